Context: an optimization exercise on an open-source flow, tuned for small area, a short achievable clock period and few clock cycles per item. The choices shown serve that exercise and are no tape-out recipe. Where RTL was checked, it was by simulation tests only, not by an equivalence proof against the original. Runs are listed by start time; runs that overlapped did not see each other's results, and the first one shown may already differ from the original design. Some runs may be left out. An edit can pass the tests and still lose a function that they never use. For run 1, only the layout was checked, not whether the RTL still works. Power is estimated from default activity; no workload was simulated.

[design/flow/config.mk]
export PLATFORM = sky130hd
export DESIGN_NAME = jpeg_ycbcr
export DESIGN_NICKNAME = jpeg_ycbcr
export VERILOG_FILES = /design/flow/design.v
export SDC_FILE = /design/flow/constraint.sdc
export NUM_CORES = 4
export LEC_CHECK = 0
export CAP_MARGIN = 20
export CORE_MARGIN = 2
export CORE_UTILIZATION = 60
export SLEW_MARGIN = 20
export SYNTH_MEMORY_MAX_BITS = 16384
[design/flow/constraint.sdc]
create_clock -name core_clock -period 10.0 [get_ports {clk}]
set_input_delay 2.0000 -clock core_clock [delete_from_list [all_inputs] [get_ports {clk}]]
set_output_delay 2.0000 -clock core_clock [all_outputs]
set_load 0.01 [all_outputs]
[design/flow/run.sh]
#!/bin/bash
# synth_recipe.tcl (not shown) runs the flow's synth.tcl, then flattens the netlist and writes it again
# the make line also repeats each setting of config.mk as NAME=value (left out here)
make -C /OpenROAD-flow-scripts/flow DESIGN_CONFIG=/design/flow/config.mk WORK_HOME=/design/flow/orfs CLKGATE_MAP_FILE= SYNTH_SCRIPT=/design/flow/synth_recipe.tcl finish
[design/flow/design.v]
`timescale 1ps / 1ps
module jpeg_ycbcr_mem(
    clk,
    WriteEnable,
    WriteBank,
    WriteColor,
    WriteCount,
    Data0In,
    Data1In,
    ReadActive,
    ReadBank,
    ReadXOdd,
    ReadYOdd,
    DataOutY,
    DataOutCb,
    DataOutCr
);
    input           clk;
    input           WriteEnable;
    input           WriteBank;
    input [2:0]     WriteColor;
    input [1:0]     WriteCount;
    input [8:0]     Data0In;
    input [8:0]     Data1In;
    input           ReadActive;
    input           ReadBank;
    input           ReadXOdd;
    input           ReadYOdd;
    output [8:0]    DataOutY;
    output [8:0]    DataOutCb;
    output [8:0]    DataOutCr;
    wire [2*16*9-1:0] TailY;
    wire [2*8*9-1:0]  TailCb;
    wire [2*8*9-1:0]  TailCr;
    genvar b, r;
    generate
        for(b = 0; b < 2; b = b + 1) begin : g_bank
            localparam [0:0] B = b;
            wire Write = WriteEnable & (WriteBank == B);
            wire Read  = ReadActive  & (ReadBank  == B);
            for(r = 0; r < 16; r = r + 1) begin : g_y
                localparam [3:0] R = r;
                reg  [16*9-1:0] Row;
                wire            Strobe = Write & (WriteColor[2] == 1'b0) &
                                         (WriteColor[1] == R[3]) &
                                         (WriteCount == ((R[2] == 1'b0) ? R[1:0] : ~R[1:0]));
                wire [8:0]      Din    = (R[2] == 1'b0) ? Data0In : Data1In;
                wire [8:0]      Head;
                if(r < 15) begin : g_head
                    assign Head = Read ? TailY[(b*16+r+1)*9 +: 9] : Din;
                end else begin : g_head
                    assign Head = Din;
                end
                always @(posedge clk) begin
                    if(Strobe | Read) Row <= {Row[15*9-1:0], Head};
                end
                assign TailY[(b*16+r)*9 +: 9] = Row[16*9-1:15*9];
            end
            for(r = 0; r < 8; r = r + 1) begin : g_c
                localparam [3:0] R = r;
                reg  [8*9-1:0]  RowCb;
                reg  [8*9-1:0]  RowCr;
                wire            RowWrite = Write &
                                           (WriteCount == ((R[2] == 1'b0) ? R[1:0] : ~R[1:0]));
                wire            StrobeCb = RowWrite & (WriteColor == 3'b100);
                wire            StrobeCr = RowWrite & (WriteColor == 3'b101);
                wire            Shift    = Read & ReadXOdd & ((r == 0) | ReadYOdd);
                wire [8:0]      Din      = (R[2] == 1'b0) ? Data0In : Data1In;
                wire [8:0]      HeadCb;
                wire [8:0]      HeadCr;
                if(r == 0) begin : g_head
                    assign HeadCb = Read ? (ReadYOdd ? TailCb[(b*8+1)*9 +: 9] : TailCb[(b*8+0)*9 +: 9]) : Din;
                    assign HeadCr = Read ? (ReadYOdd ? TailCr[(b*8+1)*9 +: 9] : TailCr[(b*8+0)*9 +: 9]) : Din;
                end else if(r < 7) begin : g_head
                    assign HeadCb = Read ? TailCb[(b*8+r+1)*9 +: 9] : Din;
                    assign HeadCr = Read ? TailCr[(b*8+r+1)*9 +: 9] : Din;
                end else begin : g_head
                    assign HeadCb = Din;
                    assign HeadCr = Din;
                end
                always @(posedge clk) begin
                    if(StrobeCb | Shift) RowCb <= {RowCb[7*9-1:0], HeadCb};
                    if(StrobeCr | Shift) RowCr <= {RowCr[7*9-1:0], HeadCr};
                end
                assign TailCb[(b*8+r)*9 +: 9] = RowCb[8*9-1:7*9];
                assign TailCr[(b*8+r)*9 +: 9] = RowCr[8*9-1:7*9];
            end
        end
    endgenerate
    assign DataOutY  = ReadBank ? TailY[16*9 +: 9]  : TailY[0 +: 9];
    assign DataOutCb = ReadBank ? TailCb[8*9 +: 9] : TailCb[0 +: 9];
    assign DataOutCr = ReadBank ? TailCr[8*9 +: 9] : TailCr[0 +: 9];
endmodule
`timescale 1ps / 1ps
module jpeg_ycbcr2rgb(
    rst,
    clk,
    Init,
    InEnable,
    InY,
    InCb,
    InCr,
    BlockWidth,
    OutEnable,
    OutPixelX,
    OutPixelY,
    OutR,
    OutG,
    OutB
);
    input           clk;
    input           rst;
    input           Init;
    input           InEnable;
    input [8:0]     InY;
    input [8:0]     InCb;
    input [8:0]     InCr;
    input [11:0]    BlockWidth;
    output          OutEnable;
    output [15:0]   OutPixelX;
    output [15:0]   OutPixelY;
    output [7:0]    OutR;
    output [7:0]    OutG;
    output [7:0]    OutB;
    reg             Phase1Enable;
    reg             Phase2Enable;
    reg             Phase3Enable;
    always @(posedge clk or negedge rst) begin
        if(!rst) begin
            Phase1Enable <= 1'b0;
            Phase2Enable <= 1'b0;
            Phase3Enable <= 1'b0;
        end else begin
            Phase1Enable <= InEnable;
            Phase2Enable <= Phase1Enable;
            Phase3Enable <= Phase2Enable;
        end
    end
    reg signed [8:0]  Phase1Y;
    reg signed [8:0]  Phase1Cb;
    reg signed [8:0]  Phase1Cr;
    always @(posedge clk) begin
        Phase1Y  <= InY;
        Phase1Cb <= InCb;
        Phase1Cr <= InCr;
    end
    wire signed [31:0] ProdR = Phase1Cr * 32'sh59BA5;
    wire signed [31:0] ProdG = -(Phase1Cb * 32'sh16066) - (Phase1Cr * 32'sh2DB47);
    wire signed [31:0] ProdB = Phase1Cb * 32'sh71687;
    reg signed [9:0]  Phase2Y;
    reg signed [9:0]  Phase2R;
    reg signed [9:0]  Phase2G;
    reg signed [9:0]  Phase2B;
    always @(posedge clk) begin
        Phase2Y <= {Phase1Y[8], Phase1Y} + 10'sd128;
        Phase2R <= ProdR[27:18];
        Phase2G <= ProdG[27:18];
        Phase2B <= ProdB[27:18];
    end
    wire signed [10:0] SumR = Phase2Y + Phase2R;
    wire signed [10:0] SumG = Phase2Y + Phase2G;
    wire signed [10:0] SumB = Phase2Y + Phase2B;
    function [7:0] F_Clip;
        input [10:0] v;
        begin
            F_Clip = v[10] ? 8'h00 : v[8] ? 8'hFF : v[7:0];
        end
    endfunction
    reg [7:0]   RegR;
    reg [7:0]   RegG;
    reg [7:0]   RegB;
    always @(posedge clk) begin
        RegR <= F_Clip(SumR);
        RegG <= F_Clip(SumG);
        RegB <= F_Clip(SumB);
    end
    reg             First;
    reg [11:0]      BlockX;
    reg [11:0]      BlockY;
    reg [3:0]       PixelX;
    reg [3:0]       PixelY;
    always @(posedge clk or negedge rst) begin
        if(!rst) begin
            First  <= 1'b1;
            BlockX <= 12'h000;
            BlockY <= 12'h000;
            PixelX <= 4'h0;
            PixelY <= 4'h0;
        end else begin
            if(Init) begin
                First  <= 1'b1;
            end else if(Phase2Enable) begin
                First  <= 1'b0;
                if(First) begin
                    BlockX <= 12'h000;
                    BlockY <= 12'h000;
                    PixelX <= 4'h0;
                    PixelY <= 4'h0;
                end else begin
                    PixelX <= PixelX + 4'h1;
                    if(PixelX == 4'hF) begin
                        PixelY <= PixelY + 4'h1;
                        if(PixelY == 4'hF) begin
                            if(BlockWidth == BlockX + 1) begin
                                BlockX <= 12'h000;
                                BlockY <= BlockY + 12'h001;
                            end else begin
                                BlockX <= BlockX + 12'h001;
                            end
                        end
                    end
                end
            end
        end
    end
    assign OutEnable = Phase3Enable;
    assign OutPixelX = {BlockX, PixelX};
    assign OutPixelY = {BlockY, PixelY};
    assign OutR      = RegR;
    assign OutG      = RegG;
    assign OutB      = RegB;
endmodule
`timescale 1ps / 1ps
module jpeg_ycbcr(
    rst,
    clk,
    ProcessInit,
    DataInEnable,
    DataInPage,
    DataInCount,
    Data0In,
    Data1In,
    DataInBlockWidth,
    OutEnable,
    OutPixelX,
    OutPixelY,
    OutR,
    OutG,
    OutB
    );
    input           rst;
    input           clk;
    input           ProcessInit;
    input           DataInEnable;
    input [2:0]     DataInPage;
    input [1:0]     DataInCount;
    input [8:0]     Data0In;
    input [8:0]     Data1In;
    input [11:0]    DataInBlockWidth;
    output          OutEnable;
    output [15:0]   OutPixelX;
    output [15:0]   OutPixelY;
    output [7:0]    OutR;
    output [7:0]    OutG;
    output [7:0]    OutB;
    reg             InInit;
    reg             InEnable;
    reg [2:0]       InPage;
    reg [1:0]       InCount;
    reg [8:0]       InData0;
    reg [8:0]       InData1;
    reg [11:0]      InWidth;
    always @(posedge clk or negedge rst) begin
        if(!rst) begin
            InInit   <= 1'b0;
            InEnable <= 1'b0;
        end else begin
            InInit   <= ProcessInit;
            InEnable <= DataInEnable;
        end
    end
    always @(posedge clk) begin
        InPage  <= DataInPage;
        InCount <= DataInCount;
        InData0 <= Data0In;
        InData1 <= Data1In;
        InWidth <= DataInBlockWidth;
    end
    reg [2:0]       DataInColor;
    reg             WriteBank;
    wire            BlockLast = InEnable & (InPage == 3'b111) & (InCount == 2'b11);
    wire            McuLast   = BlockLast & (DataInColor == 3'b101);
    always @(posedge clk or negedge rst) begin
        if(!rst) begin
            DataInColor <= 3'b000;
            WriteBank   <= 1'b0;
        end else begin
            if(InInit) begin
                DataInColor <= 3'b000;
                WriteBank   <= 1'b0;
            end else if(BlockLast) begin
                if(DataInColor == 3'b101) begin
                    DataInColor <= 3'b000;
                    WriteBank   <= ~WriteBank;
                end else begin
                    DataInColor <= DataInColor + 3'b001;
                end
            end
        end
    end
    reg [1:0]       ReadAvail;
    reg             ReadBank;
    reg [7:0]       ReadCount;       
    wire            ReadActive = (ReadAvail != 2'd0);
    wire            ReadLast   = ReadActive & (ReadCount == 8'hFF);
    always @(posedge clk or negedge rst) begin
        if(!rst) begin
            ReadAvail <= 2'd0;
            ReadBank  <= 1'b0;
            ReadCount <= 8'h00;
        end else begin
            if(InInit) begin
                ReadAvail <= 2'd0;
                ReadBank  <= 1'b0;
                ReadCount <= 8'h00;
            end else begin
                ReadAvail <= ReadAvail + {1'b0, McuLast} - {1'b0, ReadLast};
                if(ReadActive) ReadCount <= ReadCount + 8'd1;
                if(ReadLast)   ReadBank  <= ~ReadBank;
            end
        end
    end
    wire [8:0]      DataY;
    wire [8:0]      DataCb;
    wire [8:0]      DataCr;
    jpeg_ycbcr_mem u_jpeg_ycbcr_mem(
        .clk            ( clk               ),
        .WriteEnable    ( InEnable          ),
        .WriteBank      ( WriteBank         ),
        .WriteColor     ( DataInColor       ),
        .WriteCount     ( InCount           ),
        .Data0In        ( InData0           ),
        .Data1In        ( InData1           ),
        .ReadActive     ( ReadActive        ),
        .ReadBank       ( ReadBank          ),
        .ReadXOdd       ( ReadCount[0]      ),
        .ReadYOdd       ( ReadCount[4]      ),
        .DataOutY       ( DataY             ),
        .DataOutCb      ( DataCb            ),
        .DataOutCr      ( DataCr            )
    );
    jpeg_ycbcr2rgb u_jpeg_ycbcr2rgb(
        .rst        ( rst               ),
        .clk        ( clk               ),
        .Init       ( InInit            ),
        .InEnable   ( ReadActive        ),
        .InY        ( DataY             ),
        .InCb       ( DataCb            ),
        .InCr       ( DataCr            ),
        .BlockWidth ( InWidth           ),
        .OutEnable  ( OutEnable         ),
        .OutPixelX  ( OutPixelX         ),
        .OutPixelY  ( OutPixelY         ),
        .OutR       ( OutR              ),
        .OutG       ( OutG              ),
        .OutB       ( OutB              )
    );
endmodule
==> impl_metrics.py, run 1 <==
metrics = {
    "cts": {
        "hold_buffers": 0,
        "cts_buffer_depth": 4,
        "cts.reportedPaths.clkPinSlew_ns": 0.06,
        "cts_root_buf": "clkbuf_16",
        "numCtsBuffers": 663,
        "cts-resized-gates": 0,
        "clock_sinks": 7091,
        "htree_levels": 6,
        "cts_setup_buffers": 0,
        "cts_tree": "done",
        "clk-insertion-delay-late_ns": 1.06,
    },
    "drt": {
        "wirelength_mm": 369,
        "dr.pass1.iters": 7,
        "drtAntennaViolNets": 0,
        "avgViaCountPerCell": 5.41,
        "drc": 0,
        "avgRoutedWirePerCell_microns": 23.0,
        "via_count": 86700,
        "dr.first_iter.drc_count": 8238,
    },
    "critical_path": {
        "end_kind": "flip-flop",
        "cp_max_fo": 9,
        "arrival_ns": 10.18,
        "path_class": "flip-flop to flip-flop",
        "cp_slowest_cell": "dfxtp_1",
        "critPathTopFamily": "adder cells",
        "required_ns": 10.88,
        "start_kind": "flip-flop",
        "cpPeakStageDelay_ns": 0.68,
        "cp_num_buf_inv": 2,
    },
    "sta": {
        "worst_pin_slew_ns": 1.22,
        "fmax_ghz": 0.108,
        "fin_crit_sh": 0.930,
        "setup_tns_ns": 0,
        "relSlewSlack": 0.187,
        "slew_violations": 0,
        "fin_worst_skew_ns": 0.0736,
        "timing.final.crit_period_ns": 9.30,
        "timing.final.ws_setup_ns": 0.705,
        "finalSetupViolCount": 0,
        "hold_violations": 0,
        "rsz0062_at_grt": "false",
        "whs_ns": 0.325,
    },
    "synthesis": {
        "async_reset_ff_frac": 0.00747,
        "ys.flop_type": "edfxtp_1",
        "synth_cell_type_count": 64,
        "synth.avg_cell_area_sq_um": 23.8,
        "synth_area_sq_um": 231000,
        "ys_warn_count": 3,
        "synth-seq-area-share": 0.917,
        "syn_inst": 9698,
        "synth_enable_flop_cells": 6912,
        "synth.ff_latch_count": 7091,
        "synth_nets": 10300,
    },
    "placement": {
        "port_buffers": 95,
        "place_congestion": 0.775,
        "placed_area_sq_um": 239000,
        "dp.cells": 14800,
        "pre_cts_ws_ns": 0.658,
        "hpwl_mm": 203,
    },
    "die": {
        "boundaryPins": 96,
        "num_rows": 227,
        "die_height_microns": 624,
        "start_util": 0.603,
        "die_w_microns": 624,
        "die_area_sq_um": 389000,
        "coreArea_sq_um": 383000,
    },
    "power": {
        "p_total_mw": 56.4,
        "peakVddDrop_mv": 0.205,
        "power_density_nw_per_um2": 217,
        "p_leak_nw": 86.2,
    },
    "layout": {
        "utilization": 0.679,
        "drive_gt1_frac": 0.102,
        "area_growth_pct": 12.7,
        "final_cell_area_sq_um": 260000,
        "final_cells": 16000,
        "final_nets": 11100,
    },
    "global_routing": {
        "grt_max_degree": 225,
        "grt_pass1_wl_mm": 551,
        "antenna_found_initial": 13,
        "grt_use_total": 0.189,
        "grt.overflow.total": 0,
        "grt_pass1_vias": 88400,
    },
    "outcome": {
        "status": "finished clean",
    },
    "worst_hold_path": {
        "hp-class": "flip-flop to flip-flop",
    },
    "run": {
        "max_cap_violations": 0,
    },
}
==> metal layers <==
metal | vias up | share of wire | track usage
met1 | 45400 | 0.46 | 0.280
li1 | 39100 | - | -
met2 | 1604 | 0.48 | 0.302
met5 | - | 0 | 0
met4 | 0 | 0.022 | 0.0493
met3 | 554 | 0.037 | 0.0258
==> logic make-up after synthesis <==
| logic type | synth area share |
|---|---|
| AOI/OAI and AO/OA | 0.0166 |
| xor gates and xnor gates | 0.00406 |
| adders and majority gates | 0.0364 |
| buffers and inverters | 0.00749 |
| DFF | 0.917 |
| muxes | 0.00324 |
| and+or+nand+nor | 0.0154 |
==> worst paths after layout <==
path	startpoint	cells after the start	slack, ns	end
max in group asynchronous	rst	1	8.16	ReadBank
worst min-delay path	u_jpeg_ycbcr2rgb.Phase1Y[1]	0	0.32	u_jpeg_ycbcr2rgb.Phase2Y[1]
worst max-delay path	u_jpeg_ycbcr2rgb.Phase1Cb[7]	29	0.70	u_jpeg_ycbcr2rgb.Phase2G[8]
worst min register to register	u_jpeg_ycbcr2rgb.Phase1Y[1]	0	0.32	u_jpeg_ycbcr2rgb.Phase2Y[1]
min in group asynchronous	rst	1	1.07	u_jpeg_ycbcr2rgb.BlockX[5]
worst max register to register	u_jpeg_ycbcr2rgb.Phase1Cb[7]	29	0.70	u_jpeg_ycbcr2rgb.Phase2G[8]
==> placed cells by master (no fill, tap or decap), types with 36 or more instances in the layout <==
| cell | n |
|---|---|
| dfxtp_1 | 126 |
| o21ai_0 | 66 |
| xnor2_1 | 64 |
| xor2_1 | 43 |
| mux2i_1 | 42 |
| o21ai_4 | 36 |
| fa_1 | 188 |
| edfxtp_1 | 6912 |
| clkinv_2 | 102 |
| ha_1 | 370 |
| nand2_1 | 576 |
| inv_1 | 323 |
| clkinv_1 | 161 |
| a21oi_1 | 105 |
| buf_4 | 115 |
| clkbuf_1 | 153 |
| clkbuf_16 | 677 |
| nor2_1 | 98 |
| a21o_1 | 264 |
| dfrtp_1 | 50 |
| clkdlybuf4s50_1 | 94 |
==> synth_stat cells (3+ instances only) <==
master	instances	share of area
a211o_1	5	0.00019
a211oi_1	8	0.00026
a21boi_0	3	0.000098
a21o_1	264	0.0086
a21oi_1	105	0.0023
a31o_2	3	0.00011
a31oi_1	8	0.00022
and2_1	25	0.00068
and3_1	13	0.00035
and4_1	5	0.00019
buf_1	12	0.00020
buf_2	4	0.000087
clkbuf_1	115	0.0019
dfrtp_1	52	0.0056
dfxtp_1	126	0.011
edfxtp_1	6912	0.90
fa_1	188	0.016
ha_1	370	0.020
inv_1	323	0.0053
mux2_2	29	0.0014
mux2i_1	42	0.0018
nand2_1	579	0.0094
nand2b_1	12	0.00033
nand3_1	29	0.00063
nand4_1	19	0.00052
nor2_1	99	0.0016
nor2b_1	16	0.00043
nor3_1	19	0.00041
nor3b_1	4	0.00013
o2111ai_1	4	0.00015
o21a_1	33	0.0011
o21ai_0	102	0.0022
o21bai_1	7	0.00023
o31ai_1	8	0.00026
o41ai_1	5	0.00019
or2_2	7	0.00019
or3_1	4	0.00011
xnor2_1	64	0.0024
xor2_1	43	0.0016
==> cell type report <==
class | count | area [sq um]
Sequential cell | 7091 | 211000
Antenna cell | 7 | 17.5
Fill cell | 23500 | 123000
Multi-Input combinational cell | 2150 | 17900
Tap cell | 5038 | 6300
Clock inverter | 352 | 2960
Timing Repair Buffer | 230 | 2250
Clock buffer | 846 | 17700
Inverter | 324 | 1220
==> sequential cells by signal, indices dropped and copies added (netlist names), 10 cells and up <==
signal and flops:
u_jpeg_ycbcr2rgb.Phase2B 10, InWidth 12, u_jpeg_ycbcr_mem.g_bank.g_c.RowCr 1152, u_jpeg_ycbcr2rgb.BlockY 12, u_jpeg_ycbcr2rgb.Phase2Y 10, u_jpeg_ycbcr2rgb.Phase2G 10
u_jpeg_ycbcr2rgb.Phase2R 10, u_jpeg_ycbcr_mem.g_bank.g_y.Row 4608, u_jpeg_ycbcr_mem.g_bank.g_c.RowCb 1152, u_jpeg_ycbcr2rgb.BlockX 12
==> report_power, final <==
| part | switching [mW] | leakage [nW] | internal (mW) | total, mW |
|---|---|---|---|---|
| clock | 10.3 | 10.1 | 13.4 | 23.7 |
| combinational | 0.253 | 11.9 | 0.0900 | 0.343 |
| sequential | 0.0507 | 64.1 | 32.3 | 32.4 |
## Run 2: large edit since run 1, in outline
design/flow/design.v: 358 -> 1314 lines; modules unchanged: 0
  jpeg_ycbcr_mem: edited, 92 -> 679 lines, not shown
  jpeg_ycbcr2rgb: edited, 128 -> 473 lines, shown in part
  jpeg_ycbcr: edited, 135 -> 159 lines
==> module jpeg_ycbcr2rgb, changes in run 2, first 19 of 460 lines <==
@@ -28,44 +28,387 @@
     output [7:0]    OutR;
     output [7:0]    OutG;
     output [7:0]    OutB;
+    function [22:0] F_R0;
+        input [3:0] x;
+        begin
+            F_R0[0] = (x == 4'd1) | (x == 4'd3) | (x == 4'd5) | (x == 4'd7) | (x == 4'd9) | (x == 4'd11) | (x == 4'd13) | (x == 4'd15);
+            F_R0[1] = (x == 4'd2) | (x == 4'd3) | (x == 4'd6) | (x == 4'd7) | (x == 4'd10) | (x == 4'd11) | (x == 4'd14) | (x == 4'd15);
+            F_R0[2] = (x == 4'd1) | (x == 4'd3) | (x == 4'd4) | (x == 4'd6) | (x == 4'd9) | (x == 4'd11) | (x == 4'd12) | (x == 4'd14);
+            F_R0[3] = (x == 4'd1) | (x == 4'd2) | (x == 4'd6) | (x == 4'd7) | (x == 4'd8) | (x == 4'd11) | (x == 4'd12) | (x == 4'd13);
+            F_R0[4] = (x == 4'd1) | (x == 4'd2) | (x == 4'd3) | (x == 4'd4) | (x == 4'd5) | (x == 4'd11) | (x == 4'd12) | (x == 4'd13) | (x == 4'd14) | (x == 4'd15);
+            F_R0[5] = (x == 4'd2) | (x == 4'd4) | (x == 4'd6) | (x == 4'd8) | (x == 4'd10) | (x == 4'd11) | (x == 4'd13) | (x == 4'd15);
+            F_R0[6] = (x == 4'd1) | (x == 4'd4) | (x == 4'd5) | (x == 4'd8) | (x == 4'd9) | (x == 4'd11) | (x == 4'd12) | (x == 4'd15);
+            F_R0[7] = (x == 4'd1) | (x == 4'd2) | (x == 4'd3) | (x == 4'd8) | (x == 4'd9) | (x == 4'd10) | (x == 4'd15);
+            F_R0[8] = (x == 4'd2) | (x == 4'd4) | (x == 4'd6) | (x == 4'd9) | (x == 4'd11) | (x == 4'd13);
+            F_R0[9] = (x == 4'd3) | (x == 4'd4) | (x == 4'd7) | (x == 4'd8) | (x == 4'd9) | (x == 4'd12) | (x == 4'd13);
+            F_R0[10] = (x == 4'd1) | (x == 4'd3) | (x == 4'd6) | (x == 4'd8) | (x == 4'd11) | (x == 4'd13) | (x == 4'd14);
+            F_R0[11] = (x == 4'd1) | (x == 4'd2) | (x == 4'd6) | (x == 4'd7) | (x == 4'd11) | (x == 4'd12);
==> module jpeg_ycbcr as of run 2 <==
module jpeg_ycbcr(
    rst,
    clk,
    ProcessInit,
    DataInEnable,
    DataInPage,
    DataInCount,
    Data0In,
    Data1In,
    DataInBlockWidth,
    OutEnable,
    OutPixelX,
    OutPixelY,
    OutR,
    OutG,
    OutB
    );
    input           rst;
    input           clk;
    input           ProcessInit;
    input           DataInEnable;
    input [2:0]     DataInPage;
    input [1:0]     DataInCount;
    input [8:0]     Data0In;
    input [8:0]     Data1In;
    input [11:0]    DataInBlockWidth;
    output          OutEnable;
    output [15:0]   OutPixelX;
    output [15:0]   OutPixelY;
    output [7:0]    OutR;
    output [7:0]    OutG;
    output [7:0]    OutB;
    reg             InInit;
    reg             InEnable;
    reg [2:0]       InPage;
    reg [1:0]       InCount;
    reg [8:0]       InData0;
    reg [8:0]       InData1;
    reg [11:0]      InWidth;
    always @(posedge clk or negedge rst) begin
        if(!rst) begin
            InInit   <= 1'b0;
            InEnable <= 1'b0;
        end else begin
            InInit   <= ProcessInit;
            InEnable <= DataInEnable;
        end
    end
    always @(posedge clk) begin
        InPage  <= DataInPage;
        InCount <= DataInCount;
        InData0 <= Data0In;
        InData1 <= Data1In;
        InWidth <= DataInBlockWidth;
    end
    reg [2:0]       DataInColor;
    reg [1:0]       WritePhase3;
    reg [1:0]       WritePhase4;
    wire            BlockLast = InEnable & (InPage == 3'b111) & (InCount == 2'b11);
    wire            McuLast   = BlockLast & (DataInColor == 3'b101);
    always @(posedge clk or negedge rst) begin
        if(!rst) begin
            DataInColor <= 3'b000;
            WritePhase3 <= 2'd0;
            WritePhase4 <= 2'd0;
        end else begin
            if(InInit) begin
                DataInColor <= 3'b000;
                WritePhase3 <= 2'd0;
                WritePhase4 <= 2'd0;
            end else if(BlockLast) begin
                if(DataInColor == 3'b101) begin
                    DataInColor <= 3'b000;
                    WritePhase3 <= (WritePhase3 == 2'd2) ? 2'd0 : WritePhase3 + 2'd1;
                    WritePhase4 <= WritePhase4 + 2'd1;
                end else begin
                    DataInColor <= DataInColor + 3'b001;
                end
            end
        end
    end
    reg [1:0]       ReadAvail;
    reg [1:0]       ReadPhase3;
    reg [1:0]       ReadPhase4;
    reg [7:0]       ReadCount;       
    wire            ReadActive = (ReadAvail != 2'd0);
    wire [7:0]      ReadCountInc;
    function [7:0] F_Inc8;
        input [7:0] x;
        reg   [7:0] a;
        integer d;
        begin
            a = x;
            for(d = 1; d < 8; d = d * 2)
                a = a & ((a << d) | ((8'd1 << d) - 8'd1));
            F_Inc8 = x ^ {a[6:0], 1'b1};
        end
    endfunction
    assign ReadCountInc = F_Inc8(ReadCount);
    wire            ReadLast   = ReadActive & (ReadCount == 8'hFF);
    always @(posedge clk or negedge rst) begin
        if(!rst) begin
            ReadAvail  <= 2'd0;
            ReadPhase3 <= 2'd0;
            ReadPhase4 <= 2'd0;
            ReadCount  <= 8'h00;
        end else begin
            if(InInit) begin
                ReadAvail  <= 2'd0;
                ReadPhase3 <= 2'd0;
                ReadPhase4 <= 2'd0;
                ReadCount  <= 8'h00;
            end else begin
                ReadAvail <= ReadAvail + {1'b0, McuLast} - {1'b0, ReadLast};
                if(ReadActive) ReadCount <= ReadCountInc;
                if(ReadLast) begin
                    ReadPhase3 <= (ReadPhase3 == 2'd2) ? 2'd0 : ReadPhase3 + 2'd1;
                    ReadPhase4 <= ReadPhase4 + 2'd1;
                end
            end
        end
    end
    wire [8:0]      DataY;
    wire [8:0]      DataCb;
    wire [8:0]      DataCr;
    jpeg_ycbcr_mem u_jpeg_ycbcr_mem(
        .clk            ( clk               ),
        .WriteEnable    ( InEnable          ),
        .WriteColor     ( DataInColor       ),
        .WriteCount     ( InCount           ),
        .WritePhase3    ( WritePhase3       ),
        .WritePhase4    ( WritePhase4       ),
        .Data0In        ( InData0           ),
        .Data1In        ( InData1           ),
        .ReadActive     ( ReadActive        ),
        .ReadCount      ( ReadCount         ),
        .ReadPhase3     ( ReadPhase3        ),
        .ReadPhase4     ( ReadPhase4        ),
        .DataOutY       ( DataY             ),
        .DataOutCb      ( DataCb            ),
        .DataOutCr      ( DataCr            )
    );
    jpeg_ycbcr2rgb u_jpeg_ycbcr2rgb(
        .rst        ( rst               ),
        .clk        ( clk               ),
        .Init       ( InInit            ),
        .InEnable   ( ReadActive        ),
        .InY        ( DataY             ),
        .InCb       ( DataCb            ),
        .InCr       ( DataCr            ),
        .BlockWidth ( InWidth           ),
        .OutEnable  ( OutEnable         ),
        .OutPixelX  ( OutPixelX         ),
        .OutPixelY  ( OutPixelY         ),
        .OutR       ( OutR              ),
        .OutG       ( OutG              ),
        .OutB       ( OutB              )
    );
endmodule
--- a/design/flow/config.mk
+++ b/design/flow/config.mk
@@ -5,8 +5,13 @@
 export SDC_FILE = /design/flow/constraint.sdc
 export NUM_CORES = 4
 export LEC_CHECK = 0
+export ABC_CLOCK_PERIOD_IN_PS = 3000
 export CAP_MARGIN = 20
 export CORE_MARGIN = 2
 export CORE_UTILIZATION = 60
+export CTS_BUF_LIST = sky130_fd_sc_hd__clkbuf_16
+export CTS_CLUSTER_DIAMETER = 60
+export CTS_CLUSTER_SIZE = 25
+export SETUP_SLACK_MARGIN = 5
 export SLEW_MARGIN = 20
 export SYNTH_MEMORY_MAX_BITS = 16384
==> run 2 against run 1 <==
Count of clock-buffer cells in the layout decreased by 555. Sequential share of layout area decreased by 1.1 points. Final cell count decreased by 22%. Setup slack improved by 4.7 ns. Fmax increased by 100%. Global-route usage increased by 10 points. Hold slack improved by 0.0044 ns. Clock skew decreased by 0.015 ns. Register-to-register slack improved by 4.7 ns. Via count decreased by 11%. Largest power group unchanged.
==> impl_metrics.py, run 2 <==
metrics = {
    "drt": {
        "drc": 0,
        "drtAntennaViolNets": 0,
        "wl_met3_mm": 41.4,
        "dr.first_iter.drc_count": 12000,
        "wl_met1_mm": 173,
        "avgRoutedWirePerCell_microns": 33.3,
        "wirelength_mm": 416,
        "highest_layer": "met5",
        "via_count": 77100,
        "dr.pass1.iters": 9,
        "avgViaCountPerCell": 6.16,
        "dr_wl_met2_mm": 177,
    },
    "cts": {
        "clock_sinks": 5017,
        "cts_root_buf": "clkbuf_16",
        "cts_tree": "done",
        "cts.reportedPaths.clkPinSlew_ns": 0.09,
        "cts_buffer_depth": 4,
        "htree_levels": 5,
        "numCtsBuffers": 288,
        "hold_buffers": 0,
        "cts_setup_buffers": 0,
        "cts-resized-gates": 0,
        "clk-insertion-delay-late_ns": 0.94,
    },
    "synthesis": {
        "synth-seq-area-share": 0.882,
        "synth.avg_cell_area_sq_um": 20.4,
        "syn_inst": 8249,
        "async_reset_ff_frac": 0.0120,
        "synth_area_leaders": "edfxtp_1 (85%), dfxtp_1 (2.4%), nand2_1 (1.9%)",
        "synth.ff_latch_count": 5017,
        "yosys.area.top_type_share": 0.849,
        "synth_area_sq_um": 168000,
        "synth_xor_area_frac": 0.00505,
        "synth_enable_flop_cells": 4752,
        "synth_cell_type_count": 103,
        "synth_fa_ha_area_frac": 0.0130,
        "ys_warn_count": 3,
        "synth_compound_area_frac": 0.0401,
        "synthSimpleGateAreaFrac": 0.0432,
        "synth_area_leader_cell": "edfxtp_1",
        "synth_top_family_by_area": "simple AND/OR/NAND/NOR gates",
        "ys.flop_type": "edfxtp_1",
        "synth_nets": 8434,
        "muxShareOfSynthArea": 0.00876,
        "yosys-top-cells-count": "edfxtp_1 (4752), nand2_1 (849), nor2_1 (267)",
        "synth.most_common_cell": "edfxtp_1",
    },
    "die": {
        "boundaryPins": 96,
        "start_util": 0.602,
        "num_rows": 194,
        "die_area_sq_um": 285000,
        "coreArea_sq_um": 279000,
        "die_height_microns": 533,
        "die_w_microns": 533,
    },
    "run": {
        "max_cap_violations": 0,
    },
    "power": {
        "power_density_nw_per_um2": 195,
        "p_leak_nw": 60.1,
        "peakVddDrop_mv": 0.264,
        "p_total_mw": 36.0,
    },
    "critical_path": {
        "end_kind": "flip-flop",
        "start_kind": "flip-flop",
        "path_class": "flip-flop to flip-flop",
        "arrival_ns": 5.38,
        "required_ns": 10.77,
        "cp_max_fo": 12,
    },
    "sta": {
        "hold_violations": 0,
        "worst_pin_slew_ns": 1.37,
        "fmax_ghz": 0.217,
        "fin_worst_skew_ns": 0.0586,
        "slew_violations": 0,
        "fin_crit_sh": 0.461,
        "relSlewSlack": 0.0889,
        "setup_tns_ns": 0,
        "finalSetupViolCount": 0,
        "whs_ns": 0.329,
        "timing.final.crit_period_ns": 4.61,
        "rsz0062_at_grt": "false",
    },
    "layout": {
        "final_nets": 8769,
        "final_cells": 12500,
        "utilization": 0.662,
        "drive_gt1_frac": 0.103,
        "area_growth_pct": 9.85,
        "final_cell_mix": "edfxtp_1 (4752), nand2_1 (845), clkbuf_16 (291)",
        "layout_commonest_cell": "edfxtp_1",
    },
    "placement": {
        "place_congestion": 1.09,
        "port_buffers": 95,
        "hpwl_mm": 284,
        "dp.cells": 12000,
    },
    "global_routing": {
        "grt_pass1_wl_mm": 566,
        "grt.overflow.total": 0,
        "grt_use_total": 0.290,
        "grt_max_degree": 73,
        "antenna_found_initial": 46,
        "grt_pass1_vias": 71400,
    },
    "outcome": {
        "status": "finished clean",
    },
    "worst_hold_path": {
        "hp-class": "flip-flop to flip-flop",
    },
}
-- run 2: cell types whose count changed after synthesis, sizes merged, moves of 74 or more --
cell	delta
a221oi	+114
a22o	+83
a22oi	+154
nand2	+274
ha	-271
a21o	-242
nand3	+74
mux2	+77
inv	-249
nand4	+79
nor2	+173
edfxtp	-2160
dfxtp	+79
fa	-141
-- run 2: layout make-up --
cell class,count,area [sq um]
repair buffers,280,2510
inverters,76,285
flip-flops and latches,5017,148000
clock inverters,189,2380
fillers,18100,94400
clock buffers,291,7280
multi-input cells,2921,19200
diodes,20,50.0
well taps,3724,4660
-- run 2: report_power, final --
part | internal (mW) | leakage [nW] | switching, mW
registers | 22.7 | 45.3 | 0.0639
logic | 0.0558 | 10.0 | 0.177
clock network | 6.01 | 4.81 | 6.97
-- run 2: final timing paths --
| kind | startpoint | endpoint | slack (ns) | depth (start not counted) |
|---|---|---|---|---|
| setup / recovery | ReadCount[6] | u_jpeg_ycbcr2rgb.Phase1Y[3] | 5.39 | 10 |
| hold / removal | u_jpeg_ycbcr2rgb.Phase2R[2] | u_jpeg_ycbcr2rgb.Phase3R[2] | 0.33 | 0 |
| setup reg to reg | ReadCount[6] | u_jpeg_ycbcr2rgb.Phase1Y[3] | 5.39 | 10 |
| hold reg to reg | u_jpeg_ycbcr2rgb.Phase2R[2] | u_jpeg_ycbcr2rgb.Phase3R[2] | 0.33 | 0 |
| max in group asynchronous | rst | WritePhase3[0] | 7.79 | 2 |
| min in group asynchronous | rst | u_jpeg_ycbcr2rgb.BlockX[9] | 0.95 | 1 |
-- run 2: stage by stage --
step,instance area (sq um),worst slack [ns]
2_1_floorplan,168000,3.32
3_3_place_gp,175000,5.09
3_5_place_dp,175000,5.47
4_1_cts,184000,5.41
5_1_grt,185000,5.19
6_report,185000,5.39
-- run 2: cell families after synthesis --
group / Yosys count
AND/OR/NAND/NOR: 1612
multiplexers: 134
XOR/XNOR: 97
flip-flops: 5017
adder cells (fa/ha/maj): 147
AO/OA/AOI/OAI: 931
buffers and inverters: 311
-- run 2: worst max-delay path, cell delays in order (launching register included) --
cell	delay, ns
dfrtp_1	0.76
nand2b_1	0.32
nor2_1	0.18
a22oi_1	0.30
nor3_2	0.08
buf_4	0.24
a22o_1	0.32
a221oi_1	0.53
nand3_1	0.56
nor3_1	0.92
nand4_1	0.20
-- run 2: per-layer routing --
metal / global-route usage / vias to the layer above
li1: - / 32800
met3: 0.0628 / 957
met1: 0.437 / 39200
met4: 0.144 / 20
met5: 0 / -
met2: 0.407 / 4114
Testbench counts for the RTL of run 2, summed over its fixed seeds: cycles 99,872, mcus 384.
==> run 3, diff against run 2 <==
--- a/design/flow/design.v
+++ b/design/flow/design.v
@@ -1,9 +1,7 @@
 `timescale 1ps / 1ps
 module jpeg_ycbcr_mem(
     clk,
-    WriteEnable,
-    WriteColor,
-    WriteCount,
+    WriteStrobe,
     WritePhase3,
     WritePhase4,
     Data0In,
@@ -17,442 +15,440 @@
     DataOutCr
 );
     input           clk;
-    input           WriteEnable;
-    input [2:0]     WriteColor;
-    input [1:0]     WriteCount;
-    input [1:0]     WritePhase3;
-    input [1:0]     WritePhase4;
+    input [23:0]    WriteStrobe;     
+    input [2:0]     WritePhase3;     
+    input [3:0]     WritePhase4;     
     input [8:0]     Data0In;
     input [8:0]     Data1In;
     input           ReadActive;
     input [7:0]     ReadCount;       
-    input [1:0]     ReadPhase3;
-    input [1:0]     ReadPhase4;
+    input [2:0]     ReadPhase3;      
+    input [3:0]     ReadPhase4;      
     output [8:0]    DataOutY;
     output [8:0]    DataOutCb;
     output [8:0]    DataOutCr;
-    wire WrY00 = WriteEnable & (WriteColor == 3'd0) & (WriteCount == 2'd0);
+    wire WrY00 = WriteStrobe[0];
     wire RdY00 = ReadActive & (ReadCount[7:3] == 5'd0);
-    wire WrY01 = WriteEnable & (WriteColor == 3'd0) & (WriteCount == 2'd1);
+    wire WrY01 = WriteStrobe[1];
     wire RdY01 = ReadActive & (ReadCount[7:3] == 5'd2);
-    wire WrY02 = WriteEnable & (WriteColor == 3'd0) & (WriteCount == 2'd2);
+    wire WrY02 = WriteStrobe[2];
     wire RdY02 = ReadActive & (ReadCount[7:3] == 5'd4);
-    wire WrY03 = WriteEnable & (WriteColor == 3'd0) & (WriteCount == 2'd3);
+    wire WrY03 = WriteStrobe[3];
     wire RdY03 = ReadActive & (ReadCount[7:3] == 5'd6);
-    wire WrY04 = WriteEnable & (WriteColor == 3'd0) & (WriteCount == 2'd3);
+    wire WrY04 = WriteStrobe[3];
     wire RdY04 = ReadActive & (ReadCount[7:3] == 5'd8);
-    wire WrY05 = WriteEnable & (WriteColor == 3'd0) & (WriteCount == 2'd2);
+    wire WrY05 = WriteStrobe[2];
     wire RdY05 = ReadActive & (ReadCount[7:3] == 5'd10);
-    wire WrY06 = WriteEnable & (WriteColor == 3'd0) & (WriteCount == 2'd1);
+    wire WrY06 = WriteStrobe[1];
     wire RdY06 = ReadActive & (ReadCount[7:3] == 5'd12);
-    wire WrY07 = WriteEnable & (WriteColor == 3'd0) & (WriteCount == 2'd0);
+    wire WrY07 = WriteStrobe[0];
     wire RdY07 = ReadActive & (ReadCount[7:3] == 5'd14);
-    wire WrY10 = WriteEnable & (WriteColor == 3'd1) & (WriteCount == 2'd0);
+    wire WrY10 = WriteStrobe[4];
     wire RdY10 = ReadActive & (ReadCount[7:3] == 5'd1);
-    wire WrY11 = WriteEnable & (WriteColor == 3'd1) & (WriteCount == 2'd1);
+    wire WrY11 = WriteStrobe[5];
     wire RdY11 = ReadActive & (ReadCount[7:3] == 5'd3);
-    wire WrY12 = WriteEnable & (WriteColor == 3'd1) & (WriteCount == 2'd2);
+    wire WrY12 = WriteStrobe[6];
     wire RdY12 = ReadActive & (ReadCount[7:3] == 5'd5);
-    wire WrY13 = WriteEnable & (WriteColor == 3'd1) & (WriteCount == 2'd3);
+    wire WrY13 = WriteStrobe[7];
     wire RdY13 = ReadActive & (ReadCount[7:3] == 5'd7);
-    wire WrY14 = WriteEnable & (WriteColor == 3'd1) & (WriteCount == 2'd3);
+    wire WrY14 = WriteStrobe[7];
     wire RdY14 = ReadActive & (ReadCount[7:3] == 5'd9);
-    wire WrY15 = WriteEnable & (WriteColor == 3'd1) & (WriteCount == 2'd2);
+    wire WrY15 = WriteStrobe[6];
     wire RdY15 = ReadActive & (ReadCount[7:3] == 5'd11);
-    wire WrY16 = WriteEnable & (WriteColor == 3'd1) & (WriteCount == 2'd1);
+    wire WrY16 = WriteStrobe[5];
     wire RdY16 = ReadActive & (ReadCount[7:3] == 5'd13);
-    wire WrY17 = WriteEnable & (WriteColor == 3'd1) & (WriteCount == 2'd0);
+    wire WrY17 = WriteStrobe[4];
     wire RdY17 = ReadActive & (ReadCount[7:3] == 5'd15);
-    wire WrY20 = WriteEnable & (WriteColor == 3'd2) & (WriteCount == 2'd0);
+    wire WrY20 = WriteStrobe[8];
     wire RdY20 = ReadActive & (ReadCount[7:3] == 5'd16);
-    wire WrY21 = WriteEnable & (WriteColor == 3'd2) & (WriteCount == 2'd1);
+    wire WrY21 = WriteStrobe[9];
     wire RdY21 = ReadActive & (ReadCount[7:3] == 5'd18);
-    wire WrY22 = WriteEnable & (WriteColor == 3'd2) & (WriteCount == 2'd2);
+    wire WrY22 = WriteStrobe[10];
     wire RdY22 = ReadActive & (ReadCount[7:3] == 5'd20);
-    wire WrY23 = WriteEnable & (WriteColor == 3'd2) & (WriteCount == 2'd3);
+    wire WrY23 = WriteStrobe[11];
     wire RdY23 = ReadActive & (ReadCount[7:3] == 5'd22);
-    wire WrY24 = WriteEnable & (WriteColor == 3'd2) & (WriteCount == 2'd3);
+    wire WrY24 = WriteStrobe[11];
     wire RdY24 = ReadActive & (ReadCount[7:3] == 5'd24);
-    wire WrY25 = WriteEnable & (WriteColor == 3'd2) & (WriteCount == 2'd2);
+    wire WrY25 = WriteStrobe[10];
     wire RdY25 = ReadActive & (ReadCount[7:3] == 5'd26);
-    wire WrY26 = WriteEnable & (WriteColor == 3'd2) & (WriteCount == 2'd1);
+    wire WrY26 = WriteStrobe[9];
     wire RdY26 = ReadActive & (ReadCount[7:3] == 5'd28);
-    wire WrY27 = WriteEnable & (WriteColor == 3'd2) & (WriteCount == 2'd0);
+    wire WrY27 = WriteStrobe[8];
     wire RdY27 = ReadActive & (ReadCount[7:3] == 5'd30);
-    wire WrY30 = WriteEnable & (WriteColor == 3'd3) & (WriteCount == 2'd0);
+    wire WrY30 = WriteStrobe[12];
     wire RdY30 = ReadActive & (ReadCount[7:3] == 5'd17);
-    wire WrY31 = WriteEnable & (WriteColor == 3'd3) & (WriteCount == 2'd1);
+    wire WrY31 = WriteStrobe[13];
     wire RdY31 = ReadActive & (ReadCount[7:3] == 5'd19);
-    wire WrY32 = WriteEnable & (WriteColor == 3'd3) & (WriteCount == 2'd2);
+    wire WrY32 = WriteStrobe[14];
     wire RdY32 = ReadActive & (ReadCount[7:3] == 5'd21);
-    wire WrY33 = WriteEnable & (WriteColor == 3'd3) & (WriteCount == 2'd3);
+    wire WrY33 = WriteStrobe[15];
     wire RdY33 = ReadActive & (ReadCount[7:3] == 5'd23);
-    wire WrY34 = WriteEnable & (WriteColor == 3'd3) & (WriteCount == 2'd3);
+    wire WrY34 = WriteStrobe[15];
     wire RdY34 = ReadActive & (ReadCount[7:3] == 5'd25);
-    wire WrY35 = WriteEnable & (WriteColor == 3'd3) & (WriteCount == 2'd2);
+    wire WrY35 = WriteStrobe[14];
     wire RdY35 = ReadActive & (ReadCount[7:3] == 5'd27);
-    wire WrY36 = WriteEnable & (WriteColor == 3'd3) & (WriteCount == 2'd1);
+    wire WrY36 = WriteStrobe[13];
     wire RdY36 = ReadActive & (ReadCount[7:3] == 5'd29);
-    wire WrY37 = WriteEnable & (WriteColor == 3'd3) & (WriteCount == 2'd0);
+    wire WrY37 = WriteStrobe[12];
     wire RdY37 = ReadActive & (ReadCount[7:3] == 5'd31);
-    wire WrCb0 = WriteEnable & (WriteColor == 3'd4) & (WriteCount == 2'd0);
+    wire WrCb0 = WriteStrobe[16];
     wire RdCb0 = ReadActive & (ReadCount[7:5] == 3'd0);
-    wire WrCb1 = WriteEnable & (WriteColor == 3'd4) & (WriteCount == 2'd1);
+    wire WrCb1 = WriteStrobe[17];
     wire RdCb1 = ReadActive & (ReadCount[7:5] == 3'd1);
-    wire WrCb2 = WriteEnable & (WriteColor == 3'd4) & (WriteCount == 2'd2);
+    wire WrCb2 = WriteStrobe[18];
     wire RdCb2 = ReadActive & (ReadCount[7:5] == 3'd2);
-    wire WrCb3 = WriteEnable & (WriteColor == 3'd4) & (WriteCount == 2'd3);
+    wire WrCb3 = WriteStrobe[19];
     wire RdCb3 = ReadActive & (ReadCount[7:5] == 3'd3);
-    wire WrCb4 = WriteEnable & (WriteColor == 3'd4) & (WriteCount == 2'd3);
+    wire WrCb4 = WriteStrobe[19];
     wire RdCb4 = ReadActive & (ReadCount[7:5] == 3'd4);
-    wire WrCb5 = WriteEnable & (WriteColor == 3'd4) & (WriteCount == 2'd2);
+    wire WrCb5 = WriteStrobe[18];
     wire RdCb5 = ReadActive & (ReadCount[7:5] == 3'd5);
-    wire WrCb6 = WriteEnable & (WriteColor == 3'd4) & (WriteCount == 2'd1);
+    wire WrCb6 = WriteStrobe[17];
     wire RdCb6 = ReadActive & (ReadCount[7:5] == 3'd6);
-    wire WrCb7 = WriteEnable & (WriteColor == 3'd4) & (WriteCount == 2'd0);
+    wire WrCb7 = WriteStrobe[16];
     wire RdCb7 = ReadActive & (ReadCount[7:5] == 3'd7);
-    wire WrCr0 = WriteEnable & (WriteColor == 3'd5) & (WriteCount == 2'd0);
+    wire WrCr0 = WriteStrobe[20];
     wire RdCr0 = ReadActive & (ReadCount[7:5] == 3'd0);
-    wire WrCr1 = WriteEnable & (WriteColor == 3'd5) & (WriteCount == 2'd1);
+    wire WrCr1 = WriteStrobe[21];
     wire RdCr1 = ReadActive & (ReadCount[7:5] == 3'd1);
-    wire WrCr2 = WriteEnable & (WriteColor == 3'd5) & (WriteCount == 2'd2);
+    wire WrCr2 = WriteStrobe[22];
     wire RdCr2 = ReadActive & (ReadCount[7:5] == 3'd2);
-    wire WrCr3 = WriteEnable & (WriteColor == 3'd5) & (WriteCount == 2'd3);
+    wire WrCr3 = WriteStrobe[23];
     wire RdCr3 = ReadActive & (ReadCount[7:5] == 3'd3);
-    wire WrCr4 = WriteEnable & (WriteColor == 3'd5) & (WriteCount == 2'd3);
+    wire WrCr4 = WriteStrobe[23];
     wire RdCr4 = ReadActive & (ReadCount[7:5] == 3'd4);
-    wire WrCr5 = WriteEnable & (WriteColor == 3'd5) & (WriteCount == 2'd2);
+    wire WrCr5 = WriteStrobe[22];
     wire RdCr5 = ReadActive & (ReadCount[7:5] == 3'd5);
-    wire WrCr6 = WriteEnable & (WriteColor == 3'd5) & (WriteCount == 2'd1);
+    wire WrCr6 = WriteStrobe[21];
     wire RdCr6 = ReadActive & (ReadCount[7:5] == 3'd6);
-    wire WrCr7 = WriteEnable & (WriteColor == 3'd5) & (WriteCount == 2'd0);
+    wire WrCr7 = WriteStrobe[20];
     wire RdCr7 = ReadActive & (ReadCount[7:5] == 3'd7);
     reg  [71:0] Slot_0_0;
-    wire        Slot_0_0_Wr = ((WritePhase4 == 2'd0) & WrY00) | ((WritePhase4 == 2'd1) & WrCb2) | ((WritePhase4 == 2'd2) & WrY33);
-    wire        Slot_0_0_RdY = ((ReadPhase4 == 2'd0) & RdY00) | ((ReadPhase4 == 2'd2) & RdY33);
-    wire        Slot_0_0_RdCb = ((ReadPhase4 == 2'd1) & RdCb2);
+    wire        Slot_0_0_Wr = (WritePhase4[0] & WrY00) | (WritePhase4[1] & WrCb2) | (WritePhase4[2] & WrY33);
+    wire        Slot_0_0_RdY = (ReadPhase4[0] & RdY00) | (ReadPhase4[2] & RdY33);
+    wire        Slot_0_0_RdCb = (ReadPhase4[1] & RdCb2);
     always @(posedge clk) begin
         if(Slot_0_0_Wr | Slot_0_0_RdY | ((Slot_0_0_RdCb) & ReadCount[0])) Slot_0_0 <= {Slot_0_0[62:0], (Slot_0_0_RdCb) ? Slot_0_0[71:63] : Data0In};
     end
     reg  [71:0] Slot_0_1;
-    wire        Slot_0_1_Wr = ((WritePhase4 == 2'd1) & WrY00) | ((WritePhase4 == 2'd2) & WrCb2) | ((WritePhase4 == 2'd3) & WrY33);
-    wire        Slot_0_1_RdY = ((ReadPhase4 == 2'd1) & RdY00) | ((ReadPhase4 == 2'd3) & RdY33);
-    wire        Slot_0_1_RdCb = ((ReadPhase4 == 2'd2) & RdCb2);
+    wire        Slot_0_1_Wr = (WritePhase4[1] & WrY00) | (WritePhase4[2] & WrCb2) | (WritePhase4[3] & WrY33);
+    wire        Slot_0_1_RdY = (ReadPhase4[1] & RdY00) | (ReadPhase4[3] & RdY33);
+    wire        Slot_0_1_RdCb = (ReadPhase4[2] & RdCb2);
     always @(posedge clk) begin
         if(Slot_0_1_Wr | Slot_0_1_RdY | ((Slot_0_1_RdCb) & ReadCount[0])) Slot_0_1 <= {Slot_0_1[62:0], (Slot_0_1_RdCb) ? Slot_0_1[71:63] : Data0In};
     end
     reg  [71:0] Slot_0_2;
-    wire        Slot_0_2_Wr = ((WritePhase4 == 2'd2) & WrY00) | ((WritePhase4 == 2'd3) & WrCb2) | ((WritePhase4 == 2'd0) & WrY33);
-    wire        Slot_0_2_RdY = ((ReadPhase4 == 2'd2) & RdY00) | ((ReadPhase4 == 2'd0) & RdY33);
-    wire        Slot_0_2_RdCb = ((ReadPhase4 == 2'd3) & RdCb2);
+    wire        Slot_0_2_Wr = (WritePhase4[2] & WrY00) | (WritePhase4[3] & WrCb2) | (WritePhase4[0] & WrY33);
+    wire        Slot_0_2_RdY = (ReadPhase4[2] & RdY00) | (ReadPhase4[0] & RdY33);
+    wire        Slot_0_2_RdCb = (ReadPhase4[3] & RdCb2);
     always @(posedge clk) begin
         if(Slot_0_2_Wr | Slot_0_2_RdY | ((Slot_0_2_RdCb) & ReadCount[0])) Slot_0_2 <= {Slot_0_2[62:0], (Slot_0_2_RdCb) ? Slot_0_2[71:63] : Data0In};
     end
     reg  [71:0] Slot_0_3;
-    wire        Slot_0_3_Wr = ((WritePhase4 == 2'd3) & WrY00) | ((WritePhase4 == 2'd0) & WrCb2) | ((WritePhase4 == 2'd1) & WrY33);
-    wire        Slot_0_3_RdY = ((ReadPhase4 == 2'd3) & RdY00) | ((ReadPhase4 == 2'd1) & RdY33);
-    wire        Slot_0_3_RdCb = ((ReadPhase4 == 2'd0) & RdCb2);
+    wire        Slot_0_3_Wr = (WritePhase4[3] & WrY00) | (WritePhase4[0] & WrCb2) | (WritePhase4[1] & WrY33);
+    wire        Slot_0_3_RdY = (ReadPhase4[3] & RdY00) | (ReadPhase4[1] & RdY33);
+    wire        Slot_0_3_RdCb = (ReadPhase4[0] & RdCb2);
     always @(posedge clk) begin
         if(Slot_0_3_Wr | Slot_0_3_RdY | ((Slot_0_3_RdCb) & ReadCount[0])) Slot_0_3 <= {Slot_0_3[62:0], (Slot_0_3_RdCb) ? Slot_0_3[71:63] : Data0In};
     end
     reg  [71:0] Slot_1_0;
-    wire        Slot_1_0_Wr = ((WritePhase3 == 2'd0) & WrY01) | ((WritePhase3 == 2'd1) & WrY22);
-    wire        Slot_1_0_RdY = ((ReadPhase3 == 2'd0) & RdY01) | ((ReadPhase3 == 2'd1) & RdY22);
+    wire        Slot_1_0_Wr = (WritePhase3[0] & WrY01) | (WritePhase3[1] & WrY22);
+    wire        Slot_1_0_RdY = (ReadPhase3[0] & RdY01) | (ReadPhase3[1] & RdY22);
     always @(posedge clk) begin
         if(Slot_1_0_Wr | Slot_1_0_RdY) Slot_1_0 <= {Slot_1_0[62:0], Data0In};
     end
     reg  [71:0] Slot_1_1;
-    wire        Slot_1_1_Wr = ((WritePhase3 == 2'd1) & WrY01) | ((WritePhase3 == 2'd2) & WrY22);
-    wire        Slot_1_1_RdY = ((ReadPhase3 == 2'd1) & RdY01) | ((ReadPhase3 == 2'd2) & RdY22);
+    wire        Slot_1_1_Wr = (WritePhase3[1] & WrY01) | (WritePhase3[2] & WrY22);
+    wire        Slot_1_1_RdY = (ReadPhase3[1] & RdY01) | (ReadPhase3[2] & RdY22);
     always @(posedge clk) begin
         if(Slot_1_1_Wr | Slot_1_1_RdY) Slot_1_1 <= {Slot_1_1[62:0], Data0In};
     end
     reg  [71:0] Slot_1_2;
-    wire        Slot_1_2_Wr = ((WritePhase3 == 2'd2) & WrY01) | ((WritePhase3 == 2'd0) & WrY22);
-    wire        Slot_1_2_RdY = ((ReadPhase3 == 2'd2) & RdY01) | ((ReadPhase3 == 2'd0) & RdY22);
+    wire        Slot_1_2_Wr = (WritePhase3[2] & WrY01) | (WritePhase3[0] & WrY22);
+    wire        Slot_1_2_RdY = (ReadPhase3[2] & RdY01) | (ReadPhase3[0] & RdY22);
     always @(posedge clk) begin
         if(Slot_1_2_Wr | Slot_1_2_RdY) Slot_1_2 <= {Slot_1_2[62:0], Data0In};
     end
     reg  [71:0] Slot_2_0;
-    wire        Slot_2_0_Wr = ((WritePhase3 == 2'd0) & WrY02) | ((WritePhase3 == 2'd1) & WrY32);
-    wire        Slot_2_0_RdY = ((ReadPhase3 == 2'd0) & RdY02) | ((ReadPhase3 == 2'd1) & RdY32);
+    wire        Slot_2_0_Wr = (WritePhase3[0] & WrY02) | (WritePhase3[1] & WrY32);
+    wire        Slot_2_0_RdY = (ReadPhase3[0] & RdY02) | (ReadPhase3[1] & RdY32);
     always @(posedge clk) begin
         if(Slot_2_0_Wr | Slot_2_0_RdY) Slot_2_0 <= {Slot_2_0[62:0], Data0In};
     end
     reg  [71:0] Slot_2_1;
-    wire        Slot_2_1_Wr = ((WritePhase3 == 2'd1) & WrY02) | ((WritePhase3 == 2'd2) & WrY32);
-    wire        Slot_2_1_RdY = ((ReadPhase3 == 2'd1) & RdY02) | ((ReadPhase3 == 2'd2) & RdY32);
+    wire        Slot_2_1_Wr = (WritePhase3[1] & WrY02) | (WritePhase3[2] & WrY32);
+    wire        Slot_2_1_RdY = (ReadPhase3[1] & RdY02) | (ReadPhase3[2] & RdY32);
     always @(posedge clk) begin
         if(Slot_2_1_Wr | Slot_2_1_RdY) Slot_2_1 <= {Slot_2_1[62:0], Data0In};
     end
     reg  [71:0] Slot_2_2;
-    wire        Slot_2_2_Wr = ((WritePhase3 == 2'd2) & WrY02) | ((WritePhase3 == 2'd0) & WrY32);
-    wire        Slot_2_2_RdY = ((ReadPhase3 == 2'd2) & RdY02) | ((ReadPhase3 == 2'd0) & RdY32);
+    wire        Slot_2_2_Wr = (WritePhase3[2] & WrY02) | (WritePhase3[0] & WrY32);
+    wire        Slot_2_2_RdY = (ReadPhase3[2] & RdY02) | (ReadPhase3[0] & RdY32);
     always @(posedge clk) begin
         if(Slot_2_2_Wr | Slot_2_2_RdY) Slot_2_2 <= {Slot_2_2[62:0], Data0In};
     end
     reg  [71:0] Slot_3_0;
-    wire        Slot_3_0_Wr = ((WritePhase3 == 2'd0) & WrY03) | ((WritePhase3 == 2'd1) & WrY23);
-    wire        Slot_3_0_RdY = ((ReadPhase3 == 2'd0) & RdY03) | ((ReadPhase3 == 2'd1) & RdY23);
+    wire        Slot_3_0_Wr = (WritePhase3[0] & WrY03) | (WritePhase3[1] & WrY23);
+    wire        Slot_3_0_RdY = (ReadPhase3[0] & RdY03) | (ReadPhase3[1] & RdY23);
     always @(posedge clk) begin
         if(Slot_3_0_Wr | Slot_3_0_RdY) Slot_3_0 <= {Slot_3_0[62:0], Data0In};
     end
     reg  [71:0] Slot_3_1;
-    wire        Slot_3_1_Wr = ((WritePhase3 == 2'd1) & WrY03) | ((WritePhase3 == 2'd2) & WrY23);
-    wire        Slot_3_1_RdY = ((ReadPhase3 == 2'd1) & RdY03) | ((ReadPhase3 == 2'd2) & RdY23);
+    wire        Slot_3_1_Wr = (WritePhase3[1] & WrY03) | (WritePhase3[2] & WrY23);
+    wire        Slot_3_1_RdY = (ReadPhase3[1] & RdY03) | (ReadPhase3[2] & RdY23);
     always @(posedge clk) begin
         if(Slot_3_1_Wr | Slot_3_1_RdY) Slot_3_1 <= {Slot_3_1[62:0], Data0In};
     end
     reg  [71:0] Slot_3_2;
-    wire        Slot_3_2_Wr = ((WritePhase3 == 2'd2) & WrY03) | ((WritePhase3 == 2'd0) & WrY23);
-    wire        Slot_3_2_RdY = ((ReadPhase3 == 2'd2) & RdY03) | ((ReadPhase3 == 2'd0) & RdY23);
+    wire        Slot_3_2_Wr = (WritePhase3[2] & WrY03) | (WritePhase3[0] & WrY23);
+    wire        Slot_3_2_RdY = (ReadPhase3[2] & RdY03) | (ReadPhase3[0] & RdY23);
     always @(posedge clk) begin
         if(Slot_3_2_Wr | Slot_3_2_RdY) Slot_3_2 <= {Slot_3_2[62:0], Data0In};
     end
     reg  [71:0] Slot_4_0;
-    wire        Slot_4_0_Wr = ((WritePhase3 == 2'd0) & WrY04) | ((WritePhase3 == 2'd1) & WrY36);
-    wire        Slot_4_0_RdY = ((ReadPhase3 == 2'd0) & RdY04) | ((ReadPhase3 == 2'd1) & RdY36);
+    wire        Slot_4_0_Wr = (WritePhase3[0] & WrY04) | (WritePhase3[1] & WrY36);
+    wire        Slot_4_0_RdY = (ReadPhase3[0] & RdY04) | (ReadPhase3[1] & RdY36);
     always @(posedge clk) begin
         if(Slot_4_0_Wr | Slot_4_0_RdY) Slot_4_0 <= {Slot_4_0[62:0], Data1In};
     end
     reg  [71:0] Slot_4_1;
-    wire        Slot_4_1_Wr = ((WritePhase3 == 2'd1) & WrY04) | ((WritePhase3 == 2'd2) & WrY36);
-    wire        Slot_4_1_RdY = ((ReadPhase3 == 2'd1) & RdY04) | ((ReadPhase3 == 2'd2) & RdY36);
+    wire        Slot_4_1_Wr = (WritePhase3[1] & WrY04) | (WritePhase3[2] & WrY36);
+    wire        Slot_4_1_RdY = (ReadPhase3[1] & RdY04) | (ReadPhase3[2] & RdY36);
     always @(posedge clk) begin
         if(Slot_4_1_Wr | Slot_4_1_RdY) Slot_4_1 <= {Slot_4_1[62:0], Data1In};
     end
     reg  [71:0] Slot_4_2;
-    wire        Slot_4_2_Wr = ((WritePhase3 == 2'd2) & WrY04) | ((WritePhase3 == 2'd0) & WrY36);
-    wire        Slot_4_2_RdY = ((ReadPhase3 == 2'd2) & RdY04) | ((ReadPhase3 == 2'd0) & RdY36);
+    wire        Slot_4_2_Wr = (WritePhase3[2] & WrY04) | (WritePhase3[0] & WrY36);
+    wire        Slot_4_2_RdY = (ReadPhase3[2] & RdY04) | (ReadPhase3[0] & RdY36);
     always @(posedge clk) begin
         if(Slot_4_2_Wr | Slot_4_2_RdY) Slot_4_2 <= {Slot_4_2[62:0], Data1In};
     end
     reg  [71:0] Slot_5_0;
-    wire        Slot_5_0_Wr = ((WritePhase3 == 2'd0) & WrY05) | ((WritePhase3 == 2'd1) & WrY34);
-    wire        Slot_5_0_RdY = ((ReadPhase3 == 2'd0) & RdY05) | ((ReadPhase3 == 2'd1) & RdY34);
+    wire        Slot_5_0_Wr = (WritePhase3[0] & WrY05) | (WritePhase3[1] & WrY34);
+    wire        Slot_5_0_RdY = (ReadPhase3[0] & RdY05) | (ReadPhase3[1] & RdY34);
     always @(posedge clk) begin
         if(Slot_5_0_Wr | Slot_5_0_RdY) Slot_5_0 <= {Slot_5_0[62:0], Data1In};
     end
     reg  [71:0] Slot_5_1;
-    wire        Slot_5_1_Wr = ((WritePhase3 == 2'd1) & WrY05) | ((WritePhase3 == 2'd2) & WrY34);
-    wire        Slot_5_1_RdY = ((ReadPhase3 == 2'd1) & RdY05) | ((ReadPhase3 == 2'd2) & RdY34);
+    wire        Slot_5_1_Wr = (WritePhase3[1] & WrY05) | (WritePhase3[2] & WrY34);
+    wire        Slot_5_1_RdY = (ReadPhase3[1] & RdY05) | (ReadPhase3[2] & RdY34);
     always @(posedge clk) begin
         if(Slot_5_1_Wr | Slot_5_1_RdY) Slot_5_1 <= {Slot_5_1[62:0], Data1In};
     end
     reg  [71:0] Slot_5_2;
-    wire        Slot_5_2_Wr = ((WritePhase3 == 2'd2) & WrY05) | ((WritePhase3 == 2'd0) & WrY34);
-    wire        Slot_5_2_RdY = ((ReadPhase3 == 2'd2) & RdY05) | ((ReadPhase3 == 2'd0) & RdY34);
+    wire        Slot_5_2_Wr = (WritePhase3[2] & WrY05) | (WritePhase3[0] & WrY34);
+    wire        Slot_5_2_RdY = (ReadPhase3[2] & RdY05) | (ReadPhase3[0] & RdY34);
     always @(posedge clk) begin
         if(Slot_5_2_Wr | Slot_5_2_RdY) Slot_5_2 <= {Slot_5_2[62:0], Data1In};
     end
     reg  [71:0] Slot_6_0;
-    wire        Slot_6_0_Wr = ((WritePhase3 == 2'd0) & WrY06) | ((WritePhase3 == 2'd1) & WrCb6);
-    wire        Slot_6_0_RdY = ((ReadPhase3 == 2'd0) & RdY06);
-    wire        Slot_6_0_RdCb = ((ReadPhase3 == 2'd1) & RdCb6);
+    wire        Slot_6_0_Wr = (WritePhase3[0] & WrY06) | (WritePhase3[1] & WrCb6);
+    wire        Slot_6_0_RdY = (ReadPhase3[0] & RdY06);
+    wire        Slot_6_0_RdCb = (ReadPhase3[1] & RdCb6);
     always @(posedge clk) begin
         if(Slot_6_0_Wr | Slot_6_0_RdY | ((Slot_6_0_RdCb) & ReadCount[0])) Slot_6_0 <= {Slot_6_0[62:0], (Slot_6_0_RdCb) ? Slot_6_0[71:63] : Data1In};
     end
     reg  [71:0] Slot_6_1;
-    wire        Slot_6_1_Wr = ((WritePhase3 == 2'd1) & WrY06) | ((WritePhase3 == 2'd2) & WrCb6);
-    wire        Slot_6_1_RdY = ((ReadPhase3 == 2'd1) & RdY06);
-    wire        Slot_6_1_RdCb = ((ReadPhase3 == 2'd2) & RdCb6);
+    wire        Slot_6_1_Wr = (WritePhase3[1] & WrY06) | (WritePhase3[2] & WrCb6);
+    wire        Slot_6_1_RdY = (ReadPhase3[1] & RdY06);
+    wire        Slot_6_1_RdCb = (ReadPhase3[2] & RdCb6);
     always @(posedge clk) begin
         if(Slot_6_1_Wr | Slot_6_1_RdY | ((Slot_6_1_RdCb) & ReadCount[0])) Slot_6_1 <= {Slot_6_1[62:0], (Slot_6_1_RdCb) ? Slot_6_1[71:63] : Data1In};
     end
     reg  [71:0] Slot_6_2;
-    wire        Slot_6_2_Wr = ((WritePhase3 == 2'd2) & WrY06) | ((WritePhase3 == 2'd0) & WrCb6);
-    wire        Slot_6_2_RdY = ((ReadPhase3 == 2'd2) & RdY06);
-    wire        Slot_6_2_RdCb = ((ReadPhase3 == 2'd0) & RdCb6);
+    wire        Slot_6_2_Wr = (WritePhase3[2] & WrY06) | (WritePhase3[0] & WrCb6);
+    wire        Slot_6_2_RdY = (ReadPhase3[2] & RdY06);
+    wire        Slot_6_2_RdCb = (ReadPhase3[0] & RdCb6);
     always @(posedge clk) begin
         if(Slot_6_2_Wr | Slot_6_2_RdY | ((Slot_6_2_RdCb) & ReadCount[0])) Slot_6_2 <= {Slot_6_2[62:0], (Slot_6_2_RdCb) ? Slot_6_2[71:63] : Data1In};
     end
     reg  [71:0] Slot_7_0;
-    wire        Slot_7_0_Wr = ((WritePhase3 == 2'd0) & WrY07) | ((WritePhase3 == 2'd1) & WrCr5);
-    wire        Slot_7_0_RdY = ((ReadPhase3 == 2'd0) & RdY07);
-    wire        Slot_7_0_RdCr = ((ReadPhase3 == 2'd1) & RdCr5);
+    wire        Slot_7_0_Wr = (WritePhase3[0] & WrY07) | (WritePhase3[1] & WrCr5);
+    wire        Slot_7_0_RdY = (ReadPhase3[0] & RdY07);
+    wire        Slot_7_0_RdCr = (ReadPhase3[1] & RdCr5);
     always @(posedge clk) begin
         if(Slot_7_0_Wr | Slot_7_0_RdY | ((Slot_7_0_RdCr) & ReadCount[0])) Slot_7_0 <= {Slot_7_0[62:0], (Slot_7_0_RdCr) ? Slot_7_0[71:63] : Data1In};
     end
     reg  [71:0] Slot_7_1;
-    wire        Slot_7_1_Wr = ((WritePhase3 == 2'd1) & WrY07) | ((WritePhase3 == 2'd2) & WrCr5);
-    wire        Slot_7_1_RdY = ((ReadPhase3 == 2'd1) & RdY07);
-    wire        Slot_7_1_RdCr = ((ReadPhase3 == 2'd2) & RdCr5);
+    wire        Slot_7_1_Wr = (WritePhase3[1] & WrY07) | (WritePhase3[2] & WrCr5);
+    wire        Slot_7_1_RdY = (ReadPhase3[1] & RdY07);
+    wire        Slot_7_1_RdCr = (ReadPhase3[2] & RdCr5);
     always @(posedge clk) begin
         if(Slot_7_1_Wr | Slot_7_1_RdY | ((Slot_7_1_RdCr) & ReadCount[0])) Slot_7_1 <= {Slot_7_1[62:0], (Slot_7_1_RdCr) ? Slot_7_1[71:63] : Data1In};
     end
     reg  [71:0] Slot_7_2;
-    wire        Slot_7_2_Wr = ((WritePhase3 == 2'd2) & WrY07) | ((WritePhase3 == 2'd0) & WrCr5);
-    wire        Slot_7_2_RdY = ((ReadPhase3 == 2'd2) & RdY07);
-    wire        Slot_7_2_RdCr = ((ReadPhase3 == 2'd0) & RdCr5);
+    wire        Slot_7_2_Wr = (WritePhase3[2] & WrY07) | (WritePhase3[0] & WrCr5);
+    wire        Slot_7_2_RdY = (ReadPhase3[2] & RdY07);
+    wire        Slot_7_2_RdCr = (ReadPhase3[0] & RdCr5);
     always @(posedge clk) begin
         if(Slot_7_2_Wr | Slot_7_2_RdY | ((Slot_7_2_RdCr) & ReadCount[0])) Slot_7_2 <= {Slot_7_2[62:0], (Slot_7_2_RdCr) ? Slot_7_2[71:63] : Data1In};
     end
     reg  [71:0] Slot_8_0;
-    wire        Slot_8_0_Wr = ((WritePhase3 == 2'd0) & WrY14) | ((WritePhase3 == 2'd1) & WrCb7);
-    wire        Slot_8_0_RdY = ((ReadPhase3 == 2'd0) & RdY14);
-    wire        Slot_8_0_RdCb = ((ReadPhase3 == 2'd1) & RdCb7);
+    wire        Slot_8_0_Wr = (WritePhase3[0] & WrY14) | (WritePhase3[1] & WrCb7);
+    wire        Slot_8_0_RdY = (ReadPhase3[0] & RdY14);
+    wire        Slot_8_0_RdCb = (ReadPhase3[1] & RdCb7);
     always @(posedge clk) begin
         if(Slot_8_0_Wr | Slot_8_0_RdY | ((Slot_8_0_RdCb) & ReadCount[0])) Slot_8_0 <= {Slot_8_0[62:0], (Slot_8_0_RdCb) ? Slot_8_0[71:63] : Data1In};
     end
     reg  [71:0] Slot_8_1;
-    wire        Slot_8_1_Wr = ((WritePhase3 == 2'd1) & WrY14) | ((WritePhase3 == 2'd2) & WrCb7);
-    wire        Slot_8_1_RdY = ((ReadPhase3 == 2'd1) & RdY14);
-    wire        Slot_8_1_RdCb = ((ReadPhase3 == 2'd2) & RdCb7);
+    wire        Slot_8_1_Wr = (WritePhase3[1] & WrY14) | (WritePhase3[2] & WrCb7);
+    wire        Slot_8_1_RdY = (ReadPhase3[1] & RdY14);
+    wire        Slot_8_1_RdCb = (ReadPhase3[2] & RdCb7);
     always @(posedge clk) begin
         if(Slot_8_1_Wr | Slot_8_1_RdY | ((Slot_8_1_RdCb) & ReadCount[0])) Slot_8_1 <= {Slot_8_1[62:0], (Slot_8_1_RdCb) ? Slot_8_1[71:63] : Data1In};
     end
     reg  [71:0] Slot_8_2;
-    wire        Slot_8_2_Wr = ((WritePhase3 == 2'd2) & WrY14) | ((WritePhase3 == 2'd0) & WrCb7);
-    wire        Slot_8_2_RdY = ((ReadPhase3 == 2'd2) & RdY14);
-    wire        Slot_8_2_RdCb = ((ReadPhase3 == 2'd0) & RdCb7);
+    wire        Slot_8_2_Wr = (WritePhase3[2] & WrY14) | (WritePhase3[0] & WrCb7);
+    wire        Slot_8_2_RdY = (ReadPhase3[2] & RdY14);
+    wire        Slot_8_2_RdCb = (ReadPhase3[0] & RdCb7);
     always @(posedge clk) begin
         if(Slot_8_2_Wr | Slot_8_2_RdY | ((Slot_8_2_RdCb) & ReadCount[0])) Slot_8_2 <= {Slot_8_2[62:0], (Slot_8_2_RdCb) ? Slot_8_2[71:63] : Data1In};
     end
     reg  [71:0] Slot_9_0;
-    wire        Slot_9_0_Wr = ((WritePhase3 == 2'd0) & WrY15) | ((WritePhase3 == 2'd1) & WrY37);
-    wire        Slot_9_0_RdY = ((ReadPhase3 == 2'd0) & RdY15) | ((ReadPhase3 == 2'd1) & RdY37);
+    wire        Slot_9_0_Wr = (WritePhase3[0] & WrY15) | (WritePhase3[1] & WrY37);
+    wire        Slot_9_0_RdY = (ReadPhase3[0] & RdY15) | (ReadPhase3[1] & RdY37);
     always @(posedge clk) begin
         if(Slot_9_0_Wr | Slot_9_0_RdY) Slot_9_0 <= {Slot_9_0[62:0], Data1In};
     end
     reg  [71:0] Slot_9_1;
-    wire        Slot_9_1_Wr = ((WritePhase3 == 2'd1) & WrY15) | ((WritePhase3 == 2'd2) & WrY37);
-    wire        Slot_9_1_RdY = ((ReadPhase3 == 2'd1) & RdY15) | ((ReadPhase3 == 2'd2) & RdY37);
+    wire        Slot_9_1_Wr = (WritePhase3[1] & WrY15) | (WritePhase3[2] & WrY37);
+    wire        Slot_9_1_RdY = (ReadPhase3[1] & RdY15) | (ReadPhase3[2] & RdY37);
     always @(posedge clk) begin
         if(Slot_9_1_Wr | Slot_9_1_RdY) Slot_9_1 <= {Slot_9_1[62:0], Data1In};
     end
     reg  [71:0] Slot_9_2;
-    wire        Slot_9_2_Wr = ((WritePhase3 == 2'd2) & WrY15) | ((WritePhase3 == 2'd0) & WrY37);
-    wire        Slot_9_2_RdY = ((ReadPhase3 == 2'd2) & RdY15) | ((ReadPhase3 == 2'd0) & RdY37);
+    wire        Slot_9_2_Wr = (WritePhase3[2] & WrY15) | (WritePhase3[0] & WrY37);
+    wire        Slot_9_2_RdY = (ReadPhase3[2] & RdY15) | (ReadPhase3[0] & RdY37);
     always @(posedge clk) begin
         if(Slot_9_2_Wr | Slot_9_2_RdY) Slot_9_2 <= {Slot_9_2[62:0], Data1In};
     end
     reg  [71:0] Slot_10_0;
-    wire        Slot_10_0_Wr = ((WritePhase4 == 2'd0) & WrY16) | ((WritePhase4 == 2'd1) & WrCr4) | ((WritePhase4 == 2'd2) & WrCr7);
-    wire        Slot_10_0_RdY = ((ReadPhase4 == 2'd0) & RdY16);
-    wire        Slot_10_0_RdCr = ((ReadPhase4 == 2'd1) & RdCr4) | ((ReadPhase4 == 2'd2) & RdCr7);
+    wire        Slot_10_0_Wr = (WritePhase4[0] & WrY16) | (WritePhase4[1] & WrCr4) | (WritePhase4[2] & WrCr7);
+    wire        Slot_10_0_RdY = (ReadPhase4[0] & RdY16);
+    wire        Slot_10_0_RdCr = (ReadPhase4[1] & RdCr4) | (ReadPhase4[2] & RdCr7);
     always @(posedge clk) begin
         if(Slot_10_0_Wr | Slot_10_0_RdY | ((Slot_10_0_RdCr) & ReadCount[0])) Slot_10_0 <= {Slot_10_0[62:0], (Slot_10_0_RdCr) ? Slot_10_0[71:63] : Data1In};
     end
     reg  [71:0] Slot_10_1;
-    wire        Slot_10_1_Wr = ((WritePhase4 == 2'd1) & WrY16) | ((WritePhase4 == 2'd2) & WrCr4) | ((WritePhase4 == 2'd3) & WrCr7);
-    wire        Slot_10_1_RdY = ((ReadPhase4 == 2'd1) & RdY16);
-    wire        Slot_10_1_RdCr = ((ReadPhase4 == 2'd2) & RdCr4) | ((ReadPhase4 == 2'd3) & RdCr7);
+    wire        Slot_10_1_Wr = (WritePhase4[1] & WrY16) | (WritePhase4[2] & WrCr4) | (WritePhase4[3] & WrCr7);
+    wire        Slot_10_1_RdY = (ReadPhase4[1] & RdY16);
+    wire        Slot_10_1_RdCr = (ReadPhase4[2] & RdCr4) | (ReadPhase4[3] & RdCr7);
     always @(posedge clk) begin
         if(Slot_10_1_Wr | Slot_10_1_RdY | ((Slot_10_1_RdCr) & ReadCount[0])) Slot_10_1 <= {Slot_10_1[62:0], (Slot_10_1_RdCr) ? Slot_10_1[71:63] : Data1In};
     end
     reg  [71:0] Slot_10_2;
-    wire        Slot_10_2_Wr = ((WritePhase4 == 2'd2) & WrY16) | ((WritePhase4 == 2'd3) & WrCr4) | ((WritePhase4 == 2'd0) & WrCr7);
-    wire        Slot_10_2_RdY = ((ReadPhase4 == 2'd2) & RdY16);
-    wire        Slot_10_2_RdCr = ((ReadPhase4 == 2'd3) & RdCr4) | ((ReadPhase4 == 2'd0) & RdCr7);
+    wire        Slot_10_2_Wr = (WritePhase4[2] & WrY16) | (WritePhase4[3] & WrCr4) | (WritePhase4[0] & WrCr7);
+    wire        Slot_10_2_RdY = (ReadPhase4[2] & RdY16);
+    wire        Slot_10_2_RdCr = (ReadPhase4[3] & RdCr4) | (ReadPhase4[0] & RdCr7);
     always @(posedge clk) begin
         if(Slot_10_2_Wr | Slot_10_2_RdY | ((Slot_10_2_RdCr) & ReadCount[0])) Slot_10_2 <= {Slot_10_2[62:0], (Slot_10_2_RdCr) ? Slot_10_2[71:63] : Data1In};
     end
     reg  [71:0] Slot_10_3;
-    wire        Slot_10_3_Wr = ((WritePhase4 == 2'd3) & WrY16) | ((WritePhase4 == 2'd0) & WrCr4) | ((WritePhase4 == 2'd1) & WrCr7);
-    wire        Slot_10_3_RdY = ((ReadPhase4 == 2'd3) & RdY16);
-    wire        Slot_10_3_RdCr = ((ReadPhase4 == 2'd0) & RdCr4) | ((ReadPhase4 == 2'd1) & RdCr7);
+    wire        Slot_10_3_Wr = (WritePhase4[3] & WrY16) | (WritePhase4[0] & WrCr4) | (WritePhase4[1] & WrCr7);
+    wire        Slot_10_3_RdY = (ReadPhase4[3] & RdY16);
+    wire        Slot_10_3_RdCr = (ReadPhase4[0] & RdCr4) | (ReadPhase4[1] & RdCr7);
     always @(posedge clk) begin
         if(Slot_10_3_Wr | Slot_10_3_RdY | ((Slot_10_3_RdCr) & ReadCount[0])) Slot_10_3 <= {Slot_10_3[62:0], (Slot_10_3_RdCr) ? Slot_10_3[71:63] : Data1In};
     end
     reg  [71:0] Slot_11_0;
-    wire        Slot_11_0_Wr = ((WritePhase3 == 2'd0) & WrY17) | ((WritePhase3 == 2'd1) & WrCb5);
-    wire        Slot_11_0_RdY = ((ReadPhase3 == 2'd0) & RdY17);
-    wire        Slot_11_0_RdCb = ((ReadPhase3 == 2'd1) & RdCb5);
+    wire        Slot_11_0_Wr = (WritePhase3[0] & WrY17) | (WritePhase3[1] & WrCb5);
+    wire        Slot_11_0_RdY = (ReadPhase3[0] & RdY17);
+    wire        Slot_11_0_RdCb = (ReadPhase3[1] & RdCb5);
     always @(posedge clk) begin
         if(Slot_11_0_Wr | Slot_11_0_RdY | ((Slot_11_0_RdCb) & ReadCount[0])) Slot_11_0 <= {Slot_11_0[62:0], (Slot_11_0_RdCb) ? Slot_11_0[71:63] : Data1In};
     end
     reg  [71:0] Slot_11_1;
-    wire        Slot_11_1_Wr = ((WritePhase3 == 2'd1) & WrY17) | ((WritePhase3 == 2'd2) & WrCb5);
-    wire        Slot_11_1_RdY = ((ReadPhase3 == 2'd1) & RdY17);
-    wire        Slot_11_1_RdCb = ((ReadPhase3 == 2'd2) & RdCb5);
+    wire        Slot_11_1_Wr = (WritePhase3[1] & WrY17) | (WritePhase3[2] & WrCb5);
+    wire        Slot_11_1_RdY = (ReadPhase3[1] & RdY17);
+    wire        Slot_11_1_RdCb = (ReadPhase3[2] & RdCb5);
     always @(posedge clk) begin
         if(Slot_11_1_Wr | Slot_11_1_RdY | ((Slot_11_1_RdCb) & ReadCount[0])) Slot_11_1 <= {Slot_11_1[62:0], (Slot_11_1_RdCb) ? Slot_11_1[71:63] : Data1In};
     end
     reg  [71:0] Slot_11_2;
-    wire        Slot_11_2_Wr = ((WritePhase3 == 2'd2) & WrY17) | ((WritePhase3 == 2'd0) & WrCb5);
-    wire        Slot_11_2_RdY = ((ReadPhase3 == 2'd2) & RdY17);
-    wire        Slot_11_2_RdCb = ((ReadPhase3 == 2'd0) & RdCb5);
+    wire        Slot_11_2_Wr = (WritePhase3[2] & WrY17) | (WritePhase3[0] & WrCb5);
+    wire        Slot_11_2_RdY = (ReadPhase3[2] & RdY17);
+    wire        Slot_11_2_RdCb = (ReadPhase3[0] & RdCb5);
     always @(posedge clk) begin
         if(Slot_11_2_Wr | Slot_11_2_RdY | ((Slot_11_2_RdCb) & ReadCount[0])) Slot_11_2 <= {Slot_11_2[62:0], (Slot_11_2_RdCb) ? Slot_11_2[71:63] : Data1In};
     end
     reg  [71:0] Slot_12_0;
-    wire        Slot_12_0_Wr = ((WritePhase4[0] == 1'b0) & WrY24);
-    wire        Slot_12_0_RdY = ((ReadPhase4[0] == 1'b0) & RdY24);
+    wire        Slot_12_0_Wr = ((WritePhase4[0] | WritePhase4[2]) & WrY24);
+    wire        Slot_12_0_RdY = ((ReadPhase4[0] | ReadPhase4[2]) & RdY24);
     always @(posedge clk) begin
         if(Slot_12_0_Wr | Slot_12_0_RdY) Slot_12_0 <= {Slot_12_0[62:0], Data1In};
     end
     reg  [71:0] Slot_12_1;
-    wire        Slot_12_1_Wr = ((WritePhase4[0] == 1'b1) & WrY24);
-    wire        Slot_12_1_RdY = ((ReadPhase4[0] == 1'b1) & RdY24);
+    wire        Slot_12_1_Wr = ((WritePhase4[1] | WritePhase4[3]) & WrY24);
+    wire        Slot_12_1_RdY = ((ReadPhase4[1] | ReadPhase4[3]) & RdY24);
     always @(posedge clk) begin
         if(Slot_12_1_Wr | Slot_12_1_RdY) Slot_12_1 <= {Slot_12_1[62:0], Data1In};
     end
     reg  [71:0] Slot_13_0;
-    wire        Slot_13_0_Wr = ((WritePhase4[0] == 1'b0) & WrY25);
-    wire        Slot_13_0_RdY = ((ReadPhase4[0] == 1'b0) & RdY25);
+    wire        Slot_13_0_Wr = ((WritePhase4[0] | WritePhase4[2]) & WrY25);
+    wire        Slot_13_0_RdY = ((ReadPhase4[0] | ReadPhase4[2]) & RdY25);
     always @(posedge clk) begin
         if(Slot_13_0_Wr | Slot_13_0_RdY) Slot_13_0 <= {Slot_13_0[62:0], Data1In};
     end
     reg  [71:0] Slot_13_1;
-    wire        Slot_13_1_Wr = ((WritePhase4[0] == 1'b1) & WrY25);
-    wire        Slot_13_1_RdY = ((ReadPhase4[0] == 1'b1) & RdY25);
+    wire        Slot_13_1_Wr = ((WritePhase4[1] | WritePhase4[3]) & WrY25);
+    wire        Slot_13_1_RdY = ((ReadPhase4[1] | ReadPhase4[3]) & RdY25);
     always @(posedge clk) begin
         if(Slot_13_1_Wr | Slot_13_1_RdY) Slot_13_1 <= {Slot_13_1[62:0], Data1In};
     end
     reg  [71:0] Slot_14_0;
-    wire        Slot_14_0_Wr = ((WritePhase4[0] == 1'b0) & WrY26);
-    wire        Slot_14_0_RdY = ((ReadPhase4[0] == 1'b0) & RdY26);
+    wire        Slot_14_0_Wr = ((WritePhase4[0] | WritePhase4[2]) & WrY26);
+    wire        Slot_14_0_RdY = ((ReadPhase4[0] | ReadPhase4[2]) & RdY26);
     always @(posedge clk) begin
         if(Slot_14_0_Wr | Slot_14_0_RdY) Slot_14_0 <= {Slot_14_0[62:0], Data1In};
     end
     reg  [71:0] Slot_14_1;
-    wire        Slot_14_1_Wr = ((WritePhase4[0] == 1'b1) & WrY26);
-    wire        Slot_14_1_RdY = ((ReadPhase4[0] == 1'b1) & RdY26);
+    wire        Slot_14_1_Wr = ((WritePhase4[1] | WritePhase4[3]) & WrY26);
+    wire        Slot_14_1_RdY = ((ReadPhase4[1] | ReadPhase4[3]) & RdY26);
     always @(posedge clk) begin
         if(Slot_14_1_Wr | Slot_14_1_RdY) Slot_14_1 <= {Slot_14_1[62:0], Data1In};
     end
     reg  [71:0] Slot_15_0;
-    wire        Slot_15_0_Wr = ((WritePhase4[0] == 1'b0) & WrY27);
-    wire        Slot_15_0_RdY = ((ReadPhase4[0] == 1'b0) & RdY27);
+    wire        Slot_15_0_Wr = ((WritePhase4[0] | WritePhase4[2]) & WrY27);
+    wire        Slot_15_0_RdY = ((ReadPhase4[0] | ReadPhase4[2]) & RdY27);
     always @(posedge clk) begin
         if(Slot_15_0_Wr | Slot_15_0_RdY) Slot_15_0 <= {Slot_15_0[62:0], Data1In};
     end
     reg  [71:0] Slot_15_1;
-    wire        Slot_15_1_Wr = ((WritePhase4[0] == 1'b1) & WrY27);
-    wire        Slot_15_1_RdY = ((ReadPhase4[0] == 1'b1) & RdY27);
+    wire        Slot_15_1_Wr = ((WritePhase4[1] | WritePhase4[3]) & WrY27);
+    wire        Slot_15_1_RdY = ((ReadPhase4[1] | ReadPhase4[3]) & RdY27);
     always @(posedge clk) begin
         if(Slot_15_1_Wr | Slot_15_1_RdY) Slot_15_1 <= {Slot_15_1[62:0], Data1In};
     end
     reg  [71:0] Slot_16_0;
-    wire        Slot_16_0_Wr = ((WritePhase4[0] == 1'b0) & WrY35);
-    wire        Slot_16_0_RdY = ((ReadPhase4[0] == 1'b0) & RdY35);
+    wire        Slot_16_0_Wr = ((WritePhase4[0] | WritePhase4[2]) & WrY35);
+    wire        Slot_16_0_RdY = ((ReadPhase4[0] | ReadPhase4[2]) & RdY35);
     always @(posedge clk) begin
         if(Slot_16_0_Wr | Slot_16_0_RdY) Slot_16_0 <= {Slot_16_0[62:0], Data1In};
     end
     reg  [71:0] Slot_16_1;
-    wire        Slot_16_1_Wr = ((WritePhase4[0] == 1'b1) & WrY35);
-    wire        Slot_16_1_RdY = ((ReadPhase4[0] == 1'b1) & RdY35);
+    wire        Slot_16_1_Wr = ((WritePhase4[1] | WritePhase4[3]) & WrY35);
+    wire        Slot_16_1_RdY = ((ReadPhase4[1] | ReadPhase4[3]) & RdY35);
     always @(posedge clk) begin
         if(Slot_16_1_Wr | Slot_16_1_RdY) Slot_16_1 <= {Slot_16_1[62:0], Data1In};
     end
     reg  [71:0] Slot_17_0;
-    wire        Slot_17_0_Wr = ((WritePhase3 == 2'd0) & WrCb4) | ((WritePhase3 == 2'd1) & WrCr6);
-    wire        Slot_17_0_RdCb = ((ReadPhase3 == 2'd0) & RdCb4);
-    wire        Slot_17_0_RdCr = ((ReadPhase3 == 2'd1) & RdCr6);
+    wire        Slot_17_0_Wr = (WritePhase3[0] & WrCb4) | (WritePhase3[1] & WrCr6);
+    wire        Slot_17_0_RdCb = (ReadPhase3[0] & RdCb4);
+    wire        Slot_17_0_RdCr = (ReadPhase3[1] & RdCr6);
     always @(posedge clk) begin
         if(Slot_17_0_Wr | ((Slot_17_0_RdCb | Slot_17_0_RdCr) & ReadCount[0])) Slot_17_0 <= {Slot_17_0[62:0], (Slot_17_0_RdCb | Slot_17_0_RdCr) ? Slot_17_0[71:63] : Data1In};
     end
     reg  [71:0] Slot_17_1;
-    wire        Slot_17_1_Wr = ((WritePhase3 == 2'd1) & WrCb4) | ((WritePhase3 == 2'd2) & WrCr6);
-    wire        Slot_17_1_RdCb = ((ReadPhase3 == 2'd1) & RdCb4);
-    wire        Slot_17_1_RdCr = ((ReadPhase3 == 2'd2) & RdCr6);
+    wire        Slot_17_1_Wr = (WritePhase3[1] & WrCb4) | (WritePhase3[2] & WrCr6);
+    wire        Slot_17_1_RdCb = (ReadPhase3[1] & RdCb4);
+    wire        Slot_17_1_RdCr = (ReadPhase3[2] & RdCr6);
     always @(posedge clk) begin
         if(Slot_17_1_Wr | ((Slot_17_1_RdCb | Slot_17_1_RdCr) & ReadCount[0])) Slot_17_1 <= {Slot_17_1[62:0], (Slot_17_1_RdCb | Slot_17_1_RdCr) ? Slot_17_1[71:63] : Data1In};
     end
     reg  [71:0] Slot_17_2;
-    wire        Slot_17_2_Wr = ((WritePhase3 == 2'd2) & WrCb4) | ((WritePhase3 == 2'd0) & WrCr6);
-    wire        Slot_17_2_RdCb = ((ReadPhase3 == 2'd2) & RdCb4);
-    wire        Slot_17_2_RdCr = ((ReadPhase3 == 2'd0) & RdCr6);
+    wire        Slot_17_2_Wr = (WritePhase3[2] & WrCb4) | (WritePhase3[0] & WrCr6);
+    wire        Slot_17_2_RdCb = (ReadPhase3[2] & RdCb4);
+    wire        Slot_17_2_RdCr = (ReadPhase3[0] & RdCr6);
     always @(posedge clk) begin
         if(Slot_17_2_Wr | ((Slot_17_2_RdCb | Slot_17_2_RdCr) & ReadCount[0])) Slot_17_2 <= {Slot_17_2[62:0], (Slot_17_2_RdCb | Slot_17_2_RdCr) ? Slot_17_2[71:63] : Data1In};
     end
@@ -469,101 +465,101 @@
         if(Slot_19_0_Wr | Slot_19_0_RdY) Slot_19_0 <= {Slot_19_0[62:0], Data0In};
     end
     reg  [71:0] Slot_20_0;
-    wire        Slot_20_0_Wr = ((WritePhase3 == 2'd0) & WrY12) | ((WritePhase3 == 2'd1) & WrY31) | ((WritePhase3 == 2'd2) & WrCr0);
-    wire        Slot_20_0_RdY = ((ReadPhase3 == 2'd0) & RdY12) | ((ReadPhase3 == 2'd1) & RdY31);
-    wire        Slot_20_0_RdCr = ((ReadPhase3 == 2'd2) & RdCr0);
+    wire        Slot_20_0_Wr = (WritePhase3[0] & WrY12) | (WritePhase3[1] & WrY31) | (WritePhase3[2] & WrCr0);
+    wire        Slot_20_0_RdY = (ReadPhase3[0] & RdY12) | (ReadPhase3[1] & RdY31);
+    wire        Slot_20_0_RdCr = (ReadPhase3[2] & RdCr0);
     always @(posedge clk) begin
         if(Slot_20_0_Wr | Slot_20_0_RdY | ((Slot_20_0_RdCr) & ReadCount[0])) Slot_20_0 <= {Slot_20_0[62:0], (Slot_20_0_RdCr) ? Slot_20_0[71:63] : Data0In};
     end
     reg  [71:0] Slot_20_1;
-    wire        Slot_20_1_Wr = ((WritePhase3 == 2'd1) & WrY12) | ((WritePhase3 == 2'd2) & WrY31) | ((WritePhase3 == 2'd0) & WrCr0);
-    wire        Slot_20_1_RdY = ((ReadPhase3 == 2'd1) & RdY12) | ((ReadPhase3 == 2'd2) & RdY31);
-    wire        Slot_20_1_RdCr = ((ReadPhase3 == 2'd0) & RdCr0);
+    wire        Slot_20_1_Wr = (WritePhase3[1] & WrY12) | (WritePhase3[2] & WrY31) | (WritePhase3[0] & WrCr0);
+    wire        Slot_20_1_RdY = (ReadPhase3[1] & RdY12) | (ReadPhase3[2] & RdY31);
+    wire        Slot_20_1_RdCr = (ReadPhase3[0] & RdCr0);
     always @(posedge clk) begin
         if(Slot_20_1_Wr | Slot_20_1_RdY | ((Slot_20_1_RdCr) & ReadCount[0])) Slot_20_1 <= {Slot_20_1[62:0], (Slot_20_1_RdCr) ? Slot_20_1[71:63] : Data0In};
     end
     reg  [71:0] Slot_20_2;
-    wire        Slot_20_2_Wr = ((WritePhase3 == 2'd2) & WrY12) | ((WritePhase3 == 2'd0) & WrY31) | ((WritePhase3 == 2'd1) & WrCr0);
-    wire        Slot_20_2_RdY = ((ReadPhase3 == 2'd2) & RdY12) | ((ReadPhase3 == 2'd0) & RdY31);
-    wire        Slot_20_2_RdCr = ((ReadPhase3 == 2'd1) & RdCr0);
+    wire        Slot_20_2_Wr = (WritePhase3[2] & WrY12) | (WritePhase3[0] & WrY31) | (WritePhase3[1] & WrCr0);
+    wire        Slot_20_2_RdY = (ReadPhase3[2] & RdY12) | (ReadPhase3[0] & RdY31);
+    wire        Slot_20_2_RdCr = (ReadPhase3[1] & RdCr0);
     always @(posedge clk) begin
         if(Slot_20_2_Wr | Slot_20_2_RdY | ((Slot_20_2_RdCr) & ReadCount[0])) Slot_20_2 <= {Slot_20_2[62:0], (Slot_20_2_RdCr) ? Slot_20_2[71:63] : Data0In};
     end
     reg  [71:0] Slot_21_0;
-    wire        Slot_21_0_Wr = ((WritePhase4 == 2'd0) & WrY13) | ((WritePhase4 == 2'd1) & WrY30) | ((WritePhase4 == 2'd2) & WrCr3) | ((WritePhase4 == 2'd3) & WrCb0);
-    wire        Slot_21_0_RdY = ((ReadPhase4 == 2'd0) & RdY13) | ((ReadPhase4 == 2'd1) & RdY30);
-    wire        Slot_21_0_RdCb = ((ReadPhase4 == 2'd3) & RdCb0);
-    wire        Slot_21_0_RdCr = ((ReadPhase4 == 2'd2) & RdCr3);
+    wire        Slot_21_0_Wr = (WritePhase4[0] & WrY13) | (WritePhase4[1] & WrY30) | (WritePhase4[2] & WrCr3) | (WritePhase4[3] & WrCb0);
+    wire        Slot_21_0_RdY = (ReadPhase4[0] & RdY13) | (ReadPhase4[1] & RdY30);
+    wire        Slot_21_0_RdCb = (ReadPhase4[3] & RdCb0);
+    wire        Slot_21_0_RdCr = (ReadPhase4[2] & RdCr3);
     always @(posedge clk) begin
         if(Slot_21_0_Wr | Slot_21_0_RdY | ((Slot_21_0_RdCb | Slot_21_0_RdCr) & ReadCount[0])) Slot_21_0 <= {Slot_21_0[62:0], (Slot_21_0_RdCb | Slot_21_0_RdCr) ? Slot_21_0[71:63] : Data0In};
     end
     reg  [71:0] Slot_21_1;
-    wire        Slot_21_1_Wr = ((WritePhase4 == 2'd1) & WrY13) | ((WritePhase4 == 2'd2) & WrY30) | ((WritePhase4 == 2'd3) & WrCr3) | ((WritePhase4 == 2'd0) & WrCb0);
-    wire        Slot_21_1_RdY = ((ReadPhase4 == 2'd1) & RdY13) | ((ReadPhase4 == 2'd2) & RdY30);
-    wire        Slot_21_1_RdCb = ((ReadPhase4 == 2'd0) & RdCb0);
-    wire        Slot_21_1_RdCr = ((ReadPhase4 == 2'd3) & RdCr3);
+    wire        Slot_21_1_Wr = (WritePhase4[1] & WrY13) | (WritePhase4[2] & WrY30) | (WritePhase4[3] & WrCr3) | (WritePhase4[0] & WrCb0);
+    wire        Slot_21_1_RdY = (ReadPhase4[1] & RdY13) | (ReadPhase4[2] & RdY30);
+    wire        Slot_21_1_RdCb = (ReadPhase4[0] & RdCb0);
+    wire        Slot_21_1_RdCr = (ReadPhase4[3] & RdCr3);
     always @(posedge clk) begin
         if(Slot_21_1_Wr | Slot_21_1_RdY | ((Slot_21_1_RdCb | Slot_21_1_RdCr) & ReadCount[0])) Slot_21_1 <= {Slot_21_1[62:0], (Slot_21_1_RdCb | Slot_21_1_RdCr) ? Slot_21_1[71:63] : Data0In};
     end
     reg  [71:0] Slot_21_2;
-    wire        Slot_21_2_Wr = ((WritePhase4 == 2'd2) & WrY13) | ((WritePhase4 == 2'd3) & WrY30) | ((WritePhase4 == 2'd0) & WrCr3) | ((WritePhase4 == 2'd1) & WrCb0);
-    wire        Slot_21_2_RdY = ((ReadPhase4 == 2'd2) & RdY13) | ((ReadPhase4 == 2'd3) & RdY30);
-    wire        Slot_21_2_RdCb = ((ReadPhase4 == 2'd1) & RdCb0);
-    wire        Slot_21_2_RdCr = ((ReadPhase4 == 2'd0) & RdCr3);
+    wire        Slot_21_2_Wr = (WritePhase4[2] & WrY13) | (WritePhase4[3] & WrY30) | (WritePhase4[0] & WrCr3) | (WritePhase4[1] & WrCb0);
+    wire        Slot_21_2_RdY = (ReadPhase4[2] & RdY13) | (ReadPhase4[3] & RdY30);
+    wire        Slot_21_2_RdCb = (ReadPhase4[1] & RdCb0);
+    wire        Slot_21_2_RdCr = (ReadPhase4[0] & RdCr3);
     always @(posedge clk) begin
         if(Slot_21_2_Wr | Slot_21_2_RdY | ((Slot_21_2_RdCb | Slot_21_2_RdCr) & ReadCount[0])) Slot_21_2 <= {Slot_21_2[62:0], (Slot_21_2_RdCb | Slot_21_2_RdCr) ? Slot_21_2[71:63] : Data0In};
     end
     reg  [71:0] Slot_21_3;
-    wire        Slot_21_3_Wr = ((WritePhase4 == 2'd3) & WrY13) | ((WritePhase4 == 2'd0) & WrY30) | ((WritePhase4 == 2'd1) & WrCr3) | ((WritePhase4 == 2'd2) & WrCb0);
-    wire        Slot_21_3_RdY = ((ReadPhase4 == 2'd3) & RdY13) | ((ReadPhase4 == 2'd0) & RdY30);
-    wire        Slot_21_3_RdCb = ((ReadPhase4 == 2'd2) & RdCb0);
-    wire        Slot_21_3_RdCr = ((ReadPhase4 == 2'd1) & RdCr3);
+    wire        Slot_21_3_Wr = (WritePhase4[3] & WrY13) | (WritePhase4[0] & WrY30) | (WritePhase4[1] & WrCr3) | (WritePhase4[2] & WrCb0);
+    wire        Slot_21_3_RdY = (ReadPhase4[3] & RdY13) | (ReadPhase4[0] & RdY30);
+    wire        Slot_21_3_RdCb = (ReadPhase4[2] & RdCb0);
+    wire        Slot_21_3_RdCr = (ReadPhase4[1] & RdCr3);
     always @(posedge clk) begin
         if(Slot_21_3_Wr | Slot_21_3_RdY | ((Slot_21_3_RdCb | Slot_21_3_RdCr) & ReadCount[0])) Slot_21_3 <= {Slot_21_3[62:0], (Slot_21_3_RdCb | Slot_21_3_RdCr) ? Slot_21_3[71:63] : Data0In};
     end
     reg  [71:0] Slot_22_0;
-    wire        Slot_22_0_Wr = ((WritePhase4[0] == 1'b0) & WrY20) | ((WritePhase4[0] == 1'b1) & WrCr1);
-    wire        Slot_22_0_RdY = ((ReadPhase4[0] == 1'b0) & RdY20);
-    wire        Slot_22_0_RdCr = ((ReadPhase4[0] == 1'b1) & RdCr1);
+    wire        Slot_22_0_Wr = ((WritePhase4[0] | WritePhase4[2]) & WrY20) | ((WritePhase4[1] | WritePhase4[3]) & WrCr1);
+    wire        Slot_22_0_RdY = ((ReadPhase4[0] | ReadPhase4[2]) & RdY20);
+    wire        Slot_22_0_RdCr = ((ReadPhase4[1] | ReadPhase4[3]) & RdCr1);
     always @(posedge clk) begin
         if(Slot_22_0_Wr | Slot_22_0_RdY | ((Slot_22_0_RdCr) & ReadCount[0])) Slot_22_0 <= {Slot_22_0[62:0], (Slot_22_0_RdCr) ? Slot_22_0[71:63] : Data0In};
     end
     reg  [71:0] Slot_22_1;
-    wire        Slot_22_1_Wr = ((WritePhase4[0] == 1'b1) & WrY20) | ((WritePhase4[0] == 1'b0) & WrCr1);
-    wire        Slot_22_1_RdY = ((ReadPhase4[0] == 1'b1) & RdY20);
-    wire        Slot_22_1_RdCr = ((ReadPhase4[0] == 1'b0) & RdCr1);
+    wire        Slot_22_1_Wr = ((WritePhase4[1] | WritePhase4[3]) & WrY20) | ((WritePhase4[0] | WritePhase4[2]) & WrCr1);
+    wire        Slot_22_1_RdY = ((ReadPhase4[1] | ReadPhase4[3]) & RdY20);
+    wire        Slot_22_1_RdCr = ((ReadPhase4[0] | ReadPhase4[2]) & RdCr1);
     always @(posedge clk) begin
         if(Slot_22_1_Wr | Slot_22_1_RdY | ((Slot_22_1_RdCr) & ReadCount[0])) Slot_22_1 <= {Slot_22_1[62:0], (Slot_22_1_RdCr) ? Slot_22_1[71:63] : Data0In};
     end
     reg  [71:0] Slot_23_0;
-    wire        Slot_23_0_Wr = ((WritePhase4 == 2'd0) & WrY21) | ((WritePhase4 == 2'd1) & WrCr2) | ((WritePhase4 == 2'd2) & WrCb3) | ((WritePhase4 == 2'd3) & WrCb1);
-    wire        Slot_23_0_RdY = ((ReadPhase4 == 2'd0) & RdY21);
-    wire        Slot_23_0_RdCb = ((ReadPhase4 == 2'd2) & RdCb3) | ((ReadPhase4 == 2'd3) & RdCb1);
-    wire        Slot_23_0_RdCr = ((ReadPhase4 == 2'd1) & RdCr2);
+    wire        Slot_23_0_Wr = (WritePhase4[0] & WrY21) | (WritePhase4[1] & WrCr2) | (WritePhase4[2] & WrCb3) | (WritePhase4[3] & WrCb1);
+    wire        Slot_23_0_RdY = (ReadPhase4[0] & RdY21);
+    wire        Slot_23_0_RdCb = (ReadPhase4[2] & RdCb3) | (ReadPhase4[3] & RdCb1);
+    wire        Slot_23_0_RdCr = (ReadPhase4[1] & RdCr2);
     always @(posedge clk) begin
         if(Slot_23_0_Wr | Slot_23_0_RdY | ((Slot_23_0_RdCb | Slot_23_0_RdCr) & ReadCount[0])) Slot_23_0 <= {Slot_23_0[62:0], (Slot_23_0_RdCb | Slot_23_0_RdCr) ? Slot_23_0[71:63] : Data0In};
     end
     reg  [71:0] Slot_23_1;
-    wire        Slot_23_1_Wr = ((WritePhase4 == 2'd1) & WrY21) | ((WritePhase4 == 2'd2) & WrCr2) | ((WritePhase4 == 2'd3) & WrCb3) | ((WritePhase4 == 2'd0) & WrCb1);
-    wire        Slot_23_1_RdY = ((ReadPhase4 == 2'd1) & RdY21);
-    wire        Slot_23_1_RdCb = ((ReadPhase4 == 2'd3) & RdCb3) | ((ReadPhase4 == 2'd0) & RdCb1);
-    wire        Slot_23_1_RdCr = ((ReadPhase4 == 2'd2) & RdCr2);
+    wire        Slot_23_1_Wr = (WritePhase4[1] & WrY21) | (WritePhase4[2] & WrCr2) | (WritePhase4[3] & WrCb3) | (WritePhase4[0] & WrCb1);
+    wire        Slot_23_1_RdY = (ReadPhase4[1] & RdY21);
+    wire        Slot_23_1_RdCb = (ReadPhase4[3] & RdCb3) | (ReadPhase4[0] & RdCb1);
+    wire        Slot_23_1_RdCr = (ReadPhase4[2] & RdCr2);
     always @(posedge clk) begin
         if(Slot_23_1_Wr | Slot_23_1_RdY | ((Slot_23_1_RdCb | Slot_23_1_RdCr) & ReadCount[0])) Slot_23_1 <= {Slot_23_1[62:0], (Slot_23_1_RdCb | Slot_23_1_RdCr) ? Slot_23_1[71:63] : Data0In};
     end
     reg  [71:0] Slot_23_2;
-    wire        Slot_23_2_Wr = ((WritePhase4 == 2'd2) & WrY21) | ((WritePhase4 == 2'd3) & WrCr2) | ((WritePhase4 == 2'd0) & WrCb3) | ((WritePhase4 == 2'd1) & WrCb1);
-    wire        Slot_23_2_RdY = ((ReadPhase4 == 2'd2) & RdY21);
-    wire        Slot_23_2_RdCb = ((ReadPhase4 == 2'd0) & RdCb3) | ((ReadPhase4 == 2'd1) & RdCb1);
-    wire        Slot_23_2_RdCr = ((ReadPhase4 == 2'd3) & RdCr2);
+    wire        Slot_23_2_Wr = (WritePhase4[2] & WrY21) | (WritePhase4[3] & WrCr2) | (WritePhase4[0] & WrCb3) | (WritePhase4[1] & WrCb1);
+    wire        Slot_23_2_RdY = (ReadPhase4[2] & RdY21);
+    wire        Slot_23_2_RdCb = (ReadPhase4[0] & RdCb3) | (ReadPhase4[1] & RdCb1);
+    wire        Slot_23_2_RdCr = (ReadPhase4[3] & RdCr2);
     always @(posedge clk) begin
         if(Slot_23_2_Wr | Slot_23_2_RdY | ((Slot_23_2_RdCb | Slot_23_2_RdCr) & ReadCount[0])) Slot_23_2 <= {Slot_23_2[62:0], (Slot_23_2_RdCb | Slot_23_2_RdCr) ? Slot_23_2[71:63] : Data0In};
     end
     reg  [71:0] Slot_23_3;
-    wire        Slot_23_3_Wr = ((WritePhase4 == 2'd3) & WrY21) | ((WritePhase4 == 2'd0) & WrCr2) | ((WritePhase4 == 2'd1) & WrCb3) | ((WritePhase4 == 2'd2) & WrCb1);
-    wire        Slot_23_3_RdY = ((ReadPhase4 == 2'd3) & RdY21);
-    wire        Slot_23_3_RdCb = ((ReadPhase4 == 2'd1) & RdCb3) | ((ReadPhase4 == 2'd2) & RdCb1);
-    wire        Slot_23_3_RdCr = ((ReadPhase4 == 2'd0) & RdCr2);
+    wire        Slot_23_3_Wr = (WritePhase4[3] & WrY21) | (WritePhase4[0] & WrCr2) | (WritePhase4[1] & WrCb3) | (WritePhase4[2] & WrCb1);
+    wire        Slot_23_3_RdY = (ReadPhase4[3] & RdY21);
+    wire        Slot_23_3_RdCb = (ReadPhase4[1] & RdCb3) | (ReadPhase4[2] & RdCb1);
+    wire        Slot_23_3_RdCr = (ReadPhase4[0] & RdCr2);
     always @(posedge clk) begin
         if(Slot_23_3_Wr | Slot_23_3_RdY | ((Slot_23_3_RdCb | Slot_23_3_RdCr) & ReadCount[0])) Slot_23_3 <= {Slot_23_3[62:0], (Slot_23_3_RdCb | Slot_23_3_RdCr) ? Slot_23_3[71:63] : Data0In};
     end
@@ -1113,32 +1109,32 @@
     wire [12:0]     BlockYInc = F_Inc13({1'b0, BlockY});
     always @(posedge clk or negedge rst) begin
         if(!rst) begin
-            First  <= 1'b1;
-            BlockX <= 12'h000;
-            BlockY <= 12'h000;
-            PixelX <= 4'h0;
-            PixelY <= 4'h0;
+            First <= 1'b1;
         end else begin
             if(Init) begin
-                First  <= 1'b1;
+                First <= 1'b1;
             end else if(Phase3Enable) begin
-                First  <= 1'b0;
-                if(First) begin
-                    BlockX <= 12'h000;
-                    BlockY <= 12'h000;
-                    PixelX <= 4'h0;
-                    PixelY <= 4'h0;
-                end else begin
-                    PixelX <= PixelX + 4'h1;
-                    if(PixelX == 4'hF) begin
-                        PixelY <= PixelY + 4'h1;
-                        if(PixelY == 4'hF) begin
-                            if({1'b0, BlockWidth} == BlockXInc) begin
-                                BlockX <= 12'h000;
-                                BlockY <= BlockYInc[11:0];
-                            end else begin
-                                BlockX <= BlockXInc[11:0];
-                            end
+                First <= 1'b0;
+            end
+        end
+    end
+    always @(posedge clk) begin
+        if(Phase3Enable) begin
+            if(First) begin
+                BlockX <= 12'h000;
+                BlockY <= 12'h000;
+                PixelX <= 4'h0;
+                PixelY <= 4'h0;
+            end else begin
+                PixelX <= PixelX + 4'h1;
+                if(PixelX == 4'hF) begin
+                    PixelY <= PixelY + 4'h1;
+                    if(PixelY == 4'hF) begin
+                        if({1'b0, BlockWidth} == BlockXInc) begin
+                            BlockX <= 12'h000;
+                            BlockY <= BlockYInc[11:0];
+                        end else begin
+                            BlockX <= BlockXInc[11:0];
                         end
                     end
                 end
@@ -1185,58 +1181,62 @@
     output [7:0]    OutR;
     output [7:0]    OutG;
     output [7:0]    OutB;
-    reg             InInit;
-    reg             InEnable;
-    reg [2:0]       InPage;
-    reg [1:0]       InCount;
-    reg [8:0]       InData0;
-    reg [8:0]       InData1;
-    reg [11:0]      InWidth;
-    always @(posedge clk or negedge rst) begin
-        if(!rst) begin
-            InInit   <= 1'b0;
-            InEnable <= 1'b0;
-        end else begin
-            InInit   <= ProcessInit;
-            InEnable <= DataInEnable;
-        end
-    end
-    always @(posedge clk) begin
-        InPage  <= DataInPage;
-        InCount <= DataInCount;
-        InData0 <= Data0In;
-        InData1 <= Data1In;
-        InWidth <= DataInBlockWidth;
-    end
     reg [2:0]       DataInColor;
-    reg [1:0]       WritePhase3;
-    reg [1:0]       WritePhase4;
-    wire            BlockLast = InEnable & (InPage == 3'b111) & (InCount == 2'b11);
-    wire            McuLast   = BlockLast & (DataInColor == 3'b101);
+    reg [2:0]       WritePhase3;
+    reg [3:0]       WritePhase4;
+    wire            BlockLast = DataInEnable & (DataInPage == 3'b111) & (DataInCount == 2'b11);
     always @(posedge clk or negedge rst) begin
         if(!rst) begin
             DataInColor <= 3'b000;
-            WritePhase3 <= 2'd0;
-            WritePhase4 <= 2'd0;
+            WritePhase3 <= 3'b001;
+            WritePhase4 <= 4'b0001;
         end else begin
-            if(InInit) begin
+            if(ProcessInit) begin
                 DataInColor <= 3'b000;
-                WritePhase3 <= 2'd0;
-                WritePhase4 <= 2'd0;
+                WritePhase3 <= 3'b001;
+                WritePhase4 <= 4'b0001;
             end else if(BlockLast) begin
                 if(DataInColor == 3'b101) begin
                     DataInColor <= 3'b000;
-                    WritePhase3 <= (WritePhase3 == 2'd2) ? 2'd0 : WritePhase3 + 2'd1;
-                    WritePhase4 <= WritePhase4 + 2'd1;
+                    WritePhase3 <= {WritePhase3[1:0], WritePhase3[2]};
+                    WritePhase4 <= {WritePhase4[2:0], WritePhase4[3]};
                 end else begin
                     DataInColor <= DataInColor + 3'b001;
                 end
             end
         end
     end
+    reg             InInit;
+    reg             McuLast;
+    reg [23:0]      InStrobe;
+    reg [2:0]       InPhase3;
+    reg [3:0]       InPhase4;
+    reg [8:0]       InData0;
+    reg [8:0]       InData1;
+    reg [11:0]      InWidth;
+    integer         i;
+    always @(posedge clk or negedge rst) begin
+        if(!rst) begin
+            InInit   <= 1'b0;
+            McuLast  <= 1'b0;
+            InStrobe <= 24'h000000;
+        end else begin
+            InInit   <= ProcessInit;
+            McuLast  <= BlockLast & (DataInColor == 3'b101);
+            for(i = 0; i < 24; i = i + 1)
+                InStrobe[i] <= DataInEnable & (DataInColor == i / 4) & (DataInCount == i % 4);
+        end
+    end
+    always @(posedge clk) begin
+        InPhase3 <= WritePhase3;
+        InPhase4 <= WritePhase4;
+        InData0  <= Data0In;
+        InData1  <= Data1In;
+        InWidth  <= DataInBlockWidth;
+    end
     reg [1:0]       ReadAvail;
-    reg [1:0]       ReadPhase3;
-    reg [1:0]       ReadPhase4;
+    reg [2:0]       ReadPhase3;
+    reg [3:0]       ReadPhase4;
     reg [7:0]       ReadCount;       
     wire            ReadActive = (ReadAvail != 2'd0);
     wire [7:0]      ReadCountInc;
@@ -1256,21 +1256,21 @@
     always @(posedge clk or negedge rst) begin
         if(!rst) begin
             ReadAvail  <= 2'd0;
-            ReadPhase3 <= 2'd0;
-            ReadPhase4 <= 2'd0;
+            ReadPhase3 <= 3'b001;
+            ReadPhase4 <= 4'b0001;
             ReadCount  <= 8'h00;
         end else begin
             if(InInit) begin
                 ReadAvail  <= 2'd0;
-                ReadPhase3 <= 2'd0;
-                ReadPhase4 <= 2'd0;
+                ReadPhase3 <= 3'b001;
+                ReadPhase4 <= 4'b0001;
                 ReadCount  <= 8'h00;
             end else begin
                 ReadAvail <= ReadAvail + {1'b0, McuLast} - {1'b0, ReadLast};
                 if(ReadActive) ReadCount <= ReadCountInc;
                 if(ReadLast) begin
-                    ReadPhase3 <= (ReadPhase3 == 2'd2) ? 2'd0 : ReadPhase3 + 2'd1;
-                    ReadPhase4 <= ReadPhase4 + 2'd1;
+                    ReadPhase3 <= {ReadPhase3[1:0], ReadPhase3[2]};
+                    ReadPhase4 <= {ReadPhase4[2:0], ReadPhase4[3]};
                 end
             end
         end
@@ -1280,11 +1280,9 @@
     wire [8:0]      DataCr;
     jpeg_ycbcr_mem u_jpeg_ycbcr_mem(
         .clk            ( clk               ),
-        .WriteEnable    ( InEnable          ),
-        .WriteColor     ( DataInColor       ),
-        .WriteCount     ( InCount           ),
-        .WritePhase3    ( WritePhase3       ),
-        .WritePhase4    ( WritePhase4       ),
+        .WriteStrobe    ( InStrobe          ),
+        .WritePhase3    ( InPhase3          ),
+        .WritePhase4    ( InPhase4          ),
         .Data0In        ( InData0           ),
         .Data1In        ( InData1           ),
         .ReadActive     ( ReadActive        ),
==> design/flow/flow/run.sh (new file) <==
#!/bin/bash
# Layout flow: the standard layout (standard.sh, all steps from the
# standard synthesis to the routed layout), with one change: the timing
# repair steps aim at a setup slack of 6.4 ns instead of the 5 ns that
# flow/config.mk's SETUP_SLACK_MARGIN may ask for, so that repair_timing
# works on the paths longer than about 3.6 ns.  The clock, its period, the
# constraints and every other setting are the standard flow's.
set -euo pipefail
MARGIN=6.4
grep -q "SETUP_SLACK_MARGIN=5" standard.sh
sed "s/SETUP_SLACK_MARGIN=5/SETUP_SLACK_MARGIN=${MARGIN}/" standard.sh > standard_margin.sh
grep -q "SETUP_SLACK_MARGIN=${MARGIN}" standard_margin.sh
bash standard_margin.sh > make_standard.log 2>&1
test -s out/final.def
==> design/flow/standard.sh (new file) <==
#!/bin/bash
# synth_recipe.tcl (not shown) runs the flow's synth.tcl, then flattens the netlist and writes it again
# the make line also repeats each setting of config.mk as NAME=value (left out here)
make -C /OpenROAD-flow-scripts/flow DESIGN_CONFIG=/design/flow/config.mk WORK_HOME=/design/flow/orfs CLKGATE_MAP_FILE= SYNTH_SCRIPT=/design/flow/synth_recipe.tcl "${@:-finish}"
--- a/design/flow/config.mk
+++ b/design/flow/config.mk
@@ -5,7 +5,6 @@
 export SDC_FILE = /design/flow/constraint.sdc
 export NUM_CORES = 4
 export LEC_CHECK = 0
-export ABC_CLOCK_PERIOD_IN_PS = 3000
 export CAP_MARGIN = 20
 export CORE_MARGIN = 2
 export CORE_UTILIZATION = 60
removed: design/flow/run.sh
==> run 3 against run 2 <==
Still clean on timing, DRC and antenna. Clock skew shrank 0.021 ns. Routed wire length shrank 0.60%. Sequential share of layout area shrank 0.42 points. Sequential cell count grew 32. Via count grew 0.36%. Clock power is essentially flat. Critical path type unchanged. Largest cell class unchanged.
==> impl_metrics.py, run 3 <==
metrics = {
    "drt": {
        "avgViaCountPerCell": 6.22,
        "avgRoutedWirePerCell_microns": 33.3,
        "drc": 0,
        "drtAntennaViolNets": 0,
        "dr.pass1.iters": 12,
        "wirelength_mm": 414,
        "via_count": 77400,
        "dr.first_iter.drc_count": 12100,
    },
    "critical_path": {
        "cp_max_fo": 11,
        "crit_path_cell_trace": "nand2_1, buf_4, nor3_2, buf_4, a22o_1, a221oi_1, nand4_1, or4_1",
        "cp_num_buf_inv": 2,
        "start_kind": "flip-flop",
        "end_kind": "flip-flop",
        "critPathTopFamily": "simple AND/OR/NAND/NOR gates",
        "path_class": "flip-flop to flip-flop",
        "cpPeakStageDelay_ns": 0.78,
        "cp_slowest_cell": "a221oi_1",
        "arrival_ns": 4.54,
        "crit_top_cell": "buf_4",
        "required_ns": 10.80,
    },
    "synthesis": {
        "yosys-top-cells-count": "edfxtp_1 (4784), nand2_1 (600), nor2_1 (235)",
        "syn_inst": 8043,
        "async_reset_ff_frac": 0.0115,
        "ys_warn_count": 3,
        "yosys.area.top_type_share": 0.852,
        "synth_cell_type_count": 96,
        "synth_area_sq_um": 169000,
        "synth-seq-area-share": 0.885,
        "synth_area_leaders": "edfxtp_1 (85%), dfxtp_1 (2.5%), nand2_1 (1.3%)",
        "synth_enable_flop_cells": 4784,
        "ys.flop_type": "edfxtp_1",
        "synth_nets": 8220,
        "synth_area_leader_cell": "edfxtp_1",
        "synth.avg_cell_area_sq_um": 21.0,
        "synth.ff_latch_count": 5049,
        "synth.most_common_cell": "edfxtp_1",
    },
    "sta": {
        "fin_crit_sh": 0.374,
        "timing.final.ws_setup_ns": 6.26,
        "hold_violations": 0,
        "timing.final.crit_period_ns": 3.74,
        "fin_worst_skew_ns": 0.0374,
        "setup_tns_ns": 0,
        "worst_pin_slew_ns": 1.15,
        "rsz0062_at_grt": "true",
        "relSlewSlack": 0.228,
        "fmax_ghz": 0.268,
        "finalSetupViolCount": 0,
        "slew_violations": 0,
    },
    "global_routing": {
        "antenna_found_initial": 46,
        "grt_use_total": 0.288,
        "grt_pass1_wl_mm": 563,
        "grt.overflow.total": 0,
        "grt_pass1_vias": 71400,
        "grt_max_degree": 73,
    },
    "die": {
        "coreArea_sq_um": 279000,
        "die_w_microns": 534,
        "start_util": 0.604,
        "die_height_microns": 534,
        "die_area_sq_um": 285000,
        "boundaryPins": 96,
        "num_rows": 194,
    },
    "power": {
        "peakVddDrop_mv": 0.171,
        "p_switching_mw": 7.13,
        "p_total_mw": 36.0,
        "p_int_mw": 28.8,
        "power_density_nw_per_um2": 192,
        "power_frac_seq": 0.638,
        "swShare": 0.198,
        "combPwrFrac": 0.007,
        "clock_power_share": 0.355,
        "p_leak_nw": 60.7,
    },
    "layout": {
        "final_nets": 8680,
        "utilization": 0.669,
        "layout_commonest_cell": "edfxtp_1",
        "fillCellCount": 17900,
        "final_cell_area_sq_um": 187000,
        "area_growth_pct": 10.9,
        "final_cell_mix": "edfxtp_1 (4784), nand2_1 (590), clkbuf_16 (301)",
        "drive_gt1_frac": 0.142,
    },
    "cts": {
        "clock_sinks": 5049,
        "hold_buffers": 0,
        "cts_buffer_depth": 4,
        "cts.reportedPaths.clkPinSlew_ns": 0.10,
        "clk-insertion-delay-late_ns": 0.93,
        "cts_root_buf": "clkbuf_16",
        "htree_levels": 5,
        "numCtsBuffers": 288,
        "cts_tree": "done",
    },
    "placement": {
        "hpwl_mm": 271,
        "pre_cts_ws_ns": 5.00,
        "port_buffers": 95,
        "placed_area_sq_um": 175000,
        "place_congestion": 1.04,
    },
    "worst_hold_path": {
        "hp-class": "flip-flop to flip-flop",
    },
    "run": {
        "max_cap_violations": 0,
    },
    "outcome": {
        "status": "finished clean",
    },
}
[run 3: logic make-up (layout without fill, tap and decap cells)]
family                     Yosys count  after routing  synth area share
DFF                               5049           5049             0.885
adders and majority gates          140            140            0.0124
buffers and inverters              296            932           0.00718
muxes                              185            185            0.0122
AOI/OAI and AO/OA                  955            965            0.0415
and+or+nand+nor                   1311           1311            0.0358
other                                0             21                 0
xor gates and xnor gates           107            107           0.00581
[run 3: what timing repair did]
| item | CTS | global route |
|---|---|---|
| setup buffers | 59 | 63 |
| cloned | 15 | 6 |
| resized for setup | 291 | 102 |
| pin swaps | 18 | 32 |
| endpoints found under the setup margin | 2593 | 1479 |
[run 3: worst reg2reg max path: cells and delay by family, from the launching register on]
| family | cells | cell delay, ns |
|---|---|---|
| AND/OR/NAND/NOR | 4 | 1.55 |
| AO/OA/AOI/OAI | 2 | 1.09 |
| buffers and inverters | 2 | 0.59 |
| flip-flops | 1 | 0.41 |
[run 3: through the flow]
step           hold WS, ns  instances
2_1_floorplan        0.310       8043
3_3_place_gp         0.312      11800
3_5_place_dp         0.312      11800
4_1_cts              0.329      12300
5_1_grt              0.336      12400
6_report             0.328      12400
[run 3: cell type report]
type | instances | area (sq um) | share of cell area
Multi-Input combinational cell | 2708 | 19600 | 0.105
Sequential cell | 5049 | 149000 | 0.799
Inverter | 67 | 285 | 0.00153
Clock buffer | 296 | 7410 | 0.0396
Timing Repair Buffer | 389 | 3550 | 0.0190
Antenna cell | 21 | 52.6 | 0.000281
Tap cell | 3724 | 4660 | 0.0249
Clock inverter | 180 | 2070 | 0.0111
[run 3: power groups by stage]
stage | combinational, mW | clock, mW | sequential [mW]
after detailed placement | 0.244 | 0 | 23.4
after floorplan | 0.0911 | 0 | 23.4
after global placement | 0.242 | 0 | 23.4
final | 0.244 | 12.8 | 22.9
after global routing | 0.259 | 13.7 | 22.9
after CTS | 0.247 | 13.1 | 22.9
[run 3: final timing paths]
| path | depth (start not counted) | end | start | slack [ns] |
|---|---|---|---|---|
| max in group asynchronous | 2 | ReadPhase4[1] | rst | 7.94 |
| max reg2reg | 8 | u_jpeg_ycbcr2rgb.Phase1Y[8] | ReadCount[4] | 6.26 |
| min | 0 | u_jpeg_ycbcr2rgb.Phase3R[3] | u_jpeg_ycbcr2rgb.Phase2R[3] | 0.33 |
| min reg2reg | 0 | u_jpeg_ycbcr2rgb.Phase3R[3] | u_jpeg_ycbcr2rgb.Phase2R[3] | 0.33 |
| max | 8 | u_jpeg_ycbcr2rgb.Phase1Y[8] | ReadCount[4] | 6.26 |
| min in group asynchronous | 1 | u_jpeg_ycbcr2rgb.Phase4Enable | rst | 0.93 |
[run 3: routing by layer]
metal | vias up | routed length (microns) | track usage
met1 | 39600 | 168000 | 0.425
met4 | 8 | 25600 | 0.148
met2 | 4139 | 177000 | 0.404
met3 | 987 | 43700 | 0.0712
met5 | - | 49 | 0
li1 | 32700 | - | -
Testbench counts for the RTL of run 3, summed over its fixed seeds: cycles 99,872, mcus 384.
==> run 4, diff against run 3 <==
--- a/design/flow/design.v
+++ b/design/flow/design.v
@@ -6,8 +6,9 @@
     WritePhase4,
     Data0In,
     Data1In,
-    ReadActive,
-    ReadCount,
+    ReadItemY,
+    ReadRowC,
+    ReadXOdd,
     ReadPhase3,
     ReadPhase4,
     DataOutY,
@@ -20,136 +21,137 @@
     input [3:0]     WritePhase4;     
     input [8:0]     Data0In;
     input [8:0]     Data1In;
-    input           ReadActive;
-    input [7:0]     ReadCount;       
+    input [31:0]    ReadItemY;       
+    input [7:0]     ReadRowC;        
+    input           ReadXOdd;        
     input [2:0]     ReadPhase3;      
     input [3:0]     ReadPhase4;      
     output [8:0]    DataOutY;
     output [8:0]    DataOutCb;
     output [8:0]    DataOutCr;
     wire WrY00 = WriteStrobe[0];
-    wire RdY00 = ReadActive & (ReadCount[7:3] == 5'd0);
+    wire RdY00 = ReadItemY[0];
     wire WrY01 = WriteStrobe[1];
-    wire RdY01 = ReadActive & (ReadCount[7:3] == 5'd2);
+    wire RdY01 = ReadItemY[2];
     wire WrY02 = WriteStrobe[2];
-    wire RdY02 = ReadActive & (ReadCount[7:3] == 5'd4);
+    wire RdY02 = ReadItemY[4];
     wire WrY03 = WriteStrobe[3];
-    wire RdY03 = ReadActive & (ReadCount[7:3] == 5'd6);
+    wire RdY03 = ReadItemY[6];
     wire WrY04 = WriteStrobe[3];
-    wire RdY04 = ReadActive & (ReadCount[7:3] == 5'd8);
+    wire RdY04 = ReadItemY[8];
     wire WrY05 = WriteStrobe[2];
-    wire RdY05 = ReadActive & (ReadCount[7:3] == 5'd10);
+    wire RdY05 = ReadItemY[10];
     wire WrY06 = WriteStrobe[1];
-    wire RdY06 = ReadActive & (ReadCount[7:3] == 5'd12);
+    wire RdY06 = ReadItemY[12];
     wire WrY07 = WriteStrobe[0];
-    wire RdY07 = ReadActive & (ReadCount[7:3] == 5'd14);
+    wire RdY07 = ReadItemY[14];
     wire WrY10 = WriteStrobe[4];
-    wire RdY10 = ReadActive & (ReadCount[7:3] == 5'd1);
+    wire RdY10 = ReadItemY[1];
     wire WrY11 = WriteStrobe[5];
-    wire RdY11 = ReadActive & (ReadCount[7:3] == 5'd3);
+    wire RdY11 = ReadItemY[3];
     wire WrY12 = WriteStrobe[6];
-    wire RdY12 = ReadActive & (ReadCount[7:3] == 5'd5);
+    wire RdY12 = ReadItemY[5];
     wire WrY13 = WriteStrobe[7];
-    wire RdY13 = ReadActive & (ReadCount[7:3] == 5'd7);
+    wire RdY13 = ReadItemY[7];
     wire WrY14 = WriteStrobe[7];
-    wire RdY14 = ReadActive & (ReadCount[7:3] == 5'd9);
+    wire RdY14 = ReadItemY[9];
     wire WrY15 = WriteStrobe[6];
-    wire RdY15 = ReadActive & (ReadCount[7:3] == 5'd11);
+    wire RdY15 = ReadItemY[11];
     wire WrY16 = WriteStrobe[5];
-    wire RdY16 = ReadActive & (ReadCount[7:3] == 5'd13);
+    wire RdY16 = ReadItemY[13];
     wire WrY17 = WriteStrobe[4];
-    wire RdY17 = ReadActive & (ReadCount[7:3] == 5'd15);
+    wire RdY17 = ReadItemY[15];
     wire WrY20 = WriteStrobe[8];
-    wire RdY20 = ReadActive & (ReadCount[7:3] == 5'd16);
+    wire RdY20 = ReadItemY[16];
     wire WrY21 = WriteStrobe[9];
-    wire RdY21 = ReadActive & (ReadCount[7:3] == 5'd18);
+    wire RdY21 = ReadItemY[18];
     wire WrY22 = WriteStrobe[10];
-    wire RdY22 = ReadActive & (ReadCount[7:3] == 5'd20);
+    wire RdY22 = ReadItemY[20];
     wire WrY23 = WriteStrobe[11];
-    wire RdY23 = ReadActive & (ReadCount[7:3] == 5'd22);
+    wire RdY23 = ReadItemY[22];
     wire WrY24 = WriteStrobe[11];
-    wire RdY24 = ReadActive & (ReadCount[7:3] == 5'd24);
+    wire RdY24 = ReadItemY[24];
     wire WrY25 = WriteStrobe[10];
-    wire RdY25 = ReadActive & (ReadCount[7:3] == 5'd26);
+    wire RdY25 = ReadItemY[26];
     wire WrY26 = WriteStrobe[9];
-    wire RdY26 = ReadActive & (ReadCount[7:3] == 5'd28);
+    wire RdY26 = ReadItemY[28];
     wire WrY27 = WriteStrobe[8];
-    wire RdY27 = ReadActive & (ReadCount[7:3] == 5'd30);
+    wire RdY27 = ReadItemY[30];
     wire WrY30 = WriteStrobe[12];
-    wire RdY30 = ReadActive & (ReadCount[7:3] == 5'd17);
+    wire RdY30 = ReadItemY[17];
     wire WrY31 = WriteStrobe[13];
-    wire RdY31 = ReadActive & (ReadCount[7:3] == 5'd19);
+    wire RdY31 = ReadItemY[19];
     wire WrY32 = WriteStrobe[14];
-    wire RdY32 = ReadActive & (ReadCount[7:3] == 5'd21);
+    wire RdY32 = ReadItemY[21];
     wire WrY33 = WriteStrobe[15];
-    wire RdY33 = ReadActive & (ReadCount[7:3] == 5'd23);
+    wire RdY33 = ReadItemY[23];
     wire WrY34 = WriteStrobe[15];
-    wire RdY34 = ReadActive & (ReadCount[7:3] == 5'd25);
+    wire RdY34 = ReadItemY[25];
     wire WrY35 = WriteStrobe[14];
-    wire RdY35 = ReadActive & (ReadCount[7:3] == 5'd27);
+    wire RdY35 = ReadItemY[27];
     wire WrY36 = WriteStrobe[13];
-    wire RdY36 = ReadActive & (ReadCount[7:3] == 5'd29);
+    wire RdY36 = ReadItemY[29];
     wire WrY37 = WriteStrobe[12];
-    wire RdY37 = ReadActive & (ReadCount[7:3] == 5'd31);
+    wire RdY37 = ReadItemY[31];
     wire WrCb0 = WriteStrobe[16];
-    wire RdCb0 = ReadActive & (ReadCount[7:5] == 3'd0);
+    wire RdCb0 = ReadRowC[0];
     wire WrCb1 = WriteStrobe[17];
-    wire RdCb1 = ReadActive & (ReadCount[7:5] == 3'd1);
+    wire RdCb1 = ReadRowC[1];
     wire WrCb2 = WriteStrobe[18];
-    wire RdCb2 = ReadActive & (ReadCount[7:5] == 3'd2);
+    wire RdCb2 = ReadRowC[2];
     wire WrCb3 = WriteStrobe[19];
-    wire RdCb3 = ReadActive & (ReadCount[7:5] == 3'd3);
+    wire RdCb3 = ReadRowC[3];
     wire WrCb4 = WriteStrobe[19];
-    wire RdCb4 = ReadActive & (ReadCount[7:5] == 3'd4);
+    wire RdCb4 = ReadRowC[4];
     wire WrCb5 = WriteStrobe[18];
-    wire RdCb5 = ReadActive & (ReadCount[7:5] == 3'd5);
+    wire RdCb5 = ReadRowC[5];
     wire WrCb6 = WriteStrobe[17];
-    wire RdCb6 = ReadActive & (ReadCount[7:5] == 3'd6);
+    wire RdCb6 = ReadRowC[6];
     wire WrCb7 = WriteStrobe[16];
-    wire RdCb7 = ReadActive & (ReadCount[7:5] == 3'd7);
+    wire RdCb7 = ReadRowC[7];
     wire WrCr0 = WriteStrobe[20];
-    wire RdCr0 = ReadActive & (ReadCount[7:5] == 3'd0);
+    wire RdCr0 = ReadRowC[0];
     wire WrCr1 = WriteStrobe[21];
-    wire RdCr1 = ReadActive & (ReadCount[7:5] == 3'd1);
+    wire RdCr1 = ReadRowC[1];
     wire WrCr2 = WriteStrobe[22];
-    wire RdCr2 = ReadActive & (ReadCount[7:5] == 3'd2);
+    wire RdCr2 = ReadRowC[2];
     wire WrCr3 = WriteStrobe[23];
-    wire RdCr3 = ReadActive & (ReadCount[7:5] == 3'd3);
+    wire RdCr3 = ReadRowC[3];
     wire WrCr4 = WriteStrobe[23];
-    wire RdCr4 = ReadActive & (ReadCount[7:5] == 3'd4);
+    wire RdCr4 = ReadRowC[4];
     wire WrCr5 = WriteStrobe[22];
-    wire RdCr5 = ReadActive & (ReadCount[7:5] == 3'd5);
+    wire RdCr5 = ReadRowC[5];
     wire WrCr6 = WriteStrobe[21];
-    wire RdCr6 = ReadActive & (ReadCount[7:5] == 3'd6);
+    wire RdCr6 = ReadRowC[6];
     wire WrCr7 = WriteStrobe[20];
-    wire RdCr7 = ReadActive & (ReadCount[7:5] == 3'd7);
+    wire RdCr7 = ReadRowC[7];
     reg  [71:0] Slot_0_0;
     wire        Slot_0_0_Wr = (WritePhase4[0] & WrY00) | (WritePhase4[1] & WrCb2) | (WritePhase4[2] & WrY33);
     wire        Slot_0_0_RdY = (ReadPhase4[0] & RdY00) | (ReadPhase4[2] & RdY33);
     wire        Slot_0_0_RdCb = (ReadPhase4[1] & RdCb2);
     always @(posedge clk) begin
-        if(Slot_0_0_Wr | Slot_0_0_RdY | ((Slot_0_0_RdCb) & ReadCount[0])) Slot_0_0 <= {Slot_0_0[62:0], (Slot_0_0_RdCb) ? Slot_0_0[71:63] : Data0In};
+        if(Slot_0_0_Wr | Slot_0_0_RdY | ((Slot_0_0_RdCb) & ReadXOdd)) Slot_0_0 <= {Slot_0_0[62:0], (Slot_0_0_RdCb) ? Slot_0_0[71:63] : Data0In};
     end
     reg  [71:0] Slot_0_1;
     wire        Slot_0_1_Wr = (WritePhase4[1] & WrY00) | (WritePhase4[2] & WrCb2) | (WritePhase4[3] & WrY33);
     wire        Slot_0_1_RdY = (ReadPhase4[1] & RdY00) | (ReadPhase4[3] & RdY33);
     wire        Slot_0_1_RdCb = (ReadPhase4[2] & RdCb2);
     always @(posedge clk) begin
-        if(Slot_0_1_Wr | Slot_0_1_RdY | ((Slot_0_1_RdCb) & ReadCount[0])) Slot_0_1 <= {Slot_0_1[62:0], (Slot_0_1_RdCb) ? Slot_0_1[71:63] : Data0In};
+        if(Slot_0_1_Wr | Slot_0_1_RdY | ((Slot_0_1_RdCb) & ReadXOdd)) Slot_0_1 <= {Slot_0_1[62:0], (Slot_0_1_RdCb) ? Slot_0_1[71:63] : Data0In};
     end
     reg  [71:0] Slot_0_2;
     wire        Slot_0_2_Wr = (WritePhase4[2] & WrY00) | (WritePhase4[3] & WrCb2) | (WritePhase4[0] & WrY33);
     wire        Slot_0_2_RdY = (ReadPhase4[2] & RdY00) | (ReadPhase4[0] & RdY33);
     wire        Slot_0_2_RdCb = (ReadPhase4[3] & RdCb2);
     always @(posedge clk) begin
-        if(Slot_0_2_Wr | Slot_0_2_RdY | ((Slot_0_2_RdCb) & ReadCount[0])) Slot_0_2 <= {Slot_0_2[62:0], (Slot_0_2_RdCb) ? Slot_0_2[71:63] : Data0In};
+        if(Slot_0_2_Wr | Slot_0_2_RdY | ((Slot_0_2_RdCb) & ReadXOdd)) Slot_0_2 <= {Slot_0_2[62:0], (Slot_0_2_RdCb) ? Slot_0_2[71:63] : Data0In};
     end
     reg  [71:0] Slot_0_3;
     wire        Slot_0_3_Wr = (WritePhase4[3] & WrY00) | (WritePhase4[0] & WrCb2) | (WritePhase4[1] & WrY33);
     wire        Slot_0_3_RdY = (ReadPhase4[3] & RdY00) | (ReadPhase4[1] & RdY33);
     wire        Slot_0_3_RdCb = (ReadPhase4[0] & RdCb2);
     always @(posedge clk) begin
-        if(Slot_0_3_Wr | Slot_0_3_RdY | ((Slot_0_3_RdCb) & ReadCount[0])) Slot_0_3 <= {Slot_0_3[62:0], (Slot_0_3_RdCb) ? Slot_0_3[71:63] : Data0In};
+        if(Slot_0_3_Wr | Slot_0_3_RdY | ((Slot_0_3_RdCb) & ReadXOdd)) Slot_0_3 <= {Slot_0_3[62:0], (Slot_0_3_RdCb) ? Slot_0_3[71:63] : Data0In};
     end
     reg  [71:0] Slot_1_0;
     wire        Slot_1_0_Wr = (WritePhase3[0] & WrY01) | (WritePhase3[1] & WrY22);
@@ -246,63 +248,63 @@
     wire        Slot_6_0_RdY = (ReadPhase3[0] & RdY06);
     wire        Slot_6_0_RdCb = (ReadPhase3[1] & RdCb6);
     always @(posedge clk) begin
-        if(Slot_6_0_Wr | Slot_6_0_RdY | ((Slot_6_0_RdCb) & ReadCount[0])) Slot_6_0 <= {Slot_6_0[62:0], (Slot_6_0_RdCb) ? Slot_6_0[71:63] : Data1In};
+        if(Slot_6_0_Wr | Slot_6_0_RdY | ((Slot_6_0_RdCb) & ReadXOdd)) Slot_6_0 <= {Slot_6_0[62:0], (Slot_6_0_RdCb) ? Slot_6_0[71:63] : Data1In};
     end
     reg  [71:0] Slot_6_1;
     wire        Slot_6_1_Wr = (WritePhase3[1] & WrY06) | (WritePhase3[2] & WrCb6);
     wire        Slot_6_1_RdY = (ReadPhase3[1] & RdY06);
     wire        Slot_6_1_RdCb = (ReadPhase3[2] & RdCb6);
     always @(posedge clk) begin
-        if(Slot_6_1_Wr | Slot_6_1_RdY | ((Slot_6_1_RdCb) & ReadCount[0])) Slot_6_1 <= {Slot_6_1[62:0], (Slot_6_1_RdCb) ? Slot_6_1[71:63] : Data1In};
+        if(Slot_6_1_Wr | Slot_6_1_RdY | ((Slot_6_1_RdCb) & ReadXOdd)) Slot_6_1 <= {Slot_6_1[62:0], (Slot_6_1_RdCb) ? Slot_6_1[71:63] : Data1In};
     end
     reg  [71:0] Slot_6_2;
     wire        Slot_6_2_Wr = (WritePhase3[2] & WrY06) | (WritePhase3[0] & WrCb6);
     wire        Slot_6_2_RdY = (ReadPhase3[2] & RdY06);
     wire        Slot_6_2_RdCb = (ReadPhase3[0] & RdCb6);
     always @(posedge clk) begin
-        if(Slot_6_2_Wr | Slot_6_2_RdY | ((Slot_6_2_RdCb) & ReadCount[0])) Slot_6_2 <= {Slot_6_2[62:0], (Slot_6_2_RdCb) ? Slot_6_2[71:63] : Data1In};
+        if(Slot_6_2_Wr | Slot_6_2_RdY | ((Slot_6_2_RdCb) & ReadXOdd)) Slot_6_2 <= {Slot_6_2[62:0], (Slot_6_2_RdCb) ? Slot_6_2[71:63] : Data1In};
     end
     reg  [71:0] Slot_7_0;
     wire        Slot_7_0_Wr = (WritePhase3[0] & WrY07) | (WritePhase3[1] & WrCr5);
     wire        Slot_7_0_RdY = (ReadPhase3[0] & RdY07);
     wire        Slot_7_0_RdCr = (ReadPhase3[1] & RdCr5);
     always @(posedge clk) begin
-        if(Slot_7_0_Wr | Slot_7_0_RdY | ((Slot_7_0_RdCr) & ReadCount[0])) Slot_7_0 <= {Slot_7_0[62:0], (Slot_7_0_RdCr) ? Slot_7_0[71:63] : Data1In};
+        if(Slot_7_0_Wr | Slot_7_0_RdY | ((Slot_7_0_RdCr) & ReadXOdd)) Slot_7_0 <= {Slot_7_0[62:0], (Slot_7_0_RdCr) ? Slot_7_0[71:63] : Data1In};
     end
     reg  [71:0] Slot_7_1;
     wire        Slot_7_1_Wr = (WritePhase3[1] & WrY07) | (WritePhase3[2] & WrCr5);
     wire        Slot_7_1_RdY = (ReadPhase3[1] & RdY07);
     wire        Slot_7_1_RdCr = (ReadPhase3[2] & RdCr5);
     always @(posedge clk) begin
-        if(Slot_7_1_Wr | Slot_7_1_RdY | ((Slot_7_1_RdCr) & ReadCount[0])) Slot_7_1 <= {Slot_7_1[62:0], (Slot_7_1_RdCr) ? Slot_7_1[71:63] : Data1In};
+        if(Slot_7_1_Wr | Slot_7_1_RdY | ((Slot_7_1_RdCr) & ReadXOdd)) Slot_7_1 <= {Slot_7_1[62:0], (Slot_7_1_RdCr) ? Slot_7_1[71:63] : Data1In};
     end
     reg  [71:0] Slot_7_2;
     wire        Slot_7_2_Wr = (WritePhase3[2] & WrY07) | (WritePhase3[0] & WrCr5);
     wire        Slot_7_2_RdY = (ReadPhase3[2] & RdY07);
     wire        Slot_7_2_RdCr = (ReadPhase3[0] & RdCr5);
     always @(posedge clk) begin
-        if(Slot_7_2_Wr | Slot_7_2_RdY | ((Slot_7_2_RdCr) & ReadCount[0])) Slot_7_2 <= {Slot_7_2[62:0], (Slot_7_2_RdCr) ? Slot_7_2[71:63] : Data1In};
+        if(Slot_7_2_Wr | Slot_7_2_RdY | ((Slot_7_2_RdCr) & ReadXOdd)) Slot_7_2 <= {Slot_7_2[62:0], (Slot_7_2_RdCr) ? Slot_7_2[71:63] : Data1In};
     end
     reg  [71:0] Slot_8_0;
     wire        Slot_8_0_Wr = (WritePhase3[0] & WrY14) | (WritePhase3[1] & WrCb7);
     wire        Slot_8_0_RdY = (ReadPhase3[0] & RdY14);
     wire        Slot_8_0_RdCb = (ReadPhase3[1] & RdCb7);
     always @(posedge clk) begin
-        if(Slot_8_0_Wr | Slot_8_0_RdY | ((Slot_8_0_RdCb) & ReadCount[0])) Slot_8_0 <= {Slot_8_0[62:0], (Slot_8_0_RdCb) ? Slot_8_0[71:63] : Data1In};
+        if(Slot_8_0_Wr | Slot_8_0_RdY | ((Slot_8_0_RdCb) & ReadXOdd)) Slot_8_0 <= {Slot_8_0[62:0], (Slot_8_0_RdCb) ? Slot_8_0[71:63] : Data1In};
     end
     reg  [71:0] Slot_8_1;
     wire        Slot_8_1_Wr = (WritePhase3[1] & WrY14) | (WritePhase3[2] & WrCb7);
     wire        Slot_8_1_RdY = (ReadPhase3[1] & RdY14);
     wire        Slot_8_1_RdCb = (ReadPhase3[2] & RdCb7);
     always @(posedge clk) begin
-        if(Slot_8_1_Wr | Slot_8_1_RdY | ((Slot_8_1_RdCb) & ReadCount[0])) Slot_8_1 <= {Slot_8_1[62:0], (Slot_8_1_RdCb) ? Slot_8_1[71:63] : Data1In};
+        if(Slot_8_1_Wr | Slot_8_1_RdY | ((Slot_8_1_RdCb) & ReadXOdd)) Slot_8_1 <= {Slot_8_1[62:0], (Slot_8_1_RdCb) ? Slot_8_1[71:63] : Data1In};
     end
     reg  [71:0] Slot_8_2;
     wire        Slot_8_2_Wr = (WritePhase3[2] & WrY14) | (WritePhase3[0] & WrCb7);
     wire        Slot_8_2_RdY = (ReadPhase3[2] & RdY14);
     wire        Slot_8_2_RdCb = (ReadPhase3[0] & RdCb7);
     always @(posedge clk) begin
-        if(Slot_8_2_Wr | Slot_8_2_RdY | ((Slot_8_2_RdCb) & ReadCount[0])) Slot_8_2 <= {Slot_8_2[62:0], (Slot_8_2_RdCb) ? Slot_8_2[71:63] : Data1In};
+        if(Slot_8_2_Wr | Slot_8_2_RdY | ((Slot_8_2_RdCb) & ReadXOdd)) Slot_8_2 <= {Slot_8_2[62:0], (Slot_8_2_RdCb) ? Slot_8_2[71:63] : Data1In};
     end
     reg  [71:0] Slot_9_0;
     wire        Slot_9_0_Wr = (WritePhase3[0] & WrY15) | (WritePhase3[1] & WrY37);
@@ -327,49 +329,49 @@
     wire        Slot_10_0_RdY = (ReadPhase4[0] & RdY16);
     wire        Slot_10_0_RdCr = (ReadPhase4[1] & RdCr4) | (ReadPhase4[2] & RdCr7);
     always @(posedge clk) begin
-        if(Slot_10_0_Wr | Slot_10_0_RdY | ((Slot_10_0_RdCr) & ReadCount[0])) Slot_10_0 <= {Slot_10_0[62:0], (Slot_10_0_RdCr) ? Slot_10_0[71:63] : Data1In};
+        if(Slot_10_0_Wr | Slot_10_0_RdY | ((Slot_10_0_RdCr) & ReadXOdd)) Slot_10_0 <= {Slot_10_0[62:0], (Slot_10_0_RdCr) ? Slot_10_0[71:63] : Data1In};
     end
     reg  [71:0] Slot_10_1;
     wire        Slot_10_1_Wr = (WritePhase4[1] & WrY16) | (WritePhase4[2] & WrCr4) | (WritePhase4[3] & WrCr7);
     wire        Slot_10_1_RdY = (ReadPhase4[1] & RdY16);
     wire        Slot_10_1_RdCr = (ReadPhase4[2] & RdCr4) | (ReadPhase4[3] & RdCr7);
     always @(posedge clk) begin
-        if(Slot_10_1_Wr | Slot_10_1_RdY | ((Slot_10_1_RdCr) & ReadCount[0])) Slot_10_1 <= {Slot_10_1[62:0], (Slot_10_1_RdCr) ? Slot_10_1[71:63] : Data1In};
+        if(Slot_10_1_Wr | Slot_10_1_RdY | ((Slot_10_1_RdCr) & ReadXOdd)) Slot_10_1 <= {Slot_10_1[62:0], (Slot_10_1_RdCr) ? Slot_10_1[71:63] : Data1In};
     end
     reg  [71:0] Slot_10_2;
     wire        Slot_10_2_Wr = (WritePhase4[2] & WrY16) | (WritePhase4[3] & WrCr4) | (WritePhase4[0] & WrCr7);
     wire        Slot_10_2_RdY = (ReadPhase4[2] & RdY16);
     wire        Slot_10_2_RdCr = (ReadPhase4[3] & RdCr4) | (ReadPhase4[0] & RdCr7);
     always @(posedge clk) begin
-        if(Slot_10_2_Wr | Slot_10_2_RdY | ((Slot_10_2_RdCr) & ReadCount[0])) Slot_10_2 <= {Slot_10_2[62:0], (Slot_10_2_RdCr) ? Slot_10_2[71:63] : Data1In};
+        if(Slot_10_2_Wr | Slot_10_2_RdY | ((Slot_10_2_RdCr) & ReadXOdd)) Slot_10_2 <= {Slot_10_2[62:0], (Slot_10_2_RdCr) ? Slot_10_2[71:63] : Data1In};
     end
     reg  [71:0] Slot_10_3;
     wire        Slot_10_3_Wr = (WritePhase4[3] & WrY16) | (WritePhase4[0] & WrCr4) | (WritePhase4[1] & WrCr7);
     wire        Slot_10_3_RdY = (ReadPhase4[3] & RdY16);
     wire        Slot_10_3_RdCr = (ReadPhase4[0] & RdCr4) | (ReadPhase4[1] & RdCr7);
     always @(posedge clk) begin
-        if(Slot_10_3_Wr | Slot_10_3_RdY | ((Slot_10_3_RdCr) & ReadCount[0])) Slot_10_3 <= {Slot_10_3[62:0], (Slot_10_3_RdCr) ? Slot_10_3[71:63] : Data1In};
+        if(Slot_10_3_Wr | Slot_10_3_RdY | ((Slot_10_3_RdCr) & ReadXOdd)) Slot_10_3 <= {Slot_10_3[62:0], (Slot_10_3_RdCr) ? Slot_10_3[71:63] : Data1In};
     end
     reg  [71:0] Slot_11_0;
     wire        Slot_11_0_Wr = (WritePhase3[0] & WrY17) | (WritePhase3[1] & WrCb5);
     wire        Slot_11_0_RdY = (ReadPhase3[0] & RdY17);
     wire        Slot_11_0_RdCb = (ReadPhase3[1] & RdCb5);
     always @(posedge clk) begin
-        if(Slot_11_0_Wr | Slot_11_0_RdY | ((Slot_11_0_RdCb) & ReadCount[0])) Slot_11_0 <= {Slot_11_0[62:0], (Slot_11_0_RdCb) ? Slot_11_0[71:63] : Data1In};
+        if(Slot_11_0_Wr | Slot_11_0_RdY | ((Slot_11_0_RdCb) & ReadXOdd)) Slot_11_0 <= {Slot_11_0[62:0], (Slot_11_0_RdCb) ? Slot_11_0[71:63] : Data1In};
     end
     reg  [71:0] Slot_11_1;
     wire        Slot_11_1_Wr = (WritePhase3[1] & WrY17) | (WritePhase3[2] & WrCb5);
     wire        Slot_11_1_RdY = (ReadPhase3[1] & RdY17);
     wire        Slot_11_1_RdCb = (ReadPhase3[2] & RdCb5);
     always @(posedge clk) begin
-        if(Slot_11_1_Wr | Slot_11_1_RdY | ((Slot_11_1_RdCb) & ReadCount[0])) Slot_11_1 <= {Slot_11_1[62:0], (Slot_11_1_RdCb) ? Slot_11_1[71:63] : Data1In};
+        if(Slot_11_1_Wr | Slot_11_1_RdY | ((Slot_11_1_RdCb) & ReadXOdd)) Slot_11_1 <= {Slot_11_1[62:0], (Slot_11_1_RdCb) ? Slot_11_1[71:63] : Data1In};
     end
     reg  [71:0] Slot_11_2;
     wire        Slot_11_2_Wr = (WritePhase3[2] & WrY17) | (WritePhase3[0] & WrCb5);
     wire        Slot_11_2_RdY = (ReadPhase3[2] & RdY17);
     wire        Slot_11_2_RdCb = (ReadPhase3[0] & RdCb5);
     always @(posedge clk) begin
-        if(Slot_11_2_Wr | Slot_11_2_RdY | ((Slot_11_2_RdCb) & ReadCount[0])) Slot_11_2 <= {Slot_11_2[62:0], (Slot_11_2_RdCb) ? Slot_11_2[71:63] : Data1In};
+        if(Slot_11_2_Wr | Slot_11_2_RdY | ((Slot_11_2_RdCb) & ReadXOdd)) Slot_11_2 <= {Slot_11_2[62:0], (Slot_11_2_RdCb) ? Slot_11_2[71:63] : Data1In};
     end
     reg  [71:0] Slot_12_0;
     wire        Slot_12_0_Wr = ((WritePhase4[0] | WritePhase4[2]) & WrY24);
@@ -436,21 +438,21 @@
     wire        Slot_17_0_RdCb = (ReadPhase3[0] & RdCb4);
     wire        Slot_17_0_RdCr = (ReadPhase3[1] & RdCr6);
     always @(posedge clk) begin
-        if(Slot_17_0_Wr | ((Slot_17_0_RdCb | Slot_17_0_RdCr) & ReadCount[0])) Slot_17_0 <= {Slot_17_0[62:0], (Slot_17_0_RdCb | Slot_17_0_RdCr) ? Slot_17_0[71:63] : Data1In};
+        if(Slot_17_0_Wr | ((Slot_17_0_RdCb | Slot_17_0_RdCr) & ReadXOdd)) Slot_17_0 <= {Slot_17_0[62:0], (Slot_17_0_RdCb | Slot_17_0_RdCr) ? Slot_17_0[71:63] : Data1In};
     end
     reg  [71:0] Slot_17_1;
     wire        Slot_17_1_Wr = (WritePhase3[1] & WrCb4) | (WritePhase3[2] & WrCr6);
     wire        Slot_17_1_RdCb = (ReadPhase3[1] & RdCb4);
     wire        Slot_17_1_RdCr = (ReadPhase3[2] & RdCr6);
     always @(posedge clk) begin
-        if(Slot_17_1_Wr | ((Slot_17_1_RdCb | Slot_17_1_RdCr) & ReadCount[0])) Slot_17_1 <= {Slot_17_1[62:0], (Slot_17_1_RdCb | Slot_17_1_RdCr) ? Slot_17_1[71:63] : Data1In};
+        if(Slot_17_1_Wr | ((Slot_17_1_RdCb | Slot_17_1_RdCr) & ReadXOdd)) Slot_17_1 <= {Slot_17_1[62:0], (Slot_17_1_RdCb | Slot_17_1_RdCr) ? Slot_17_1[71:63] : Data1In};
     end
     reg  [71:0] Slot_17_2;
     wire        Slot_17_2_Wr = (WritePhase3[2] & WrCb4) | (WritePhase3[0] & WrCr6);
     wire        Slot_17_2_RdCb = (ReadPhase3[2] & RdCb4);
     wire        Slot_17_2_RdCr = (ReadPhase3[0] & RdCr6);
     always @(posedge clk) begin
-        if(Slot_17_2_Wr | ((Slot_17_2_RdCb | Slot_17_2_RdCr) & ReadCount[0])) Slot_17_2 <= {Slot_17_2[62:0], (Slot_17_2_RdCb | Slot_17_2_RdCr) ? Slot_17_2[71:63] : Data1In};
+        if(Slot_17_2_Wr | ((Slot_17_2_RdCb | Slot_17_2_RdCr) & ReadXOdd)) Slot_17_2 <= {Slot_17_2[62:0], (Slot_17_2_RdCb | Slot_17_2_RdCr) ? Slot_17_2[71:63] : Data1In};
     end
     reg  [71:0] Slot_18_0;
     wire        Slot_18_0_Wr = (1'b1 & WrY10);
@@ -469,21 +471,21 @@
     wire        Slot_20_0_RdY = (ReadPhase3[0] & RdY12) | (ReadPhase3[1] & RdY31);
     wire        Slot_20_0_RdCr = (ReadPhase3[2] & RdCr0);
     always @(posedge clk) begin
-        if(Slot_20_0_Wr | Slot_20_0_RdY | ((Slot_20_0_RdCr) & ReadCount[0])) Slot_20_0 <= {Slot_20_0[62:0], (Slot_20_0_RdCr) ? Slot_20_0[71:63] : Data0In};
+        if(Slot_20_0_Wr | Slot_20_0_RdY | ((Slot_20_0_RdCr) & ReadXOdd)) Slot_20_0 <= {Slot_20_0[62:0], (Slot_20_0_RdCr) ? Slot_20_0[71:63] : Data0In};
     end
     reg  [71:0] Slot_20_1;
     wire        Slot_20_1_Wr = (WritePhase3[1] & WrY12) | (WritePhase3[2] & WrY31) | (WritePhase3[0] & WrCr0);
     wire        Slot_20_1_RdY = (ReadPhase3[1] & RdY12) | (ReadPhase3[2] & RdY31);
     wire        Slot_20_1_RdCr = (ReadPhase3[0] & RdCr0);
     always @(posedge clk) begin
-        if(Slot_20_1_Wr | Slot_20_1_RdY | ((Slot_20_1_RdCr) & ReadCount[0])) Slot_20_1 <= {Slot_20_1[62:0], (Slot_20_1_RdCr) ? Slot_20_1[71:63] : Data0In};
+        if(Slot_20_1_Wr | Slot_20_1_RdY | ((Slot_20_1_RdCr) & ReadXOdd)) Slot_20_1 <= {Slot_20_1[62:0], (Slot_20_1_RdCr) ? Slot_20_1[71:63] : Data0In};
     end
     reg  [71:0] Slot_20_2;
     wire        Slot_20_2_Wr = (WritePhase3[2] & WrY12) | (WritePhase3[0] & WrY31) | (WritePhase3[1] & WrCr0);
     wire        Slot_20_2_RdY = (ReadPhase3[2] & RdY12) | (ReadPhase3[0] & RdY31);
     wire        Slot_20_2_RdCr = (ReadPhase3[1] & RdCr0);
     always @(posedge clk) begin
-        if(Slot_20_2_Wr | Slot_20_2_RdY | ((Slot_20_2_RdCr) & ReadCount[0])) Slot_20_2 <= {Slot_20_2[62:0], (Slot_20_2_RdCr) ? Slot_20_2[71:63] : Data0In};
+        if(Slot_20_2_Wr | Slot_20_2_RdY | ((Slot_20_2_RdCr) & ReadXOdd)) Slot_20_2 <= {Slot_20_2[62:0], (Slot_20_2_RdCr) ? Slot_20_2[71:63] : Data0In};
     end
     reg  [71:0] Slot_21_0;
     wire        Slot_21_0_Wr = (WritePhase4[0] & WrY13) | (WritePhase4[1] & WrY30) | (WritePhase4[2] & WrCr3) | (WritePhase4[3] & WrCb0);
@@ -491,7 +493,7 @@
     wire        Slot_21_0_RdCb = (ReadPhase4[3] & RdCb0);
     wire        Slot_21_0_RdCr = (ReadPhase4[2] & RdCr3);
     always @(posedge clk) begin
-        if(Slot_21_0_Wr | Slot_21_0_RdY | ((Slot_21_0_RdCb | Slot_21_0_RdCr) & ReadCount[0])) Slot_21_0 <= {Slot_21_0[62:0], (Slot_21_0_RdCb | Slot_21_0_RdCr) ? Slot_21_0[71:63] : Data0In};
+        if(Slot_21_0_Wr | Slot_21_0_RdY | ((Slot_21_0_RdCb | Slot_21_0_RdCr) & ReadXOdd)) Slot_21_0 <= {Slot_21_0[62:0], (Slot_21_0_RdCb | Slot_21_0_RdCr) ? Slot_21_0[71:63] : Data0In};
     end
     reg  [71:0] Slot_21_1;
     wire        Slot_21_1_Wr = (WritePhase4[1] & WrY13) | (WritePhase4[2] & WrY30) | (WritePhase4[3] & WrCr3) | (WritePhase4[0] & WrCb0);
@@ -499,7 +501,7 @@
     wire        Slot_21_1_RdCb = (ReadPhase4[0] & RdCb0);
     wire        Slot_21_1_RdCr = (ReadPhase4[3] & RdCr3);
     always @(posedge clk) begin
-        if(Slot_21_1_Wr | Slot_21_1_RdY | ((Slot_21_1_RdCb | Slot_21_1_RdCr) & ReadCount[0])) Slot_21_1 <= {Slot_21_1[62:0], (Slot_21_1_RdCb | Slot_21_1_RdCr) ? Slot_21_1[71:63] : Data0In};
+        if(Slot_21_1_Wr | Slot_21_1_RdY | ((Slot_21_1_RdCb | Slot_21_1_RdCr) & ReadXOdd)) Slot_21_1 <= {Slot_21_1[62:0], (Slot_21_1_RdCb | Slot_21_1_RdCr) ? Slot_21_1[71:63] : Data0In};
     end
     reg  [71:0] Slot_21_2;
     wire        Slot_21_2_Wr = (WritePhase4[2] & WrY13) | (WritePhase4[3] & WrY30) | (WritePhase4[0] & WrCr3) | (WritePhase4[1] & WrCb0);
@@ -507,7 +509,7 @@
     wire        Slot_21_2_RdCb = (ReadPhase4[1] & RdCb0);
     wire        Slot_21_2_RdCr = (ReadPhase4[0] & RdCr3);
     always @(posedge clk) begin
-        if(Slot_21_2_Wr | Slot_21_2_RdY | ((Slot_21_2_RdCb | Slot_21_2_RdCr) & ReadCount[0])) Slot_21_2 <= {Slot_21_2[62:0], (Slot_21_2_RdCb | Slot_21_2_RdCr) ? Slot_21_2[71:63] : Data0In};
+        if(Slot_21_2_Wr | Slot_21_2_RdY | ((Slot_21_2_RdCb | Slot_21_2_RdCr) & ReadXOdd)) Slot_21_2 <= {Slot_21_2[62:0], (Slot_21_2_RdCb | Slot_21_2_RdCr) ? Slot_21_2[71:63] : Data0In};
     end
     reg  [71:0] Slot_21_3;
     wire        Slot_21_3_Wr = (WritePhase4[3] & WrY13) | (WritePhase4[0] & WrY30) | (WritePhase4[1] & WrCr3) | (WritePhase4[2] & WrCb0);
@@ -515,21 +517,21 @@
     wire        Slot_21_3_RdCb = (ReadPhase4[2] & RdCb0);
     wire        Slot_21_3_RdCr = (ReadPhase4[1] & RdCr3);
     always @(posedge clk) begin
-        if(Slot_21_3_Wr | Slot_21_3_RdY | ((Slot_21_3_RdCb | Slot_21_3_RdCr) & ReadCount[0])) Slot_21_3 <= {Slot_21_3[62:0], (Slot_21_3_RdCb | Slot_21_3_RdCr) ? Slot_21_3[71:63] : Data0In};
+        if(Slot_21_3_Wr | Slot_21_3_RdY | ((Slot_21_3_RdCb | Slot_21_3_RdCr) & ReadXOdd)) Slot_21_3 <= {Slot_21_3[62:0], (Slot_21_3_RdCb | Slot_21_3_RdCr) ? Slot_21_3[71:63] : Data0In};
     end
     reg  [71:0] Slot_22_0;
     wire        Slot_22_0_Wr = ((WritePhase4[0] | WritePhase4[2]) & WrY20) | ((WritePhase4[1] | WritePhase4[3]) & WrCr1);
     wire        Slot_22_0_RdY = ((ReadPhase4[0] | ReadPhase4[2]) & RdY20);
     wire        Slot_22_0_RdCr = ((ReadPhase4[1] | ReadPhase4[3]) & RdCr1);
     always @(posedge clk) begin
-        if(Slot_22_0_Wr | Slot_22_0_RdY | ((Slot_22_0_RdCr) & ReadCount[0])) Slot_22_0 <= {Slot_22_0[62:0], (Slot_22_0_RdCr) ? Slot_22_0[71:63] : Data0In};
+        if(Slot_22_0_Wr | Slot_22_0_RdY | ((Slot_22_0_RdCr) & ReadXOdd)) Slot_22_0 <= {Slot_22_0[62:0], (Slot_22_0_RdCr) ? Slot_22_0[71:63] : Data0In};
     end
     reg  [71:0] Slot_22_1;
     wire        Slot_22_1_Wr = ((WritePhase4[1] | WritePhase4[3]) & WrY20) | ((WritePhase4[0] | WritePhase4[2]) & WrCr1);
     wire        Slot_22_1_RdY = ((ReadPhase4[1] | ReadPhase4[3]) & RdY20);
     wire        Slot_22_1_RdCr = ((ReadPhase4[0] | ReadPhase4[2]) & RdCr1);
     always @(posedge clk) begin
-        if(Slot_22_1_Wr | Slot_22_1_RdY | ((Slot_22_1_RdCr) & ReadCount[0])) Slot_22_1 <= {Slot_22_1[62:0], (Slot_22_1_RdCr) ? Slot_22_1[71:63] : Data0In};
+        if(Slot_22_1_Wr | Slot_22_1_RdY | ((Slot_22_1_RdCr) & ReadXOdd)) Slot_22_1 <= {Slot_22_1[62:0], (Slot_22_1_RdCr) ? Slot_22_1[71:63] : Data0In};
     end
     reg  [71:0] Slot_23_0;
     wire        Slot_23_0_Wr = (WritePhase4[0] & WrY21) | (WritePhase4[1] & WrCr2) | (WritePhase4[2] & WrCb3) | (WritePhase4[3] & WrCb1);
@@ -537,7 +539,7 @@
     wire        Slot_23_0_RdCb = (ReadPhase4[2] & RdCb3) | (ReadPhase4[3] & RdCb1);
     wire        Slot_23_0_RdCr = (ReadPhase4[1] & RdCr2);
     always @(posedge clk) begin
-        if(Slot_23_0_Wr | Slot_23_0_RdY | ((Slot_23_0_RdCb | Slot_23_0_RdCr) & ReadCount[0])) Slot_23_0 <= {Slot_23_0[62:0], (Slot_23_0_RdCb | Slot_23_0_RdCr) ? Slot_23_0[71:63] : Data0In};
+        if(Slot_23_0_Wr | Slot_23_0_RdY | ((Slot_23_0_RdCb | Slot_23_0_RdCr) & ReadXOdd)) Slot_23_0 <= {Slot_23_0[62:0], (Slot_23_0_RdCb | Slot_23_0_RdCr) ? Slot_23_0[71:63] : Data0In};
     end
     reg  [71:0] Slot_23_1;
     wire        Slot_23_1_Wr = (WritePhase4[1] & WrY21) | (WritePhase4[2] & WrCr2) | (WritePhase4[3] & WrCb3) | (WritePhase4[0] & WrCb1);
@@ -545,7 +547,7 @@
     wire        Slot_23_1_RdCb = (ReadPhase4[3] & RdCb3) | (ReadPhase4[0] & RdCb1);
     wire        Slot_23_1_RdCr = (ReadPhase4[2] & RdCr2);
     always @(posedge clk) begin
-        if(Slot_23_1_Wr | Slot_23_1_RdY | ((Slot_23_1_RdCb | Slot_23_1_RdCr) & ReadCount[0])) Slot_23_1 <= {Slot_23_1[62:0], (Slot_23_1_RdCb | Slot_23_1_RdCr) ? Slot_23_1[71:63] : Data0In};
+        if(Slot_23_1_Wr | Slot_23_1_RdY | ((Slot_23_1_RdCb | Slot_23_1_RdCr) & ReadXOdd)) Slot_23_1 <= {Slot_23_1[62:0], (Slot_23_1_RdCb | Slot_23_1_RdCr) ? Slot_23_1[71:63] : Data0In};
     end
     reg  [71:0] Slot_23_2;
     wire        Slot_23_2_Wr = (WritePhase4[2] & WrY21) | (WritePhase4[3] & WrCr2) | (WritePhase4[0] & WrCb3) | (WritePhase4[1] & WrCb1);
@@ -553,7 +555,7 @@
     wire        Slot_23_2_RdCb = (ReadPhase4[0] & RdCb3) | (ReadPhase4[1] & RdCb1);
     wire        Slot_23_2_RdCr = (ReadPhase4[3] & RdCr2);
     always @(posedge clk) begin
-        if(Slot_23_2_Wr | Slot_23_2_RdY | ((Slot_23_2_RdCb | Slot_23_2_RdCr) & ReadCount[0])) Slot_23_2 <= {Slot_23_2[62:0], (Slot_23_2_RdCb | Slot_23_2_RdCr) ? Slot_23_2[71:63] : Data0In};
+        if(Slot_23_2_Wr | Slot_23_2_RdY | ((Slot_23_2_RdCb | Slot_23_2_RdCr) & ReadXOdd)) Slot_23_2 <= {Slot_23_2[62:0], (Slot_23_2_RdCb | Slot_23_2_RdCr) ? Slot_23_2[71:63] : Data0In};
     end
     reg  [71:0] Slot_23_3;
     wire        Slot_23_3_Wr = (WritePhase4[3] & WrY21) | (WritePhase4[0] & WrCr2) | (WritePhase4[1] & WrCb3) | (WritePhase4[2] & WrCb1);
@@ -561,7 +563,7 @@
     wire        Slot_23_3_RdCb = (ReadPhase4[1] & RdCb3) | (ReadPhase4[2] & RdCb1);
     wire        Slot_23_3_RdCr = (ReadPhase4[0] & RdCr2);
     always @(posedge clk) begin
-        if(Slot_23_3_Wr | Slot_23_3_RdY | ((Slot_23_3_RdCb | Slot_23_3_RdCr) & ReadCount[0])) Slot_23_3 <= {Slot_23_3[62:0], (Slot_23_3_RdCb | Slot_23_3_RdCr) ? Slot_23_3[71:63] : Data0In};
+        if(Slot_23_3_Wr | Slot_23_3_RdY | ((Slot_23_3_RdCb | Slot_23_3_RdCr) & ReadXOdd)) Slot_23_3 <= {Slot_23_3[62:0], (Slot_23_3_RdCb | Slot_23_3_RdCr) ? Slot_23_3[71:63] : Data0In};
     end
     assign DataOutY  = ({9{Slot_0_0_RdY}} & Slot_0_0[71:63])
                      | ({9{Slot_0_1_RdY}} & Slot_0_1[71:63])
@@ -962,38 +964,38 @@
             F_Add11 = p ^ {gg[9:0], 1'b0};
         end
     endfunction
-    function [20:0] F_Add21;
-        input [20:0] a;
-        input [20:0] b;
-        reg   [20:0] p, g, pp, gg;
+    function [16:0] F_Add17;
+        input [16:0] a;
+        input [16:0] b;
+        reg   [16:0] p, g, pp, gg;
         integer d;
         begin
             p  = a ^ b;
             g  = a & b;
             pp = p;
             gg = g;
-            for(d = 1; d < 21; d = d * 2) begin
+            for(d = 1; d < 17; d = d * 2) begin
                 gg = gg | (pp & (gg << d));
                 pp = pp & (pp << d);
             end
-            F_Add21 = p ^ {gg[19:0], 1'b0};
+            F_Add17 = p ^ {gg[15:0], 1'b0};
         end
     endfunction
-    function [22:0] F_Add23;
-        input [22:0] a;
-        input [22:0] b;
-        reg   [22:0] p, g, pp, gg;
+    function [18:0] F_Add19;
+        input [18:0] a;
+        input [18:0] b;
+        reg   [18:0] p, g, pp, gg;
         integer d;
         begin
             p  = a ^ b;
             g  = a & b;
             pp = p;
             gg = g;
-            for(d = 1; d < 23; d = d * 2) begin
+            for(d = 1; d < 19; d = d * 2) begin
                 gg = gg | (pp & (gg << d));
                 pp = pp & (pp << d);
             end
-            F_Add23 = p ^ {gg[21:0], 1'b0};
+            F_Add19 = p ^ {gg[17:0], 1'b0};
         end
     endfunction
     function [27:0] F_Add28;
@@ -1049,8 +1051,6 @@
         Phase1Cb <= InCb;
         Phase1Cr <= InCr;
     end
-    wire [22:0]     SumR  = F_Add23(F_R0(Phase1Cr[3:0]), F_R1(Phase1Cr[8:4]));
-    wire [20:0]     SumB  = F_Add21(F_B0(Phase1Cb[3:0]), F_B1(Phase1Cb[8:4]));
     wire [27:0]     G0    = F_GB0(Phase1Cb[3:0]);
     wire [27:0]     G1    = F_GB1(Phase1Cb[8:4]);
     wire [27:0]     G2    = F_GR0(Phase1Cr[3:0]);
@@ -1059,19 +1059,29 @@
     wire [27:0]     GC0   = {(G0[26:0] & G1[26:0]) | (G0[26:0] & G2[26:0]) | (G1[26:0] & G2[26:0]), 1'b0};
     wire [27:0]     GS1   = GS0 ^ GC0 ^ G3;
     wire [27:0]     GC1   = {(GS0[26:0] & GC0[26:0]) | (GS0[26:0] & G3[26:0]) | (GC0[26:0] & G3[26:0]), 1'b0};
+    wire [22:0]     R0    = F_R0(Phase1Cr[3:0]);
+    wire [22:0]     R1    = F_R1(Phase1Cr[8:4]);
+    wire [20:0]     B0    = F_B0(Phase1Cb[3:0]);
+    wire [20:0]     B1    = F_B1(Phase1Cb[8:4]);
     wire [2:0]      Y128  = {Phase1Y[8], Phase1Y[8:7]} + 3'd1;
     reg [9:0]       Phase2Y;
-    reg [9:0]       Phase2R;
-    reg [9:0]       Phase2B;
+    reg [18:0]     Phase2R0;
+    reg [18:0]     Phase2R1;
+    reg [16:0]     Phase2B0;
+    reg [16:0]     Phase2B1;
     reg [27:0]      Phase2GS;
     reg [27:0]      Phase2GC;
     always @(posedge clk) begin
         Phase2Y  <= {Y128, Phase1Y[6:0]};
-        Phase2R  <= SumR[22:13];
-        Phase2B  <= SumB[20:11];
+        Phase2R0 <= R0[22:4];
+        Phase2R1 <= R1[22:4];
+        Phase2B0 <= B0[20:4];
+        Phase2B1 <= B1[20:4];
         Phase2GS <= GS1;
         Phase2GC <= GC1;
     end
+    wire [18:0]     SumR  = F_Add19(Phase2R0, Phase2R1);
+    wire [16:0]     SumB  = F_Add17(Phase2B0, Phase2B1);
     wire [27:0]     SumG  = F_Add28(Phase2GS, Phase2GC);
     reg [9:0]       Phase3Y;
     reg [9:0]       Phase3R;
@@ -1079,9 +1089,9 @@
     reg [9:0]       Phase3B;
     always @(posedge clk) begin
         Phase3Y <= Phase2Y;
-        Phase3R <= Phase2R;
+        Phase3R <= SumR[18:9];
         Phase3G <= SumG[27:18];
-        Phase3B <= Phase2B;
+        Phase3B <= SumB[16:7];
     end
     wire [10:0]     OutSumR = F_Add11({Phase3Y[9], Phase3Y}, {Phase3R[9], Phase3R});
     wire [10:0]     OutSumG = F_Add11({Phase3Y[9], Phase3Y}, {Phase3G[9], Phase3G});
@@ -1105,8 +1115,14 @@
     reg [11:0]      BlockY;
     reg [3:0]       PixelX;
     reg [3:0]       PixelY;
+    wire [11:0]     CurBlockX = First ? 12'h000 : BlockX;
+    wire [11:0]     CurBlockY = First ? 12'h000 : BlockY;
+    wire [3:0]      CurPixelX = First ? 4'h0 : PixelX;
+    wire [3:0]      CurPixelY = First ? 4'h0 : PixelY;
     wire [12:0]     BlockXInc = F_Inc13({1'b0, BlockX});
     wire [12:0]     BlockYInc = F_Inc13({1'b0, BlockY});
+    reg [15:0]      RegPixelX;
+    reg [15:0]      RegPixelY;
     always @(posedge clk or negedge rst) begin
         if(!rst) begin
             First <= 1'b1;
@@ -1119,31 +1135,29 @@
         end
     end
     always @(posedge clk) begin
+        RegPixelX <= {CurBlockX, CurPixelX};
+        RegPixelY <= {CurBlockY, CurPixelY};
         if(Phase3Enable) begin
-            if(First) begin
-                BlockX <= 12'h000;
-                BlockY <= 12'h000;
-                PixelX <= 4'h0;
-                PixelY <= 4'h0;
-            end else begin
-                PixelX <= PixelX + 4'h1;
-                if(PixelX == 4'hF) begin
-                    PixelY <= PixelY + 4'h1;
-                    if(PixelY == 4'hF) begin
-                        if({1'b0, BlockWidth} == BlockXInc) begin
-                            BlockX <= 12'h000;
-                            BlockY <= BlockYInc[11:0];
-                        end else begin
-                            BlockX <= BlockXInc[11:0];
-                        end
+            BlockX <= CurBlockX;
+            BlockY <= CurBlockY;
+            PixelX <= CurPixelX + 4'h1;
+            PixelY <= CurPixelY;
+            if(CurPixelX == 4'hF) begin
+                PixelY <= CurPixelY + 4'h1;
+                if(CurPixelY == 4'hF) begin
+                    if({1'b0, BlockWidth} == BlockXInc) begin
+                        BlockX <= 12'h000;
+                        BlockY <= BlockYInc[11:0];
+                    end else begin
+                        BlockX <= BlockXInc[11:0];
                     end
                 end
             end
         end
     end
     assign OutEnable = Phase4Enable;
-    assign OutPixelX = {BlockX, PixelX};
-    assign OutPixelY = {BlockY, PixelY};
+    assign OutPixelX = RegPixelX;
+    assign OutPixelY = RegPixelY;
     assign OutR      = RegR;
     assign OutG      = RegG;
     assign OutB      = RegB;
@@ -1213,7 +1227,6 @@
     reg [3:0]       InPhase4;
     reg [8:0]       InData0;
     reg [8:0]       InData1;
-    reg [11:0]      InWidth;
     integer         i;
     always @(posedge clk or negedge rst) begin
         if(!rst) begin
@@ -1232,7 +1245,6 @@
         InPhase4 <= WritePhase4;
         InData0  <= Data0In;
         InData1  <= Data1In;
-        InWidth  <= DataInBlockWidth;
     end
     reg [1:0]       ReadAvail;
     reg [2:0]       ReadPhase3;
@@ -1253,25 +1265,31 @@
     endfunction
     assign ReadCountInc = F_Inc8(ReadCount);
     wire            ReadLast   = ReadActive & (ReadCount == 8'hFF);
+    wire [1:0]      ReadAvailNext = InInit ? 2'd0 : ReadAvail + {1'b0, McuLast} - {1'b0, ReadLast};
+    wire [7:0]      ReadCountNext = InInit ? 8'h00 : ReadActive ? ReadCountInc : ReadCount;
+    reg [31:0]      ReadItemY;
+    reg [7:0]       ReadRowC;
     always @(posedge clk or negedge rst) begin
         if(!rst) begin
             ReadAvail  <= 2'd0;
             ReadPhase3 <= 3'b001;
             ReadPhase4 <= 4'b0001;
             ReadCount  <= 8'h00;
+            ReadItemY  <= 32'h00000000;
+            ReadRowC   <= 8'h00;
         end else begin
+            ReadAvail <= ReadAvailNext;
+            ReadCount <= ReadCountNext;
+            for(i = 0; i < 32; i = i + 1)
+                ReadItemY[i] <= (ReadAvailNext != 2'd0) & (ReadCountNext[7:3] == i);
+            for(i = 0; i < 8; i = i + 1)
+                ReadRowC[i]  <= (ReadAvailNext != 2'd0) & (ReadCountNext[7:5] == i);
             if(InInit) begin
-                ReadAvail  <= 2'd0;
                 ReadPhase3 <= 3'b001;
                 ReadPhase4 <= 4'b0001;
-                ReadCount  <= 8'h00;
-            end else begin
-                ReadAvail <= ReadAvail + {1'b0, McuLast} - {1'b0, ReadLast};
-                if(ReadActive) ReadCount <= ReadCountInc;
-                if(ReadLast) begin
-                    ReadPhase3 <= {ReadPhase3[1:0], ReadPhase3[2]};
-                    ReadPhase4 <= {ReadPhase4[2:0], ReadPhase4[3]};
-                end
+            end else if(ReadLast) begin
+                ReadPhase3 <= {ReadPhase3[1:0], ReadPhase3[2]};
+                ReadPhase4 <= {ReadPhase4[2:0], ReadPhase4[3]};
             end
         end
     end
@@ -1285,8 +1303,9 @@
         .WritePhase4    ( InPhase4          ),
         .Data0In        ( InData0           ),
         .Data1In        ( InData1           ),
-        .ReadActive     ( ReadActive        ),
-        .ReadCount      ( ReadCount         ),
+        .ReadItemY      ( ReadItemY         ),
+        .ReadRowC       ( ReadRowC          ),
+        .ReadXOdd       ( ReadCount[0]      ),
         .ReadPhase3     ( ReadPhase3        ),
         .ReadPhase4     ( ReadPhase4        ),
         .DataOutY       ( DataY             ),
@@ -1301,7 +1320,7 @@
         .InY        ( DataY             ),
         .InCb       ( DataCb            ),
         .InCr       ( DataCr            ),
-        .BlockWidth ( InWidth           ),
+        .BlockWidth ( DataInBlockWidth  ),
         .OutEnable  ( OutEnable         ),
         .OutPixelX  ( OutPixelX         ),
         .OutPixelY  ( OutPixelY         ),
==> design/flow/flow/run.sh (replaced) <==
#!/bin/bash
# Layout flow: the standard layout (standard.sh: the standard synthesis
# and every ORFS step to the routed layout) with two changes to how the
# layout is optimised; the clock, its period, the constraints and all other
# settings are the standard flow's.
#  - The timing repair steps aim at a setup slack of MARGIN ns instead of
#    the at most 5 ns that flow/config.mk's SETUP_SLACK_MARGIN may ask for,
#    so repair_timing also works on paths longer than about 10 - MARGIN ns.
#  - The port buffers are buf_4 cells (resizable) instead of the delay
#    buffers buffer_ports picks by default; every port still gets a buffer.
# make's full output goes to make_standard.log; each ORFS step also writes
# its own log under orfs/logs/.
set -euo pipefail
MARGIN=6.6
grep -q "SETUP_SLACK_MARGIN=5" standard.sh
sed "s/SETUP_SLACK_MARGIN=5/SETUP_SLACK_MARGIN=${MARGIN} 'BUFFER_PORTS_ARGS=-buffer_cell sky130_fd_sc_hd__buf_4'/" standard.sh > standard_tuned.sh
grep -q "SETUP_SLACK_MARGIN=${MARGIN}" standard_tuned.sh
bash standard_tuned.sh > make_standard.log 2>&1
test -s out/final.def
--- a/design/flow/config.mk
+++ b/design/flow/config.mk
@@ -9,8 +9,8 @@
 export CORE_MARGIN = 2
 export CORE_UTILIZATION = 60
 export CTS_BUF_LIST = sky130_fd_sc_hd__clkbuf_16
-export CTS_CLUSTER_DIAMETER = 60
-export CTS_CLUSTER_SIZE = 25
+export CTS_CLUSTER_DIAMETER = 70
+export CTS_CLUSTER_SIZE = 30
 export SETUP_SLACK_MARGIN = 5
 export SLEW_MARGIN = 20
 export SYNTH_MEMORY_MAX_BITS = 16384
==> run 4 against run 3 <==
Still clean. Setup slack improved by 0.20 ns. Sequential cell count increased by 102. Die area rose by 1.3%. Non-clock buffer count shrank 137. Fmax grew 5.6%. Critical path depth fell by 1. Hold slack improved by 0.0084 ns. Sequential share of layout area up 2.1 points. Clock skew grew 0.042 ns. Clock power shrank 14%. First-iteration DRC count decreased by 1.2%. Critical path type unchanged.
==> impl_metrics.py, run 4 <==
metrics = {
    "die": {
        "coreArea_sq_um": 283000,
        "num_rows": 195,
        "die_w_microns": 538,
        "boundaryPins": 96,
        "start_util": 0.604,
        "die_area_sq_um": 289000,
        "die_height_microns": 538,
    },
    "critical_path": {
        "cp_max_fo": 36,
        "path_class": "flip-flop to flip-flop",
        "required_ns": 10.60,
        "arrival_ns": 4.14,
        "end_kind": "flip-flop",
        "start_kind": "flip-flop",
    },
    "global_routing": {
        "grt_pass1_vias": 71100,
        "grt_pass1_wl_mm": 581,
        "grt_max_degree": 73,
        "antenna_found_initial": 55,
        "grt.overflow.total": 0,
        "grt_use_total": 0.299,
    },
    "power": {
        "p_total_mw": 34.5,
        "power_density_nw_per_um2": 187,
        "p_leak_nw": 60.6,
        "peakVddDrop_mv": 0.204,
    },
    "synthesis": {
        "synth_nets": 8496,
        "synth_area_leaders": "edfxtp_1 (84%), dfxtp_1 (3.2%), nand2_1 (1.8%)",
        "synthSimpleGateAreaFrac": 0.0393,
        "synth_cell_type_count": 79,
        "synth-seq-area-share": 0.887,
        "synth.most_common_cell": "edfxtp_1",
        "synth_area_leader_cell": "edfxtp_1",
        "synth_xor_area_frac": 0.00585,
        "ys.flop_type": "edfxtp_1",
        "synth.avg_cell_area_sq_um": 20.5,
        "async_reset_ff_frac": 0.0190,
        "syn_inst": 8320,
        "synth_top_family_by_area": "simple AND/OR/NAND/NOR gates",
        "synth_enable_flop_cells": 4784,
        "yosys-top-cells-count": "edfxtp_1 (4784), nand2_1 (831), dfxtp_1 (269)",
        "synth_area_sq_um": 171000,
        "ys_warn_count": 3,
        "synth.ff_latch_count": 5151,
        "muxShareOfSynthArea": 0.00824,
        "synth_compound_area_frac": 0.0392,
        "synth_fa_ha_area_frac": 0.0121,
        "yosys.area.top_type_share": 0.841,
    },
    "layout": {
        "area_growth_pct": 8.28,
        "final_cell_mix": "edfxtp_1 (4784), nand2_1 (816), clkbuf_16 (225)",
        "final_nets": 8709,
        "layout_commonest_cell": "edfxtp_1",
        "drive_gt1_frac": 0.0995,
    },
    "drt": {
        "avgRoutedWirePerCell_microns": 34.8,
        "drtAntennaViolNets": 0,
        "via_count": 77700,
        "dr.first_iter.drc_count": 11900,
        "wirelength_mm": 434,
        "dr.pass1.iters": 10,
        "drc": 0,
        "avgViaCountPerCell": 6.23,
    },
    "sta": {
        "finalSetupViolCount": 0,
        "worst_pin_slew_ns": 1.22,
        "timing.final.crit_period_ns": 3.54,
        "slew_violations": 0,
        "rsz0062_at_grt": "true",
        "relSlewSlack": 0.189,
        "hold_violations": 0,
        "whs_ns": 0.336,
        "fin_crit_sh": 0.354,
        "fmax_ghz": 0.282,
        "fin_worst_skew_ns": 0.0793,
        "setup_tns_ns": 0,
    },
    "run": {
        "max_cap_violations": 0,
    },
    "cts": {
        "clk-insertion-delay-late_ns": 0.99,
        "cts_tree": "done",
        "cts.reportedPaths.clkPinSlew_ns": 0.10,
        "clock_sinks": 5151,
        "cts_root_buf": "clkbuf_16",
        "cts_buffer_depth": 4,
        "hold_buffers": 0,
        "numCtsBuffers": 220,
        "htree_levels": 4,
    },
    "placement": {
        "place_congestion": 1.04,
        "port_buffers": 95,
        "hpwl_mm": 300,
    },
    "worst_hold_path": {
        "hp-class": "flip-flop to flip-flop",
    },
    "outcome": {
        "status": "finished clean",
    },
}
-- run 4: cell families after synthesis --
| kind of cell | after synthesis |
|---|---|
| fa+ha+maj | 137 |
| simple gates | 1504 |
| buf+inv | 372 |
| flops | 5151 |
| mux | 127 |
| xor+xnor | 114 |
| compound gates | 915 |
-- run 4: final timing paths --
| check | from | endpoint | depth (start not counted) | slack (ns) |
|---|---|---|---|---|
| max | ReadPhase4[2] | u_jpeg_ycbcr_mem.Slot_23_0[71] | 7 | 6.46 |
| min | u_jpeg_ycbcr2rgb.Phase2Y[8] | u_jpeg_ycbcr2rgb.Phase3Y[8] | 0 | 0.34 |
| max reg2reg | ReadPhase4[2] | u_jpeg_ycbcr_mem.Slot_23_0[71] | 7 | 6.46 |
| min reg2reg | u_jpeg_ycbcr2rgb.Phase2Y[8] | u_jpeg_ycbcr2rgb.Phase3Y[8] | 0 | 0.34 |
| max in group asynchronous | rst | ReadRowC[5] | 2 | 7.58 |
| min in group asynchronous | rst | u_jpeg_ycbcr2rgb.Phase4Enable | 1 | 1.06 |
-- run 4: critical path: stages (launching register included) --
cell and delay [ns]:
dfrtp_1 0.60, buf_4 0.39, and2_2 0.43, a21o_1 0.14
buf_4 0.26, nand2b_1 0.48, nand2_1 0.34, nand3_4 0.51
-- run 4: per-layer routing --
layer / up-vias / global-route usage / routed length [microns] / part of all wire
met3: 1008 / 0.0616 / 41100 / 0.095
met1: 39800 / 0.423 / 170000 / 0.39
met4: 22 / 0.168 / 30700 / 0.071
met2: 4173 / 0.443 / 192000 / 0.44
met5: - / 0 / 137 / 0.00032
li1: 32700 / - / - / -
-- run 4: power breakdown --
| part | internal (mW) | switching, mW | total, mW |
|---|---|---|---|
| sequential | 23.3 | 0.0516 | 23.3 |
| combinational | 0.0521 | 0.191 | 0.244 |
| clock | 4.50 | 6.46 | 11.0 |
-- run 4: repair_timing --
item / in CTS / in global routing
pin swaps: 2 / 4
gates resized for setup: 124 / 23
buffers inserted: 5 / 3
cloned: 7 / 3
setup endpoints to repair: 761 / 409
-- run 4: layout make-up --
cell class                 instances  area, sq um
sequential                      5151       152000
fill                           18400        97800
multi-input combinational       2807        18800
clock buffer                     225         5630
tap                             3743         4680
timing repair buffer             252         2180
clock inverter                   157         1600
inverter                         101          383
antenna                           34         85.1
-- run 4: per-stage QoR --
stage / utilization / worst slack (ns) / cell area [sq um] / cells
floorplan: - / 4.89 / 171000 / 8320
global placement: 0.626 / 5.68 / 177000 / 12000
detailed placement: 0.626 / 5.68 / 177000 / 12000
CTS: 0.653 / 6.51 / 185000 / 12400
global route: 0.654 / 6.51 / 185000 / 12400
finish: 0.654 / 6.46 / 185000 / 12500
Testbench counts for the RTL of run 4, summed over its fixed seeds: cycles 99,872, mcus 384.
==> run 5, diff against run 4 <==
--- a/design/flow/design.v
+++ b/design/flow/design.v
@@ -1,567 +1,1009 @@
 `timescale 1ps / 1ps
 module jpeg_ycbcr_mem(
+    rst,
     clk,
     WriteStrobe,
     WritePhase3,
     WritePhase4,
     Data0In,
     Data1In,
-    ReadItemY,
-    ReadRowC,
+    ReadNextItemY,
+    ReadNextRowC,
     ReadXOdd,
-    ReadPhase3,
-    ReadPhase4,
+    ReadNextPhase3,
+    ReadNextPhase4,
     DataOutY,
     DataOutCb,
     DataOutCr
 );
+    input           rst;
     input           clk;
     input [23:0]    WriteStrobe;     
     input [2:0]     WritePhase3;     
     input [3:0]     WritePhase4;     
     input [8:0]     Data0In;
     input [8:0]     Data1In;
-    input [31:0]    ReadItemY;       
-    input [7:0]     ReadRowC;        
+    input [31:0]    ReadNextItemY;   
+    input [7:0]     ReadNextRowC;    
     input           ReadXOdd;        
-    input [2:0]     ReadPhase3;      
-    input [3:0]     ReadPhase4;      
+    input [2:0]     ReadNextPhase3;  
+    input [3:0]     ReadNextPhase4;  
     output [8:0]    DataOutY;
     output [8:0]    DataOutCb;
     output [8:0]    DataOutCr;
     wire WrY00 = WriteStrobe[0];
-    wire RdY00 = ReadItemY[0];
+    wire RdY00 = ReadNextItemY[0];
     wire WrY01 = WriteStrobe[1];
-    wire RdY01 = ReadItemY[2];
+    wire RdY01 = ReadNextItemY[2];
     wire WrY02 = WriteStrobe[2];
-    wire RdY02 = ReadItemY[4];
+    wire RdY02 = ReadNextItemY[4];
     wire WrY03 = WriteStrobe[3];
-    wire RdY03 = ReadItemY[6];
+    wire RdY03 = ReadNextItemY[6];
     wire WrY04 = WriteStrobe[3];
-    wire RdY04 = ReadItemY[8];
+    wire RdY04 = ReadNextItemY[8];
     wire WrY05 = WriteStrobe[2];
-    wire RdY05 = ReadItemY[10];
+    wire RdY05 = ReadNextItemY[10];
     wire WrY06 = WriteStrobe[1];
-    wire RdY06 = ReadItemY[12];
+    wire RdY06 = ReadNextItemY[12];
     wire WrY07 = WriteStrobe[0];
-    wire RdY07 = ReadItemY[14];
+    wire RdY07 = ReadNextItemY[14];
     wire WrY10 = WriteStrobe[4];
-    wire RdY10 = ReadItemY[1];
+    wire RdY10 = ReadNextItemY[1];
     wire WrY11 = WriteStrobe[5];
-    wire RdY11 = ReadItemY[3];
+    wire RdY11 = ReadNextItemY[3];
     wire WrY12 = WriteStrobe[6];
-    wire RdY12 = ReadItemY[5];
+    wire RdY12 = ReadNextItemY[5];
     wire WrY13 = WriteStrobe[7];
-    wire RdY13 = ReadItemY[7];
+    wire RdY13 = ReadNextItemY[7];
     wire WrY14 = WriteStrobe[7];
-    wire RdY14 = ReadItemY[9];
+    wire RdY14 = ReadNextItemY[9];
     wire WrY15 = WriteStrobe[6];
-    wire RdY15 = ReadItemY[11];
+    wire RdY15 = ReadNextItemY[11];
     wire WrY16 = WriteStrobe[5];
-    wire RdY16 = ReadItemY[13];
+    wire RdY16 = ReadNextItemY[13];
     wire WrY17 = WriteStrobe[4];
-    wire RdY17 = ReadItemY[15];
+    wire RdY17 = ReadNextItemY[15];
     wire WrY20 = WriteStrobe[8];
-    wire RdY20 = ReadItemY[16];
+    wire RdY20 = ReadNextItemY[16];
     wire WrY21 = WriteStrobe[9];
-    wire RdY21 = ReadItemY[18];
+    wire RdY21 = ReadNextItemY[18];
     wire WrY22 = WriteStrobe[10];
-    wire RdY22 = ReadItemY[20];
+    wire RdY22 = ReadNextItemY[20];
     wire WrY23 = WriteStrobe[11];
-    wire RdY23 = ReadItemY[22];
+    wire RdY23 = ReadNextItemY[22];
     wire WrY24 = WriteStrobe[11];
-    wire RdY24 = ReadItemY[24];
+    wire RdY24 = ReadNextItemY[24];
     wire WrY25 = WriteStrobe[10];
-    wire RdY25 = ReadItemY[26];
+    wire RdY25 = ReadNextItemY[26];
     wire WrY26 = WriteStrobe[9];
-    wire RdY26 = ReadItemY[28];
+    wire RdY26 = ReadNextItemY[28];
     wire WrY27 = WriteStrobe[8];
-    wire RdY27 = ReadItemY[30];
+    wire RdY27 = ReadNextItemY[30];
     wire WrY30 = WriteStrobe[12];
-    wire RdY30 = ReadItemY[17];
+    wire RdY30 = ReadNextItemY[17];
     wire WrY31 = WriteStrobe[13];
-    wire RdY31 = ReadItemY[19];
+    wire RdY31 = ReadNextItemY[19];
     wire WrY32 = WriteStrobe[14];
-    wire RdY32 = ReadItemY[21];
+    wire RdY32 = ReadNextItemY[21];
     wire WrY33 = WriteStrobe[15];
-    wire RdY33 = ReadItemY[23];
+    wire RdY33 = ReadNextItemY[23];
     wire WrY34 = WriteStrobe[15];
-    wire RdY34 = ReadItemY[25];
+    wire RdY34 = ReadNextItemY[25];
     wire WrY35 = WriteStrobe[14];
-    wire RdY35 = ReadItemY[27];
+    wire RdY35 = ReadNextItemY[27];
     wire WrY36 = WriteStrobe[13];
-    wire RdY36 = ReadItemY[29];
+    wire RdY36 = ReadNextItemY[29];
     wire WrY37 = WriteStrobe[12];
-    wire RdY37 = ReadItemY[31];
+    wire RdY37 = ReadNextItemY[31];
     wire WrCb0 = WriteStrobe[16];
-    wire RdCb0 = ReadRowC[0];
+    wire RdCb0 = ReadNextRowC[0];
     wire WrCb1 = WriteStrobe[17];
-    wire RdCb1 = ReadRowC[1];
+    wire RdCb1 = ReadNextRowC[1];
     wire WrCb2 = WriteStrobe[18];
-    wire RdCb2 = ReadRowC[2];
+    wire RdCb2 = ReadNextRowC[2];
     wire WrCb3 = WriteStrobe[19];
-    wire RdCb3 = ReadRowC[3];
+    wire RdCb3 = ReadNextRowC[3];
     wire WrCb4 = WriteStrobe[19];
-    wire RdCb4 = ReadRowC[4];
+    wire RdCb4 = ReadNextRowC[4];
     wire WrCb5 = WriteStrobe[18];
-    wire RdCb5 = ReadRowC[5];
+    wire RdCb5 = ReadNextRowC[5];
     wire WrCb6 = WriteStrobe[17];
-    wire RdCb6 = ReadRowC[6];
+    wire RdCb6 = ReadNextRowC[6];
     wire WrCb7 = WriteStrobe[16];
-    wire RdCb7 = ReadRowC[7];
+    wire RdCb7 = ReadNextRowC[7];
     wire WrCr0 = WriteStrobe[20];
-    wire RdCr0 = ReadRowC[0];
+    wire RdCr0 = ReadNextRowC[0];
     wire WrCr1 = WriteStrobe[21];
-    wire RdCr1 = ReadRowC[1];
+    wire RdCr1 = ReadNextRowC[1];
     wire WrCr2 = WriteStrobe[22];
-    wire RdCr2 = ReadRowC[2];
+    wire RdCr2 = ReadNextRowC[2];
     wire WrCr3 = WriteStrobe[23];
-    wire RdCr3 = ReadRowC[3];
+    wire RdCr3 = ReadNextRowC[3];
     wire WrCr4 = WriteStrobe[23];
-    wire RdCr4 = ReadRowC[4];
+    wire RdCr4 = ReadNextRowC[4];
     wire WrCr5 = WriteStrobe[22];
-    wire RdCr5 = ReadRowC[5];
+    wire RdCr5 = ReadNextRowC[5];
     wire WrCr6 = WriteStrobe[21];
-    wire RdCr6 = ReadRowC[6];
+    wire RdCr6 = ReadNextRowC[6];
     wire WrCr7 = WriteStrobe[20];
-    wire RdCr7 = ReadRowC[7];
+    wire RdCr7 = ReadNextRowC[7];
     reg  [71:0] Slot_0_0;
     wire        Slot_0_0_Wr = (WritePhase4[0] & WrY00) | (WritePhase4[1] & WrCb2) | (WritePhase4[2] & WrY33);
-    wire        Slot_0_0_RdY = (ReadPhase4[0] & RdY00) | (ReadPhase4[2] & RdY33);
-    wire        Slot_0_0_RdCb = (ReadPhase4[1] & RdCb2);
+    reg         Slot_0_0_RdY;
+    always @(posedge clk or negedge rst) begin
+        if(!rst) Slot_0_0_RdY <= 1'b0;
+        else     Slot_0_0_RdY <= (ReadNextPhase4[0] & RdY00) | (ReadNextPhase4[2] & RdY33);
+    end
+    reg         Slot_0_0_RdCb;
+    always @(posedge clk or negedge rst) begin
+        if(!rst) Slot_0_0_RdCb <= 1'b0;
+        else     Slot_0_0_RdCb <= (ReadNextPhase4[1] & RdCb2);
+    end
     always @(posedge clk) begin
         if(Slot_0_0_Wr | Slot_0_0_RdY | ((Slot_0_0_RdCb) & ReadXOdd)) Slot_0_0 <= {Slot_0_0[62:0], (Slot_0_0_RdCb) ? Slot_0_0[71:63] : Data0In};
     end
     reg  [71:0] Slot_0_1;
     wire        Slot_0_1_Wr = (WritePhase4[1] & WrY00) | (WritePhase4[2] & WrCb2) | (WritePhase4[3] & WrY33);
-    wire        Slot_0_1_RdY = (ReadPhase4[1] & RdY00) | (ReadPhase4[3] & RdY33);
-    wire        Slot_0_1_RdCb = (ReadPhase4[2] & RdCb2);
+    reg         Slot_0_1_RdY;
+    always @(posedge clk or negedge rst) begin
+        if(!rst) Slot_0_1_RdY <= 1'b0;
+        else     Slot_0_1_RdY <= (ReadNextPhase4[1] & RdY00) | (ReadNextPhase4[3] & RdY33);
+    end
+    reg         Slot_0_1_RdCb;
+    always @(posedge clk or negedge rst) begin
+        if(!rst) Slot_0_1_RdCb <= 1'b0;
+        else     Slot_0_1_RdCb <= (ReadNextPhase4[2] & RdCb2);
+    end
     always @(posedge clk) begin
         if(Slot_0_1_Wr | Slot_0_1_RdY | ((Slot_0_1_RdCb) & ReadXOdd)) Slot_0_1 <= {Slot_0_1[62:0], (Slot_0_1_RdCb) ? Slot_0_1[71:63] : Data0In};
     end
     reg  [71:0] Slot_0_2;
     wire        Slot_0_2_Wr = (WritePhase4[2] & WrY00) | (WritePhase4[3] & WrCb2) | (WritePhase4[0] & WrY33);
-    wire        Slot_0_2_RdY = (ReadPhase4[2] & RdY00) | (ReadPhase4[0] & RdY33);
-    wire        Slot_0_2_RdCb = (ReadPhase4[3] & RdCb2);
+    reg         Slot_0_2_RdY;
+    always @(posedge clk or negedge rst) begin
+        if(!rst) Slot_0_2_RdY <= 1'b0;
+        else     Slot_0_2_RdY <= (ReadNextPhase4[2] & RdY00) | (ReadNextPhase4[0] & RdY33);
+    end
+    reg         Slot_0_2_RdCb;
+    always @(posedge clk or negedge rst) begin
+        if(!rst) Slot_0_2_RdCb <= 1'b0;
+        else     Slot_0_2_RdCb <= (ReadNextPhase4[3] & RdCb2);
+    end
     always @(posedge clk) begin
         if(Slot_0_2_Wr | Slot_0_2_RdY | ((Slot_0_2_RdCb) & ReadXOdd)) Slot_0_2 <= {Slot_0_2[62:0], (Slot_0_2_RdCb) ? Slot_0_2[71:63] : Data0In};
     end
     reg  [71:0] Slot_0_3;
     wire        Slot_0_3_Wr = (WritePhase4[3] & WrY00) | (WritePhase4[0] & WrCb2) | (WritePhase4[1] & WrY33);
-    wire        Slot_0_3_RdY = (ReadPhase4[3] & RdY00) | (ReadPhase4[1] & RdY33);
-    wire        Slot_0_3_RdCb = (ReadPhase4[0] & RdCb2);
+    reg         Slot_0_3_RdY;
+    always @(posedge clk or negedge rst) begin
+        if(!rst) Slot_0_3_RdY <= 1'b0;
+        else     Slot_0_3_RdY <= (ReadNextPhase4[3] & RdY00) | (ReadNextPhase4[1] & RdY33);
+    end
+    reg         Slot_0_3_RdCb;
+    always @(posedge clk or negedge rst) begin
+        if(!rst) Slot_0_3_RdCb <= 1'b0;
+        else     Slot_0_3_RdCb <= (ReadNextPhase4[0] & RdCb2);
+    end
     always @(posedge clk) begin
         if(Slot_0_3_Wr | Slot_0_3_RdY | ((Slot_0_3_RdCb) & ReadXOdd)) Slot_0_3 <= {Slot_0_3[62:0], (Slot_0_3_RdCb) ? Slot_0_3[71:63] : Data0In};
     end
     reg  [71:0] Slot_1_0;
     wire        Slot_1_0_Wr = (WritePhase3[0] & WrY01) | (WritePhase3[1] & WrY22);
-    wire        Slot_1_0_RdY = (ReadPhase3[0] & RdY01) | (ReadPhase3[1] & RdY22);
+    reg         Slot_1_0_RdY;
+    always @(posedge clk or negedge rst) begin
+        if(!rst) Slot_1_0_RdY <= 1'b0;
+        else     Slot_1_0_RdY <= (ReadNextPhase3[0] & RdY01) | (ReadNextPhase3[1] & RdY22);
+    end
     always @(posedge clk) begin
         if(Slot_1_0_Wr | Slot_1_0_RdY) Slot_1_0 <= {Slot_1_0[62:0], Data0In};
     end
     reg  [71:0] Slot_1_1;
     wire        Slot_1_1_Wr = (WritePhase3[1] & WrY01) | (WritePhase3[2] & WrY22);
-    wire        Slot_1_1_RdY = (ReadPhase3[1] & RdY01) | (ReadPhase3[2] & RdY22);
+    reg         Slot_1_1_RdY;
+    always @(posedge clk or negedge rst) begin
+        if(!rst) Slot_1_1_RdY <= 1'b0;
+        else     Slot_1_1_RdY <= (ReadNextPhase3[1] & RdY01) | (ReadNextPhase3[2] & RdY22);
+    end
     always @(posedge clk) begin
         if(Slot_1_1_Wr | Slot_1_1_RdY) Slot_1_1 <= {Slot_1_1[62:0], Data0In};
     end
     reg  [71:0] Slot_1_2;
     wire        Slot_1_2_Wr = (WritePhase3[2] & WrY01) | (WritePhase3[0] & WrY22);
-    wire        Slot_1_2_RdY = (ReadPhase3[2] & RdY01) | (ReadPhase3[0] & RdY22);
+    reg         Slot_1_2_RdY;
+    always @(posedge clk or negedge rst) begin
+        if(!rst) Slot_1_2_RdY <= 1'b0;
+        else     Slot_1_2_RdY <= (ReadNextPhase3[2] & RdY01) | (ReadNextPhase3[0] & RdY22);
+    end
     always @(posedge clk) begin
         if(Slot_1_2_Wr | Slot_1_2_RdY) Slot_1_2 <= {Slot_1_2[62:0], Data0In};
     end
     reg  [71:0] Slot_2_0;
     wire        Slot_2_0_Wr = (WritePhase3[0] & WrY02) | (WritePhase3[1] & WrY32);
-    wire        Slot_2_0_RdY = (ReadPhase3[0] & RdY02) | (ReadPhase3[1] & RdY32);
+    reg         Slot_2_0_RdY;
+    always @(posedge clk or negedge rst) begin
+        if(!rst) Slot_2_0_RdY <= 1'b0;
+        else     Slot_2_0_RdY <= (ReadNextPhase3[0] & RdY02) | (ReadNextPhase3[1] & RdY32);
+    end
     always @(posedge clk) begin
         if(Slot_2_0_Wr | Slot_2_0_RdY) Slot_2_0 <= {Slot_2_0[62:0], Data0In};
     end
     reg  [71:0] Slot_2_1;
     wire        Slot_2_1_Wr = (WritePhase3[1] & WrY02) | (WritePhase3[2] & WrY32);
-    wire        Slot_2_1_RdY = (ReadPhase3[1] & RdY02) | (ReadPhase3[2] & RdY32);
+    reg         Slot_2_1_RdY;
+    always @(posedge clk or negedge rst) begin
+        if(!rst) Slot_2_1_RdY <= 1'b0;
+        else     Slot_2_1_RdY <= (ReadNextPhase3[1] & RdY02) | (ReadNextPhase3[2] & RdY32);
+    end
     always @(posedge clk) begin
         if(Slot_2_1_Wr | Slot_2_1_RdY) Slot_2_1 <= {Slot_2_1[62:0], Data0In};
     end
     reg  [71:0] Slot_2_2;
     wire        Slot_2_2_Wr = (WritePhase3[2] & WrY02) | (WritePhase3[0] & WrY32);
-    wire        Slot_2_2_RdY = (ReadPhase3[2] & RdY02) | (ReadPhase3[0] & RdY32);
+    reg         Slot_2_2_RdY;
+    always @(posedge clk or negedge rst) begin
+        if(!rst) Slot_2_2_RdY <= 1'b0;
+        else     Slot_2_2_RdY <= (ReadNextPhase3[2] & RdY02) | (ReadNextPhase3[0] & RdY32);
+    end
     always @(posedge clk) begin
         if(Slot_2_2_Wr | Slot_2_2_RdY) Slot_2_2 <= {Slot_2_2[62:0], Data0In};
     end
     reg  [71:0] Slot_3_0;
     wire        Slot_3_0_Wr = (WritePhase3[0] & WrY03) | (WritePhase3[1] & WrY23);
-    wire        Slot_3_0_RdY = (ReadPhase3[0] & RdY03) | (ReadPhase3[1] & RdY23);
+    reg         Slot_3_0_RdY;
+    always @(posedge clk or negedge rst) begin
+        if(!rst) Slot_3_0_RdY <= 1'b0;
+        else     Slot_3_0_RdY <= (ReadNextPhase3[0] & RdY03) | (ReadNextPhase3[1] & RdY23);
+    end
     always @(posedge clk) begin
         if(Slot_3_0_Wr | Slot_3_0_RdY) Slot_3_0 <= {Slot_3_0[62:0], Data0In};
     end
     reg  [71:0] Slot_3_1;
     wire        Slot_3_1_Wr = (WritePhase3[1] & WrY03) | (WritePhase3[2] & WrY23);
-    wire        Slot_3_1_RdY = (ReadPhase3[1] & RdY03) | (ReadPhase3[2] & RdY23);
+    reg         Slot_3_1_RdY;
+    always @(posedge clk or negedge rst) begin
+        if(!rst) Slot_3_1_RdY <= 1'b0;
+        else     Slot_3_1_RdY <= (ReadNextPhase3[1] & RdY03) | (ReadNextPhase3[2] & RdY23);
+    end
     always @(posedge clk) begin
         if(Slot_3_1_Wr | Slot_3_1_RdY) Slot_3_1 <= {Slot_3_1[62:0], Data0In};
     end
     reg  [71:0] Slot_3_2;
     wire        Slot_3_2_Wr = (WritePhase3[2] & WrY03) | (WritePhase3[0] & WrY23);
-    wire        Slot_3_2_RdY = (ReadPhase3[2] & RdY03) | (ReadPhase3[0] & RdY23);
+    reg         Slot_3_2_RdY;
+    always @(posedge clk or negedge rst) begin
+        if(!rst) Slot_3_2_RdY <= 1'b0;
+        else     Slot_3_2_RdY <= (ReadNextPhase3[2] & RdY03) | (ReadNextPhase3[0] & RdY23);
+    end
     always @(posedge clk) begin
         if(Slot_3_2_Wr | Slot_3_2_RdY) Slot_3_2 <= {Slot_3_2[62:0], Data0In};
     end
     reg  [71:0] Slot_4_0;
     wire        Slot_4_0_Wr = (WritePhase3[0] & WrY04) | (WritePhase3[1] & WrY36);
-    wire        Slot_4_0_RdY = (ReadPhase3[0] & RdY04) | (ReadPhase3[1] & RdY36);
+    reg         Slot_4_0_RdY;
+    always @(posedge clk or negedge rst) begin
+        if(!rst) Slot_4_0_RdY <= 1'b0;
+        else     Slot_4_0_RdY <= (ReadNextPhase3[0] & RdY04) | (ReadNextPhase3[1] & RdY36);
+    end
     always @(posedge clk) begin
         if(Slot_4_0_Wr | Slot_4_0_RdY) Slot_4_0 <= {Slot_4_0[62:0], Data1In};
     end
     reg  [71:0] Slot_4_1;
     wire        Slot_4_1_Wr = (WritePhase3[1] & WrY04) | (WritePhase3[2] & WrY36);
-    wire        Slot_4_1_RdY = (ReadPhase3[1] & RdY04) | (ReadPhase3[2] & RdY36);
+    reg         Slot_4_1_RdY;
+    always @(posedge clk or negedge rst) begin
+        if(!rst) Slot_4_1_RdY <= 1'b0;
+        else     Slot_4_1_RdY <= (ReadNextPhase3[1] & RdY04) | (ReadNextPhase3[2] & RdY36);
+    end
     always @(posedge clk) begin
         if(Slot_4_1_Wr | Slot_4_1_RdY) Slot_4_1 <= {Slot_4_1[62:0], Data1In};
     end
     reg  [71:0] Slot_4_2;
     wire        Slot_4_2_Wr = (WritePhase3[2] & WrY04) | (WritePhase3[0] & WrY36);
-    wire        Slot_4_2_RdY = (ReadPhase3[2] & RdY04) | (ReadPhase3[0] & RdY36);
+    reg         Slot_4_2_RdY;
+    always @(posedge clk or negedge rst) begin
+        if(!rst) Slot_4_2_RdY <= 1'b0;
+        else     Slot_4_2_RdY <= (ReadNextPhase3[2] & RdY04) | (ReadNextPhase3[0] & RdY36);
+    end
     always @(posedge clk) begin
         if(Slot_4_2_Wr | Slot_4_2_RdY) Slot_4_2 <= {Slot_4_2[62:0], Data1In};
     end
     reg  [71:0] Slot_5_0;
     wire        Slot_5_0_Wr = (WritePhase3[0] & WrY05) | (WritePhase3[1] & WrY34);
-    wire        Slot_5_0_RdY = (ReadPhase3[0] & RdY05) | (ReadPhase3[1] & RdY34);
+    reg         Slot_5_0_RdY;
+    always @(posedge clk or negedge rst) begin
+        if(!rst) Slot_5_0_RdY <= 1'b0;
+        else     Slot_5_0_RdY <= (ReadNextPhase3[0] & RdY05) | (ReadNextPhase3[1] & RdY34);
+    end
     always @(posedge clk) begin
         if(Slot_5_0_Wr | Slot_5_0_RdY) Slot_5_0 <= {Slot_5_0[62:0], Data1In};
     end
     reg  [71:0] Slot_5_1;
     wire        Slot_5_1_Wr = (WritePhase3[1] & WrY05) | (WritePhase3[2] & WrY34);
-    wire        Slot_5_1_RdY = (ReadPhase3[1] & RdY05) | (ReadPhase3[2] & RdY34);
+    reg         Slot_5_1_RdY;
+    always @(posedge clk or negedge rst) begin
+        if(!rst) Slot_5_1_RdY <= 1'b0;
+        else     Slot_5_1_RdY <= (ReadNextPhase3[1] & RdY05) | (ReadNextPhase3[2] & RdY34);
+    end
     always @(posedge clk) begin
         if(Slot_5_1_Wr | Slot_5_1_RdY) Slot_5_1 <= {Slot_5_1[62:0], Data1In};
     end
     reg  [71:0] Slot_5_2;
     wire        Slot_5_2_Wr = (WritePhase3[2] & WrY05) | (WritePhase3[0] & WrY34);
-    wire        Slot_5_2_RdY = (ReadPhase3[2] & RdY05) | (ReadPhase3[0] & RdY34);
+    reg         Slot_5_2_RdY;
+    always @(posedge clk or negedge rst) begin
+        if(!rst) Slot_5_2_RdY <= 1'b0;
+        else     Slot_5_2_RdY <= (ReadNextPhase3[2] & RdY05) | (ReadNextPhase3[0] & RdY34);
+    end
     always @(posedge clk) begin
         if(Slot_5_2_Wr | Slot_5_2_RdY) Slot_5_2 <= {Slot_5_2[62:0], Data1In};
     end
     reg  [71:0] Slot_6_0;
     wire        Slot_6_0_Wr = (WritePhase3[0] & WrY06) | (WritePhase3[1] & WrCb6);
-    wire        Slot_6_0_RdY = (ReadPhase3[0] & RdY06);
-    wire        Slot_6_0_RdCb = (ReadPhase3[1] & RdCb6);
+    reg         Slot_6_0_RdY;
+    always @(posedge clk or negedge rst) begin
+        if(!rst) Slot_6_0_RdY <= 1'b0;
+        else     Slot_6_0_RdY <= (ReadNextPhase3[0] & RdY06);
+    end
+    reg         Slot_6_0_RdCb;
+    always @(posedge clk or negedge rst) begin
+        if(!rst) Slot_6_0_RdCb <= 1'b0;
+        else     Slot_6_0_RdCb <= (ReadNextPhase3[1] & RdCb6);
+    end
     always @(posedge clk) begin
         if(Slot_6_0_Wr | Slot_6_0_RdY | ((Slot_6_0_RdCb) & ReadXOdd)) Slot_6_0 <= {Slot_6_0[62:0], (Slot_6_0_RdCb) ? Slot_6_0[71:63] : Data1In};
     end
     reg  [71:0] Slot_6_1;
     wire        Slot_6_1_Wr = (WritePhase3[1] & WrY06) | (WritePhase3[2] & WrCb6);
-    wire        Slot_6_1_RdY = (ReadPhase3[1] & RdY06);
-    wire        Slot_6_1_RdCb = (ReadPhase3[2] & RdCb6);
+    reg         Slot_6_1_RdY;
+    always @(posedge clk or negedge rst) begin
+        if(!rst) Slot_6_1_RdY <= 1'b0;
+        else     Slot_6_1_RdY <= (ReadNextPhase3[1] & RdY06);
+    end
+    reg         Slot_6_1_RdCb;
+    always @(posedge clk or negedge rst) begin
+        if(!rst) Slot_6_1_RdCb <= 1'b0;
+        else     Slot_6_1_RdCb <= (ReadNextPhase3[2] & RdCb6);
+    end
     always @(posedge clk) begin
         if(Slot_6_1_Wr | Slot_6_1_RdY | ((Slot_6_1_RdCb) & ReadXOdd)) Slot_6_1 <= {Slot_6_1[62:0], (Slot_6_1_RdCb) ? Slot_6_1[71:63] : Data1In};
     end
     reg  [71:0] Slot_6_2;
     wire        Slot_6_2_Wr = (WritePhase3[2] & WrY06) | (WritePhase3[0] & WrCb6);
-    wire        Slot_6_2_RdY = (ReadPhase3[2] & RdY06);
-    wire        Slot_6_2_RdCb = (ReadPhase3[0] & RdCb6);
+    reg         Slot_6_2_RdY;
+    always @(posedge clk or negedge rst) begin
+        if(!rst) Slot_6_2_RdY <= 1'b0;
+        else     Slot_6_2_RdY <= (ReadNextPhase3[2] & RdY06);
+    end
+    reg         Slot_6_2_RdCb;
+    always @(posedge clk or negedge rst) begin
+        if(!rst) Slot_6_2_RdCb <= 1'b0;
+        else     Slot_6_2_RdCb <= (ReadNextPhase3[0] & RdCb6);
+    end
     always @(posedge clk) begin
         if(Slot_6_2_Wr | Slot_6_2_RdY | ((Slot_6_2_RdCb) & ReadXOdd)) Slot_6_2 <= {Slot_6_2[62:0], (Slot_6_2_RdCb) ? Slot_6_2[71:63] : Data1In};
     end
     reg  [71:0] Slot_7_0;
     wire        Slot_7_0_Wr = (WritePhase3[0] & WrY07) | (WritePhase3[1] & WrCr5);
-    wire        Slot_7_0_RdY = (ReadPhase3[0] & RdY07);
-    wire        Slot_7_0_RdCr = (ReadPhase3[1] & RdCr5);
+    reg         Slot_7_0_RdY;
+    always @(posedge clk or negedge rst) begin
+        if(!rst) Slot_7_0_RdY <= 1'b0;
+        else     Slot_7_0_RdY <= (ReadNextPhase3[0] & RdY07);
+    end
+    reg         Slot_7_0_RdCr;
+    always @(posedge clk or negedge rst) begin
+        if(!rst) Slot_7_0_RdCr <= 1'b0;
+        else     Slot_7_0_RdCr <= (ReadNextPhase3[1] & RdCr5);
+    end
     always @(posedge clk) begin
         if(Slot_7_0_Wr | Slot_7_0_RdY | ((Slot_7_0_RdCr) & ReadXOdd)) Slot_7_0 <= {Slot_7_0[62:0], (Slot_7_0_RdCr) ? Slot_7_0[71:63] : Data1In};
     end
     reg  [71:0] Slot_7_1;
     wire        Slot_7_1_Wr = (WritePhase3[1] & WrY07) | (WritePhase3[2] & WrCr5);
-    wire        Slot_7_1_RdY = (ReadPhase3[1] & RdY07);
-    wire        Slot_7_1_RdCr = (ReadPhase3[2] & RdCr5);
+    reg         Slot_7_1_RdY;
+    always @(posedge clk or negedge rst) begin
+        if(!rst) Slot_7_1_RdY <= 1'b0;
+        else     Slot_7_1_RdY <= (ReadNextPhase3[1] & RdY07);
+    end
+    reg         Slot_7_1_RdCr;
+    always @(posedge clk or negedge rst) begin
+        if(!rst) Slot_7_1_RdCr <= 1'b0;
+        else     Slot_7_1_RdCr <= (ReadNextPhase3[2] & RdCr5);
+    end
     always @(posedge clk) begin
         if(Slot_7_1_Wr | Slot_7_1_RdY | ((Slot_7_1_RdCr) & ReadXOdd)) Slot_7_1 <= {Slot_7_1[62:0], (Slot_7_1_RdCr) ? Slot_7_1[71:63] : Data1In};
     end
     reg  [71:0] Slot_7_2;
     wire        Slot_7_2_Wr = (WritePhase3[2] & WrY07) | (WritePhase3[0] & WrCr5);
-    wire        Slot_7_2_RdY = (ReadPhase3[2] & RdY07);
-    wire        Slot_7_2_RdCr = (ReadPhase3[0] & RdCr5);
+    reg         Slot_7_2_RdY;
+    always @(posedge clk or negedge rst) begin
+        if(!rst) Slot_7_2_RdY <= 1'b0;
+        else     Slot_7_2_RdY <= (ReadNextPhase3[2] & RdY07);
+    end
+    reg         Slot_7_2_RdCr;
+    always @(posedge clk or negedge rst) begin
+        if(!rst) Slot_7_2_RdCr <= 1'b0;
+        else     Slot_7_2_RdCr <= (ReadNextPhase3[0] & RdCr5);
+    end
     always @(posedge clk) begin
         if(Slot_7_2_Wr | Slot_7_2_RdY | ((Slot_7_2_RdCr) & ReadXOdd)) Slot_7_2 <= {Slot_7_2[62:0], (Slot_7_2_RdCr) ? Slot_7_2[71:63] : Data1In};
     end
     reg  [71:0] Slot_8_0;
     wire        Slot_8_0_Wr = (WritePhase3[0] & WrY14) | (WritePhase3[1] & WrCb7);
-    wire        Slot_8_0_RdY = (ReadPhase3[0] & RdY14);
-    wire        Slot_8_0_RdCb = (ReadPhase3[1] & RdCb7);
+    reg         Slot_8_0_RdY;
+    always @(posedge clk or negedge rst) begin
+        if(!rst) Slot_8_0_RdY <= 1'b0;
+        else     Slot_8_0_RdY <= (ReadNextPhase3[0] & RdY14);
+    end
+    reg         Slot_8_0_RdCb;
+    always @(posedge clk or negedge rst) begin
+        if(!rst) Slot_8_0_RdCb <= 1'b0;
+        else     Slot_8_0_RdCb <= (ReadNextPhase3[1] & RdCb7);
+    end
     always @(posedge clk) begin
         if(Slot_8_0_Wr | Slot_8_0_RdY | ((Slot_8_0_RdCb) & ReadXOdd)) Slot_8_0 <= {Slot_8_0[62:0], (Slot_8_0_RdCb) ? Slot_8_0[71:63] : Data1In};
     end
     reg  [71:0] Slot_8_1;
     wire        Slot_8_1_Wr = (WritePhase3[1] & WrY14) | (WritePhase3[2] & WrCb7);
-    wire        Slot_8_1_RdY = (ReadPhase3[1] & RdY14);
-    wire        Slot_8_1_RdCb = (ReadPhase3[2] & RdCb7);
+    reg         Slot_8_1_RdY;
+    always @(posedge clk or negedge rst) begin
+        if(!rst) Slot_8_1_RdY <= 1'b0;
+        else     Slot_8_1_RdY <= (ReadNextPhase3[1] & RdY14);
+    end
+    reg         Slot_8_1_RdCb;
+    always @(posedge clk or negedge rst) begin
+        if(!rst) Slot_8_1_RdCb <= 1'b0;
+        else     Slot_8_1_RdCb <= (ReadNextPhase3[2] & RdCb7);
+    end
     always @(posedge clk) begin
         if(Slot_8_1_Wr | Slot_8_1_RdY | ((Slot_8_1_RdCb) & ReadXOdd)) Slot_8_1 <= {Slot_8_1[62:0], (Slot_8_1_RdCb) ? Slot_8_1[71:63] : Data1In};
     end
     reg  [71:0] Slot_8_2;
     wire        Slot_8_2_Wr = (WritePhase3[2] & WrY14) | (WritePhase3[0] & WrCb7);
-    wire        Slot_8_2_RdY = (ReadPhase3[2] & RdY14);
-    wire        Slot_8_2_RdCb = (ReadPhase3[0] & RdCb7);
+    reg         Slot_8_2_RdY;
+    always @(posedge clk or negedge rst) begin
+        if(!rst) Slot_8_2_RdY <= 1'b0;
+        else     Slot_8_2_RdY <= (ReadNextPhase3[2] & RdY14);
+    end
+    reg         Slot_8_2_RdCb;
+    always @(posedge clk or negedge rst) begin
+        if(!rst) Slot_8_2_RdCb <= 1'b0;
+        else     Slot_8_2_RdCb <= (ReadNextPhase3[0] & RdCb7);
+    end
     always @(posedge clk) begin
         if(Slot_8_2_Wr | Slot_8_2_RdY | ((Slot_8_2_RdCb) & ReadXOdd)) Slot_8_2 <= {Slot_8_2[62:0], (Slot_8_2_RdCb) ? Slot_8_2[71:63] : Data1In};
     end
     reg  [71:0] Slot_9_0;
     wire        Slot_9_0_Wr = (WritePhase3[0] & WrY15) | (WritePhase3[1] & WrY37);
-    wire        Slot_9_0_RdY = (ReadPhase3[0] & RdY15) | (ReadPhase3[1] & RdY37);
+    reg         Slot_9_0_RdY;
+    always @(posedge clk or negedge rst) begin
+        if(!rst) Slot_9_0_RdY <= 1'b0;
+        else     Slot_9_0_RdY <= (ReadNextPhase3[0] & RdY15) | (ReadNextPhase3[1] & RdY37);
+    end
     always @(posedge clk) begin
         if(Slot_9_0_Wr | Slot_9_0_RdY) Slot_9_0 <= {Slot_9_0[62:0], Data1In};
     end
     reg  [71:0] Slot_9_1;
     wire        Slot_9_1_Wr = (WritePhase3[1] & WrY15) | (WritePhase3[2] & WrY37);
-    wire        Slot_9_1_RdY = (ReadPhase3[1] & RdY15) | (ReadPhase3[2] & RdY37);
+    reg         Slot_9_1_RdY;
+    always @(posedge clk or negedge rst) begin
+        if(!rst) Slot_9_1_RdY <= 1'b0;
+        else     Slot_9_1_RdY <= (ReadNextPhase3[1] & RdY15) | (ReadNextPhase3[2] & RdY37);
+    end
     always @(posedge clk) begin
         if(Slot_9_1_Wr | Slot_9_1_RdY) Slot_9_1 <= {Slot_9_1[62:0], Data1In};
     end
     reg  [71:0] Slot_9_2;
     wire        Slot_9_2_Wr = (WritePhase3[2] & WrY15) | (WritePhase3[0] & WrY37);
-    wire        Slot_9_2_RdY = (ReadPhase3[2] & RdY15) | (ReadPhase3[0] & RdY37);
+    reg         Slot_9_2_RdY;
+    always @(posedge clk or negedge rst) begin
+        if(!rst) Slot_9_2_RdY <= 1'b0;
+        else     Slot_9_2_RdY <= (ReadNextPhase3[2] & RdY15) | (ReadNextPhase3[0] & RdY37);
+    end
     always @(posedge clk) begin
         if(Slot_9_2_Wr | Slot_9_2_RdY) Slot_9_2 <= {Slot_9_2[62:0], Data1In};
     end
     reg  [71:0] Slot_10_0;
     wire        Slot_10_0_Wr = (WritePhase4[0] & WrY16) | (WritePhase4[1] & WrCr4) | (WritePhase4[2] & WrCr7);
-    wire        Slot_10_0_RdY = (ReadPhase4[0] & RdY16);
-    wire        Slot_10_0_RdCr = (ReadPhase4[1] & RdCr4) | (ReadPhase4[2] & RdCr7);
+    reg         Slot_10_0_RdY;
+    always @(posedge clk or negedge rst) begin
+        if(!rst) Slot_10_0_RdY <= 1'b0;
+        else     Slot_10_0_RdY <= (ReadNextPhase4[0] & RdY16);
+    end
+    reg         Slot_10_0_RdCr;
+    always @(posedge clk or negedge rst) begin
+        if(!rst) Slot_10_0_RdCr <= 1'b0;
+        else     Slot_10_0_RdCr <= (ReadNextPhase4[1] & RdCr4) | (ReadNextPhase4[2] & RdCr7);
+    end
     always @(posedge clk) begin
         if(Slot_10_0_Wr | Slot_10_0_RdY | ((Slot_10_0_RdCr) & ReadXOdd)) Slot_10_0 <= {Slot_10_0[62:0], (Slot_10_0_RdCr) ? Slot_10_0[71:63] : Data1In};
     end
     reg  [71:0] Slot_10_1;
     wire        Slot_10_1_Wr = (WritePhase4[1] & WrY16) | (WritePhase4[2] & WrCr4) | (WritePhase4[3] & WrCr7);
-    wire        Slot_10_1_RdY = (ReadPhase4[1] & RdY16);
-    wire        Slot_10_1_RdCr = (ReadPhase4[2] & RdCr4) | (ReadPhase4[3] & RdCr7);
+    reg         Slot_10_1_RdY;
+    always @(posedge clk or negedge rst) begin
+        if(!rst) Slot_10_1_RdY <= 1'b0;
+        else     Slot_10_1_RdY <= (ReadNextPhase4[1] & RdY16);
+    end
+    reg         Slot_10_1_RdCr;
+    always @(posedge clk or negedge rst) begin
+        if(!rst) Slot_10_1_RdCr <= 1'b0;
+        else     Slot_10_1_RdCr <= (ReadNextPhase4[2] & RdCr4) | (ReadNextPhase4[3] & RdCr7);
+    end
     always @(posedge clk) begin
         if(Slot_10_1_Wr | Slot_10_1_RdY | ((Slot_10_1_RdCr) & ReadXOdd)) Slot_10_1 <= {Slot_10_1[62:0], (Slot_10_1_RdCr) ? Slot_10_1[71:63] : Data1In};
     end
     reg  [71:0] Slot_10_2;
     wire        Slot_10_2_Wr = (WritePhase4[2] & WrY16) | (WritePhase4[3] & WrCr4) | (WritePhase4[0] & WrCr7);
-    wire        Slot_10_2_RdY = (ReadPhase4[2] & RdY16);
-    wire        Slot_10_2_RdCr = (ReadPhase4[3] & RdCr4) | (ReadPhase4[0] & RdCr7);
+    reg         Slot_10_2_RdY;
+    always @(posedge clk or negedge rst) begin
+        if(!rst) Slot_10_2_RdY <= 1'b0;
+        else     Slot_10_2_RdY <= (ReadNextPhase4[2] & RdY16);
+    end
+    reg         Slot_10_2_RdCr;
+    always @(posedge clk or negedge rst) begin
+        if(!rst) Slot_10_2_RdCr <= 1'b0;
+        else     Slot_10_2_RdCr <= (ReadNextPhase4[3] & RdCr4) | (ReadNextPhase4[0] & RdCr7);
+    end
     always @(posedge clk) begin
         if(Slot_10_2_Wr | Slot_10_2_RdY | ((Slot_10_2_RdCr) & ReadXOdd)) Slot_10_2 <= {Slot_10_2[62:0], (Slot_10_2_RdCr) ? Slot_10_2[71:63] : Data1In};
     end
     reg  [71:0] Slot_10_3;
     wire        Slot_10_3_Wr = (WritePhase4[3] & WrY16) | (WritePhase4[0] & WrCr4) | (WritePhase4[1] & WrCr7);
-    wire        Slot_10_3_RdY = (ReadPhase4[3] & RdY16);
-    wire        Slot_10_3_RdCr = (ReadPhase4[0] & RdCr4) | (ReadPhase4[1] & RdCr7);
+    reg         Slot_10_3_RdY;
+    always @(posedge clk or negedge rst) begin
+        if(!rst) Slot_10_3_RdY <= 1'b0;
+        else     Slot_10_3_RdY <= (ReadNextPhase4[3] & RdY16);
+    end
+    reg         Slot_10_3_RdCr;
+    always @(posedge clk or negedge rst) begin
+        if(!rst) Slot_10_3_RdCr <= 1'b0;
+        else     Slot_10_3_RdCr <= (ReadNextPhase4[0] & RdCr4) | (ReadNextPhase4[1] & RdCr7);
+    end
     always @(posedge clk) begin
         if(Slot_10_3_Wr | Slot_10_3_RdY | ((Slot_10_3_RdCr) & ReadXOdd)) Slot_10_3 <= {Slot_10_3[62:0], (Slot_10_3_RdCr) ? Slot_10_3[71:63] : Data1In};
     end
     reg  [71:0] Slot_11_0;
     wire        Slot_11_0_Wr = (WritePhase3[0] & WrY17) | (WritePhase3[1] & WrCb5);
-    wire        Slot_11_0_RdY = (ReadPhase3[0] & RdY17);
-    wire        Slot_11_0_RdCb = (ReadPhase3[1] & RdCb5);
+    reg         Slot_11_0_RdY;
+    always @(posedge clk or negedge rst) begin
+        if(!rst) Slot_11_0_RdY <= 1'b0;
+        else     Slot_11_0_RdY <= (ReadNextPhase3[0] & RdY17);
+    end
+    reg         Slot_11_0_RdCb;
+    always @(posedge clk or negedge rst) begin
+        if(!rst) Slot_11_0_RdCb <= 1'b0;
+        else     Slot_11_0_RdCb <= (ReadNextPhase3[1] & RdCb5);
+    end
     always @(posedge clk) begin
         if(Slot_11_0_Wr | Slot_11_0_RdY | ((Slot_11_0_RdCb) & ReadXOdd)) Slot_11_0 <= {Slot_11_0[62:0], (Slot_11_0_RdCb) ? Slot_11_0[71:63] : Data1In};
     end
     reg  [71:0] Slot_11_1;
     wire        Slot_11_1_Wr = (WritePhase3[1] & WrY17) | (WritePhase3[2] & WrCb5);
-    wire        Slot_11_1_RdY = (ReadPhase3[1] & RdY17);
-    wire        Slot_11_1_RdCb = (ReadPhase3[2] & RdCb5);
+    reg         Slot_11_1_RdY;
+    always @(posedge clk or negedge rst) begin
+        if(!rst) Slot_11_1_RdY <= 1'b0;
+        else     Slot_11_1_RdY <= (ReadNextPhase3[1] & RdY17);
+    end
+    reg         Slot_11_1_RdCb;
+    always @(posedge clk or negedge rst) begin
+        if(!rst) Slot_11_1_RdCb <= 1'b0;
+        else     Slot_11_1_RdCb <= (ReadNextPhase3[2] & RdCb5);
+    end
     always @(posedge clk) begin
         if(Slot_11_1_Wr | Slot_11_1_RdY | ((Slot_11_1_RdCb) & ReadXOdd)) Slot_11_1 <= {Slot_11_1[62:0], (Slot_11_1_RdCb) ? Slot_11_1[71:63] : Data1In};
     end
     reg  [71:0] Slot_11_2;
     wire        Slot_11_2_Wr = (WritePhase3[2] & WrY17) | (WritePhase3[0] & WrCb5);
-    wire        Slot_11_2_RdY = (ReadPhase3[2] & RdY17);
-    wire        Slot_11_2_RdCb = (ReadPhase3[0] & RdCb5);
+    reg         Slot_11_2_RdY;
+    always @(posedge clk or negedge rst) begin
+        if(!rst) Slot_11_2_RdY <= 1'b0;
+        else     Slot_11_2_RdY <= (ReadNextPhase3[2] & RdY17);
+    end
+    reg         Slot_11_2_RdCb;
+    always @(posedge clk or negedge rst) begin
+        if(!rst) Slot_11_2_RdCb <= 1'b0;
+        else     Slot_11_2_RdCb <= (ReadNextPhase3[0] & RdCb5);
+    end
     always @(posedge clk) begin
         if(Slot_11_2_Wr | Slot_11_2_RdY | ((Slot_11_2_RdCb) & ReadXOdd)) Slot_11_2 <= {Slot_11_2[62:0], (Slot_11_2_RdCb) ? Slot_11_2[71:63] : Data1In};
     end
     reg  [71:0] Slot_12_0;
     wire        Slot_12_0_Wr = ((WritePhase4[0] | WritePhase4[2]) & WrY24);
-    wire        Slot_12_0_RdY = ((ReadPhase4[0] | ReadPhase4[2]) & RdY24);
+    reg         Slot_12_0_RdY;
+    always @(posedge clk or negedge rst) begin
+        if(!rst) Slot_12_0_RdY <= 1'b0;
+        else     Slot_12_0_RdY <= ((ReadNextPhase4[0] | ReadNextPhase4[2]) & RdY24);
+    end
     always @(posedge clk) begin
         if(Slot_12_0_Wr | Slot_12_0_RdY) Slot_12_0 <= {Slot_12_0[62:0], Data1In};
     end
     reg  [71:0] Slot_12_1;
     wire        Slot_12_1_Wr = ((WritePhase4[1] | WritePhase4[3]) & WrY24);
-    wire        Slot_12_1_RdY = ((ReadPhase4[1] | ReadPhase4[3]) & RdY24);
+    reg         Slot_12_1_RdY;
+    always @(posedge clk or negedge rst) begin
+        if(!rst) Slot_12_1_RdY <= 1'b0;
+        else     Slot_12_1_RdY <= ((ReadNextPhase4[1] | ReadNextPhase4[3]) & RdY24);
+    end
     always @(posedge clk) begin
         if(Slot_12_1_Wr | Slot_12_1_RdY) Slot_12_1 <= {Slot_12_1[62:0], Data1In};
     end
     reg  [71:0] Slot_13_0;
     wire        Slot_13_0_Wr = ((WritePhase4[0] | WritePhase4[2]) & WrY25);
-    wire        Slot_13_0_RdY = ((ReadPhase4[0] | ReadPhase4[2]) & RdY25);
+    reg         Slot_13_0_RdY;
+    always @(posedge clk or negedge rst) begin
+        if(!rst) Slot_13_0_RdY <= 1'b0;
+        else     Slot_13_0_RdY <= ((ReadNextPhase4[0] | ReadNextPhase4[2]) & RdY25);
+    end
     always @(posedge clk) begin
         if(Slot_13_0_Wr | Slot_13_0_RdY) Slot_13_0 <= {Slot_13_0[62:0], Data1In};
     end
     reg  [71:0] Slot_13_1;
     wire        Slot_13_1_Wr = ((WritePhase4[1] | WritePhase4[3]) & WrY25);
-    wire        Slot_13_1_RdY = ((ReadPhase4[1] | ReadPhase4[3]) & RdY25);
+    reg         Slot_13_1_RdY;
+    always @(posedge clk or negedge rst) begin
+        if(!rst) Slot_13_1_RdY <= 1'b0;
+        else     Slot_13_1_RdY <= ((ReadNextPhase4[1] | ReadNextPhase4[3]) & RdY25);
+    end
     always @(posedge clk) begin
         if(Slot_13_1_Wr | Slot_13_1_RdY) Slot_13_1 <= {Slot_13_1[62:0], Data1In};
     end
     reg  [71:0] Slot_14_0;
     wire        Slot_14_0_Wr = ((WritePhase4[0] | WritePhase4[2]) & WrY26);
-    wire        Slot_14_0_RdY = ((ReadPhase4[0] | ReadPhase4[2]) & RdY26);
+    reg         Slot_14_0_RdY;
+    always @(posedge clk or negedge rst) begin
+        if(!rst) Slot_14_0_RdY <= 1'b0;
+        else     Slot_14_0_RdY <= ((ReadNextPhase4[0] | ReadNextPhase4[2]) & RdY26);
+    end
     always @(posedge clk) begin
         if(Slot_14_0_Wr | Slot_14_0_RdY) Slot_14_0 <= {Slot_14_0[62:0], Data1In};
     end
     reg  [71:0] Slot_14_1;
     wire        Slot_14_1_Wr = ((WritePhase4[1] | WritePhase4[3]) & WrY26);
-    wire        Slot_14_1_RdY = ((ReadPhase4[1] | ReadPhase4[3]) & RdY26);
+    reg         Slot_14_1_RdY;
+    always @(posedge clk or negedge rst) begin
+        if(!rst) Slot_14_1_RdY <= 1'b0;
+        else     Slot_14_1_RdY <= ((ReadNextPhase4[1] | ReadNextPhase4[3]) & RdY26);
+    end
     always @(posedge clk) begin
         if(Slot_14_1_Wr | Slot_14_1_RdY) Slot_14_1 <= {Slot_14_1[62:0], Data1In};
     end
     reg  [71:0] Slot_15_0;
     wire        Slot_15_0_Wr = ((WritePhase4[0] | WritePhase4[2]) & WrY27);
-    wire        Slot_15_0_RdY = ((ReadPhase4[0] | ReadPhase4[2]) & RdY27);
+    reg         Slot_15_0_RdY;
+    always @(posedge clk or negedge rst) begin
+        if(!rst) Slot_15_0_RdY <= 1'b0;
+        else     Slot_15_0_RdY <= ((ReadNextPhase4[0] | ReadNextPhase4[2]) & RdY27);
+    end
     always @(posedge clk) begin
         if(Slot_15_0_Wr | Slot_15_0_RdY) Slot_15_0 <= {Slot_15_0[62:0], Data1In};
     end
     reg  [71:0] Slot_15_1;
     wire        Slot_15_1_Wr = ((WritePhase4[1] | WritePhase4[3]) & WrY27);
-    wire        Slot_15_1_RdY = ((ReadPhase4[1] | ReadPhase4[3]) & RdY27);
+    reg         Slot_15_1_RdY;
+    always @(posedge clk or negedge rst) begin
+        if(!rst) Slot_15_1_RdY <= 1'b0;
+        else     Slot_15_1_RdY <= ((ReadNextPhase4[1] | ReadNextPhase4[3]) & RdY27);
+    end
     always @(posedge clk) begin
         if(Slot_15_1_Wr | Slot_15_1_RdY) Slot_15_1 <= {Slot_15_1[62:0], Data1In};
     end
     reg  [71:0] Slot_16_0;
     wire        Slot_16_0_Wr = ((WritePhase4[0] | WritePhase4[2]) & WrY35);
-    wire        Slot_16_0_RdY = ((ReadPhase4[0] | ReadPhase4[2]) & RdY35);
+    reg         Slot_16_0_RdY;
+    always @(posedge clk or negedge rst) begin
+        if(!rst) Slot_16_0_RdY <= 1'b0;
+        else     Slot_16_0_RdY <= ((ReadNextPhase4[0] | ReadNextPhase4[2]) & RdY35);
+    end
     always @(posedge clk) begin
         if(Slot_16_0_Wr | Slot_16_0_RdY) Slot_16_0 <= {Slot_16_0[62:0], Data1In};
     end
     reg  [71:0] Slot_16_1;
     wire        Slot_16_1_Wr = ((WritePhase4[1] | WritePhase4[3]) & WrY35);
-    wire        Slot_16_1_RdY = ((ReadPhase4[1] | ReadPhase4[3]) & RdY35);
+    reg         Slot_16_1_RdY;
+    always @(posedge clk or negedge rst) begin
+        if(!rst) Slot_16_1_RdY <= 1'b0;
+        else     Slot_16_1_RdY <= ((ReadNextPhase4[1] | ReadNextPhase4[3]) & RdY35);
+    end
     always @(posedge clk) begin
         if(Slot_16_1_Wr | Slot_16_1_RdY) Slot_16_1 <= {Slot_16_1[62:0], Data1In};
     end
     reg  [71:0] Slot_17_0;
     wire        Slot_17_0_Wr = (WritePhase3[0] & WrCb4) | (WritePhase3[1] & WrCr6);
-    wire        Slot_17_0_RdCb = (ReadPhase3[0] & RdCb4);
-    wire        Slot_17_0_RdCr = (ReadPhase3[1] & RdCr6);
+    reg         Slot_17_0_RdCb;
+    always @(posedge clk or negedge rst) begin
+        if(!rst) Slot_17_0_RdCb <= 1'b0;
+        else     Slot_17_0_RdCb <= (ReadNextPhase3[0] & RdCb4);
+    end
+    reg         Slot_17_0_RdCr;
+    always @(posedge clk or negedge rst) begin
+        if(!rst) Slot_17_0_RdCr <= 1'b0;
+        else     Slot_17_0_RdCr <= (ReadNextPhase3[1] & RdCr6);
+    end
     always @(posedge clk) begin
         if(Slot_17_0_Wr | ((Slot_17_0_RdCb | Slot_17_0_RdCr) & ReadXOdd)) Slot_17_0 <= {Slot_17_0[62:0], (Slot_17_0_RdCb | Slot_17_0_RdCr) ? Slot_17_0[71:63] : Data1In};
     end
     reg  [71:0] Slot_17_1;
     wire        Slot_17_1_Wr = (WritePhase3[1] & WrCb4) | (WritePhase3[2] & WrCr6);
-    wire        Slot_17_1_RdCb = (ReadPhase3[1] & RdCb4);
-    wire        Slot_17_1_RdCr = (ReadPhase3[2] & RdCr6);
+    reg         Slot_17_1_RdCb;
+    always @(posedge clk or negedge rst) begin
+        if(!rst) Slot_17_1_RdCb <= 1'b0;
+        else     Slot_17_1_RdCb <= (ReadNextPhase3[1] & RdCb4);
+    end
+    reg         Slot_17_1_RdCr;
+    always @(posedge clk or negedge rst) begin
+        if(!rst) Slot_17_1_RdCr <= 1'b0;
+        else     Slot_17_1_RdCr <= (ReadNextPhase3[2] & RdCr6);
+    end
     always @(posedge clk) begin
         if(Slot_17_1_Wr | ((Slot_17_1_RdCb | Slot_17_1_RdCr) & ReadXOdd)) Slot_17_1 <= {Slot_17_1[62:0], (Slot_17_1_RdCb | Slot_17_1_RdCr) ? Slot_17_1[71:63] : Data1In};
     end
     reg  [71:0] Slot_17_2;
     wire        Slot_17_2_Wr = (WritePhase3[2] & WrCb4) | (WritePhase3[0] & WrCr6);
-    wire        Slot_17_2_RdCb = (ReadPhase3[2] & RdCb4);
-    wire        Slot_17_2_RdCr = (ReadPhase3[0] & RdCr6);
+    reg         Slot_17_2_RdCb;
+    always @(posedge clk or negedge rst) begin
+        if(!rst) Slot_17_2_RdCb <= 1'b0;
+        else     Slot_17_2_RdCb <= (ReadNextPhase3[2] & RdCb4);
+    end
+    reg         Slot_17_2_RdCr;
+    always @(posedge clk or negedge rst) begin
+        if(!rst) Slot_17_2_RdCr <= 1'b0;
+        else     Slot_17_2_RdCr <= (ReadNextPhase3[0] & RdCr6);
+    end
     always @(posedge clk) begin
         if(Slot_17_2_Wr | ((Slot_17_2_RdCb | Slot_17_2_RdCr) & ReadXOdd)) Slot_17_2 <= {Slot_17_2[62:0], (Slot_17_2_RdCb | Slot_17_2_RdCr) ? Slot_17_2[71:63] : Data1In};
     end
     reg  [71:0] Slot_18_0;
     wire        Slot_18_0_Wr = (1'b1 & WrY10);
-    wire        Slot_18_0_RdY = (1'b1 & RdY10);
+    reg         Slot_18_0_RdY;
+    always @(posedge clk or negedge rst) begin
+        if(!rst) Slot_18_0_RdY <= 1'b0;
+        else     Slot_18_0_RdY <= (1'b1 & RdY10);
+    end
     always @(posedge clk) begin
         if(Slot_18_0_Wr | Slot_18_0_RdY) Slot_18_0 <= {Slot_18_0[62:0], Data0In};
     end
     reg  [71:0] Slot_19_0;
     wire        Slot_19_0_Wr = (1'b1 & WrY11);
-    wire        Slot_19_0_RdY = (1'b1 & RdY11);
+    reg         Slot_19_0_RdY;
+    always @(posedge clk or negedge rst) begin
+        if(!rst) Slot_19_0_RdY <= 1'b0;
+        else     Slot_19_0_RdY <= (1'b1 & RdY11);
+    end
     always @(posedge clk) begin
         if(Slot_19_0_Wr | Slot_19_0_RdY) Slot_19_0 <= {Slot_19_0[62:0], Data0In};
     end
     reg  [71:0] Slot_20_0;
     wire        Slot_20_0_Wr = (WritePhase3[0] & WrY12) | (WritePhase3[1] & WrY31) | (WritePhase3[2] & WrCr0);
-    wire        Slot_20_0_RdY = (ReadPhase3[0] & RdY12) | (ReadPhase3[1] & RdY31);
-    wire        Slot_20_0_RdCr = (ReadPhase3[2] & RdCr0);
+    reg         Slot_20_0_RdY;
+    always @(posedge clk or negedge rst) begin
+        if(!rst) Slot_20_0_RdY <= 1'b0;
+        else     Slot_20_0_RdY <= (ReadNextPhase3[0] & RdY12) | (ReadNextPhase3[1] & RdY31);
+    end
+    reg         Slot_20_0_RdCr;
+    always @(posedge clk or negedge rst) begin
+        if(!rst) Slot_20_0_RdCr <= 1'b0;
+        else     Slot_20_0_RdCr <= (ReadNextPhase3[2] & RdCr0);
+    end
     always @(posedge clk) begin
         if(Slot_20_0_Wr | Slot_20_0_RdY | ((Slot_20_0_RdCr) & ReadXOdd)) Slot_20_0 <= {Slot_20_0[62:0], (Slot_20_0_RdCr) ? Slot_20_0[71:63] : Data0In};
     end
     reg  [71:0] Slot_20_1;
     wire        Slot_20_1_Wr = (WritePhase3[1] & WrY12) | (WritePhase3[2] & WrY31) | (WritePhase3[0] & WrCr0);
-    wire        Slot_20_1_RdY = (ReadPhase3[1] & RdY12) | (ReadPhase3[2] & RdY31);
-    wire        Slot_20_1_RdCr = (ReadPhase3[0] & RdCr0);
+    reg         Slot_20_1_RdY;
+    always @(posedge clk or negedge rst) begin
+        if(!rst) Slot_20_1_RdY <= 1'b0;
+        else     Slot_20_1_RdY <= (ReadNextPhase3[1] & RdY12) | (ReadNextPhase3[2] & RdY31);
+    end
+    reg         Slot_20_1_RdCr;
+    always @(posedge clk or negedge rst) begin
+        if(!rst) Slot_20_1_RdCr <= 1'b0;
+        else     Slot_20_1_RdCr <= (ReadNextPhase3[0] & RdCr0);
+    end
     always @(posedge clk) begin
         if(Slot_20_1_Wr | Slot_20_1_RdY | ((Slot_20_1_RdCr) & ReadXOdd)) Slot_20_1 <= {Slot_20_1[62:0], (Slot_20_1_RdCr) ? Slot_20_1[71:63] : Data0In};
     end
     reg  [71:0] Slot_20_2;
     wire        Slot_20_2_Wr = (WritePhase3[2] & WrY12) | (WritePhase3[0] & WrY31) | (WritePhase3[1] & WrCr0);
-    wire        Slot_20_2_RdY = (ReadPhase3[2] & RdY12) | (ReadPhase3[0] & RdY31);
-    wire        Slot_20_2_RdCr = (ReadPhase3[1] & RdCr0);
+    reg         Slot_20_2_RdY;
+    always @(posedge clk or negedge rst) begin
+        if(!rst) Slot_20_2_RdY <= 1'b0;
+        else     Slot_20_2_RdY <= (ReadNextPhase3[2] & RdY12) | (ReadNextPhase3[0] & RdY31);
+    end
+    reg         Slot_20_2_RdCr;
+    always @(posedge clk or negedge rst) begin
+        if(!rst) Slot_20_2_RdCr <= 1'b0;
+        else     Slot_20_2_RdCr <= (ReadNextPhase3[1] & RdCr0);
+    end
     always @(posedge clk) begin
         if(Slot_20_2_Wr | Slot_20_2_RdY | ((Slot_20_2_RdCr) & ReadXOdd)) Slot_20_2 <= {Slot_20_2[62:0], (Slot_20_2_RdCr) ? Slot_20_2[71:63] : Data0In};
     end
     reg  [71:0] Slot_21_0;
     wire        Slot_21_0_Wr = (WritePhase4[0] & WrY13) | (WritePhase4[1] & WrY30) | (WritePhase4[2] & WrCr3) | (WritePhase4[3] & WrCb0);
-    wire        Slot_21_0_RdY = (ReadPhase4[0] & RdY13) | (ReadPhase4[1] & RdY30);
-    wire        Slot_21_0_RdCb = (ReadPhase4[3] & RdCb0);
-    wire        Slot_21_0_RdCr = (ReadPhase4[2] & RdCr3);
+    reg         Slot_21_0_RdY;
+    always @(posedge clk or negedge rst) begin
+        if(!rst) Slot_21_0_RdY <= 1'b0;
+        else     Slot_21_0_RdY <= (ReadNextPhase4[0] & RdY13) | (ReadNextPhase4[1] & RdY30);
+    end
+    reg         Slot_21_0_RdCb;
+    always @(posedge clk or negedge rst) begin
+        if(!rst) Slot_21_0_RdCb <= 1'b0;
+        else     Slot_21_0_RdCb <= (ReadNextPhase4[3] & RdCb0);
+    end
+    reg         Slot_21_0_RdCr;
+    always @(posedge clk or negedge rst) begin
+        if(!rst) Slot_21_0_RdCr <= 1'b0;
+        else     Slot_21_0_RdCr <= (ReadNextPhase4[2] & RdCr3);
+    end
     always @(posedge clk) begin
         if(Slot_21_0_Wr | Slot_21_0_RdY | ((Slot_21_0_RdCb | Slot_21_0_RdCr) & ReadXOdd)) Slot_21_0 <= {Slot_21_0[62:0], (Slot_21_0_RdCb | Slot_21_0_RdCr) ? Slot_21_0[71:63] : Data0In};
     end
     reg  [71:0] Slot_21_1;
     wire        Slot_21_1_Wr = (WritePhase4[1] & WrY13) | (WritePhase4[2] & WrY30) | (WritePhase4[3] & WrCr3) | (WritePhase4[0] & WrCb0);
-    wire        Slot_21_1_RdY = (ReadPhase4[1] & RdY13) | (ReadPhase4[2] & RdY30);
-    wire        Slot_21_1_RdCb = (ReadPhase4[0] & RdCb0);
-    wire        Slot_21_1_RdCr = (ReadPhase4[3] & RdCr3);
+    reg         Slot_21_1_RdY;
+    always @(posedge clk or negedge rst) begin
+        if(!rst) Slot_21_1_RdY <= 1'b0;
+        else     Slot_21_1_RdY <= (ReadNextPhase4[1] & RdY13) | (ReadNextPhase4[2] & RdY30);
+    end
+    reg         Slot_21_1_RdCb;
+    always @(posedge clk or negedge rst) begin
+        if(!rst) Slot_21_1_RdCb <= 1'b0;
+        else     Slot_21_1_RdCb <= (ReadNextPhase4[0] & RdCb0);
+    end
+    reg         Slot_21_1_RdCr;
+    always @(posedge clk or negedge rst) begin
+        if(!rst) Slot_21_1_RdCr <= 1'b0;
+        else     Slot_21_1_RdCr <= (ReadNextPhase4[3] & RdCr3);
+    end
     always @(posedge clk) begin
         if(Slot_21_1_Wr | Slot_21_1_RdY | ((Slot_21_1_RdCb | Slot_21_1_RdCr) & ReadXOdd)) Slot_21_1 <= {Slot_21_1[62:0], (Slot_21_1_RdCb | Slot_21_1_RdCr) ? Slot_21_1[71:63] : Data0In};
     end
     reg  [71:0] Slot_21_2;
     wire        Slot_21_2_Wr = (WritePhase4[2] & WrY13) | (WritePhase4[3] & WrY30) | (WritePhase4[0] & WrCr3) | (WritePhase4[1] & WrCb0);
-    wire        Slot_21_2_RdY = (ReadPhase4[2] & RdY13) | (ReadPhase4[3] & RdY30);
-    wire        Slot_21_2_RdCb = (ReadPhase4[1] & RdCb0);
-    wire        Slot_21_2_RdCr = (ReadPhase4[0] & RdCr3);
+    reg         Slot_21_2_RdY;
+    always @(posedge clk or negedge rst) begin
+        if(!rst) Slot_21_2_RdY <= 1'b0;
+        else     Slot_21_2_RdY <= (ReadNextPhase4[2] & RdY13) | (ReadNextPhase4[3] & RdY30);
+    end
+    reg         Slot_21_2_RdCb;
+    always @(posedge clk or negedge rst) begin
+        if(!rst) Slot_21_2_RdCb <= 1'b0;
+        else     Slot_21_2_RdCb <= (ReadNextPhase4[1] & RdCb0);
+    end
+    reg         Slot_21_2_RdCr;
+    always @(posedge clk or negedge rst) begin
+        if(!rst) Slot_21_2_RdCr <= 1'b0;
+        else     Slot_21_2_RdCr <= (ReadNextPhase4[0] & RdCr3);
+    end
     always @(posedge clk) begin
         if(Slot_21_2_Wr | Slot_21_2_RdY | ((Slot_21_2_RdCb | Slot_21_2_RdCr) & ReadXOdd)) Slot_21_2 <= {Slot_21_2[62:0], (Slot_21_2_RdCb | Slot_21_2_RdCr) ? Slot_21_2[71:63] : Data0In};
     end
     reg  [71:0] Slot_21_3;
     wire        Slot_21_3_Wr = (WritePhase4[3] & WrY13) | (WritePhase4[0] & WrY30) | (WritePhase4[1] & WrCr3) | (WritePhase4[2] & WrCb0);
-    wire        Slot_21_3_RdY = (ReadPhase4[3] & RdY13) | (ReadPhase4[0] & RdY30);
-    wire        Slot_21_3_RdCb = (ReadPhase4[2] & RdCb0);
-    wire        Slot_21_3_RdCr = (ReadPhase4[1] & RdCr3);
+    reg         Slot_21_3_RdY;
+    always @(posedge clk or negedge rst) begin
+        if(!rst) Slot_21_3_RdY <= 1'b0;
+        else     Slot_21_3_RdY <= (ReadNextPhase4[3] & RdY13) | (ReadNextPhase4[0] & RdY30);
+    end
+    reg         Slot_21_3_RdCb;
+    always @(posedge clk or negedge rst) begin
+        if(!rst) Slot_21_3_RdCb <= 1'b0;
+        else     Slot_21_3_RdCb <= (ReadNextPhase4[2] & RdCb0);
+    end
+    reg         Slot_21_3_RdCr;
+    always @(posedge clk or negedge rst) begin
+        if(!rst) Slot_21_3_RdCr <= 1'b0;
+        else     Slot_21_3_RdCr <= (ReadNextPhase4[1] & RdCr3);
+    end
     always @(posedge clk) begin
         if(Slot_21_3_Wr | Slot_21_3_RdY | ((Slot_21_3_RdCb | Slot_21_3_RdCr) & ReadXOdd)) Slot_21_3 <= {Slot_21_3[62:0], (Slot_21_3_RdCb | Slot_21_3_RdCr) ? Slot_21_3[71:63] : Data0In};
     end
     reg  [71:0] Slot_22_0;
     wire        Slot_22_0_Wr = ((WritePhase4[0] | WritePhase4[2]) & WrY20) | ((WritePhase4[1] | WritePhase4[3]) & WrCr1);
-    wire        Slot_22_0_RdY = ((ReadPhase4[0] | ReadPhase4[2]) & RdY20);
-    wire        Slot_22_0_RdCr = ((ReadPhase4[1] | ReadPhase4[3]) & RdCr1);
+    reg         Slot_22_0_RdY;
+    always @(posedge clk or negedge rst) begin
+        if(!rst) Slot_22_0_RdY <= 1'b0;
+        else     Slot_22_0_RdY <= ((ReadNextPhase4[0] | ReadNextPhase4[2]) & RdY20);
+    end
+    reg         Slot_22_0_RdCr;
+    always @(posedge clk or negedge rst) begin
+        if(!rst) Slot_22_0_RdCr <= 1'b0;
+        else     Slot_22_0_RdCr <= ((ReadNextPhase4[1] | ReadNextPhase4[3]) & RdCr1);
+    end
     always @(posedge clk) begin
         if(Slot_22_0_Wr | Slot_22_0_RdY | ((Slot_22_0_RdCr) & ReadXOdd)) Slot_22_0 <= {Slot_22_0[62:0], (Slot_22_0_RdCr) ? Slot_22_0[71:63] : Data0In};
     end
     reg  [71:0] Slot_22_1;
     wire        Slot_22_1_Wr = ((WritePhase4[1] | WritePhase4[3]) & WrY20) | ((WritePhase4[0] | WritePhase4[2]) & WrCr1);
-    wire        Slot_22_1_RdY = ((ReadPhase4[1] | ReadPhase4[3]) & RdY20);
-    wire        Slot_22_1_RdCr = ((ReadPhase4[0] | ReadPhase4[2]) & RdCr1);
+    reg         Slot_22_1_RdY;
+    always @(posedge clk or negedge rst) begin
+        if(!rst) Slot_22_1_RdY <= 1'b0;
+        else     Slot_22_1_RdY <= ((ReadNextPhase4[1] | ReadNextPhase4[3]) & RdY20);
+    end
+    reg         Slot_22_1_RdCr;
+    always @(posedge clk or negedge rst) begin
+        if(!rst) Slot_22_1_RdCr <= 1'b0;
+        else     Slot_22_1_RdCr <= ((ReadNextPhase4[0] | ReadNextPhase4[2]) & RdCr1);
+    end
     always @(posedge clk) begin
         if(Slot_22_1_Wr | Slot_22_1_RdY | ((Slot_22_1_RdCr) & ReadXOdd)) Slot_22_1 <= {Slot_22_1[62:0], (Slot_22_1_RdCr) ? Slot_22_1[71:63] : Data0In};
     end
     reg  [71:0] Slot_23_0;
     wire        Slot_23_0_Wr = (WritePhase4[0] & WrY21) | (WritePhase4[1] & WrCr2) | (WritePhase4[2] & WrCb3) | (WritePhase4[3] & WrCb1);
-    wire        Slot_23_0_RdY = (ReadPhase4[0] & RdY21);
-    wire        Slot_23_0_RdCb = (ReadPhase4[2] & RdCb3) | (ReadPhase4[3] & RdCb1);
-    wire        Slot_23_0_RdCr = (ReadPhase4[1] & RdCr2);
+    reg         Slot_23_0_RdY;
+    always @(posedge clk or negedge rst) begin
+        if(!rst) Slot_23_0_RdY <= 1'b0;
+        else     Slot_23_0_RdY <= (ReadNextPhase4[0] & RdY21);
+    end
+    reg         Slot_23_0_RdCb;
+    always @(posedge clk or negedge rst) begin
+        if(!rst) Slot_23_0_RdCb <= 1'b0;
+        else     Slot_23_0_RdCb <= (ReadNextPhase4[2] & RdCb3) | (ReadNextPhase4[3] & RdCb1);
+    end
+    reg         Slot_23_0_RdCr;
+    always @(posedge clk or negedge rst) begin
+        if(!rst) Slot_23_0_RdCr <= 1'b0;
+        else     Slot_23_0_RdCr <= (ReadNextPhase4[1] & RdCr2);
+    end
     always @(posedge clk) begin
         if(Slot_23_0_Wr | Slot_23_0_RdY | ((Slot_23_0_RdCb | Slot_23_0_RdCr) & ReadXOdd)) Slot_23_0 <= {Slot_23_0[62:0], (Slot_23_0_RdCb | Slot_23_0_RdCr) ? Slot_23_0[71:63] : Data0In};
     end
     reg  [71:0] Slot_23_1;
     wire        Slot_23_1_Wr = (WritePhase4[1] & WrY21) | (WritePhase4[2] & WrCr2) | (WritePhase4[3] & WrCb3) | (WritePhase4[0] & WrCb1);
-    wire        Slot_23_1_RdY = (ReadPhase4[1] & RdY21);
-    wire        Slot_23_1_RdCb = (ReadPhase4[3] & RdCb3) | (ReadPhase4[0] & RdCb1);
-    wire        Slot_23_1_RdCr = (ReadPhase4[2] & RdCr2);
+    reg         Slot_23_1_RdY;
+    always @(posedge clk or negedge rst) begin
+        if(!rst) Slot_23_1_RdY <= 1'b0;
+        else     Slot_23_1_RdY <= (ReadNextPhase4[1] & RdY21);
+    end
+    reg         Slot_23_1_RdCb;
+    always @(posedge clk or negedge rst) begin
+        if(!rst) Slot_23_1_RdCb <= 1'b0;
+        else     Slot_23_1_RdCb <= (ReadNextPhase4[3] & RdCb3) | (ReadNextPhase4[0] & RdCb1);
+    end
+    reg         Slot_23_1_RdCr;
+    always @(posedge clk or negedge rst) begin
+        if(!rst) Slot_23_1_RdCr <= 1'b0;
+        else     Slot_23_1_RdCr <= (ReadNextPhase4[2] & RdCr2);
+    end
     always @(posedge clk) begin
         if(Slot_23_1_Wr | Slot_23_1_RdY | ((Slot_23_1_RdCb | Slot_23_1_RdCr) & ReadXOdd)) Slot_23_1 <= {Slot_23_1[62:0], (Slot_23_1_RdCb | Slot_23_1_RdCr) ? Slot_23_1[71:63] : Data0In};
     end
     reg  [71:0] Slot_23_2;
     wire        Slot_23_2_Wr = (WritePhase4[2] & WrY21) | (WritePhase4[3] & WrCr2) | (WritePhase4[0] & WrCb3) | (WritePhase4[1] & WrCb1);
-    wire        Slot_23_2_RdY = (ReadPhase4[2] & RdY21);
-    wire        Slot_23_2_RdCb = (ReadPhase4[0] & RdCb3) | (ReadPhase4[1] & RdCb1);
-    wire        Slot_23_2_RdCr = (ReadPhase4[3] & RdCr2);
+    reg         Slot_23_2_RdY;
+    always @(posedge clk or negedge rst) begin
+        if(!rst) Slot_23_2_RdY <= 1'b0;
+        else     Slot_23_2_RdY <= (ReadNextPhase4[2] & RdY21);
+    end
+    reg         Slot_23_2_RdCb;
+    always @(posedge clk or negedge rst) begin
+        if(!rst) Slot_23_2_RdCb <= 1'b0;
+        else     Slot_23_2_RdCb <= (ReadNextPhase4[0] & RdCb3) | (ReadNextPhase4[1] & RdCb1);
+    end
+    reg         Slot_23_2_RdCr;
+    always @(posedge clk or negedge rst) begin
+        if(!rst) Slot_23_2_RdCr <= 1'b0;
+        else     Slot_23_2_RdCr <= (ReadNextPhase4[3] & RdCr2);
+    end
     always @(posedge clk) begin
         if(Slot_23_2_Wr | Slot_23_2_RdY | ((Slot_23_2_RdCb | Slot_23_2_RdCr) & ReadXOdd)) Slot_23_2 <= {Slot_23_2[62:0], (Slot_23_2_RdCb | Slot_23_2_RdCr) ? Slot_23_2[71:63] : Data0In};
     end
     reg  [71:0] Slot_23_3;
     wire        Slot_23_3_Wr = (WritePhase4[3] & WrY21) | (WritePhase4[0] & WrCr2) | (WritePhase4[1] & WrCb3) | (WritePhase4[2] & WrCb1);
-    wire        Slot_23_3_RdY = (ReadPhase4[3] & RdY21);
-    wire        Slot_23_3_RdCb = (ReadPhase4[1] & RdCb3) | (ReadPhase4[2] & RdCb1);
-    wire        Slot_23_3_RdCr = (ReadPhase4[0] & RdCr2);
+    reg         Slot_23_3_RdY;
+    always @(posedge clk or negedge rst) begin
+        if(!rst) Slot_23_3_RdY <= 1'b0;
+        else     Slot_23_3_RdY <= (ReadNextPhase4[3] & RdY21);
+    end
+    reg         Slot_23_3_RdCb;
+    always @(posedge clk or negedge rst) begin
+        if(!rst) Slot_23_3_RdCb <= 1'b0;
+        else     Slot_23_3_RdCb <= (ReadNextPhase4[1] & RdCb3) | (ReadNextPhase4[2] & RdCb1);
+    end
+    reg         Slot_23_3_RdCr;
+    always @(posedge clk or negedge rst) begin
+        if(!rst) Slot_23_3_RdCr <= 1'b0;
+        else     Slot_23_3_RdCr <= (ReadNextPhase4[0] & RdCr2);
+    end
     always @(posedge clk) begin
         if(Slot_23_3_Wr | Slot_23_3_RdY | ((Slot_23_3_RdCb | Slot_23_3_RdCr) & ReadXOdd)) Slot_23_3 <= {Slot_23_3[62:0], (Slot_23_3_RdCb | Slot_23_3_RdCr) ? Slot_23_3[71:63] : Data0In};
     end
@@ -1228,6 +1670,7 @@
     reg [8:0]       InData0;
     reg [8:0]       InData1;
     integer         i;
+    genvar          g;
     always @(posedge clk or negedge rst) begin
         if(!rst) begin
             InInit   <= 1'b0;
@@ -1267,47 +1710,47 @@
     wire            ReadLast   = ReadActive & (ReadCount == 8'hFF);
     wire [1:0]      ReadAvailNext = InInit ? 2'd0 : ReadAvail + {1'b0, McuLast} - {1'b0, ReadLast};
     wire [7:0]      ReadCountNext = InInit ? 8'h00 : ReadActive ? ReadCountInc : ReadCount;
-    reg [31:0]      ReadItemY;
-    reg [7:0]       ReadRowC;
+    wire [31:0]     ReadNextItemY;
+    wire [7:0]      ReadNextRowC;
+    wire [2:0]      ReadNextPhase3 = InInit ? 3'b001 : ReadLast ? {ReadPhase3[1:0], ReadPhase3[2]} : ReadPhase3;
+    wire [3:0]      ReadNextPhase4 = InInit ? 4'b0001 : ReadLast ? {ReadPhase4[2:0], ReadPhase4[3]} : ReadPhase4;
+    generate
+        for(g = 0; g < 32; g = g + 1) begin : g_item_y
+            assign ReadNextItemY[g] = (ReadAvailNext != 2'd0) & (ReadCountNext[7:3] == g);
+        end
+        for(g = 0; g < 8; g = g + 1) begin : g_row_c
+            assign ReadNextRowC[g]  = (ReadAvailNext != 2'd0) & (ReadCountNext[7:5] == g);
+        end
+    endgenerate
     always @(posedge clk or negedge rst) begin
         if(!rst) begin
             ReadAvail  <= 2'd0;
             ReadPhase3 <= 3'b001;
             ReadPhase4 <= 4'b0001;
             ReadCount  <= 8'h00;
-            ReadItemY  <= 32'h00000000;
-            ReadRowC   <= 8'h00;
         end else begin
-            ReadAvail <= ReadAvailNext;
-            ReadCount <= ReadCountNext;
-            for(i = 0; i < 32; i = i + 1)
-                ReadItemY[i] <= (ReadAvailNext != 2'd0) & (ReadCountNext[7:3] == i);
-            for(i = 0; i < 8; i = i + 1)
-                ReadRowC[i]  <= (ReadAvailNext != 2'd0) & (ReadCountNext[7:5] == i);
-            if(InInit) begin
-                ReadPhase3 <= 3'b001;
-                ReadPhase4 <= 4'b0001;
-            end else if(ReadLast) begin
-                ReadPhase3 <= {ReadPhase3[1:0], ReadPhase3[2]};
-                ReadPhase4 <= {ReadPhase4[2:0], ReadPhase4[3]};
-            end
+            ReadAvail  <= ReadAvailNext;
+            ReadCount  <= ReadCountNext;
+            ReadPhase3 <= ReadNextPhase3;
+            ReadPhase4 <= ReadNextPhase4;
         end
     end
     wire [8:0]      DataY;
     wire [8:0]      DataCb;
     wire [8:0]      DataCr;
     jpeg_ycbcr_mem u_jpeg_ycbcr_mem(
+        .rst            ( rst               ),
         .clk            ( clk               ),
         .WriteStrobe    ( InStrobe          ),
         .WritePhase3    ( InPhase3          ),
         .WritePhase4    ( InPhase4          ),
         .Data0In        ( InData0           ),
         .Data1In        ( InData1           ),
-        .ReadItemY      ( ReadItemY         ),
-        .ReadRowC       ( ReadRowC          ),
+        .ReadNextItemY  ( ReadNextItemY     ),
+        .ReadNextRowC   ( ReadNextRowC      ),
         .ReadXOdd       ( ReadCount[0]      ),
-        .ReadPhase3     ( ReadPhase3        ),
-        .ReadPhase4     ( ReadPhase4        ),
+        .ReadNextPhase3 ( ReadNextPhase3    ),
+        .ReadNextPhase4 ( ReadNextPhase4    ),
         .DataOutY       ( DataY             ),
         .DataOutCb      ( DataCb            ),
         .DataOutCr      ( DataCr            )
==> run 5 against run 4 <==
Clock skew is 0.0043 ns lower. Setup slack better by 0.076 ns. Sequential cell count is 60 higher. Die area is 0.62% higher. Count of clock-buffer cells in the layout is 3 lower. Critical endpoint is now OutEnable. Register-to-register slack better by 0.25 ns. Clock power hardly changed. Sequential power hardly changed. Sequential share of layout area is 0.12 points higher. Routed wire length is 9.3% higher.
==> impl_metrics.py, run 5 <==
metrics = {
    "outcome": {
        "status": "finished clean",
    },
    "sta": {
        "fin_worst_skew_ns": 0.0750,
        "worst_pin_slew_ns": 1.23,
        "timing.final.crit_period_ns": 3.46,
        "slew_violations": 0,
        "timing.final.ws_setup_ns": 6.54,
        "fmax_ghz": 0.289,
        "finalSetupViolCount": 0,
        "setup_tns_ns": 0,
        "fin_crit_sh": 0.346,
        "relSlewSlack": 0.174,
        "hold_violations": 0,
        "rsz0062_at_grt": "true",
    },
    "drt": {
        "via_count": 79000,
        "wirelength_mm": 474,
        "dr.first_iter.drc_count": 12900,
        "drc": 0,
        "dr.pass1.iters": 9,
        "drtAntennaViolNets": 0,
        "avgViaCountPerCell": 6.35,
        "avgRoutedWirePerCell_microns": 38.1,
    },
    "cts": {
        "htree_levels": 4,
        "clock_sinks": 5211,
        "clk-insertion-delay-late_ns": 0.99,
        "numCtsBuffers": 220,
        "hold_buffers": 0,
        "cts_root_buf": "clkbuf_16",
        "cts_tree": "done",
        "cts_buffer_depth": 4,
        "cts.reportedPaths.clkPinSlew_ns": 0.10,
    },
    "die": {
        "die_area_sq_um": 291000,
        "start_util": 0.603,
        "coreArea_sq_um": 285000,
        "boundaryPins": 96,
        "num_rows": 196,
        "die_height_microns": 539,
        "die_w_microns": 539,
    },
    "synthesis": {
        "synth_cell_type_count": 78,
        "async_reset_ff_frac": 0.0303,
        "synth-seq-area-share": 0.890,
        "synth_enable_flop_cells": 4784,
        "synth_nets": 8375,
        "synth_fa_ha_area_frac": 0.0120,
        "synth_area_leader_cell": "edfxtp_1",
        "synth_area_leaders": "edfxtp_1 (84%), dfxtp_1 (3.1%), dfrtp_1 (2.2%)",
        "syn_inst": 8199,
        "yosys-top-cells-count": "edfxtp_1 (4784), nand2_1 (482), o21ai_0 (297)",
        "synthSimpleGateAreaFrac": 0.0329,
        "ys_warn_count": 3,
        "synth_top_family_by_area": "compound AO/OA/AOI/OAI gates",
        "synth_xor_area_frac": 0.00515,
        "yosys.area.top_type_share": 0.836,
        "synth.avg_cell_area_sq_um": 21.0,
        "synth.most_common_cell": "edfxtp_1",
        "muxShareOfSynthArea": 0.00837,
        "ys.flop_type": "edfxtp_1",
        "synth_area_sq_um": 172000,
        "synth_compound_area_frac": 0.0428,
        "synth.ff_latch_count": 5211,
    },
    "critical_path": {
        "cp_slowest_cell": "dfrtp_1",
        "critPathTopFamily": "flip-flops",
        "crit_path_cell_trace": "buf_6",
        "start_kind": "flip-flop",
        "arrival_ns": 1.46,
        "cp_num_buf_inv": 1,
        "cpPeakStageDelay_ns": 0.39,
        "end_kind": "output port",
        "cp_max_fo": 1,
        "required_ns": 8.00,
        "path_class": "flip-flop to output port",
    },
    "layout": {
        "utilization": 0.655,
        "area_growth_pct": 8.52,
        "drive_gt1_frac": 0.108,
        "final_nets": 8662,
        "final_cells": 12400,
        "layout_commonest_cell": "edfxtp_1",
        "final_cell_mix": "edfxtp_1 (4784), nand2_1 (458), o21ai_0 (297)",
    },
    "power": {
        "p_leak_nw": 60.8,
        "p_total_mw": 34.8,
        "peakVddDrop_mv": 0.302,
        "power_density_nw_per_um2": 187,
    },
    "worst_hold_path": {
        "hp-class": "flip-flop to flip-flop",
    },
    "run": {
        "max_cap_violations": 0,
    },
    "global_routing": {
        "grt_pass1_wl_mm": 626,
        "grt_use_total": 0.324,
        "grt_pass1_vias": 72700,
        "grt_max_degree": 73,
        "antenna_found_initial": 78,
        "grt.overflow.total": 0,
    },
    "placement": {
        "hpwl_mm": 329,
        "dp.cells": 12000,
        "pre_cts_ws_ns": 5.46,
        "port_buffers": 95,
        "place_congestion": 1.07,
    },
}
==> run 5: cells by family (layout without fill, tap and decap cells) <==
logic type | after synthesis | after routing
AO/OA/AOI/OAI | 1047 | 1047
AND/OR/NAND/NOR | 1194 | 1194
flip-flops | 5211 | 5211
adder cells (fa/ha/maj) | 137 | 137
multiplexers | 130 | 130
buffers and inverters | 379 | 812
XOR/XNOR | 101 | 101
other | 0 | 44
==> run 5: path summary, 6_finish.rpt <==
| kind | startpoint | slack, ns | cells past startpoint | end |
|---|---|---|---|---|
| min | u_jpeg_ycbcr2rgb.Phase2Y[4] | 0.34 | 0 | u_jpeg_ycbcr2rgb.Phase3Y[4] |
| max | u_jpeg_ycbcr2rgb.Phase4Enable | 6.54 | 1 | OutEnable |
| max in group asynchronous | rst | 7.00 | 3 | u_jpeg_ycbcr_mem.Slot_6_2_RdCb |
| min in group asynchronous | rst | 0.94 | 1 | u_jpeg_ycbcr2rgb.Phase4Enable |
| min reg2reg | u_jpeg_ycbcr2rgb.Phase2Y[4] | 0.34 | 0 | u_jpeg_ycbcr2rgb.Phase3Y[4] |
| max reg2reg | u_jpeg_ycbcr_mem.Slot_17_1_RdCb | 6.71 | 4 | u_jpeg_ycbcr2rgb.Phase1Cb[2] |
==> run 5: timing repair <==
action,4_1_cts,5_1_grt
endpoints found under the setup margin,185,123
cloned,0,0
setup buffers,8,3
pin swaps,2,2
gates resized for setup,118,23
==> run 5: power breakdown <==
group	switching [mW]	leakage (nW)	total, mW	internal (mW)
sequential	0.0480	47.5	23.6	23.5
clock	6.59	3.65	11.0	4.40
combinational	0.187	9.62	0.239	0.0519
total	6.82	60.8	34.8	28.0
==> run 5: layout make-up <==
cell class              count  area [sq um]
multi-input cells        2609         18100
flip-flops and latches   5211        153000
diodes                     44           110
well taps                3762          4710
fillers                 18500         98500
inverters                 122           458
repair buffers            322          2920
clock inverters           146          1510
clock buffers             222          5560
==> run 5: per-layer routing <==
metal | vias to the layer above | part of all wire | GRT usage
li1 | 32600 | - | -
met1 | 40900 | 0.39 | 0.468
met2 | 4557 | 0.42 | 0.447
met3 | 977 | 0.12 | 0.0872
met4 | 42 | 0.072 | 0.192
met5 | - | 0.00060 | 0
==> run 5: stage by stage <==
stage                     hold WS (ns)  area, sq um
after detailed placement         0.314       178000
after floorplan                  0.310       172000
after global routing             0.345       186000
final                            0.338       187000
after global placement           0.317       178000
after CTS                        0.339       186000
Testbench counts for the RTL of run 5, summed over its fixed seeds: cycles 99,872, mcus 384.
==> run 6, diff against run 5 <==
--- a/design/flow/design.v
+++ b/design/flow/design.v
@@ -1563,6 +1563,7 @@
     wire [3:0]      CurPixelY = First ? 4'h0 : PixelY;
     wire [12:0]     BlockXInc = F_Inc13({1'b0, BlockX});
     wire [12:0]     BlockYInc = F_Inc13({1'b0, BlockY});
+    reg             BlockXWrap;
     reg [15:0]      RegPixelX;
     reg [15:0]      RegPixelY;
     always @(posedge clk or negedge rst) begin
@@ -1577,6 +1578,7 @@
         end
     end
     always @(posedge clk) begin
+        BlockXWrap <= ({1'b0, BlockWidth} == BlockXInc);
         RegPixelX <= {CurBlockX, CurPixelX};
         RegPixelY <= {CurBlockY, CurPixelY};
         if(Phase3Enable) begin
@@ -1587,7 +1589,7 @@
             if(CurPixelX == 4'hF) begin
                 PixelY <= CurPixelY + 4'h1;
                 if(CurPixelY == 4'hF) begin
-                    if({1'b0, BlockWidth} == BlockXInc) begin
+                    if(BlockXWrap) begin
                         BlockX <= 12'h000;
                         BlockY <= BlockYInc[11:0];
                     end else begin
--- a/design/flow/config.mk
+++ b/design/flow/config.mk
@@ -9,8 +9,8 @@
 export CORE_MARGIN = 2
 export CORE_UTILIZATION = 60
 export CTS_BUF_LIST = sky130_fd_sc_hd__clkbuf_16
-export CTS_CLUSTER_DIAMETER = 70
-export CTS_CLUSTER_SIZE = 30
+export CTS_CLUSTER_DIAMETER = 65
+export CTS_CLUSTER_SIZE = 28
 export SETUP_SLACK_MARGIN = 5
 export SLEW_MARGIN = 20
 export SYNTH_MEMORY_MAX_BITS = 16384
==> run 6 against run 5 <==
Critical path depth unchanged. Fmax fell by 0.13%. Die area is 0.12% higher. Synthesized cell count is 1.3% higher. First-iteration DRC count fell by 5.5%. Critical path type unchanged. Largest power group unchanged.
==> impl_metrics.py, run 6 <==
metrics = {
    "cts": {
        "cts_buffer_depth": 4,
        "hold_buffers": 0,
        "htree_levels": 4,
        "cts.reportedPaths.clkPinSlew_ns": 0.09,
        "clock_sinks": 5212,
        "clk-insertion-delay-late_ns": 0.98,
        "numCtsBuffers": 239,
        "cts_root_buf": "clkbuf_16",
        "cts_tree": "done",
    },
    "sta": {
        "fin_worst_skew_ns": 0.103,
        "hold_violations": 0,
        "relSlewSlack": 0.202,
        "whs_ns": 0.335,
        "slew_violations": 0,
        "worst_pin_slew_ns": 1.20,
        "setup_tns_ns": 0,
        "fmax_ghz": 0.288,
        "finalSetupViolCount": 0,
        "rsz0062_at_grt": "true",
        "timing.final.crit_period_ns": 3.47,
        "fin_crit_sh": 0.347,
    },
    "synthesis": {
        "synth.avg_cell_area_sq_um": 20.7,
        "synth_area_sq_um": 172000,
        "synth_enable_flop_cells": 4784,
        "synth_area_leader_cell": "edfxtp_1",
        "ys.flop_type": "edfxtp_1",
        "synth.most_common_cell": "edfxtp_1",
        "ys_warn_count": 3,
        "synth_area_leaders": "edfxtp_1 (83%), dfxtp_1 (3.1%), dfrtp_1 (2.2%)",
        "syn_inst": 8309,
        "synth.ff_latch_count": 5212,
        "async_reset_ff_frac": 0.0303,
        "yosys.area.top_type_share": 0.835,
        "synth-seq-area-share": 0.889,
        "yosys-top-cells-count": "edfxtp_1 (4784), nand2_1 (498), o21ai_0 (310)",
        "synth_cell_type_count": 78,
        "synth_nets": 8485,
    },
    "global_routing": {
        "grt_pass1_vias": 72900,
        "antenna_found_initial": 49,
        "grt_max_degree": 74,
        "grt_pass1_wl_mm": 622,
        "grt_use_total": 0.320,
        "grt.overflow.total": 0,
    },
    "critical_path": {
        "path_class": "flip-flop to output port",
        "cp_num_buf_inv": 1,
        "required_ns": 8.00,
        "arrival_ns": 1.47,
        "cp_slowest_cell": "dfrtp_1",
        "crit_path_cell_trace": "buf_6",
        "regToRegStartpoint": "u_jpeg_ycbcr2rgb.Phase1Cb[3]",
        "end_kind": "output port",
        "cpPeakStageDelay_ns": 0.39,
        "start_kind": "flip-flop",
        "cp_max_fo": 1,
        "critPathTopFamily": "flip-flops",
        "startpoint": "u_jpeg_ycbcr2rgb.Phase4Enable",
    },
    "layout": {
        "utilization": 0.656,
        "final_nets": 8774,
        "final_cell_mix": "edfxtp_1 (4784), nand2_1 (475), o21ai_0 (309)",
        "area_growth_pct": 8.67,
        "layout_commonest_cell": "edfxtp_1",
        "fillCellCount": 18500,
        "final_cells": 12600,
        "final_cell_area_sq_um": 187000,
        "drive_gt1_frac": 0.103,
    },
    "placement": {
        "placed_area_sq_um": 179000,
        "dp.cells": 12100,
        "place_congestion": 1.08,
        "port_buffers": 95,
        "hpwl_mm": 329,
    },
    "worst_hold_path": {
        "min-delay-start": "u_jpeg_ycbcr2rgb.Phase2Y[0]",
        "hp-class": "flip-flop to flip-flop",
    },
    "die": {
        "die_height_microns": 540,
        "coreArea_sq_um": 285000,
        "die_w_microns": 540,
        "start_util": 0.603,
        "die_area_sq_um": 291000,
        "num_rows": 196,
        "boundaryPins": 96,
    },
    "drt": {
        "avgRoutedWirePerCell_microns": 37.2,
        "drtAntennaViolNets": 0,
        "drc": 0,
        "via_count": 79900,
        "dr.pass1.iters": 9,
        "wirelength_mm": 468,
        "avgViaCountPerCell": 6.36,
        "dr.first_iter.drc_count": 12200,
    },
    "power": {
        "peakVddDrop_mv": 0.199,
        "power_density_nw_per_um2": 189,
        "p_leak_nw": 60.8,
    },
    "run": {
        "max_cap_violations": 0,
    },
    "outcome": {
        "status": "finished clean",
    },
}
[run 6: changes by cell type in the layout (fill, tap and decap cells not counted), moves of 17 or more]
cell	before	now
a22oi_1	67	261
a221oi_1	156	62
nand4_1	100	119
a22o_1	149	54
inv_1	184	209
nand2_1	458	475
buf_6	61	42
o21a_1	38	10
a21oi_1	127	167
clkbuf_16	222	242
[run 6: power breakdown]
| group | internal [mW] | total, mW | switching [mW] | leakage [nW] |
|---|---|---|---|---|
| sequential | 23.5 | 23.6 | 0.0474 | 47.5 |
| clock | 4.75 | 11.4 | 6.68 | 4.01 |
| combinational | 0.0492 | 0.228 | 0.179 | 9.30 |
[run 6: per-stage QoR]
| stage | power [mW] | worst slack (ns) |
|---|---|---|
| 2_1_floorplan | 24.1 | 6.64 |
| 3_3_place_gp | 24.3 | 5.92 |
| 3_5_place_dp | 24.3 | 5.83 |
| 4_1_cts | 35.5 | 6.48 |
| 5_1_grt | 36.2 | 6.48 |
| 6_report | 35.3 | 6.53 |
[run 6: metal layers]
metal,part of all wire,GRT usage
met1,0.40,0.462
met3,0.12,0.0913
met2,0.42,0.445
met5,0.00035,0.000329
met4,0.067,0.176
[run 6: final cells by class]
class	instances	area, sq um	share of cell area
Clock buffer	242	6060	0.0324
Tap cell	3762	4710	0.0252
Antenna cell	34	85.1	0.000455
Timing Repair Buffer	302	2640	0.0141
Multi-Input combinational cell	2711	18300	0.0978
Sequential cell	5212	153000	0.819
Clock inverter	169	1610	0.00861
Inverter	132	495	0.00265
[run 6: repair_timing]
action / 4_1_cts / 5_1_grt
cloned: 0 / 0
pin swaps: 1 / 2
resized for setup: 73 / 21
setup endpoints to repair: 146 / 108
setup buffers: 1 / 3
[run 6: path summary, 6_finish.rpt]
check | to | slack (ns) | depth (start not counted)
worst min-delay path | u_jpeg_ycbcr2rgb.Phase3Y[0] | 0.33 | 0
worst min register to register | u_jpeg_ycbcr2rgb.Phase3Y[0] | 0.33 | 0
worst max-delay path | OutEnable | 6.53 | 1
min in group asynchronous | u_jpeg_ycbcr2rgb.Phase4Enable | 0.86 | 1
max in group asynchronous | u_jpeg_ycbcr_mem.Slot_11_2_RdCb | 6.88 | 3
worst max register to register | u_jpeg_ycbcr2rgb.Phase2GS[8] | 6.81 | 6
[run 6: cells by family (layout without fill, tap and decap cells)]
family | after synthesis | count (layout) | share of synthesized area
compound gates | 1101 | 1101 | 0.0430
xor+xnor | 99 | 99 | 0.00512
fa+ha+maj | 138 | 138 | 0.0121
buf+inv | 386 | 845 | 0.00846
flops | 5212 | 5212 | 0.889
mux | 119 | 119 | 0.00767
other cells | 0 | 34 | 0
simple gates | 1254 | 1254 | 0.0343
Testbench counts for the RTL of run 6, summed over its fixed seeds: cycles 99,872, mcus 384.

## re-timing with driven ports
No port has a modelled driver above. Below, the same layouts with a new extraction and two added sets of constraints.
Step 1 (the two cells are an assumption about what drives the block):
set clk [get_ports {clk}]
set_driving_cell -lib_cell sky130_fd_sc_hd__clkbuf_16 $clk
set_driving_cell -lib_cell sky130_fd_sc_hd__buf_2 [delete_from_list [all_inputs] $clk]
Step 2 times the ports against the registers' clock, not the clock port: input delays grow and output delays shrink by t, the midpoint of the rising clock arrivals with the driver on.
Slacks: ideal / step 1 / step 2; pairs: ideal / step 1.
run	t (ns)	setup WS [ns]	worst setup path after step 2
run 1	1.127	0.705 / 0.705 / 0.705	register to register
run 2	1.038	5.390 / 5.390 / 5.390	register to register
run 3	1.022	6.263 / 6.263 / 5.688	input to register
run 4	1.052	6.460 / 6.460 / 5.703	input to register
run 5	1.075	6.536 / 6.421 / 5.717	input to register
run 6	1.037	6.531 / 6.426 / 5.907	input, reset recovery
After both steps every run listed still meets setup and hold. The setup slack of run 5, which loses most, moves by -0.115 ns with the drivers and by -0.819 ns with both steps. The worst setup slack also covers recovery checks on asynchronous resets.
